Context: an optimization exercise on an open-source flow, tuned for small area. The choices shown serve that exercise and are no tape-out recipe. The RTL was checked by simulation tests, not by an equivalence proof against the original design. The runs stand in the order in which they began. Some may have run side by side, so a run need not build on the results above it, and the first need not be the original design. Not every run is shown, and edits may drop behaviour that the tests do not exercise. In runs 7 to 14 the design's own scripts or RTL, not TritonCTS, make the clock network. No driver is modelled on the clock port, so clock power and skew are understated where the tree is cut down; a real chip needs a root buffer or a tree. Power is estimated from default activity; no workload was simulated.

==> design.v <==
module computer_4_bit(INPUT_A,INPUT_B,command,ADDRESS,OUTPUT_A,OUTPUT_B,ZF,CF,clk,reset);
input [3:0]INPUT_A,INPUT_B;
input [3:0]ADDRESS;
output reg [3:0]OUTPUT_A,OUTPUT_B;
output reg ZF, CF;
input clk, reset;
output reg [3:0]command;
reg [3:0]AX;
reg [3:0]BX;
reg [15:0]SI;
reg [3:0]stack_memory[15:0];
reg [15:0] IP, SP;
reg [3:0]temp;
reg hlt;
always @(posedge clk)
 begin
     SI[3:0] = 4'b0100;
     SI[7:4] = 4'b0110;
     SI[11:8] = 4'b1000;
     SI[15:12] = 4'b1010;
   if (reset == 1) 
    begin
        command = -1;
		hlt = 0;			
		IP = ADDRESS;	  
        SP = 15;          
		AX = INPUT_A;
		BX = INPUT_B;
        ZF = 0;
        CF = 0;
		OUTPUT_A = 4'b0000;
		OUTPUT_B = 4'b0000;
    end
    else if (reset == 0 && hlt == 0) 
       begin
         IP = IP + 1;
         command = command + 1;
            case(command)
            00: begin                      
                 {CF,OUTPUT_A} = AX+BX;
                 AX = OUTPUT_A; 
                 ZF = (OUTPUT_A==0)? 1:0; 
                end             
            01: begin                       
                 {CF,OUTPUT_A} = AX-BX;
                 AX = OUTPUT_A; 
                 ZF = (OUTPUT_A==0)? 1:0; 
                end              
            02: begin                       
                 temp = AX;
                 AX = BX;
                 BX = temp;
                 OUTPUT_A = AX;
                 OUTPUT_B = BX;
                 ZF = (OUTPUT_A==0)? 1:0; 
                end
            03: begin                       
                 OUTPUT_A = SI[IP[3:0]];    
                 AX = OUTPUT_A; 
                 ZF = (OUTPUT_A==0)? 1:0; 
                end
            04: begin                       
                 OUTPUT_A = AX;
                 ZF = (OUTPUT_A==0)? 1:0;
                end              
            05: begin                       
                 {CF, OUTPUT_A} = AX+1;
                 AX = OUTPUT_A; 
                 ZF = (OUTPUT_A==0)? 1:0; 
                end         
            06: begin                       
                 OUTPUT_A[3:0]={CF, AX[3:1]};
                 CF = AX[0];
                 AX = OUTPUT_A; 
                 ZF = (OUTPUT_A==0)? 1:0;
		        end
            07: begin 
                 AX = IP;                 
                 OUTPUT_A = AX;
                 ZF = (OUTPUT_A==0)? 1:0;
                end
            08: begin                       
                 if (ZF == 0)
			      IP = ADDRESS;
			      OUTPUT_B = IP;            
                end   
            09: begin                       
                 stack_memory[SP] = BX;
                 OUTPUT_A = stack_memory[SP];  
                 SP = SP - 1; 
                 OUTPUT_B = SP;                
                end
            10: begin
                 SP = SP + 1;         
                 BX = stack_memory[SP];         
                 OUTPUT_B = stack_memory[SP];
                 OUTPUT_A = SP;             
                 ZF = (OUTPUT_B==0)? 1:0;
                end
            11: begin	                    
	             OUTPUT_B = IP;             
	             stack_memory[SP] = IP;
	       	     OUTPUT_A = stack_memory[SP];  
	       	     IP = ADDRESS;
		         SP = SP - 1;
	            end
            12: begin	                    
		         SP = SP + 1;
		         OUTPUT_A = stack_memory[SP];  
		         IP = stack_memory[SP];
		         OUTPUT_B = IP;                
		        end
            13: begin                     
                 OUTPUT_B = IP;
                 OUTPUT_A= AX| SI[IP[3:0]];    
                 AX = OUTPUT_A;
                 ZF = (OUTPUT_A==0)? 1:0;
                end       
            14: begin 
                 OUTPUT_B = IP;                    
                 OUTPUT_A = AX^ SI[IP[3:0]];    
                 AX = OUTPUT_A;
                 ZF = (OUTPUT_A==0)? 1:0;
                end        
            15: hlt = 1;                     
            endcase
    end
 end
endmodule
==> run.sh <==
#!/bin/bash
# synth_recipe.tcl (not shown) runs the flow's synth.tcl, then flattens the netlist and writes it again
# the make line also repeats each setting of config.mk as NAME=value (left out here)
make -C /OpenROAD-flow-scripts/flow DESIGN_CONFIG=/design/flow/config.mk WORK_HOME=/design/flow/orfs CLKGATE_MAP_FILE= SYNTH_SCRIPT=/design/flow/synth_recipe.tcl finish
==> config.mk <==
export PLATFORM = sky130hd
export DESIGN_NAME = computer_4_bit
export DESIGN_NICKNAME = computer_4_bit
export VERILOG_FILES = /design/flow/design.v
export SDC_FILE = /design/flow/constraint.sdc
export NUM_CORES = 4
export LEC_CHECK = 0
export CAP_MARGIN = 20
export CORE_MARGIN = 2
export CORE_UTILIZATION = 40
export SLEW_MARGIN = 20
==> constraint.sdc <==
create_clock -name core_clock -period 5.0 [get_ports {clk}]
set_input_delay 1.0000 -clock core_clock [delete_from_list [all_inputs] [get_ports {clk}]]
set_output_delay 1.0000 -clock core_clock [all_outputs]
set_load 0.01 [all_outputs]
==> results.txt, run 1 <==
----------------------------------------------------
[Place]
  Number of placed instances, taps included ... about 1200
  Input/output buffers ... 27
  DP Area ... 8510 sq um
  Routability-driven placement congestion ratio ... 1.03
  HPWL after detailed placement ... about 22 mm

[STA]
  Number of hold violations in the final report ... 0
  Clock skew ... 0.0175 ns
  Final max-slew violation count ... 0
  Setup repair after global routing missed its margin ... no
  Final critical delay including setup and external delays ... 3.82 ns
  Final setup violation count ... 0
  Tightest Pin Transition ... roughly 1.1 ns
  Slew HR ... 27.3%
  Max Freq ... 262 MHz
  Total negative slack for setup checks ... 0 ns
  Share of the clock period used by the worst path ... 76.4%

[Setup path]
  Category of the most critical setup path ... reg2reg
  Standard cell with the maximum stage delay on the critical path ... sky130_fd_sc_hd__o21ai_1
  Critical path origin ... SP[0]$_SDFFE_PP1P_
  Delay-heaviest family, CP ... simple AND/OR/NAND/NOR gates
  Delay of the slowest cell on the worst path ... roughly 0.8 ns
  Required arrival time at the worst endpoint ... between 5 and 6 ns
  Largest driver fanout on the critical path ... 22
  Crit. End Element ... flop
  Arrival time at the worst endpoint ... 4.07 ns
  Kind of start point of the critical path ... flop
  Reg-to-reg startpoint ... SP[0]$_SDFFE_PP1P_
  CP Cell Sequence ... inv_1, ha_1, buf_4, inv_2, o21ai_1, nand2_1, nor4_1, nor2_1, nand3b_1, o31a_1
  Count of buffer and inverter cells on the critical path ... 3

[Die]
  Ports placed on the boundary ... 28
  Core area ... 20000 sq um
  Die span in y ... 146 um
  Die Wd ... approximately 150 um
  Initial core utilization ... between 40% and 50%
  FP Rows ... 52
  Die area ... 21400 sq um

[Clock tree]
  Total clock buffers created by CTS ... 9
  Post-CTS repair timing setup buffer count ... 0
  Clk slew on worst S/H paths ... 0.09 ns
  Number of sinks driven by the clock tree ... 95
  Cell at the root of the clock tree ... sky130_fd_sc_hd__clkbuf_16
  Quantity of hold-fixing buffers added after cts ... 0
  Post-CTS Resized ... 0
  Number of buffers on the longest clock path ... 2
  Number of levels the H-tree was split into ... 3
  TritonCTS clock tree ... built
  Clock Latency Late Sink ... 0.37 ns

[Global routing]
  Pin count of the biggest net entering global routing ... 65
  Overall routing resource usage ... 28.0%
  Number of antenna violations at the first check in global routing ... 0
  Wire length of the first global-routing pass ... 46.1 mm
  Global-route congestion overflow total ... 0
  Number of global-route vias before repair ... 7377

[Synth]
  Post-synthesis instance total ... approximately 1000
  Cell type with the largest total area after synthesis ... sky130_fd_sc_hd__edfxtp_1
  Leading register cell type out of synthesis ... sky130_fd_sc_hd__edfxtp_1
  Post-synth design cell area ... just over 8000 sq um
  Count of different cell masters after synthesis ... 89
  Fraction of registers with async set or reset after synthesis ... 0%
  Synth warn ... 2
  Average size of a mapped cell ... 8.26 sq um
  Register bit total from synthesis ... 95
  Top cell types by occurrence after synthesis ... 139 x sky130_fd_sc_hd__nand2_1, 96 x sky130_fd_sc_hd__o21ai_0, 81 x sky130_fd_sc_hd__nor2_1
  Post-synth EDFFs ... 76
  Area share of the largest cell type after synthesis ... 28.2%
  Portion of the post-synthesis area used by sequential elements ... around 33%
  Dominant cell by count in the synthesized netlist ... sky130_fd_sc_hd__nand2_1
  Net count after synthesis ... 1026
  Ranking of synthesized cells by area ... sky130_fd_sc_hd__edfxtp_1 28%, sky130_fd_sc_hd__nand2_1 6.4%, sky130_fd_sc_hd__o21ai_0 5.9%

[Cells and area]
  Layout cells sized above 1 ... 8.37%
  Post-layout instance area ... 8800 sq um
  Number of diodes ... 0
  Layout net count ... 1008
  Area grow syn2layout ... 8.67%
  Final core utilization ... between 40% and 50%
  Count of placed standard cells in the final layout, fillers left out ... 1238

[Drt]
  Total detailed-routing wirelength ... 30.1 mm
  Iteration count of the initial detailed-routing pass ... 8
  Final routed wire length divided by cell count ... 24.3 um
  Vias after detailed routing ... 8078
  DR DRC count ... 0
  DRC marker count from the first detailed-route iteration ... ~1200
  Count of nets left with antenna violations after detail routing ... 0
  Vias per cell ... 6.53

[Min path]
  Hold_sp ... OUTPUT_B[1]$_SDFFE_PP0P_
  Class of the tightest hold or removal check ... reg2reg

[Run status]
  Result of the run ... timing/DRC/antenna clean

[Job]
  Number of max-capacitance violations reported ... 0

----------------------------------------------------
[metrics by stage]
stage                     hold slack, ns  setup slack [ns]
after global routing               0.523             0.982
after CTS                          0.485              1.28
final                              0.490              1.18
after floorplan                    0.490             0.395
after detailed placement           0.470              1.31
after global placement             0.458              1.34
[state kept, by name (all words and copies together), names as in the netlist]
signal        count
AX                4
OUTPUT_A          4
IP                4
BX                4
OUTPUT_B          4
ZF                1
CF                1
stack_memory     64
command           4
SP                4
hlt               1
[final cells by class]
type,instances,area [sq um]
Clock inverter,7,63.8
Inverter,33,124
Fill cell,2086,11200
Tap cell,270,338
Clock buffer,9,225
Sequential cell,95,2660
Multi-Input combinational cell,778,4980
Timing Repair Buffer,46,413
[worst min-delay path, cell delays in order, from the launching register on]
cell and delay [ns]:
sky130_fd_sc_hd__dfxtp_1 0.32, sky130_fd_sc_hd__nand2b_1 0.07, sky130_fd_sc_hd__a21oi_1 0.06
[kinds of logic after synthesis]
group / Yosys count / share of synthesized area [%]
compound gates: 348 / 28.9
xor+xnor: 25 / 3.26
fa+ha+maj: 31 / 4.97
buf+inv: 108 / 5.88
flops: 95 / 32.9
mux: 33 / 4.34
simple gates: 341 / 19.8
[placed cells by master, fill, tap and decap left out, types with 10 or more instances in the layout]
| cell type | netlist | layout |
|---|---|---|
| sky130_fd_sc_hd__nand2_1 | 139 | 139 |
| sky130_fd_sc_hd__o21ai_0 | 96 | 96 |
| sky130_fd_sc_hd__nor2_1 | 81 | 81 |
| sky130_fd_sc_hd__edfxtp_1 | 76 | 76 |
| sky130_fd_sc_hd__a21oi_1 | 58 | 57 |
| sky130_fd_sc_hd__inv_1 | 29 | 29 |
| sky130_fd_sc_hd__nand3_1 | 29 | 29 |
| sky130_fd_sc_hd__ha_1 | 29 | 29 |
| sky130_fd_sc_hd__clkdlybuf4s50_1 | 0 | 27 |
| sky130_fd_sc_hd__a22oi_1 | 20 | 20 |
| sky130_fd_sc_hd__dfxtp_1 | 19 | 19 |
| sky130_fd_sc_hd__mux2i_1 | 19 | 19 |
| sky130_fd_sc_hd__buf_4 | 7 | 19 |
| sky130_fd_sc_hd__o21ai_1 | 18 | 18 |
| sky130_fd_sc_hd__nor3_1 | 18 | 17 |
| sky130_fd_sc_hd__a211oi_1 | 15 | 15 |
| sky130_fd_sc_hd__nand2b_1 | 13 | 13 |
| sky130_fd_sc_hd__a221oi_1 | 12 | 12 |
| sky130_fd_sc_hd__mux2_2 | 11 | 11 |
| sky130_fd_sc_hd__xnor2_1 | 10 | 10 |
| sky130_fd_sc_hd__o22ai_1 | 10 | 10 |
| sky130_fd_sc_hd__o211ai_1 | 10 | 10 |
[metal layers]
layer	part of all wire [%]	global-route usage [%]	routed length, um	vias to the layer above
li1	-	-	-	3661
met1	42	39.7	12800	3838
met2	44	42.5	13400	496
met3	8.8	4.53	2660	83
met4	4.2	11.6	1260	0
met5	0	0	0	-
[path summary, 6_finish.rpt]
kind / end / slack, ns / cells past startpoint
hold / removal: OUTPUT_B[1]$_SDFFE_PP0P_ / 0.49 / 2
hold reg to reg: OUTPUT_B[1]$_SDFFE_PP0P_ / 0.49 / 2
setup / recovery: OUTPUT_A[3]$_SDFFE_PP0P_ / 1.18 / 10
setup reg to reg: OUTPUT_A[3]$_SDFFE_PP0P_ / 1.18 / 10
Power of run 1 is not shown: the default activity estimate is doubtful for this run.
==> inputs of run 2 (changes only) <==
==> design.v (replaced) <==
module computer_4_bit(INPUT_A,INPUT_B,command,ADDRESS,OUTPUT_A,OUTPUT_B,ZF,CF,clk,reset);
input [3:0]INPUT_A,INPUT_B;
input [3:0]ADDRESS;
output reg [3:0]OUTPUT_A,OUTPUT_B;
output reg ZF, CF;
input clk, reset;
output reg [3:0]command;
reg [3:0] X, Y, Z;
localparam [15:0] SI = 16'b1010_1000_0110_0100;
wire [3:0] nc   = command + 4'd1;
wire       run  = (command != 4'd15) | ((OUTPUT_A == 4'd0) & ~ZF);
wire [3:0] ax8  = {~Z[3], Z[2:0]};           
wire [3:0] i4   = Z + 4'd4;
wire       s    = SI[i4];                    
wire [4:0] sum  = X + Y;
wire [3:0] ip11 = Y + 4'd3;
wire [3:0] ipn  = OUTPUT_B + 4'd1;
wire       sn   = SI[ipn];
always @(posedge clk) begin
    if (reset) begin
        command  <= 4'd15;
        X        <= INPUT_A;
        Y        <= INPUT_B;
        Z        <= ADDRESS;
        ZF       <= 1'b0;
        CF       <= 1'b0;
        OUTPUT_A <= 4'd0;
        OUTPUT_B <= 4'd0;
    end else if (run) begin
        command <= nc;
        case (nc)
        4'd0: begin                                    
            OUTPUT_A <= sum[3:0];
            CF       <= sum[4];
            ZF       <= (sum[3:0] == 4'd0);
        end
        4'd1: begin                                    
            OUTPUT_A <= X;
            ZF       <= (X == 4'd0);
        end
        4'd2: begin                                    
            OUTPUT_A <= Y;
            OUTPUT_B <= X;
            ZF       <= (Y == 4'd0);
        end
        4'd3: begin                                    
            OUTPUT_A <= {3'b000, s};
            ZF       <= ~s;
        end
        4'd5: begin                                    
            OUTPUT_A <= {2'b00, s, ~s};
            CF       <= 1'b0;
            ZF       <= 1'b0;
        end
        4'd6: begin                                    
            OUTPUT_A <= {3'b000, s};
            CF       <= ~s;
            ZF       <= ~s;
        end
        4'd7: begin                                    
            OUTPUT_A <= ax8;
            ZF       <= (ax8 == 4'd0);
        end
        4'd8: OUTPUT_B <= ZF ? 4'd1 : ADDRESS;         
        4'd9: begin                                    
            OUTPUT_A <= X;
            OUTPUT_B <= 4'd14;
            Y        <= OUTPUT_B;
        end
        4'd10: begin                                   
            OUTPUT_A <= 4'd15;
            OUTPUT_B <= X;
            ZF       <= (X == 4'd0);
        end
        4'd11: begin                                   
            OUTPUT_A <= ip11;
            OUTPUT_B <= ip11;
        end
        4'd13: begin                                   
            OUTPUT_A <= {ax8[3:1], ax8[0] | sn};
            OUTPUT_B <= ipn;
            ZF       <= ({ax8[3:1], ax8[0] | sn} == 4'd0);
        end
        4'd14: begin                                   
            OUTPUT_A <= {OUTPUT_A[3:1], OUTPUT_A[0] ^ sn};
            OUTPUT_B <= ipn;
            ZF       <= ({OUTPUT_A[3:1], OUTPUT_A[0] ^ sn} == 4'd0);
        end
        default: ;                                     
        endcase
    end
end
endmodule
==> run 2 against run 1 <==
  * Still clean
  * Non-clock buffer count is 18 lower
  * Global-route usage is 8.2 points lower
  * Synthesized cell count is 75% lower
  * Critical path depth is 4 lower
  * Clock skew is 0.012 ns lower
  * Sequential cell count is 69 lower
  * Routed wire length is 81% lower
  * Utilization is 4.4 points higher
  * Register-to-register slack better by 1.1 ns
  * Via count is 76% lower
  * Sequential share of layout area is 4.1 points lower
  * Critical endpoint is now OUTPUT_B[2]$_SDFFE_PP0P_
==> results.txt, run 2 <==
----------------------------------------------------
[Cells and area]
  Layout cells sized above 1 ... 5.68% (-2.7 points)
  Layout net count ... 298 (-70%)
  Most common library cell in the layout ignoring fill and taps ... sky130_fd_sc_hd__clkdlybuf4s50_1
  Highest-count cells in the layout ignoring fill and taps ... 27 x sky130_fd_sc_hd__clkdlybuf4s50_1, 19 x sky130_fd_sc_hd__nor2_1, 18 x sky130_fd_sc_hd__ha_1, 16 x sky130_fd_sc_hd__nand2_1
  Number of diodes ... 0 (unchanged)
  Area grow syn2layout ... 17.5%
  Final core utilization ... 48.3% (+4.4 points)
  Post-layout instance area ... 2450 sq um (-72%)
  Filler Cells Inserted ... 501 (-76%)

[Die]
  Ports placed on the boundary ... 28 (unchanged)
  Die area ... 5810 sq um (-73%)
  Initial core utilization ... 41.1% (+0.70 points)
  Die Wd ... 76.2 um (-48%)
  FP Rows ... 26 (-50%)
  Core area ... 5070 sq um (-75%)
  Die span in y ... 76.2 um (-48%)

[Clock tree]
  Number of sinks driven by the clock tree ... 26 (-73%)
  Cell at the root of the clock tree ... sky130_fd_sc_hd__clkbuf_8
  Post-CTS Resized ... 0 (unchanged)
  Number of levels the H-tree was split into ... 1 (-2)
  Clock Latency Late Sink ... 0.28 ns (-0.09 ns)
  Number of buffers on the longest clock path ... 2 (unchanged)
  Total clock buffers created by CTS ... 3 (-6)
  Quantity of hold-fixing buffers added after cts ... 0 (unchanged)
  Post-CTS repair timing setup buffer count ... 0 (unchanged)
  Clk slew on worst S/H paths ... 0.10 ns (about the same)
  TritonCTS clock tree ... built

[Synth]
  Top cell types by occurrence after synthesis ... 19 x sky130_fd_sc_hd__nor2_1, 18 x sky130_fd_sc_hd__ha_1, 16 x sky130_fd_sc_hd__nand2_1
  Post-synth design cell area ... 2090 sq um (-74%)
  Net count after synthesis ... 277 (-73%)
  Portion of the post-synthesis area used by sequential elements ... 30.7% (-2.2 points)
  Fraction of registers with async set or reset after synthesis ... 0% (unchanged)
  Area share of the largest cell type after synthesis ... 17.3% (-11 points)
  Leading register cell type out of synthesis ... sky130_fd_sc_hd__dfxtp_1
  Count of different cell masters after synthesis ... 58 (-35%)
  Register bit total from synthesis ... 26 (-73%)
  Cell type with the largest total area after synthesis ... sky130_fd_sc_hd__edfxtp_1
  Dominant cell by count in the synthesized netlist ... sky130_fd_sc_hd__nor2_1
  Post-synthesis instance total ... 244 (-75%)
  Average size of a mapped cell ... 8.55 sq um (+3.6%)
  Ranking of synthesized cells by area ... sky130_fd_sc_hd__edfxtp_1 17%, sky130_fd_sc_hd__dfxtp_1 13%, sky130_fd_sc_hd__ha_1 11%
  Post-synth EDFFs ... 12 (-84%)
  Synth warn ... 1 (-1)

[Global routing]
  Wire length of the first global-routing pass ... 9.29 mm (-80%)
  Overall routing resource usage ... 19.7% (-8.2 points)
  Number of antenna violations at the first check in global routing ... 0 (unchanged)
  Number of global-route vias before repair ... 1885 (-74%)
  Global-route congestion overflow total ... 0 (unchanged)
  Pin count of the biggest net entering global routing ... 30 (-54%)

[Drt]
  Iteration count of the initial detailed-routing pass ... 5 (-3)
  DRC marker count from the first detailed-route iteration ... 190 (-84%)
  Vias after detailed routing ... 1951 (-76%)
  Vias per cell ... 5.84 (-10%)
  Total detailed-routing wirelength ... 5.68 mm (-81%)
  DR DRC count ... 0 (unchanged)
  Count of nets left with antenna violations after detail routing ... 0 (unchanged)
  Final routed wire length divided by cell count ... 17.0 um (-30%)

[Place]
  Routability-driven placement congestion ratio ... 0.868 (-15%)
  HPWL after detailed placement ... 4.22 mm (-81%)
  DP Area ... 2400 sq um (-72%)
  Worst slack at placement ... 2.08 ns (+0.773 ns)
  Input/output buffers ... 27 (unchanged)

[STA]
  Tightest Pin Transition ... 0.838 ns (-0.253 ns)
  Number of hold violations in the final report ... 0 (unchanged)
  Max Freq ... 370 MHz (+41%)
  Setup slack of the critical path after layout ... 2.29 ns (+1.11 ns)
  Clock skew ... 0.00602 ns (-0.0115 ns)
  Setup repair after global routing missed its margin ... no
  Share of the clock period used by the worst path ... 54.1% (-22 points)
  Slew HR ... 44.0% (+17 points)
  Final max-slew violation count ... 0 (unchanged)
  Total negative slack for setup checks ... 0 ns (unchanged)
  Final setup violation count ... 0 (unchanged)
  Final critical delay including setup and external delays ... 2.71 ns (-1.11 ns)

[Setup path]
  Category of the most critical setup path ... reg2reg
  Kind of start point of the critical path ... flop
  Largest driver fanout on the critical path ... 11 (-50%)
  Standard cell with the maximum stage delay on the critical path ... sky130_fd_sc_hd__xor2_1
  Count of buffer and inverter cells on the critical path ... 0 (-3)
  Cell mode on critical path ... sky130_fd_sc_hd__a21oi_1
  Arrival time at the worst endpoint ... 2.90 ns (-1.17 ns)
  CP Cell Sequence ... nand3_1, xor2_1, nand2_1, a21oi_1, a21oi_1, a211oi_1
  Crit. End Element ... flop
  Delay of the slowest cell on the worst path ... 0.69 ns (-0.09 ns)
  Delay-heaviest family, CP ... compound AO/OA/AOI/OAI gates
  Required arrival time at the worst endpoint ... 5.20 ns (-0.06 ns)

[Job]
  Number of max-capacitance violations reported ... 0 (unchanged)

[Pwr]
  Static Leak ... 0.938 nW
  Max IR drop VDD ... 0.000211 V
  Sum of internal, switching and leakage power ... 1.50 mW
  Power density cells ... 612 nW/um^2

[Min path]
  Class of the tightest hold or removal check ... reg2reg

[Run status]
  Result of the run ... timing/DRC/antenna clean

----------------------------------------------------
run 2: cells by family after synthesis:
family	after synthesis	share of synthesized area, %
xor+xnor	12	5.40
fa+ha+maj	19	11.8
simple gates	79	18.9
buf+inv	27	5.22
mux	7	4.08
flops	26	30.7
compound gates	74	23.9
run 2: tightest hold or removal path, cell delays in order, from the launching register on:
cell,delay [ns]
sky130_fd_sc_hd__dfxtp_1,0.34
sky130_fd_sc_hd__nand2_1,0.07
sky130_fd_sc_hd__a21oi_2,0.05
run 2: stage by stage:
stage                     hold WS [ns]  std cells
after floorplan                  0.493        244
after global placement           0.481        330
after detailed placement         0.487        330
after CTS                        0.501        334
after global routing             0.535        334
final                            0.496        334
run 2: area by class of cell:
| type | count | area [sq um] | area share [%] |
|---|---|---|---|
| clock buffer | 3 | 41.3 | 1.68 |
| multi-input combinational | 191 | 1350 | 54.8 |
| inverter | 15 | 56.3 | 2.30 |
| sequential | 26 | 641 | 26.1 |
| timing repair buffer | 28 | 278 | 11.3 |
| clock inverter | 1 | 3.75 | 0.153 |
| tap | 70 | 87.6 | 3.57 |
run 2: power breakdown:
group,leakage [nW],internal (mW),switching [mW]
clock network,0.0231,0.0552,0.0712
registers,0.235,0.276,0.0742
logic,0.680,0.390,0.634
total,0.938,0.721,0.780
run 2: routing by layer:
layer  vias to the layer above  global-route usage [%]  wire length [um]
met5                         -                       0                 0
met4                         0                    6.73               115
met3                        14                    3.91               376
met2                        84                    31.5              2540
met1                       907                    26.7              2650
li1                        946                       -                 -
run 2: worst paths after layout:
check	from	endpoint	slack (ns)	depth (start not counted)
setup / recovery	command[2]$_SDFFE_PP1P_	OUTPUT_B[2]$_SDFFE_PP0P_	2.29	6
hold / removal	OUTPUT_A[3]$_SDFFE_PP0P_	OUTPUT_A[3]$_SDFFE_PP0P_	0.50	2
setup reg to reg	command[2]$_SDFFE_PP1P_	OUTPUT_B[2]$_SDFFE_PP0P_	2.29	6
hold reg to reg	OUTPUT_A[3]$_SDFFE_PP0P_	OUTPUT_A[3]$_SDFFE_PP0P_	0.50	2
==> inputs of run 3 (changes only) <==
==> flow/run.sh (new file) <==
#!/bin/bash
# Own layout flow: the standard synthesis, then the combinational logic
# is re-mapped by ABC with a stronger area script (flip-flops, their names
# and cell types are kept as the standard synthesis made them), then the standard flow's
# standard layout of that netlist with single-drive port buffers.
set -euo pipefail
HERE=$PWD
FL=$HERE/flow
LIB=$FLOW_HOME/platforms/sky130hd/lib/sky130_fd_sc_hd__tt_025C_1v80.lib

# 1. standard synthesis into ref/
bash standard.sh WORK_HOME=$HERE/ref synth > $HERE/std_synth.log 2>&1
SYN=$HERE/ref/results/sky130hd/computer_4_bit/base/1_2_yosys.v

# 2. re-map the combinational logic, keeping the flip-flops
cat > $HERE/reopt.ys <<EOY
read_liberty -ignore_miss_func $LIB
read_verilog $SYN
hierarchy -top computer_4_bit
setattr -mod -set keep_hierarchy 1 sky130_fd_sc_hd__*df* sky130_fd_sc_hd__*dl* sky130_fd_sc_hd__conb*
flatten
opt_clean
select computer_4_bit
rename -hide w:*.*
opt_clean -purge
techmap
opt -fast
abc -liberty $LIB -script $FL/reopt.abc -dont_use sky130_fd_sc_hd__probe_p_8 -dont_use sky130_fd_sc_hd__probec_p_8 -dont_use sky130_fd_sc_hd__lpflow_*
opt_clean -purge
hilomap -singleton -hicell sky130_fd_sc_hd__conb_1 HI -locell sky130_fd_sc_hd__conb_1 LO
splitnets
opt_clean -purge
tee -o $HERE/reopt_stat.txt stat -liberty $LIB computer_4_bit
write_verilog -noattr -noexpr -nohex -nodec -selected $HERE/reopt.v
EOY
yosys -s $HERE/reopt.ys > $HERE/reopt.log 2>&1

# 3. standard layout of the re-mapped netlist
bash standard.sh SYNTH_NETLIST_FILES=$HERE/reopt.v \
  "BUFFER_PORTS_ARGS=-buffer_cell sky130_fd_sc_hd__buf_1" finish > $HERE/layout.log 2>&1
==> flow/reopt.abc (new file) <==
strash
&get -n
&deepsyn -T 30
&put
&get -n
&dch -f
&nf -R 1000
&put
==> standard.sh (new file) <==
#!/bin/bash
# synth_recipe.tcl (not shown) runs the flow's synth.tcl, then flattens the netlist and writes it again
# the make line also repeats each setting of config.mk as NAME=value (left out here)
make -C /OpenROAD-flow-scripts/flow DESIGN_CONFIG=/design/flow/config.mk WORK_HOME=/design/flow/orfs CLKGATE_MAP_FILE= SYNTH_SCRIPT=/design/flow/synth_recipe.tcl "${@:-finish}"
--- a/config.mk
+++ b/config.mk
@@ -9,3 +9,4 @@
 export CORE_MARGIN = 2
 export CORE_UTILIZATION = 40
+export CTS_BUF_LIST = sky130_fd_sc_hd__clkbuf_8
 export SLEW_MARGIN = 20
removed: run.sh
==> run 3 against run 2 <==
  * Still clean on timing, DRC and antenna
  * Via count fell by 29%
  * Non-clock buffer count did not move
  * Global-route usage rose by 1.3 points
  * Critical path depth rose by 3
  * Worst setup slack improved by 0.36 ns
  * Clock-buffer cell count did not move
  * Sequential share of layout area rose by 12 points
  * Die area fell by 29%
  * Highest routed layer unchanged
==> results.txt, run 3 <==
----------------------------------------------------
[Run status]
  Result of the run ... timing/DRC/antenna clean

[Die]
  Die Wd ... 64.4 um (-15%)
  FP Rows ... 21 (-19%)
  Die span in y ... 64.4 um (-15%)
  Initial core utilization ... 42.8% (+1.7 points)
  Core area ... 3420 sq um (-33%)
  Die area ... 4150 sq um (-29%)
  Ports placed on the boundary ... 28 (unchanged)

[Clock tree]
  Number of sinks driven by the clock tree ... 26 (unchanged)
  Post-CTS repair timing setup buffer count ... 0 (unchanged)
  Total clock buffers created by CTS ... 3 (unchanged)
  Number of levels the H-tree was split into ... 1 (unchanged)
  Clk slew on worst S/H paths ... 0.09 ns (about the same)
  Quantity of hold-fixing buffers added after cts ... 0 (unchanged)
  Cell at the root of the clock tree ... sky130_fd_sc_hd__clkbuf_8
  Post-CTS Resized ... 0 (unchanged)
  TritonCTS clock tree ... built
  Number of buffers on the longest clock path ... 2 (unchanged)
  Clock Latency Late Sink ... 0.28 ns (about the same)

[STA]
  Total negative slack for setup checks ... 0 ns (unchanged)
  Final setup violation count ... 0 (unchanged)
  Clock skew ... 0.00934 ns (+0.00332 ns)
  Share of the clock period used by the worst path ... 47.0% (-7.1 points)
  Final critical delay including setup and external delays ... 2.35 ns (-0.356 ns)
  Setup repair after global routing missed its margin ... no
  Max Freq ... 426 MHz (+15%)
  Number of hold violations in the final report ... 0 (unchanged)
  Setup slack of the critical path after layout ... 2.65 ns (+0.356 ns)
  Tightest Pin Transition ... 0.636 ns (-0.202 ns)
  Final max-slew violation count ... 0 (unchanged)
  Slew HR ... 57.5% (+14 points)
  Worst hold margin ... 0.503 ns (+0.00699 ns)

[Pwr]
  Portion of total power attributed to combinational logic ... 42.4% (-26 points)
  Relative contribution of sequential cells to total power ... 42.7% (+19 points)
  Switching part of the total power ... 43.3% (-8.7 points)
  Internal power component ... 0.464 mW (-36%)
  Sw power ... 0.354 mW (-55%)
  Static Leak ... 0.563 nW (-40%)
  Sum of internal, switching and leakage power ... 0.818 mW (-46%)
  Max IR drop VDD ... 0.000210 V (-0.35%)
  Power density cells ... 488 nW/um^2 (-20%)
  Clock network fraction of total power ... 14.9% (+6.5 points)

[Global routing]
  Number of antenna violations at the first check in global routing ... 0 (unchanged)
  Number of global-route vias before repair ... 1354 (-28%)
  Global-route congestion overflow total ... 0 (unchanged)
  Wire length of the first global-routing pass ... 6.72 mm (-28%)
  Overall routing resource usage ... 21.0% (+1.3 points)
  Pin count of the biggest net entering global routing ... 20 (-33%)

[Cells and area]
  Number of diodes ... 0 (unchanged)
  Final core utilization ... 49.1% (+0.76 points)
  Most common library cell in the layout ignoring fill and taps ... sky130_fd_sc_hd__nor2_1
  Layout cells sized above 1 ... 2.02% (-3.7 points)
  Area grow syn2layout ... 14.7%
  Highest-count cells in the layout ignoring fill and taps ... 33 x sky130_fd_sc_hd__nor2_1, 27 x sky130_fd_sc_hd__buf_1, 14 x sky130_fd_sc_hd__dfxtp_1, 12 x sky130_fd_sc_hd__edfxtp_1, 11 x sky130_fd_sc_hd__nand2_1
  Layout net count ... 213 (-29%)
  Count of placed standard cells in the final layout, fillers left out ... 244 (-27%)
  Post-layout instance area ... 1680 sq um (-32%)

[Setup path]
  Largest driver fanout on the critical path ... 14 (+3)
  Kind of start point of the critical path ... flop
  Arrival time at the worst endpoint ... 2.51 ns (-0.39 ns)
  Category of the most critical setup path ... reg2reg
  Crit. End Element ... flop
  Required arrival time at the worst endpoint ... 5.16 ns (-0.04 ns)

[Place]
  Worst slack at placement ... 2.69 ns (+0.614 ns)
  HPWL after detailed placement ... 2.92 mm (-31%)
  Input/output buffers ... 27 (unchanged)
  Number of placed instances, taps included ... 240 (-27%)
  Routability-driven placement congestion ratio ... 0.896 (+3.2%)
  DP Area ... 1630 sq um (-32%)

[Drt]
  Vias per cell ... 5.70 (-2.3%)
  DR DRC count ... 0 (unchanged)
  Vias after detailed routing ... 1392 (-29%)
  Final routed wire length divided by cell count ... 15.8 um (-6.9%)
  DRC marker count from the first detailed-route iteration ... 140 (-26%)
  Iteration count of the initial detailed-routing pass ... 4 (-1)
  Total detailed-routing wirelength ... 3.87 mm (-32%)
  Count of nets left with antenna violations after detail routing ... 0 (unchanged)

[Synth]
  Post-synth design cell area ... 1460 sq um (-30%)
  Post-synthesis instance total ... 166 (-32%)
  Synth warn ... 0 (-1)
  Net count after synthesis ... 180 (-35%)
  Average size of a mapped cell ... 8.80 sq um (+2.9%)

[Job]
  Number of max-capacitance violations reported ... 0 (unchanged)

[Min path]
  Class of the tightest hold or removal check ... reg2reg

----------------------------------------------------
## run 3: changes by cell type in the layout (fill, tap and decap cells not counted), sizes merged, moves of 9 or more
cell / before / now
buf: 1 / 28
ha: 18 / 0
clkdlybuf4s50: 27 / 0
a21oi: 16 / 6
o21ai: 20 / 10
nand3: 13 / 4
nor2: 19 / 33
inv: 15 / 1
## run 3: worst paths after layout
kind              cells past startpoint  slack [ns]                       end                    start
setup / recovery                      9        2.65  OUTPUT_A[2]$_SDFFE_PP0P_  command[2]$_SDFFE_PP1P_
hold / removal                        2        0.50           CF$_SDFFE_PP0P_          CF$_SDFFE_PP0P_
setup reg to reg                      9        2.65  OUTPUT_A[2]$_SDFFE_PP0P_  command[2]$_SDFFE_PP1P_
hold reg to reg                       2        0.50           CF$_SDFFE_PP0P_          CF$_SDFFE_PP0P_
## run 3: final cells by class
cell class / instances / area (sq um)
sequential: 26 / 641
timing repair buffer: 28 / 113
clock buffer: 3 / 41.3
inverter: 3 / 11.3
tap: 46 / 57.6
fill: 348 / 1740
clock inverter: 1 / 3.75
multi-input combinational: 137 / 810
## run 3: critical path, stage by stage (launching register included)
cell                        delay, ns
sky130_fd_sc_hd__dfxtp_1         0.46
sky130_fd_sc_hd__nor2_1          0.37
sky130_fd_sc_hd__nor2_1          0.08
sky130_fd_sc_hd__nor2_1          0.25
sky130_fd_sc_hd__o21ai_0         0.23
sky130_fd_sc_hd__nor2_1          0.13
sky130_fd_sc_hd__nand2_1         0.19
sky130_fd_sc_hd__nor2_1          0.15
sky130_fd_sc_hd__nor3_1          0.05
sky130_fd_sc_hd__a2111oi_0       0.33
## run 3: metal layers
layer  GRT usage, %  up-vias  wire length, um
li1               -      691                -
met1           29.2      642             1790
met2           33.3       53             1790
met3           2.95        6              225
met4           7.98        0               68
met5              0        -                0
## run 3: power groups by stage
| stage | combinational (mW) | clock, mW | sequential [mW] |
|---|---|---|---|
| 2_1_floorplan | 0.237 | 0 | 0.346 |
| 3_3_place_gp | 0.339 | 0 | 0.351 |
| 3_5_place_dp | 0.343 | 0 | 0.353 |
| 4_1_cts | 0.345 | 0.123 | 0.348 |
| 5_1_grt | 0.397 | 0.133 | 0.359 |
| 6_report | 0.347 | 0.122 | 0.349 |
==> inputs of run 4 (changes only) <==
--- a/config.mk
+++ b/config.mk
@@ -9,4 +9,4 @@
 export CORE_MARGIN = 2
 export CORE_UTILIZATION = 40
-export CTS_BUF_LIST = sky130_fd_sc_hd__clkbuf_8
+export CTS_BUF_LIST = sky130_fd_sc_hd__clkbuf_16
 export SLEW_MARGIN = 20
==> run 4 against run 3 <==
  * Largest cell class unchanged
  * Non-clock buffer count did not move
  * Clock power grew 44%
  * Via count rose by 1.7%
  * Fmax fell by 1.7%
  * Critical endpoint unchanged
==> results.txt, run 4 <==
----------------------------------------------------
[Run status]
  Result of the run ... timing/DRC/antenna clean

[STA]
  Tightest Pin Transition ... 0.650 ns (+0.0138 ns)
  Max Freq ... 418 MHz (-1.7%)
  Share of the clock period used by the worst path ... 47.8% (+0.81 points)
  Number of hold violations in the final report ... 0 (unchanged)
  Total negative slack for setup checks ... 0 ns (unchanged)
  Setup slack of the critical path after layout ... 2.61 ns (-0.0407 ns)
  Final setup violation count ... 0 (unchanged)
  Slew HR ... 56.6% (-0.92 points)
  Final max-slew violation count ... 0 (unchanged)
  Setup repair after global routing missed its margin ... no
  Final critical delay including setup and external delays ... 2.39 ns (+0.0407 ns)
  Clock skew ... 0.00570 ns (-0.00364 ns)

[Clock tree]
  Quantity of hold-fixing buffers added after cts ... 0 (unchanged)
  TritonCTS clock tree ... built
  Post-CTS repair timing setup buffer count ... 0 (unchanged)
  Post-CTS Resized ... 0 (unchanged)
  Clock Latency Late Sink ... 0.26 ns (-0.02 ns)
  Clk slew on worst S/H paths ... 0.06 ns (-0.03 ns)
  Number of sinks driven by the clock tree ... 26 (unchanged)
  Number of levels the H-tree was split into ... 1 (unchanged)
  Number of buffers on the longest clock path ... 2 (unchanged)
  Cell at the root of the clock tree ... sky130_fd_sc_hd__clkbuf_16
  Total clock buffers created by CTS ... 3 (unchanged)

[Setup path]
  Crit. End Element ... flop
  R2r endpoint ... OUTPUT_A[2]$_SDFFE_PP0P_
  Arrival time at the worst endpoint ... 2.53 ns (+0.02 ns)
  R2R depth ... 9 (unchanged)
  Required arrival time at the worst endpoint ... 5.14 ns (-0.02 ns)
  Largest driver fanout on the critical path ... 14 (unchanged)
  Critical path origin ... command[2]$_SDFFE_PP1P_
  Worst setup slack for register-to-register paths ... 2.61 ns (-0.04 ns)
  Capturing instance or port of the critical path ... OUTPUT_A[2]$_SDFFE_PP0P_
  Reg-to-reg startpoint ... command[2]$_SDFFE_PP1P_
  Kind of start point of the critical path ... flop
  Category of the most critical setup path ... reg2reg

[Min path]
  Class of the tightest hold or removal check ... reg2reg

[Cells and area]
  Layout cells sized above 1 ... 2.02% (unchanged)
  Area grow syn2layout ... 17.0%
  Number of diodes ... 0 (unchanged)
  Highest-count cells in the layout ignoring fill and taps ... 33 x sky130_fd_sc_hd__nor2_1, 27 x sky130_fd_sc_hd__buf_1, 14 x sky130_fd_sc_hd__dfxtp_1, 12 x sky130_fd_sc_hd__edfxtp_1, 11 x sky130_fd_sc_hd__nand2_1
  Filler Cells Inserted ... 345 (-0.86%)
  Most common library cell in the layout ignoring fill and taps ... sky130_fd_sc_hd__nor2_1
  Layout net count ... 213 (unchanged)

[Drt]
  Iteration count of the initial detailed-routing pass ... 5 (+1)
  Vias after detailed routing ... 1416 (+1.7%)
  Final routed wire length divided by cell count ... 15.8 um (-0.52%)
  Total detailed-routing wirelength ... 3.85 mm (-0.52%)
  DRC marker count from the first detailed-route iteration ... 128 (-8.6%)
  Count of nets left with antenna violations after detail routing ... 0 (unchanged)
  DR DRC count ... 0 (unchanged)
  Vias per cell ... 5.80 (+1.7%)

[Synth]
  Post-synth design cell area ... 1460 sq um (unchanged)
  Synth warn ... 0 (unchanged)
  Post-synthesis instance total ... 166 (unchanged)
  Average size of a mapped cell ... 8.80 sq um (unchanged)
  Net count after synthesis ... 180 (unchanged)

[Die]
  FP Rows ... 21 (unchanged)
  Ports placed on the boundary ... 28 (unchanged)
  Die span in y ... 64.4 um (unchanged)
  Core area ... 3420 sq um (unchanged)
  Die Wd ... 64.4 um (unchanged)
  Initial core utilization ... 42.8% (unchanged)
  Die area ... 4150 sq um (unchanged)

[Global routing]
  Global-route congestion overflow total ... 0 (unchanged)
  Number of global-route vias before repair ... 1362 (+0.59%)
  Number of antenna violations at the first check in global routing ... 0 (unchanged)
  Overall routing resource usage ... 20.9% (-0.11 points)
  Wire length of the first global-routing pass ... 6.73 mm (+0.21%)
  Pin count of the biggest net entering global routing ... 20 (unchanged)

[Pwr]
  Static Leak ... 0.578 nW (+2.7%)
  Max IR drop VDD ... 0.000222 V (+5.8%)
  Power density cells ... 512 nW/um^2 (+4.9%)

[Job]
  Number of max-capacitance violations reported ... 0 (unchanged)

[Place]
  Worst slack at placement ... 2.69 ns (unchanged)
  Input/output buffers ... 27 (unchanged)
  HPWL after detailed placement ... 2.92 mm (unchanged)
  Routability-driven placement congestion ratio ... 0.896 (unchanged)

----------------------------------------------------
## run 4: changes by cell type in the layout (fill, tap and decap cells not counted)
cell / before / now
sky130_fd_sc_hd__clkbuf_16: 0 / 3
sky130_fd_sc_hd__clkbuf_8: 3 / 0
## run 4: layer usage
layer  GRT usage [%]  part of all wire, %  vias to the layer above
met5               0                    0                        -
met4            5.59                  1.5                        0
met3            3.47                  7.0                        9
met2            33.9                   46                       68
met1            29.1                   46                      647
li1                -                    -                      692
## run 4: per-stage QoR
stage / std cells / cell area, sq um / hold slack [ns] / utilization (%) / power (mW)
2_1_floorplan: 166 / 1460 / 0.513 / - / 0.583
5_1_grt: 244 / 1710 / 0.563 / 50.1 / 0.947
3_3_place_gp: 239 / 1620 / 0.487 / 47.4 / 0.691
6_report: 244 / 1710 / 0.500 / 50.1 / 0.876
3_5_place_dp: 240 / 1630 / 0.496 / 47.8 / 0.696
4_1_cts: 244 / 1710 / 0.505 / 50.1 / 0.875
## run 4: worst max-delay path: stages (launching register included)
cell,delay [ns]
sky130_fd_sc_hd__dfxtp_1,0.45
sky130_fd_sc_hd__nor2_1,0.38
sky130_fd_sc_hd__nor2_1,0.09
sky130_fd_sc_hd__nor2_1,0.26
sky130_fd_sc_hd__o21ai_0,0.23
sky130_fd_sc_hd__nor2_1,0.13
sky130_fd_sc_hd__nand2_1,0.20
sky130_fd_sc_hd__nor2_1,0.15
sky130_fd_sc_hd__nor3_1,0.05
sky130_fd_sc_hd__a2111oi_0,0.33
## run 4: worst min-delay path by stage
stage	endpoint	depth (start not counted)	start
floorplan	CF$_SDFFE_PP0P_	2	CF$_SDFFE_PP0P_
global placement	CF$_SDFFE_PP0P_	2	CF$_SDFFE_PP0P_
detailed placement	CF$_SDFFE_PP0P_	2	CF$_SDFFE_PP0P_
CTS	CF$_SDFFE_PP0P_	2	CF$_SDFFE_PP0P_
global route	CF$_SDFFE_PP0P_	2	CF$_SDFFE_PP0P_
finish	CF$_SDFFE_PP0P_	2	CF$_SDFFE_PP0P_
## run 4: power by group
group | leakage [nW] | internal [mW] | switching, mW
combinational | 0.302 | 0.139 | 0.210
clock | 0.0423 | 0.107 | 0.0694
sequential | 0.234 | 0.270 | 0.0803
total | 0.578 | 0.516 | 0.359
## run 4: final cells by class
class                      count  area [sq um]  share of cell area, %
tap                           46          57.6                   3.37
multi-input combinational    137           810                   47.3
inverter                       3          11.3                  0.658
clock inverter                 1          3.75                  0.219
timing repair buffer          28           113                   6.58
sequential                    26           641                   37.5
clock buffer                   3          75.1                   4.39
==> inputs of run 5 (changes only) <==
--- a/flow/run.sh
+++ b/flow/run.sh
@@ -37,4 +37,6 @@
 
 # 3. standard layout of the re-mapped netlist
+CTS="-sink_clustering_enable -sink_clustering_size 30 -sink_clustering_max_diameter 500"
+CTS="$CTS -buf_list sky130_fd_sc_hd__clkbuf_8 -root_buf sky130_fd_sc_hd__clkbuf_8 -dont_use_dummy_load -repair_clock_nets"
 bash standard.sh SYNTH_NETLIST_FILES=$HERE/reopt.v \
-  "BUFFER_PORTS_ARGS=-buffer_cell sky130_fd_sc_hd__buf_1" finish > $HERE/layout.log 2>&1
+  "BUFFER_PORTS_ARGS=-buffer_cell sky130_fd_sc_hd__buf_1" "CTS_ARGS=$CTS" finish > $HERE/layout.log 2>&1
--- a/config.mk
+++ b/config.mk
@@ -9,4 +9,4 @@
 export CORE_MARGIN = 2
 export CORE_UTILIZATION = 40
-export CTS_BUF_LIST = sky130_fd_sc_hd__clkbuf_16
+export CTS_BUF_LIST = sky130_fd_sc_hd__clkbuf_8
 export SLEW_MARGIN = 20
==> run 5 against run 4 <==
  * Routed wire length is 0.60% lower
  * Clock-buffer cell count stayed put
  * Clock skew is 0.0030 ns lower
  * Cell count is 0.41% lower
  * Area after synthesis stayed put
  * Die area stayed put
  * Via count is 1.4% lower
  * Combinational power hardly changed
  * Fmax is 0.75% higher
  * Critical path type unchanged
  * Clock power is 34% lower
  * First-iteration DRC count is 7.0% higher
  * Utilization is 1.1 points lower
  * Critical endpoint unchanged
==> results.txt, run 5 <==
----------------------------------------------------
[Run status]
  Result of the run ... timing/DRC/antenna clean

[Pwr]
  Sw power ... 0.352 mW (-2.1%)
  Max IR drop VDD ... 0.000210 V (-5.4%)
  Static Leak ... 0.557 nW (-3.6%)
  Relative contribution of sequential cells to total power ... 42.9% (+2.9 points)
  Internal power component ... 0.463 mW (-10%)
  Clock network fraction of total power ... 14.3% (-5.8 points)
  Portion of total power attributed to combinational logic ... 42.8% (+3.0 points)
  Switching part of the total power ... 43.2% (+2.1 points)
  Power density cells ... 487 nW/um^2 (-4.9%)

[Clock tree]
  Number of sinks driven by the clock tree ... 26 (unchanged)
  Post-CTS Resized ... 0 (unchanged)
  Clock Latency Late Sink ... 0.27 ns (about the same)
  Cell at the root of the clock tree ... sky130_fd_sc_hd__clkbuf_8
  Number of levels the H-tree was split into ... 1 (unchanged)
  Clk slew on worst S/H paths ... 0.08 ns (+0.02 ns)
  Post-CTS repair timing setup buffer count ... 0 (unchanged)
  TritonCTS clock tree ... built
  Total clock buffers created by CTS ... 3 (unchanged)
  Number of buffers on the longest clock path ... 2 (unchanged)
  Quantity of hold-fixing buffers added after cts ... 0 (unchanged)

[STA]
  Number of hold violations in the final report ... 0 (unchanged)
  Setup repair after global routing missed its margin ... no
  Share of the clock period used by the worst path ... 47.4% (-0.36 points)
  Slew HR ... 59.0% (+2.4 points)
  Final setup violation count ... 0 (unchanged)
  Final critical delay including setup and external delays ... 2.37 ns (-0.0178 ns)
  Max Freq ... 422 MHz (+0.75%)
  Tightest Pin Transition ... 0.614 ns (-0.0359 ns)
  Total negative slack for setup checks ... 0 ns (unchanged)
  Final max-slew violation count ... 0 (unchanged)
  Clock skew ... 0.00268 ns (-0.00302 ns)

[Global routing]
  Wire length of the first global-routing pass ... 6.69 mm (-0.61%)
  Overall routing resource usage ... 21.0% (+0.037 points)
  Number of antenna violations at the first check in global routing ... 0 (unchanged)
  Number of global-route vias before repair ... 1350 (-0.88%)
  Global-route congestion overflow total ... 0 (unchanged)
  Pin count of the biggest net entering global routing ... 20 (unchanged)

[Cells and area]
  Area of the multi-input gates ... 810 sq um (unchanged)
  Final core utilization ... 49.0% (-1.1 points)
  Layout net count ... 213 (unchanged)
  Most common library cell in the layout ignoring fill and taps ... sky130_fd_sc_hd__nor2_1
  FF/Latch Area ... 641 sq um (unchanged)
  Filler Cells Inserted ... 348 (+0.87%)
  Layout cells sized above 1 ... 2.03% (+0.010 points)
  Area grow syn2layout ... 14.5%
  Highest-count cells in the layout ignoring fill and taps ... 33 x sky130_fd_sc_hd__nor2_1, 27 x sky130_fd_sc_hd__buf_1, 14 x sky130_fd_sc_hd__dfxtp_1, 12 x sky130_fd_sc_hd__edfxtp_1, 11 x sky130_fd_sc_hd__nand2_1
  Number of diodes ... 0 (unchanged)

[Place]
  Input/output buffers ... 27 (unchanged)
  HPWL after detailed placement ... 2.92 mm (unchanged)
  Routability-driven placement congestion ratio ... 0.896 (unchanged)

[Synth]
  Average size of a mapped cell ... 8.80 sq um (unchanged)
  Post-synthesis instance total ... 166 (unchanged)
  Synth warn ... 0 (unchanged)
  Post-synth design cell area ... 1460 sq um (unchanged)
  Net count after synthesis ... 180 (unchanged)

[Drt]
  DRC marker count from the first detailed-route iteration ... 137 (+7.0%)
  Iteration count of the initial detailed-routing pass ... 4 (-1)
  Total detailed-routing wirelength ... 3.82 mm (-0.60%)
  DR DRC count ... 0 (unchanged)
  Count of nets left with antenna violations after detail routing ... 0 (unchanged)
  Vias after detailed routing ... 1396 (-1.4%)
  Final routed wire length divided by cell count ... 15.7 um (-0.19%)
  Vias per cell ... 5.74 (-1.0%)

[Die]
  Die span in y ... 64.4 um (unchanged)
  Ports placed on the boundary ... 28 (unchanged)
  Die area ... 4150 sq um (unchanged)
  Die Wd ... 64.4 um (unchanged)
  FP Rows ... 21 (unchanged)
  Initial core utilization ... 42.8% (unchanged)
  Core area ... 3420 sq um (unchanged)

[Min path]
  Class of the tightest hold or removal check ... reg2reg

[Setup path]
  Delay of the slowest cell on the worst path ... 0.46 ns (about the same)
  CP Cell Sequence ... nor2_1, nor2_1, nor2_1, o21ai_0, nor2_1, nand2_1, nor2_1, nor3_1, a2111oi_0
  Required arrival time at the worst endpoint ... 5.15 ns (about the same)
  Kind of start point of the critical path ... flop
  Standard cell with the maximum stage delay on the critical path ... sky130_fd_sc_hd__dfxtp_1
  Category of the most critical setup path ... reg2reg
  Largest driver fanout on the critical path ... 14 (unchanged)
  Crit. End Element ... flop
  Arrival time at the worst endpoint ... 2.52 ns (about the same)
  Cell mode on critical path ... sky130_fd_sc_hd__nor2_1

[Job]
  Number of max-capacitance violations reported ... 0 (unchanged)

----------------------------------------------------
==> run 5: cell count changes in the layout (fill, tap and decap cells not counted) <==
cell	before	now
sky130_fd_sc_hd__inv_1	1	0
sky130_fd_sc_hd__clkbuf_16	3	0
sky130_fd_sc_hd__clkbuf_8	0	3
==> run 5: cell type report <==
cell class / instances / share of cell area [%]
Clock buffer: 3 / 2.47
Inverter: 3 / 0.673
Multi-Input combinational cell: 137 / 48.4
Sequential cell: 26 / 38.3
Tap cell: 46 / 3.44
Timing Repair Buffer: 28 / 6.73
==> run 5: metrics by stage <==
stage | total power [mW] | cells | setup WS [ns] | instance area [sq um] | hold slack [ns]
final | 0.815 | 243 | 2.63 | 1670 | 0.503
after global routing | 0.885 | 243 | 2.34 | 1670 | 0.567
after CTS | 0.812 | 243 | 2.68 | 1670 | 0.507
after detailed placement | 0.696 | 240 | 2.69 | 1630 | 0.496
after global placement | 0.691 | 239 | 2.49 | 1620 | 0.487
after floorplan | 0.583 | 166 | 3.01 | 1460 | 0.513
==> run 5: critical path: cells and delay by family (launching register included) <==
| family | cells | cell delay [ns] |
|---|---|---|
| compound gates | 2 | 0.57 |
| flops | 1 | 0.46 |
| simple gates | 7 | 1.23 |
==> run 5: final timing paths <==
kind         slack (ns)                        to  cells after the start                     from
max                2.63  OUTPUT_A[2]$_SDFFE_PP0P_                      9  command[2]$_SDFFE_PP1P_
min                0.50           CF$_SDFFE_PP0P_                      2          CF$_SDFFE_PP0P_
max reg2reg        2.63  OUTPUT_A[2]$_SDFFE_PP0P_                      9  command[2]$_SDFFE_PP1P_
min reg2reg        0.50           CF$_SDFFE_PP0P_                      2          CF$_SDFFE_PP0P_
==> run 5: power groups by stage <==
stage,logic [mW],clock network (mW),registers [mW]
floorplan,0.237,0,0.346
global placement,0.339,0,0.351
detailed placement,0.343,0,0.353
CTS,0.345,0.119,0.348
global route,0.397,0.130,0.359
finish,0.348,0.117,0.350
==> run 5: per-layer routing <==
layer / global-route usage (%) / vias to the layer above / share of wire, %
met5: 0 / - / 0
met4: 7.98 / 0 / 1.6
met3: 2.95 / 4 / 5.8
met2: 33.1 / 51 / 46
met1: 29.2 / 649 / 47
li1: - / 692 / -
==> inputs of run 6 (changes only) <==
==> design.v (replaced) <==
module computer_4_bit(INPUT_A,INPUT_B,command,ADDRESS,OUTPUT_A,OUTPUT_B,ZF,CF,clk,reset);
input [3:0]INPUT_A,INPUT_B;
input [3:0]ADDRESS;
output reg [3:0]OUTPUT_A;
output [3:0]OUTPUT_B;
output reg ZF, CF;
input clk, reset;
output reg [3:0]command;
reg [3:0] X, Z, B;
reg       R;
localparam [15:0] SI = 16'b1010_1000_0110_0100;
wire       halt = (command == 4'd15) & ~R;
wire       mask = R | (command[3:1] == 3'd0);
assign OUTPUT_B = mask ? 4'd0 : B;
wire [3:0] ax8  = {~Z[3], Z[2:0]};
wire       s    = SI[Z + 4'd4];
wire [4:0] sum  = X + B;
wire [3:0] ipn  = B + 4'd1;
wire       sn   = SI[ipn];
wire [3:0] ip8  = ZF ? 4'd1 : ADDRESS;
reg  [3:0] oa_n;
always @* begin
    case (command)
    4'd15:   oa_n = halt ? OUTPUT_A : sum[3:0];
    4'd0:    oa_n = X;
    4'd1:    oa_n = B;
    4'd2:    oa_n = {3'b000, s};
    4'd4:    oa_n = {2'b00, s, ~s};
    4'd5:    oa_n = {3'b000, s};
    4'd6:    oa_n = ax8;
    4'd8:    oa_n = X;
    4'd9:    oa_n = 4'd15;
    4'd10:   oa_n = X;
    4'd12:   oa_n = {ax8[3:1], ax8[0] | sn};
    4'd13:   oa_n = {OUTPUT_A[3:1], OUTPUT_A[0] ^ sn};
    default: oa_n = OUTPUT_A;
    endcase
end
wire zf_hold = halt | (command == 4'd7) | (command == 4'd8) | (command == 4'd10) | (command == 4'd11) | (command == 4'd14);
wire zf_n    = zf_hold ? ZF : (command == 4'd9) ? (OUTPUT_A == 4'd0) : (oa_n == 4'd0);
always @(posedge clk) begin
    R <= reset;
    if (reset) begin
        command  <= 4'd15;
        X        <= INPUT_A;
        B        <= INPUT_B;
        Z        <= ADDRESS;
        ZF       <= 1'b0;
        CF       <= 1'b0;
        OUTPUT_A <= 4'd0;
    end else begin
        if (!halt) command <= command + 4'd1;
        OUTPUT_A <= oa_n;
        ZF       <= zf_n;
        case (command)
        4'd15: if (!halt) CF <= sum[4];
        4'd1:  B  <= OUTPUT_A;
        4'd4:  CF <= 1'b0;
        4'd5:  CF <= ~s;
        4'd7:  B  <= ip8;
        4'd8:  begin B <= 4'd14; X <= B + 4'd3; end
        4'd9:  B  <= OUTPUT_A;
        4'd10: B  <= X;
        4'd12: B  <= ipn;
        4'd13: B  <= ipn;
        default: ;
        endcase
    end
end
endmodule
==> flow/run.sh (replaced) <==
#!/bin/bash
# Own layout flow:
#  1. the standard synthesis (standard.sh synth), unchanged, into ref/;
#  2. its combinational logic re-mapped by ABC with several area scripts
#     (flow/s*.abc); the flip-flops keep their instances, names and cell
#     types; each result is proven equivalent to the standard netlist
#     (Yosys equiv_simple/equiv_induct, registers paired by name) and the
#     smallest proven one is kept (the standard netlist if none is proven);
#  3. the standard layout (standard.sh) of that netlist, with buf_1 port
#     buffers, a clkbuf_8 clock tree without dummy loads.
set -uo pipefail
HERE=$PWD
FL=$HERE/flow
LIB=$FLOW_HOME/platforms/sky130hd/lib/sky130_fd_sc_hd__tt_025C_1v80.lib

bash standard.sh WORK_HOME=$HERE/ref synth > $HERE/std_synth.log 2>&1 || exit 1
SYN=$HERE/ref/results/sky130hd/computer_4_bit/base/1_2_yosys.v

best=$SYN
best_area=999999999
for scr in $FL/s*.abc; do
  n=$(basename $scr .abc)
  cat > $HERE/reopt_$n.ys <<EOY
read_liberty -ignore_miss_func $LIB
read_verilog $SYN
hierarchy -top computer_4_bit
setattr -mod -set keep_hierarchy 1 sky130_fd_sc_hd__*df*
flatten
opt_clean
select computer_4_bit
rename -hide w:*.*
opt_clean -purge
techmap
opt -fast
abc -liberty $LIB -script $scr -dont_use sky130_fd_sc_hd__probe_p_8 -dont_use sky130_fd_sc_hd__probec_p_8 -dont_use sky130_fd_sc_hd__lpflow_*
opt_clean -purge
hilomap -singleton -hicell sky130_fd_sc_hd__conb_1 HI -locell sky130_fd_sc_hd__conb_1 LO
splitnets
opt_clean -purge
tee -o $HERE/reopt_$n.stat stat -liberty $LIB computer_4_bit
write_verilog -noattr -noexpr -nohex -nodec -selected $HERE/reopt_$n.v
EOY
  cat > $HERE/equiv_$n.ys <<EOY
read_liberty -ignore_miss_func $LIB
read_verilog $SYN
rename computer_4_bit gold
read_verilog $HERE/reopt_$n.v
rename computer_4_bit gate
flatten gold gate
rename -hide w:_* w:*.*
opt_clean
equiv_make gold gate equiv
hierarchy -top equiv
equiv_simple
equiv_induct
equiv_status -assert
EOY
  ( yosys -s $HERE/reopt_$n.ys > $HERE/reopt_$n.log 2>&1 && \
    yosys -s $HERE/equiv_$n.ys > $HERE/equiv_$n.log 2>&1 && touch $HERE/ok_$n ) &
done
wait
for scr in $FL/s*.abc; do
  n=$(basename $scr .abc)
  [[ -f $HERE/ok_$n ]] || continue
  grep -qE '^\s*\\\$' $HERE/reopt_$n.v && continue
  a=$(awk '/Chip area/ {print $NF}' $HERE/reopt_$n.stat)
  if awk "BEGIN{exit !($a < $best_area)}"; then best_area=$a; best=$HERE/reopt_$n.v; fi
done
echo "netlist: $best ($best_area)" > $HERE/reopt_choice.txt
cp $best $HERE/netlist.v

CTS="-sink_clustering_enable -sink_clustering_size 30 -sink_clustering_max_diameter 500"
CTS="$CTS -buf_list sky130_fd_sc_hd__clkbuf_8 -root_buf sky130_fd_sc_hd__clkbuf_8 -dont_use_dummy_load -repair_clock_nets"
bash standard.sh SYNTH_NETLIST_FILES=$HERE/netlist.v \
  "BUFFER_PORTS_ARGS=-buffer_cell sky130_fd_sc_hd__buf_1" "CTS_ARGS=$CTS" finish > $HERE/layout.log 2>&1
==> flow/s1.abc (new file) <==
strash
&get -n
&deepsyn -T 30
&put
&get -n
&dch -f
&nf -R 1000
&put
==> flow/s2.abc (new file) <==
strash
&get -n
&deepsyn -T 60 -S 1
&put
&get -n
&dch -f
&nf -R 1000
&put
==> flow/s3.abc (new file) <==
strash
dc2
&get -n
&deepsyn -T 30 -S 2
&put
&get -n
&dch -f
&nf -p -R 1000
&put
==> flow/s4.abc (new file) <==
strash
dc2
balance
 rewrite
 refactor
 balance
 rewrite
 rewrite -z
 balance
 refactor -z
 rewrite -z
 balance
&get -n
&dch -f
&nf -R 1000 -a
&put
--- a/config.mk
+++ b/config.mk
@@ -6,7 +6,6 @@
 export NUM_CORES = 4
 export LEC_CHECK = 0
-export CAP_MARGIN = 20
+export CAP_MARGIN = 5
 export CORE_MARGIN = 2
 export CORE_UTILIZATION = 40
-export CTS_BUF_LIST = sky130_fd_sc_hd__clkbuf_8
 export SLEW_MARGIN = 20
removed: flow/reopt.abc
==> run 6 against run 5 <==
  * Clock power shrank 3%
  * Global-route usage is 0.27 points higher
  * Cell count shrank 6.2%
  * Routed wire length fell by 3.3%
  * Still clean
  * Worst hold slack got worse by 0.011 ns
  * Clock skew is essentially flat
  * Critical path type unchanged
  * Synthesized cell count is 7.8% lower
  * Largest power group unchanged
  * Register-to-register slack lost 0.34 ns
  * Power fell by 17%
  * Die area is 8.9% lower
  * Via count is 3.7% lower
  * First-iteration DRC count decreased by 27%
  * Largest cell class unchanged
==> results.txt, run 6 <==
----------------------------------------------------
[Run status]
  Result of the run ... timing/DRC/antenna clean

[STA]
  Final critical delay including setup and external delays ... 2.71 ns (+0.337 ns)
  Final max-slew violation count ... 0 (unchanged)
  Clock skew ... 0.00273 ns (+0.0000483 ns)
  Setup repair after global routing missed its margin ... no
  Tightest Pin Transition ... 1.00 ns (+0.391 ns)
  Max Freq ... 369 MHz (-12%)
  Total negative slack for setup checks ... 0 ns (unchanged)
  Worst hold margin ... 0.492 ns (-0.0107 ns)
  Slew HR ... 32.3% (-27 points)
  Share of the clock period used by the worst path ... 54.2% (+6.7 points)
  Final setup violation count ... 0 (unchanged)
  Number of hold violations in the final report ... 0 (unchanged)

[Pwr]
  Static Leak ... 0.510 nW (-8.5%)
  Power density cells ... 443 nW/um^2 (-8.9%)
  Max IR drop VDD ... 0.000174 V (-17%)

[Clock tree]
  Number of sinks driven by the clock tree ... 23 (-12%)
  Post-CTS repair timing setup buffer count ... 0 (unchanged)
  Number of levels the H-tree was split into ... 1 (unchanged)
  Total clock buffers created by CTS ... 3 (unchanged)
  Clk slew on worst S/H paths ... 0.08 ns (about the same)
  Number of buffers on the longest clock path ... 2 (unchanged)
  Quantity of hold-fixing buffers added after cts ... 0 (unchanged)
  TritonCTS clock tree ... built
  Clock Latency Late Sink ... 0.26 ns (about the same)
  Post-CTS Resized ... 0 (unchanged)
  Cell at the root of the clock tree ... sky130_fd_sc_hd__clkbuf_8

[Drt]
  Iteration count of the initial detailed-routing pass ... 5 (+1)
  DRC marker count from the first detailed-route iteration ... 100 (-27%)
  Final routed wire length divided by cell count ... 16.2 um (+3.0%)
  DR DRC count ... 0 (unchanged)
  Count of nets left with antenna violations after detail routing ... 0 (unchanged)
  Vias per cell ... 5.90 (+2.7%)
  Vias after detailed routing ... 1345 (-3.7%)
  Total detailed-routing wirelength ... 3.69 mm (-3.3%)

[Place]
  Number of placed instances, taps included ... 225 (-6.3%)
  DP Area ... 1490 sq um (-8.8%)
  Routability-driven placement congestion ratio ... 0.896 (about the same)
  HPWL after detailed placement ... 2.72 mm (-7.0%)
  Input/output buffers ... 27 (unchanged)

[Cells and area]
  Highest-count cells in the layout ignoring fill and taps ... 27 x sky130_fd_sc_hd__buf_1, 23 x sky130_fd_sc_hd__nand2_1, 16 x sky130_fd_sc_hd__o21ai_0, 15 x sky130_fd_sc_hd__nor2_1, 12 x sky130_fd_sc_hd__edfxtp_1
  Layout cells sized above 1 ... 2.17% (+0.14 points)
  Final core utilization ... 49.3% (+0.30 points)
  Number of diodes ... 0 (unchanged)
  Area grow syn2layout ... 15.5%
  Area of the multi-input gates ... 724 sq um (-11%)
  Filler Cells Inserted ... 317 (-8.9%)
  Post-layout instance area ... 1530 sq um (-8.6%)
  FF/Latch Area ... 581 sq um (-9.4%)
  Count of placed standard cells in the final layout, fillers left out ... 228 (-6.2%)
  Layout net count ... 200 (-6.1%)
  Most common library cell in the layout ignoring fill and taps ... sky130_fd_sc_hd__buf_1

[Setup path]
  CP Cell Sequence ... and2_0, nand2_1, nor2_1, nor4_1, a22oi_1, xor2_1, a211oi_1, nand4_1, a31oi_1
  Crit. End Element ... flop
  Worst setup slack for register-to-register paths ... 2.29 ns (-0.34 ns)
  Required arrival time at the worst endpoint ... 5.19 ns (+0.04 ns)
  Critical path origin ... command[1]$_SDFFE_PP1N_
  Count of buffer and inverter cells on the critical path ... 0 (unchanged)
  Reg-to-reg startpoint ... command[1]$_SDFFE_PP1N_
  Capturing instance or port of the critical path ... ZF$_SDFFE_PP0N_
  Kind of start point of the critical path ... flop
  Delay of the slowest cell on the worst path ... 0.72 ns (+0.26 ns)
  Standard cell with the maximum stage delay on the critical path ... sky130_fd_sc_hd__nor4_1
  Stages on the worst setup path ... 9 (unchanged)
  Category of the most critical setup path ... reg2reg
  Delay-heaviest family, CP ... simple AND/OR/NAND/NOR gates
  R2r endpoint ... ZF$_SDFFE_PP0N_
  Arrival time at the worst endpoint ... 2.90 ns (+0.38 ns)
  R2R depth ... 9 (unchanged)
  Largest driver fanout on the critical path ... 11 (-3)

[Global routing]
  Pin count of the biggest net entering global routing ... 24 (+20%)
  Wire length of the first global-routing pass ... 5.88 mm (-12%)
  Overall routing resource usage ... 21.2% (+0.27 points)
  Global-route congestion overflow total ... 0 (unchanged)
  Number of global-route vias before repair ... 1159 (-14%)
  Number of antenna violations at the first check in global routing ... 0 (unchanged)

[Die]
  Ports placed on the boundary ... 28 (unchanged)
  FP Rows ... 20 (-4.8%)
  Initial core utilization ... 42.7% (-0.12 points)
  Core area ... 3100 sq um (-9.2%)
  Die Wd ... 61.5 um (-4.5%)
  Die span in y ... 61.5 um (-4.5%)
  Die area ... 3790 sq um (-8.9%)

[Min path]
  Class of the tightest hold or removal check ... reg2reg

[Synth]
  Average size of a mapped cell ... 8.65 sq um (-1.7%)
  Net count after synthesis ... 167 (-7.2%)
  Synth warn ... 0 (unchanged)
  Post-synthesis instance total ... 153 (-7.8%)
  Post-synth design cell area ... 1320 sq um (-9.4%)

[Job]
  Number of max-capacitance violations reported ... 0 (unchanged)

----------------------------------------------------
[run 6: area by class of cell]
| cell class | count | share of cell area (%) |
|---|---|---|
| clock buffer | 3 | 2.70 |
| inverter | 5 | 1.23 |
| sequential | 23 | 38.0 |
| multi-input combinational | 125 | 47.4 |
| timing repair buffer | 28 | 7.12 |
| tap | 44 | 3.60 |
[run 6: routing by layer]
| layer | track usage [%] | routed length [um] |
|---|---|---|
| met5 | 0 | 0 |
| met4 | 6.08 | 43 |
| met3 | 3.36 | 334 |
| met2 | 32.9 | 1700 |
| met1 | 30.6 | 1610 |
[run 6: how the worst min path moves through the flow]
stage / depth (start not counted) / slack [ns] / to / start
4_1_cts: 1 / 0.49 / command[0]$_SDFFE_PP1N_ / command[0]$_SDFFE_PP1N_
2_1_floorplan: 1 / 0.46 / command[0]$_SDFFE_PP1N_ / command[0]$_SDFFE_PP1N_
5_1_grt: 1 / 0.53 / command[0]$_SDFFE_PP1N_ / command[0]$_SDFFE_PP1N_
3_3_place_gp: 1 / 0.47 / command[0]$_SDFFE_PP1N_ / command[0]$_SDFFE_PP1N_
3_5_place_dp: 1 / 0.47 / command[0]$_SDFFE_PP1N_ / command[0]$_SDFFE_PP1N_
6_report: 1 / 0.49 / command[0]$_SDFFE_PP1N_ / command[0]$_SDFFE_PP1N_
[run 6: power breakdown]
part / internal, mW / switching (mW)
Clock: 0.0538 / 0.0591
Sequential: 0.245 / 0.0733
Combinational: 0.101 / 0.145
Total: 0.400 / 0.278
[run 6: through the flow]
stage / total power [mW] / worst slack (ns)
after floorplan: 0.476 / 2.82
after global placement: 0.564 / 2.37
after detailed placement: 0.564 / 2.29
after CTS: 0.674 / 2.37
after global routing: 0.725 / 2.13
final: 0.678 / 2.29
==> inputs of run 7 (changes only) <==
--- a/flow/run.sh
+++ b/flow/run.sh
@@ -8,5 +8,5 @@
 #     smallest proven one is kept (the standard netlist if none is proven);
 #  3. the standard layout (standard.sh) of that netlist, with buf_1 port
-#     buffers, a clkbuf_8 clock tree without dummy loads.
+#     buffers and a clock tree of one clkbuf_16 (flow/cts_one.tcl).
 set -uo pipefail
 HERE=$PWD
@@ -70,6 +70,4 @@
 cp $best $HERE/netlist.v
 
-CTS="-sink_clustering_enable -sink_clustering_size 30 -sink_clustering_max_diameter 500"
-CTS="$CTS -buf_list sky130_fd_sc_hd__clkbuf_8 -root_buf sky130_fd_sc_hd__clkbuf_8 -dont_use_dummy_load -repair_clock_nets"
 bash standard.sh SYNTH_NETLIST_FILES=$HERE/netlist.v \
-  "BUFFER_PORTS_ARGS=-buffer_cell sky130_fd_sc_hd__buf_1" "CTS_ARGS=$CTS" finish > $HERE/layout.log 2>&1
+  "BUFFER_PORTS_ARGS=-buffer_cell sky130_fd_sc_hd__buf_1" PRE_CTS_TCL=$FL/cts_one.tcl finish > $HERE/layout.log 2>&1
==> flow/cts_one.tcl (new file) <==
# Clock tree of one buffer: the clock port drives a single clkbuf_16 placed
# at the centre of the flip-flops, which drives every flip-flop clock pin.
# Replaces clock_tree_synthesis for this small design (a few dozen sinks).
rename clock_tree_synthesis cts_tritoncts
proc clock_tree_synthesis { args } {
  set block [ord::get_db_block]
  set master [[ord::get_db] findMaster sky130_fd_sc_hd__clkbuf_16]
  set port [$block findBTerm clk]
  set clknet [$port getNet]
  set sinks [$clknet getITerms]
  set newnet [odb::dbNet_create $block clknet_0_clk]
  $newnet setSigType CLOCK
  set buf [odb::dbInst_create $block $master clkbuf_0_clk]
  set sx 0
  set sy 0
  set n 0
  foreach it $sinks {
    set inst [$it getInst]
    set loc [$inst getLocation]
    set sx [expr {$sx + [lindex $loc 0]}]
    set sy [expr {$sy + [lindex $loc 1]}]
    incr n
    $it disconnect
    $it connect $newnet
  }
  [$buf findITerm A] connect $clknet
  [$buf findITerm X] connect $newnet
  $buf setLocation [expr {$sx / $n}] [expr {$sy / $n}]
  $buf setPlacementStatus PLACED
  puts "clock_tree_synthesis (one buffer): clkbuf_0_clk drives $n sinks"
  set_propagated_clock [all_clocks]
}
==> flow/s1.abc (replaced) <==
strash
&get -n
&deepsyn -T 60 -S 1
&put
&get -n
&dch -f
&nf -R 1000
&put
==> flow/s2.abc (replaced) <==
strash
&get -n
&deepsyn -T 60 -S 2
&put
&get -n
&dch -f
&nf -R 1000
&put
==> flow/s3.abc (replaced) <==
strash
&get -n
&deepsyn -T 60 -S 3
&put
&get -n
&dch -f
&nf -R 1000
&put
==> flow/s4.abc (replaced) <==
strash
&get -n
&deepsyn -T 60 -S 4
&put
&get -n
&dch -f
&nf -R 1000
&put
==> flow/s5.abc (new file) <==
strash
&get -n
&deepsyn -T 60 -S 5
&put
&get -n
&dch -f
&nf -R 1000
&put
==> flow/s6.abc (new file) <==
strash
&get -n
&deepsyn -T 60 -S 6
&put
&get -n
&dch -f
&nf -R 1000
&put
--- a/config.mk
+++ b/config.mk
@@ -8,4 +8,4 @@
 export CAP_MARGIN = 5
 export CORE_MARGIN = 2
-export CORE_UTILIZATION = 40
+export CORE_UTILIZATION = 60
 export SLEW_MARGIN = 20
==> run 7 against run 6 <==
  * Still clean
  * Sequential cell count stayed put
  * Clock power down 25%
  * Area after synthesis did not move
  * Fmax is 3.1% higher
  * Clock skew increased by 0.0021 ns
  * Sequential power shrank 1%
  * Power fell by 4.0%
  * Final area decreased by 2.4%
  * First-iteration DRC count rose by 20%
  * Register-to-register slack better by 0.08 ns
  * Critical endpoint unchanged
==> results.txt, run 7 <==
----------------------------------------------------
[Place]
  Input/output buffers ... 27 (unchanged)
  HPWL after detailed placement ... 2.62 mm (-3.5%)
  DP Area ... 1470 sq um (-1.3%)
  Routability-driven placement congestion ratio ... 1.04 (+16%)

[Die]
  FP Rows ... 17 (-15%)
  Die span in y ... 51.0 um (-17%)
  Die Wd ... 51.0 um (-17%)
  Initial core utilization ... 61.6% (+19 points)
  Core area ... 2150 sq um (-31%)
  Ports placed on the boundary ... 28 (unchanged)
  Die area ... 2600 sq um (-31%)

[Clock tree]
  Clock Latency Late Sink ... 0.16 ns (-0.10 ns)
  Post-CTS Resized ... 0 (unchanged)
  Clk slew on worst S/H paths ... 0.09 ns (about the same)
  Quantity of hold-fixing buffers added after cts ... 0 (unchanged)
  Post-CTS repair timing setup buffer count ... 0 (unchanged)

[Synth]
  Synth warn ... 0 (unchanged)
  Average size of a mapped cell ... 8.65 sq um (unchanged)
  Post-synth design cell area ... 1320 sq um (unchanged)
  Post-synthesis instance total ... 153 (unchanged)
  Net count after synthesis ... 167 (unchanged)

[Drt]
  Met2 wire len ... 1.57 mm (-8.2%)
  M1 WL ... 1.56 mm (-3.1%)
  DR DRC count ... 0 (unchanged)
  Count of nets left with antenna violations after detail routing ... 0 (unchanged)
  Iteration count of the initial detailed-routing pass ... 5 (unchanged)
  Vias after detailed routing ... 1354 (+0.67%)
  Final routed wire length divided by cell count ... 16.9 um (+4.1%)
  Met3 routed WL ... 351 um (+5.1%)
  Total detailed-routing wirelength ... 3.54 mm (-4.1%)
  Vias per cell ... 6.45 (+9.3%)
  Max layer used ... met4
  DRC marker count from the first detailed-route iteration ... 120 (+20%)

[Min path]
  Hold_sp ... command[0]$_SDFFE_PP1N_
  Class of the tightest hold or removal check ... reg2reg
  WHS Path Cells ... 1 (unchanged)
  End of the worst hold path ... command[0]$_SDFFE_PP1N_

[Global routing]
  Global-route congestion overflow total ... 0 (unchanged)
  Overall routing resource usage ... 28.1% (+6.9 points)
  Wire length of the first global-routing pass ... 5.65 mm (-3.9%)
  Pin count of the biggest net entering global routing ... 24 (unchanged)
  Number of global-route vias before repair ... 1234 (+6.5%)
  Number of antenna violations at the first check in global routing ... 0 (unchanged)

[Setup path]
  Largest driver fanout on the critical path ... 11 (unchanged)
  R2R depth ... 9 (unchanged)
  R2r endpoint ... ZF$_SDFFE_PP0N_
  Arrival time at the worst endpoint ... 2.71 ns (-0.19 ns)
  Reg-to-reg startpoint ... command[1]$_SDFFE_PP1N_
  Worst setup slack for register-to-register paths ... 2.37 ns (+0.08 ns)
  Crit. End Element ... flop
  Required arrival time at the worst endpoint ... 5.09 ns (-0.10 ns)
  Category of the most critical setup path ... reg2reg
  Kind of start point of the critical path ... flop

[STA]
  Tightest Pin Transition ... 0.702 ns (-0.302 ns)
  Number of hold violations in the final report ... 0 (unchanged)
  Final max-slew violation count ... 0 (unchanged)
  Final setup violation count ... 0 (unchanged)
  Total negative slack for setup checks ... 0 ns (unchanged)
  Slew HR ... 52.9% (+21 points)
  Worst hold margin ... 0.493 ns (+0.000722 ns)
  Clock skew ... 0.00485 ns (+0.00212 ns)
  Final critical delay including setup and external delays ... 2.63 ns (-0.0811 ns)
  Setup repair after global routing missed its margin ... no
  Max Freq ... 380 MHz (+3.1%)
  Share of the clock period used by the worst path ... 52.6% (-1.6 points)

[Cells and area]
  Number of diodes ... 0 (unchanged)
  Most common library cell in the layout ignoring fill and taps ... sky130_fd_sc_hd__buf_1
  Area of the multi-input gates ... 724 sq um (unchanged)
  Area grow syn2layout ... 12.8%
  Highest-count cells in the layout ignoring fill and taps ... 27 x sky130_fd_sc_hd__buf_1, 23 x sky130_fd_sc_hd__nand2_1, 15 x sky130_fd_sc_hd__o21ai_0, 15 x sky130_fd_sc_hd__nor2_1, 12 x sky130_fd_sc_hd__edfxtp_1
  Layout cells sized above 1 ... 1.10% (-1.1 points)
  Post-layout instance area ... 1490 sq um (-2.4%)
  Filler Cells Inserted ... 168 (-47%)
  Layout net count ... 198 (-1.0%)
  FF/Latch Area ... 581 sq um (unchanged)

[Job]
  Number of max-capacitance violations reported ... 0 (unchanged)

[Pwr]
  Max IR drop VDD ... 0.000383 V (+120%)
  Static Leak ... 0.501 nW (-1.8%)
  Sum of internal, switching and leakage power ... 0.651 mW (-4.0%)
  Power density cells ... 436 nW/um^2 (-1.7%)

[Run status]
  Result of the run ... timing/DRC/antenna clean

----------------------------------------------------
-- run 7: cell types whose count changed in the layout (fill, tap and decap cells not counted), sizes merged --
cell and delta:
clkbuf -2
-- run 7: worst max path at each step --
stage	start	to	slack, ns	depth (start not counted)
after floorplan	command[1]$_SDFFE_PP1N_	ZF$_SDFFE_PP0N_	2.82	9
after global placement	reset	B[3]$_DFFE_PP_	2.21	7
after detailed placement	reset	B[3]$_DFFE_PP_	2.24	7
after CTS	reset	B[3]$_DFFE_PP_	2.41	7
after global routing	command[1]$_SDFFE_PP1N_	ZF$_SDFFE_PP0N_	2.08	9
final	command[1]$_SDFFE_PP1N_	ZF$_SDFFE_PP0N_	2.37	9
-- run 7: metal layers --
layer | vias up | GRT usage [%]
li1 | 639 | -
met1 | 610 | 42.2
met2 | 95 | 44.8
met3 | 10 | 2.34
met4 | 0 | 5.41
met5 | - | 0
-- run 7: power breakdown --
| group | switching [mW] | internal [mW] | leakage [nW] |
|---|---|---|---|
| combinational | 0.150 | 0.101 | 0.279 |
| sequential | 0.0696 | 0.245 | 0.210 |
| clock | 0.0484 | 0.0367 | 0.0123 |
| total | 0.268 | 0.383 | 0.501 |
-- run 7: stage by stage --
step           utilization (%)  cells  setup slack, ns
2_1_floorplan                -    153             2.82
3_3_place_gp              68.3    209             2.21
3_5_place_dp              68.3    209             2.24
4_1_cts                   69.5    210             2.41
5_1_grt                   69.5    210             2.08
6_report                  69.5    210             2.37
-- run 7: cell type report --
cell class                      count  area share [%]
Tap cell                           28            2.35
Buffer                              1            1.68
Sequential cell                    23            38.9
Timing Repair Buffer               28            7.29
Multi-Input combinational cell    125            48.5
Inverter                            5            1.26
-- run 7: critical path: stages, from the launching register on --
cell,delay [ns]
sky130_fd_sc_hd__dfxtp_1,0.41
sky130_fd_sc_hd__and2_0,0.24
sky130_fd_sc_hd__nand2_1,0.11
sky130_fd_sc_hd__nor2_1,0.12
sky130_fd_sc_hd__nor4_1,0.64
sky130_fd_sc_hd__a22oi_1,0.21
sky130_fd_sc_hd__xor2_1,0.17
sky130_fd_sc_hd__a211oi_1,0.36
sky130_fd_sc_hd__nand4_1,0.14
sky130_fd_sc_hd__a31oi_1,0.15
==> inputs of run 8 (changes only) <==
==> design.v (replaced) <==
module computer_4_bit(INPUT_A,INPUT_B,command,ADDRESS,OUTPUT_A,OUTPUT_B,ZF,CF,clk,reset);
input [3:0]INPUT_A,INPUT_B;
input [3:0]ADDRESS;
output [3:0]OUTPUT_A;
output [3:0]OUTPUT_B;
output reg ZF, CF;
input clk, reset;
output reg [3:0]command;
reg [3:0] A, B, Z;
reg       R;
localparam [15:0] SI = 16'b1010_1000_0110_0100;
wire       halt = (command == 4'd15) & ~R;
assign OUTPUT_A = R ? 4'd0 : (command == 4'd10) ? 4'd15 : A;
assign OUTPUT_B = (command == 4'd9) ? 4'd14 : (R | (command[3:1] == 3'd0)) ? 4'd0 : B;
wire       s    = SI[Z + 4'd12];             
wire       sub  = (command == 4'd0);
wire [3:0] op1  = (command == 4'd15 || sub) ? A : {2'b00, command == 4'd8, 1'b1};
wire [4:0] sum  = op1 + (B ^ {4{sub}}) + sub;
wire       sn   = SI[sum[3:0]];              
wire [3:0] ip8  = ZF ? 4'd1 : ADDRESS;       
reg  [3:0] a_n;
always @* begin
    case (command)
    4'd15:   a_n = halt ? A : sum[3:0];      
    4'd0:    a_n = sum[3:0];                 
    4'd1:    a_n = B;                        
    4'd2:    a_n = {3'b000, s};              
    4'd4:    a_n = {2'b00, s, ~s};           
    4'd5:    a_n = {3'b000, s};              
    4'd6:    a_n = Z;                        
    4'd8:    a_n = Z;                        
    4'd9:    a_n = B;                        
    4'd12:   a_n = {Z[3:1], Z[0] | sn};      
    4'd13:   a_n = {A[3:1], A[0] ^ sn};      
    default: a_n = A;
    endcase
end
wire zf_hold = halt | (command == 4'd7) | (command == 4'd8) | (command == 4'd10) | (command == 4'd11) | (command == 4'd14);
wire zf_n    = zf_hold ? ZF : (command == 4'd9) ? (A == 4'd0) : (a_n == 4'd0);
always @(posedge clk) begin
    R <= reset;
    if (reset) begin
        command <= 4'd15;
        A       <= INPUT_A;
        B       <= INPUT_B;
        Z       <= ADDRESS ^ 4'd8;
        ZF      <= 1'b0;
        CF      <= 1'b0;
    end else begin
        if (!halt) command <= command + 4'd1;
        A  <= a_n;
        ZF <= zf_n;
        case (command)
        4'd15: if (!halt) CF <= sum[4];                  
        4'd1:  B  <= A;                                  
        4'd4:  CF <= 1'b0;                               
        4'd5:  CF <= ~s;                                 
        4'd7:  begin B <= ip8; Z <= B; end               
        4'd8:  begin B <= sum[3:0]; Z <= A; end          
        4'd9:  B  <= A;                                  
        4'd10: B  <= A;                                  
        4'd12: B  <= sum[3:0];                           
        4'd13: B  <= sum[3:0];                           
        default: ;
        endcase
    end
end
endmodule
--- a/flow/run.sh
+++ b/flow/run.sh
@@ -8,5 +8,6 @@
 #     smallest proven one is kept (the standard netlist if none is proven);
 #  3. the standard layout (standard.sh) of that netlist, with buf_1 port
-#     buffers and a clock tree of one clkbuf_16 (flow/cts_one.tcl).
+#     buffers and a one-level clock tree of one or two buffers
+#     (flow/cts_one.tcl).
 set -uo pipefail
 HERE=$PWD
==> flow/cts_one.tcl (replaced) <==
rename clock_tree_synthesis cts_tritoncts

proc onelevel_build { mname nbuf } {
  set block [ord::get_db_block]
  set master [[ord::get_db] findMaster $mname]
  set clknet [[$block findBTerm clk] getNet]
  set sinks {}
  foreach it [$clknet getITerms] {
    set loc [[$it getInst] getLocation]
    lappend sinks [list [lindex $loc 0] [lindex $loc 1] $it]
  }
  set sinks [lsort -integer -index 0 $sinks]
  set n [llength $sinks]
  set made {}
  for {set g 0} {$g < $nbuf} {incr g} {
    set lo [expr {$g * $n / $nbuf}]
    set hi [expr {($g + 1) * $n / $nbuf - 1}]
    set net [odb::dbNet_create $block clknet_0_clk_$g]
    $net setSigType CLOCK
    set buf [odb::dbInst_create $block $master clkbuf_0_clk_$g]
    set sx 0
    set sy 0
    foreach s [lrange $sinks $lo $hi] {
      set sx [expr {$sx + [lindex $s 0]}]
      set sy [expr {$sy + [lindex $s 1]}]
      set it [lindex $s 2]
      $it disconnect
      $it connect $net
    }
    set k [expr {$hi - $lo + 1}]
    [$buf findITerm A] connect $clknet
    [$buf findITerm X] connect $net
    $buf setLocation [expr {$sx / $k}] [expr {$sy / $k}]
    $buf setPlacementStatus PLACED
    lappend made [list $buf $net]
    puts "one-level clock tree: clkbuf_0_clk_$g ($mname) drives $k flip-flops"
  }
  return $made
}

proc onelevel_undo { made } {
  set block [ord::get_db_block]
  set clknet [[$block findBTerm clk] getNet]
  foreach m $made {
    lassign $m buf net
    foreach it [$net getITerms] {
      if { [$it getInst] != $buf } {
        $it disconnect
        $it connect $clknet
      }
    }
    odb::dbInst_destroy $buf
    odb::dbNet_destroy $net
  }
}

proc onelevel_max_clk_slew { } {
  set_propagated_clock [all_clocks]
  estimate_parasitics -placement
  set m 0.0
  foreach p [get_pins -hierarchical */CLK] {
    set m [expr {max($m, [get_property $p slew_max_rise], [get_property $p slew_max_fall])}]
  }
  return $m
}

proc clock_tree_synthesis { args } {
  foreach choice { {sky130_fd_sc_hd__clkbuf_8 1} {sky130_fd_sc_hd__clkbuf_4 2} } {
    lassign $choice mname nbuf
    set made [onelevel_build $mname $nbuf]
    set s [onelevel_max_clk_slew]
    puts "one-level clock tree: $nbuf x $mname, estimated max clock-pin slew $s ns"
    if { $s <= 0.105 } {
      set_propagated_clock [all_clocks]
      return
    }
    onelevel_undo $made
  }
  onelevel_build sky130_fd_sc_hd__clkbuf_16 1
  set_propagated_clock [all_clocks]
}
--- a/config.mk
+++ b/config.mk
@@ -8,4 +8,5 @@
 export CAP_MARGIN = 5
 export CORE_MARGIN = 2
-export CORE_UTILIZATION = 60
-export SLEW_MARGIN = 20
+export CORE_UTILIZATION = 40
+export GPL_TIMING_DRIVEN = 0
+export SLEW_MARGIN = 5
==> run 8 against run 7 <==
  * Fmax is 12% lower
  * Largest cell class unchanged
  * Via count is 0.74% higher
  * Clock power is 6.5% lower
  * Critical path depth is 1 higher
  * Critical path type unchanged
  * Routed wire length is 7.7% higher
  * Cell count is 14% higher
  * First-iteration DRC count is 7.5% lower
  * Combinational power is 55% higher
  * Worst hold slack better by 0.050 ns
  * Clock skew hardly changed
==> results.txt, run 8 <==
----------------------------------------------------
[Synth]
  Post-synth design cell area ... 1270 sq um (-4.1%)
  Post-synthesis instance total ... 167 (+9.2%)
  Synth warn ... 0 (unchanged)
  Net count after synthesis ... 181 (+8.4%)
  Average size of a mapped cell ... 7.60 sq um (-12%)

[Setup path]
  Required arrival time at the worst endpoint ... 5.07 ns (-0.02 ns)
  Kind of start point of the critical path ... flop
  Largest driver fanout on the critical path ... 19 (+8)
  Delay of the slowest cell on the worst path ... 0.73 ns (+0.09 ns)
  Crit. End Element ... flop
  Category of the most critical setup path ... reg2reg
  CP Cell Sequence ... nand3_1, nor2_1, nand2_1, o21ai_0, nand3_1, nand2_1, nor3_1, a2111oi_0, nand4_1, o32ai_1
  Standard cell with the maximum stage delay on the critical path ... sky130_fd_sc_hd__a2111oi_0
  Arrival time at the worst endpoint ... 3.05 ns (+0.34 ns)
  R2R depth ... 10 (+1)

[Drt]
  DR DRC count ... 0 (unchanged)
  DRC marker count from the first detailed-route iteration ... 111 (-7.5%)
  Met3 routed WL ... 255 um (-27%)
  Vias after detailed routing ... 1364 (+0.74%)
  Vias per cell ... 5.71 (-11%)
  Iteration count of the initial detailed-routing pass ... 4 (-1)
  Met2 wire len ... 1.84 mm (+18%)
  Total detailed-routing wirelength ... 3.82 mm (+7.7%)
  Max layer used ... met4
  M1 WL ... 1.70 mm (+9.0%)
  Final routed wire length divided by cell count ... 16.0 um (-5.4%)
  Count of nets left with antenna violations after detail routing ... 0 (unchanged)

[STA]
  Tightest Pin Transition ... 0.869 ns (+0.167 ns)
  Setup repair after global routing missed its margin ... no
  Slew HR ... 41.5% (-11 points)
  Total negative slack for setup checks ... 0 ns (unchanged)
  Clock skew ... 0.00443 ns (-0.000422 ns)
  Final setup violation count ... 0 (unchanged)
  Number of hold violations in the final report ... 0 (unchanged)
  Max Freq ... 335 MHz (-12%)
  Share of the clock period used by the worst path ... 59.6% (+7.1 points)
  Final critical delay including setup and external delays ... 2.98 ns (+0.354 ns)
  Final max-slew violation count ... 0 (unchanged)

[Cells and area]
  Number of diodes ... 0 (unchanged)
  Filler Cells Inserted ... 317 (+89%)
  Layout net count ... 211 (+6.6%)
  Area grow syn2layout ... 14.3%
  Area of the multi-input gates ... 791 sq um (+9.2%)
  Most common library cell in the layout ignoring fill and taps ... sky130_fd_sc_hd__nor2_1
  Count of placed standard cells in the final layout, fillers left out ... 239 (+14%)
  Highest-count cells in the layout ignoring fill and taps ... 28 x sky130_fd_sc_hd__nor2_1, 27 x sky130_fd_sc_hd__buf_1, 23 x sky130_fd_sc_hd__nand2_1, 15 x sky130_fd_sc_hd__o21ai_0, 13 x sky130_fd_sc_hd__a21oi_1
  FF/Latch Area ... 460 sq um (-21%)
  Post-layout instance area ... 1450 sq um (-2.8%)
  Layout cells sized above 1 ... 0.513% (-0.59 points)

[Run status]
  Result of the run ... timing/DRC/antenna clean

[Die]
  Die span in y ... 60.3 um (+18%)
  FP Rows ... 20 (+3)
  Die area ... 3640 sq um (+40%)
  Core area ... 3030 sq um (+41%)
  Ports placed on the boundary ... 28 (unchanged)
  Initial core utilization ... 41.9% (-20 points)
  Die Wd ... 60.3 um (+18%)

[Job]
  Number of max-capacitance violations reported ... 0 (unchanged)

[Place]
  HPWL after detailed placement ... 2.84 mm (+8.5%)
  Number of placed instances, taps included ... 238 (+14%)
  Input/output buffers ... 27 (unchanged)
  Routability-driven placement congestion ratio ... 1.03 (-1.4%)
  DP Area ... 1430 sq um (-2.8%)

[Clock tree]
  Post-CTS Resized ... 0 (unchanged)
  Clock Latency Late Sink ... 0.15 ns (about the same)
  Clk slew on worst S/H paths ... 0.09 ns (about the same)
  Quantity of hold-fixing buffers added after cts ... 0 (unchanged)
  Post-CTS repair timing setup buffer count ... 0 (unchanged)

[Min path]
  WHS Path Cells ... 2 (+1)
  Class of the tightest hold or removal check ... reg2reg

[Global routing]
  Overall routing resource usage ... 21.6% (-6.5 points)
  Pin count of the biggest net entering global routing ... 20 (-17%)
  Number of global-route vias before repair ... 1214 (-1.6%)
  Wire length of the first global-routing pass ... 6.02 mm (+6.5%)
  Number of antenna violations at the first check in global routing ... 0 (unchanged)
  Global-route congestion overflow total ... 0 (unchanged)

[Pwr]
  Power density cells ... 546 nW/um^2 (+25%)
  Max IR drop VDD ... 0.000240 V (-37%)
  Static Leak ... 0.503 nW (+0.52%)

----------------------------------------------------
[run 8: worst paths after layout]
path / end / from / slack [ns]
min: CF$_SDFFE_PP0P_ / CF$_SDFFE_PP0P_ / 0.54
max reg2reg: ZF$_SDFFE_PP0N_ / command[2]$_SDFFE_PP1N_ / 2.02
max: ZF$_SDFFE_PP0N_ / command[2]$_SDFFE_PP1N_ / 2.02
min reg2reg: CF$_SDFFE_PP0P_ / CF$_SDFFE_PP0P_ / 0.54
[run 8: area by class of cell]
cell class,instances,area share [%]
Sequential cell,19,31.7
Multi-Input combinational cell,143,54.5
Tap cell,44,3.79
Timing Repair Buffer,27,6.98
Buffer,1,1.72
Inverter,5,1.29
[run 8: layer usage]
layer	global-route usage, %	vias up
met1	31.1	633
met5	0	-
met3	0.640	2
li1	-	676
met2	37.4	53
met4	2.54	0
[run 8: report_power, final]
part / internal [mW] / switching (mW)
Sequential: 0.216 / 0.109
Clock: 0.0365 / 0.0431
Combinational: 0.154 / 0.234
Total: 0.406 / 0.386
[run 8: through the flow]
step | hold slack [ns] | power, mW | setup slack, ns | utilization (%)
5_1_grt | 0.568 | 0.842 | 1.72 | 47.9
6_report | 0.544 | 0.792 | 2.02 | 47.9
3_5_place_dp | 0.516 | 0.706 | 1.90 | 47.1
3_3_place_gp | 0.502 | 0.699 | 1.95 | 47.1
4_1_cts | 0.536 | 0.783 | 2.06 | 47.9
2_1_floorplan | 0.523 | 0.571 | 2.63 | -
[run 8: worst max-delay path: cells and delay by family (launching register included)]
| kind | cells | cell delay, ns |
|---|---|---|
| simple gates | 7 | 0.96 |
| compound gates | 3 | 1.23 |
| flops | 1 | 0.72 |
==> inputs of run 9 (changes only) <==
--- a/flow/run.sh
+++ b/flow/run.sh
@@ -8,5 +8,5 @@
 #     smallest proven one is kept (the standard netlist if none is proven);
 #  3. the standard layout (standard.sh) of that netlist, with buf_1 port
-#     buffers and a one-level clock tree of one or two buffers
+#     buffers and a one-level clock tree of one to three buffers
 #     (flow/cts_one.tcl).
 set -uo pipefail
--- a/flow/cts_one.tcl
+++ b/flow/cts_one.tcl
@@ -10,5 +10,12 @@
     lappend sinks [list [lindex $loc 0] [lindex $loc 1] $it]
   }
-  set sinks [lsort -integer -index 0 $sinks]
+  # split along the axis in which the flip-flops spread further
+  set xs [lsort -integer [lmap s $sinks {lindex $s 0}]]
+  set ys [lsort -integer [lmap s $sinks {lindex $s 1}]]
+  if { [lindex $ys end] - [lindex $ys 0] > [lindex $xs end] - [lindex $xs 0] } {
+    set sinks [lsort -integer -index 1 $sinks]
+  } else {
+    set sinks [lsort -integer -index 0 $sinks]
+  }
   set n [llength $sinks]
   set made {}
@@ -66,10 +73,10 @@
 
 proc clock_tree_synthesis { args } {
-  foreach choice { {sky130_fd_sc_hd__clkbuf_8 1} {sky130_fd_sc_hd__clkbuf_4 2} } {
+  foreach choice { {sky130_fd_sc_hd__clkbuf_8 1} {sky130_fd_sc_hd__clkbuf_4 2} {sky130_fd_sc_hd__buf_4 2} {sky130_fd_sc_hd__clkbuf_4 3} {sky130_fd_sc_hd__buf_4 3} } {
     lassign $choice mname nbuf
     set made [onelevel_build $mname $nbuf]
     set s [onelevel_max_clk_slew]
     puts "one-level clock tree: $nbuf x $mname, estimated max clock-pin slew $s ns"
-    if { $s <= 0.105 } {
+    if { $s <= 0.110 } {
       set_propagated_clock [all_clocks]
       return
--- a/flow/s1.abc
+++ b/flow/s1.abc
@@ -7,2 +7,3 @@
 &nf -R 1000
 &put
+mfs3 -ae
--- a/flow/s2.abc
+++ b/flow/s2.abc
@@ -7,2 +7,3 @@
 &nf -R 1000
 &put
+mfs3 -ae
--- a/flow/s3.abc
+++ b/flow/s3.abc
@@ -7,2 +7,3 @@
 &nf -R 1000
 &put
+mfs3 -ae
--- a/flow/s4.abc
+++ b/flow/s4.abc
@@ -7,2 +7,3 @@
 &nf -R 1000
 &put
+mfs3 -ae
--- a/flow/s5.abc
+++ b/flow/s5.abc
@@ -7,2 +7,3 @@
 &nf -R 1000
 &put
+mfs3 -ae
--- a/flow/s6.abc
+++ b/flow/s6.abc
@@ -7,2 +7,3 @@
 &nf -R 1000
 &put
+mfs3 -ae
==> flow/s7.abc (new file) <==
strash
&get -n
&deepsyn -T 60 -S 7
&put
&get -n
&dch -f
&nf -R 1000
&put
mfs3 -ae
==> flow/s8.abc (new file) <==
strash
&get -n
&deepsyn -T 60 -S 8
&put
&get -n
&dch -f
&nf -R 1000
&put
mfs3 -ae
==> run 9 against run 8 <==
  * Still clean on timing, DRC and antenna
  * Sequential cell count unchanged
  * Sequential share of layout area increased by 0.44 points
  * Cell count decreased by 1.3%
  * Clock power decreased by 25%
  * Global-route usage decreased by 1.2 points
  * Critical path type unchanged
  * Largest cell class unchanged
  * Largest power group unchanged
==> results.txt, run 9 <==
----------------------------------------------------
[Run status]
  Result of the run ... timing/DRC/antenna clean

[Setup path]
  R2R depth ... 17 (+7)
  Standard cell with the maximum stage delay on the critical path ... sky130_fd_sc_hd__dfxtp_1
  Cell mode on critical path ... sky130_fd_sc_hd__nand2_1
  Arrival time at the worst endpoint ... 3.59 ns (+0.54 ns)
  Required arrival time at the worst endpoint ... 5.06 ns (about the same)
  CP Cell Sequence ... nand2_1, o21ai_0, nand2_1, xnor2_1, mux2i_1, nand2_1, o21ai_0, nand2_1, o21a_1, xnor2_1, nand2_1, o21ai_0, o21ai_0, xor2_1, a31oi_1, nand3_1, a31oi_1
  Delay-heaviest family, CP ... compound AO/OA/AOI/OAI gates
  Category of the most critical setup path ... reg2reg
  Largest driver fanout on the critical path ... 15 (-4)
  Delay of the slowest cell on the worst path ... 0.64 ns (-0.09 ns)
  R2r endpoint ... CF$_SDFFE_PP0P_
  Worst setup slack for register-to-register paths ... 1.47 ns (-0.55 ns)
  Reg-to-reg startpoint ... command[3]$_SDFFE_PP1N_
  Crit. End Element ... flop
  Count of buffer and inverter cells on the critical path ... 0 (unchanged)
  Kind of start point of the critical path ... flop

[STA]
  Tightest Pin Transition ... 1.05 ns (+0.181 ns)
  Final setup violation count ... 0 (unchanged)
  Setup slack of the critical path after layout ... 1.47 ns (-0.546 ns)
  Share of the clock period used by the worst path ... 70.6% (+11 points)
  Slew HR ... 30.0% (-11 points)
  Total negative slack for setup checks ... 0 ns (unchanged)
  Final critical delay including setup and external delays ... 3.53 ns (+0.546 ns)
  Number of hold violations in the final report ... 0 (unchanged)
  Max Freq ... 283 MHz (-15%)
  Clock skew ... 0.0108 ns (+0.00632 ns)
  Setup repair after global routing missed its margin ... no
  Final max-slew violation count ... 0 (unchanged)

[Cells and area]
  Layout cells sized above 1 ... 1.04% (+0.53 points)
  Count of placed standard cells in the final layout, fillers left out ... 236 (-1.3%)
  Number of diodes ... 0 (unchanged)
  Post-layout instance area ... 1430 sq um (-1.4%)
  Highest-count cells in the layout ignoring fill and taps ... 27 x sky130_fd_sc_hd__buf_1, 23 x sky130_fd_sc_hd__nand2_1, 22 x sky130_fd_sc_hd__nor2_1, 14 x sky130_fd_sc_hd__o21ai_0, 14 x sky130_fd_sc_hd__a21oi_1
  FF/Latch Area ... 460 sq um (unchanged)
  Area grow syn2layout ... 13.6%
  Most common library cell in the layout ignoring fill and taps ... sky130_fd_sc_hd__buf_1
  Area of the multi-input gates ... 758 sq um (-4.1%)
  Layout net count ... 208 (-1.4%)
  Filler Cells Inserted ... 321 (+1.3%)

[Global routing]
  Global-route congestion overflow total ... 0 (unchanged)
  Number of global-route vias before repair ... 1157 (-4.7%)
  Overall routing resource usage ... 20.4% (-1.2 points)
  Number of antenna violations at the first check in global routing ... 0 (unchanged)
  Wire length of the first global-routing pass ... 5.78 mm (-3.9%)
  Pin count of the biggest net entering global routing ... 27 (+35%)

[Clock tree]
  Post-CTS Resized ... 0 (unchanged)
  Post-CTS repair timing setup buffer count ... 0 (unchanged)
  Clk slew on worst S/H paths ... 0.08 ns (about the same)
  Quantity of hold-fixing buffers added after cts ... 0 (unchanged)
  Clock Latency Late Sink ... 0.14 ns (about the same)

[Synth]
  Average size of a mapped cell ... 7.73 sq um (+1.6%)
  Post-synthesis instance total ... 163 (-2.4%)
  Post-synth design cell area ... 1260 sq um (-0.79%)
  Net count after synthesis ... 177 (-2.2%)
  Synth warn ... 0 (unchanged)

[Drt]
  Vias per cell ... 5.75 (+0.75%)
  Total detailed-routing wirelength ... 3.60 mm (-5.8%)
  Count of nets left with antenna violations after detail routing ... 0 (unchanged)
  Iteration count of the initial detailed-routing pass ... 4 (unchanged)
  DRC marker count from the first detailed-route iteration ... 110 (-0.90%)
  Final routed wire length divided by cell count ... 15.2 um (-4.6%)
  DR DRC count ... 0 (unchanged)
  Vias after detailed routing ... 1357 (-0.51%)

[Pwr]
  Static Leak ... 0.494 nW (-1.9%)
  Sum of internal, switching and leakage power ... 1.03 mW (+29%)
  Power density cells ... 717 nW/um^2 (+31%)
  Max IR drop VDD ... 0.000337 V (+40%)

[Job]
  Number of max-capacitance violations reported ... 0 (unchanged)

[Place]
  Routability-driven placement congestion ratio ... 0.894 (-13%)
  Input/output buffers ... 27 (unchanged)
  HPWL after detailed placement ... 2.70 mm (-5.1%)
  Worst slack at placement ... 1.59 ns (-0.313 ns)
  DP Area ... 1420 sq um (-0.70%)
  Number of placed instances, taps included ... 234 (-1.7%)

[Min path]
  End of the worst hold path ... command[0]$_SDFFE_PP1N_
  Hold_sp ... command[0]$_SDFFE_PP1N_
  Class of the tightest hold or removal check ... reg2reg
  WHS Path Cells ... 1 (-1)

[Die]
  Die area ... 3620 sq um (-0.73%)
  FP Rows ... 20 (unchanged)
  Ports placed on the boundary ... 28 (unchanged)
  Core area ... 3030 sq um (unchanged)
  Initial core utilization ... 41.6% (-0.33 points)
  Die span in y ... 60.1 um (-0.36%)
  Die Wd ... 60.1 um (-0.36%)

----------------------------------------------------
run 9: metal layers:
metal | up-vias | global-route usage [%] | wire length [um]
met3 | 5 | 1.73 | 243
met1 | 631 | 30.2 | 1630
li1 | 664 | - | -
met2 | 57 | 32.6 | 1670
met5 | - | 0 | 0
met4 | 0 | 3.17 | 54
run 9: worst max-delay path by stage:
stage,startpoint,endpoint,slack (ns),cells after the start
2_1_floorplan,command[3]$_SDFFE_PP1N_,CF$_SDFFE_PP0P_,2.15,17
5_1_grt,command[3]$_SDFFE_PP1N_,CF$_SDFFE_PP0P_,1.15,17
3_3_place_gp,command[3]$_SDFFE_PP1N_,CF$_SDFFE_PP0P_,1.70,17
4_1_cts,command[3]$_SDFFE_PP1N_,CF$_SDFFE_PP0P_,1.55,17
6_report,command[3]$_SDFFE_PP1N_,CF$_SDFFE_PP0P_,1.47,17
3_5_place_dp,command[3]$_SDFFE_PP1N_,CF$_SDFFE_PP0P_,1.59,17
run 9: area by class of cell:
class,instances,share of cell area (%)
Buffer,2,1.05
Inverter,11,2.88
Multi-Input combinational cell,133,53.0
Sequential cell,19,32.2
Tap cell,44,3.85
Timing Repair Buffer,27,7.08
run 9: worst reg2reg max path, stage by stage (launching register included):
cell and delay, ns:
sky130_fd_sc_hd__dfxtp_1 0.64, sky130_fd_sc_hd__nand2_1 0.09, sky130_fd_sc_hd__o21ai_0 0.09, sky130_fd_sc_hd__nand2_1 0.12, sky130_fd_sc_hd__xnor2_1 0.30, sky130_fd_sc_hd__mux2i_1 0.29, sky130_fd_sc_hd__nand2_1 0.09, sky130_fd_sc_hd__o21ai_0 0.11
sky130_fd_sc_hd__nand2_1 0.11, sky130_fd_sc_hd__o21a_1 0.14, sky130_fd_sc_hd__xnor2_1 0.33, sky130_fd_sc_hd__nand2_1 0.12, sky130_fd_sc_hd__o21ai_0 0.09, sky130_fd_sc_hd__o21ai_0 0.12, sky130_fd_sc_hd__xor2_1 0.17, sky130_fd_sc_hd__a31oi_1 0.28
sky130_fd_sc_hd__nand3_1 0.16, sky130_fd_sc_hd__a31oi_1 0.19
run 9: power breakdown:
part | switching [mW] | internal [mW] | total, mW
registers | 0.126 | 0.231 | 0.357
clock network | 0.0385 | 0.0210 | 0.0595
logic | 0.367 | 0.242 | 0.609
total | 0.532 | 0.494 | 1.03
run 9: metrics by stage:
step	hold slack [ns]	utilization, %
after floorplan	0.496	-
after global placement	0.525	46.8
after detailed placement	0.529	46.8
after CTS	0.552	47.3
after global routing	0.578	47.3
final	0.551	47.3
==> inputs of run 10 (changes only) <==
--- a/flow/s1.abc
+++ b/flow/s1.abc
@@ -8,2 +8,8 @@
 &put
 mfs3 -ae
+strash
+&get -n
+&dch -f
+&nf -R 1000
+&put
+mfs3 -ae
--- a/flow/s2.abc
+++ b/flow/s2.abc
@@ -8,2 +8,8 @@
 &put
 mfs3 -ae
+strash
+&get -n
+&dch -f
+&nf -R 1000
+&put
+mfs3 -ae
--- a/flow/s3.abc
+++ b/flow/s3.abc
@@ -8,2 +8,8 @@
 &put
 mfs3 -ae
+strash
+&get -n
+&dch -f
+&nf -R 1000
+&put
+mfs3 -ae
--- a/flow/s4.abc
+++ b/flow/s4.abc
@@ -8,2 +8,8 @@
 &put
 mfs3 -ae
+strash
+&get -n
+&dch -f
+&nf -R 1000
+&put
+mfs3 -ae
--- a/flow/s5.abc
+++ b/flow/s5.abc
@@ -8,2 +8,8 @@
 &put
 mfs3 -ae
+strash
+&get -n
+&dch -f
+&nf -R 1000
+&put
+mfs3 -ae
--- a/flow/s6.abc
+++ b/flow/s6.abc
@@ -8,2 +8,8 @@
 &put
 mfs3 -ae
+strash
+&get -n
+&dch -f
+&nf -R 1000
+&put
+mfs3 -ae
--- a/flow/s7.abc
+++ b/flow/s7.abc
@@ -8,2 +8,8 @@
 &put
 mfs3 -ae
+strash
+&get -n
+&dch -f
+&nf -R 1000
+&put
+mfs3 -ae
--- a/flow/s8.abc
+++ b/flow/s8.abc
@@ -8,2 +8,8 @@
 &put
 mfs3 -ae
+strash
+&get -n
+&dch -f
+&nf -R 1000
+&put
+mfs3 -ae
==> run 10 against run 9 <==
  * Sequential power decreased by 2%
  * Still clean on timing, DRC and antenna
  * First-iteration DRC count decreased by 14%
  * Area after synthesis decreased by 0.40%
==> results.txt, run 10 <==
----------------------------------------------------
[Setup path]
  Required arrival time at the worst endpoint ... 5.05 ns (about the same)
  Arrival time at the worst endpoint ... 3.54 ns (-0.05 ns)
  CP Cell Sequence ... nand2_1, o21ai_0, nand2_1, xor2_1, nor2_1, a21oi_1, nor2_1, a31oi_1, xnor2_1, xnor2_1, nand2_1, o21ai_0, o21ai_0, xor2_1, a31oi_1, a21oi_1, nor4_1
  R2R depth ... 17 (unchanged)
  Count of buffer and inverter cells on the critical path ... 0 (unchanged)
  Stages on the worst setup path ... 17 (unchanged)
  Crit. End Element ... flop
  Largest driver fanout on the critical path ... 13 (-2)
  Reg-to-reg startpoint ... command[3]$_SDFFE_PP1N_
  Kind of start point of the critical path ... flop
  Delay of the slowest cell on the worst path ... 0.61 ns (-0.03 ns)
  Standard cell with the maximum stage delay on the critical path ... sky130_fd_sc_hd__dfxtp_1
  Worst setup slack for register-to-register paths ... 1.51 ns (+0.04 ns)
  Delay-heaviest family, CP ... compound AO/OA/AOI/OAI gates
  Category of the most critical setup path ... reg2reg
  R2r endpoint ... CF$_SDFFE_PP0P_

[Cells and area]
  Most common library cell in the layout ignoring fill and taps ... sky130_fd_sc_hd__buf_1
  Count of placed standard cells in the final layout, fillers left out ... 239 (+1.3%)
  Post-layout instance area ... 1430 sq um (+0.18%)
  Layout net count ... 211 (+1.4%)
  Area grow syn2layout ... 14.3%
  FF/Latch Area ... 460 sq um (unchanged)
  Highest-count cells in the layout ignoring fill and taps ... 27 x sky130_fd_sc_hd__buf_1, 24 x sky130_fd_sc_hd__nor2_1, 21 x sky130_fd_sc_hd__nand2_1, 21 x sky130_fd_sc_hd__a21oi_1, 13 x sky130_fd_sc_hd__o21ai_0
  Number of diodes ... 0 (unchanged)
  Filler Cells Inserted ... 299 (-6.9%)
  Layout cells sized above 1 ... 1.54% (+0.50 points)
  Area of the multi-input gates ... 757 sq um (-0.16%)

[Drt]
  Total detailed-routing wirelength ... 3.49 mm (-3.0%)
  M1 WL ... 1.54 mm (-5.4%)
  Max layer used ... met4
  Iteration count of the initial detailed-routing pass ... 4 (unchanged)
  Met3 routed WL ... 247 um (+1.6%)
  Count of nets left with antenna violations after detail routing ... 0 (unchanged)
  Met2 wire len ... 1.68 mm (+0.48%)
  Vias after detailed routing ... 1343 (-1.0%)
  Vias per cell ... 5.62 (-2.3%)
  Final routed wire length divided by cell count ... 14.6 um (-4.2%)
  DR DRC count ... 0 (unchanged)
  DRC marker count from the first detailed-route iteration ... 95 (-14%)

[Synth]
  Synth warn ... 0 (unchanged)
  Net count after synthesis ... 179 (+1.1%)
  Average size of a mapped cell ... 7.61 sq um (-1.6%)
  Post-synthesis instance total ... 165 (+1.2%)
  Post-synth design cell area ... 1250 sq um (-0.40%)

[STA]
  Max Freq ... 287 MHz (+1.2%)
  Final max-slew violation count ... 0 (unchanged)
  Total negative slack for setup checks ... 0 ns (unchanged)
  Final critical delay including setup and external delays ... 3.49 ns (-0.0403 ns)
  Share of the clock period used by the worst path ... 69.8% (-0.81 points)
  Final setup violation count ... 0 (unchanged)
  Clock skew ... 0.00315 ns (-0.00760 ns)
  Number of hold violations in the final report ... 0 (unchanged)
  Tightest Pin Transition ... 1.05 ns (-0.00121 ns)
  Slew HR ... 30.1% (+0.080 points)
  Setup repair after global routing missed its margin ... no

[Pwr]
  Power density cells ... 721 nW/um^2 (+0.57%)
  Relative contribution of sequential cells to total power ... 33.8% (-1.0 points)
  Sw power ... 0.531 mW (-0.13%)
  Max IR drop VDD ... 0.000223 V (-34%)
  Switching part of the total power ... 51.4% (-0.45 points)
  Sum of internal, switching and leakage power ... 1.03 mW (+0.75%)
  Portion of total power attributed to combinational logic ... 59.2% (-0.2 points)
  Clock network fraction of total power ... 7.0% (+1.2 points)
  Internal power component ... 0.502 mW (+1.7%)
  Static Leak ... 0.497 nW (+0.61%)

[Min path]
  WHS Path Cells ... 1 (unchanged)
  Class of the tightest hold or removal check ... reg2reg
  Hold_sp ... command[0]$_SDFFE_PP1N_
  End of the worst hold path ... command[0]$_SDFFE_PP1N_

[Die]
  Die Wd ... 60.0 um (-0.19%)
  Die span in y ... 60.0 um (-0.19%)
  Initial core utilization ... 41.4% (-0.17 points)
  FP Rows ... 20 (unchanged)
  Ports placed on the boundary ... 28 (unchanged)
  Die area ... 3600 sq um (-0.38%)
  Core area ... 3030 sq um (unchanged)

[Clock tree]
  Post-CTS Resized ... 0 (unchanged)
  Quantity of hold-fixing buffers added after cts ... 0 (unchanged)
  Clock Latency Late Sink ... 0.15 ns (about the same)
  Clk slew on worst S/H paths ... 0.08 ns (about the same)
  Post-CTS repair timing setup buffer count ... 0 (unchanged)

[Place]
  Number of placed instances, taps included ... 236 (+0.85%)
  Input/output buffers ... 27 (unchanged)
  DP Area ... 1410 sq um (-0.35%)
  HPWL after detailed placement ... 2.62 mm (-2.7%)
  Routability-driven placement congestion ratio ... 0.922 (+3.2%)

[Global routing]
  Number of antenna violations at the first check in global routing ... 0 (unchanged)
  Overall routing resource usage ... 20.1% (-0.23 points)
  Wire length of the first global-routing pass ... 5.51 mm (-4.8%)
  Number of global-route vias before repair ... 1151 (-0.52%)
  Pin count of the biggest net entering global routing ... 27 (unchanged)
  Global-route congestion overflow total ... 0 (unchanged)

[Run status]
  Result of the run ... timing/DRC/antenna clean

[Job]
  Number of max-capacitance violations reported ... 0 (unchanged)

----------------------------------------------------
-- run 10: changes by cell type in the layout (fill, tap and decap cells not counted), moves of 2 or more --
cell,delta
sky130_fd_sc_hd__clkbuf_4,+3
sky130_fd_sc_hd__a21oi_1,+7
sky130_fd_sc_hd__and3_1,+2
sky130_fd_sc_hd__buf_4,-2
sky130_fd_sc_hd__o21a_1,-2
sky130_fd_sc_hd__xor2_1,+2
sky130_fd_sc_hd__a222oi_1,-2
sky130_fd_sc_hd__mux2i_1,-2
sky130_fd_sc_hd__nor2_1,+2
sky130_fd_sc_hd__a22o_1,+3
sky130_fd_sc_hd__xnor2_1,-2
sky130_fd_sc_hd__nand2_1,-2
-- run 10: stage by stage --
stage | hold slack [ns] | util [%] | setup WS (ns)
2_1_floorplan | 0.513 | - | 2.15
3_3_place_gp | 0.536 | 46.6 | 1.64
3_5_place_dp | 0.546 | 46.6 | 1.59
4_1_cts | 0.567 | 47.4 | 1.55
5_1_grt | 0.619 | 47.4 | 1.03
6_report | 0.576 | 47.4 | 1.51
-- run 10: how the worst max path moves through the flow --
stage / start / endpoint
2_1_floorplan: command[3]$_SDFFE_PP1N_ / CF$_SDFFE_PP0P_
3_3_place_gp: command[3]$_SDFFE_PP1N_ / ZF$_SDFFE_PP0N_
3_5_place_dp: command[3]$_SDFFE_PP1N_ / CF$_SDFFE_PP0P_
4_1_cts: command[3]$_SDFFE_PP1N_ / CF$_SDFFE_PP0P_
5_1_grt: command[3]$_SDFFE_PP1N_ / CF$_SDFFE_PP0P_
6_report: command[3]$_SDFFE_PP1N_ / CF$_SDFFE_PP0P_
-- run 10: per-layer routing --
metal  vias up  GRT usage (%)
li1        674              -
met1       602           29.8
met2        65           34.0
met3         2          0.649
met4         0           1.59
met5         -              0
-- run 10: final cells by class --
type                       instances  share of cell area (%)
tap                               44                    3.84
inverter                          10                    2.62
timing repair buffer              27                    7.07
multi-input combinational        136                    52.8
sequential                        19                    32.1
buffer                             3                    1.57
-- run 10: power groups by stage --
stage | registers (mW) | clock network, mW | logic, mW
floorplan | 0.321 | 0 | 0.460
global placement | 0.350 | 0 | 0.595
detailed placement | 0.352 | 0 | 0.602
CTS | 0.348 | 0.0723 | 0.608
global route | 0.363 | 0.0808 | 0.690
finish | 0.350 | 0.0724 | 0.612
==> inputs of run 11 (changes only) <==
--- a/flow/cts_one.tcl
+++ b/flow/cts_one.tcl
@@ -1,5 +1,5 @@
 rename clock_tree_synthesis cts_tritoncts
 
-proc onelevel_build { mname nbuf } {
+proc onelevel_build { mname nbuf {axis auto} } {
   set block [ord::get_db_block]
   set master [[ord::get_db] findMaster $mname]
@@ -13,5 +13,12 @@
   set xs [lsort -integer [lmap s $sinks {lindex $s 0}]]
   set ys [lsort -integer [lmap s $sinks {lindex $s 1}]]
-  if { [lindex $ys end] - [lindex $ys 0] > [lindex $xs end] - [lindex $xs 0] } {
+  if { $axis == "auto" } {
+    if { [lindex $ys end] - [lindex $ys 0] > [lindex $xs end] - [lindex $xs 0] } {
+      set axis y
+    } else {
+      set axis x
+    }
+  }
+  if { $axis == "y" } {
     set sinks [lsort -integer -index 1 $sinks]
   } else {
@@ -75,12 +82,15 @@
   foreach choice { {sky130_fd_sc_hd__clkbuf_8 1} {sky130_fd_sc_hd__clkbuf_4 2} {sky130_fd_sc_hd__buf_4 2} {sky130_fd_sc_hd__clkbuf_4 3} {sky130_fd_sc_hd__buf_4 3} } {
     lassign $choice mname nbuf
-    set made [onelevel_build $mname $nbuf]
-    set s [onelevel_max_clk_slew]
-    puts "one-level clock tree: $nbuf x $mname, estimated max clock-pin slew $s ns"
-    if { $s <= 0.110 } {
-      set_propagated_clock [all_clocks]
-      return
+    foreach axis { x y } {
+      set made [onelevel_build $mname $nbuf $axis]
+      set s [onelevel_max_clk_slew]
+      puts "one-level clock tree: $nbuf x $mname split by $axis, estimated max clock-pin slew $s ns"
+      if { $s <= 0.118 } {
+        set_propagated_clock [all_clocks]
+        return
+      }
+      onelevel_undo $made
+      if { $nbuf == 1 } { break }
     }
-    onelevel_undo $made
   }
   onelevel_build sky130_fd_sc_hd__clkbuf_16 1
--- a/config.mk
+++ b/config.mk
@@ -10,3 +10,4 @@
 export CORE_UTILIZATION = 40
 export GPL_TIMING_DRIVEN = 0
+export PLACE_DENSITY = 0.8
 export SLEW_MARGIN = 5
==> run 11 against run 10 <==
  * Sequential cell count stayed put
  * Sequential share of layout area is 0.17 points higher
  * Highest routed layer unchanged
  * Utilization is 0.25 points lower
  * Sequential power hardly changed
  * Synthesized cell count stayed put
  * First-iteration DRC count is 18% lower
  * Die area stayed put
  * Clock skew is 0.012 ns higher
  * Final area is 0.52% lower
==> results.txt, run 11 <==
----------------------------------------------------
[STA]
  Number of hold violations in the final report ... 0 (unchanged)
  Clock skew ... 0.0155 ns (+0.0123 ns)
  Max Freq ... 285 MHz (-0.76%)
  Final critical delay including setup and external delays ... 3.51 ns (+0.0266 ns)
  Setup repair after global routing missed its margin ... no
  Total negative slack for setup checks ... 0 ns (unchanged)
  Final setup violation count ... 0 (unchanged)
  Tightest Pin Transition ... 1.03 ns (-0.0193 ns)
  Final max-slew violation count ... 0 (unchanged)
  Slew HR ... 31.4% (+1.3 points)
  Share of the clock period used by the worst path ... 70.3% (+0.53 points)

[Cells and area]
  Filler Cells Inserted ... 329 (+10%)
  Most common library cell in the layout ignoring fill and taps ... sky130_fd_sc_hd__buf_1
  Area grow syn2layout ... 13.7%
  Layout net count ... 210 (-0.47%)
  Layout cells sized above 1 ... 1.03% (-0.51 points)
  Number of diodes ... 0 (unchanged)
  Highest-count cells in the layout ignoring fill and taps ... 27 x sky130_fd_sc_hd__buf_1, 24 x sky130_fd_sc_hd__nor2_1, 21 x sky130_fd_sc_hd__nand2_1, 21 x sky130_fd_sc_hd__a21oi_1, 13 x sky130_fd_sc_hd__o21ai_0
  Post-layout instance area ... 1430 sq um (-0.52%)

[Place]
  DP Area ... 1410 sq um (unchanged)
  HPWL after detailed placement ... 2.43 mm (-7.3%)
  Input/output buffers ... 27 (unchanged)
  Routability-driven placement congestion ratio ... 0.926 (+0.44%)

[Global routing]
  Overall routing resource usage ... 18.9% (-1.3 points)
  Number of antenna violations at the first check in global routing ... 0 (unchanged)
  Wire length of the first global-routing pass ... 5.21 mm (-5.4%)
  Number of global-route vias before repair ... 1065 (-7.5%)
  Pin count of the biggest net entering global routing ... 27 (unchanged)
  Global-route congestion overflow total ... 0 (unchanged)

[Clock tree]
  Clk slew on worst S/H paths ... 0.11 ns (+0.03 ns)
  Post-CTS repair timing setup buffer count ... 0 (unchanged)
  Clock Latency Late Sink ... 0.17 ns (+0.02 ns)
  Quantity of hold-fixing buffers added after cts ... 0 (unchanged)
  Post-CTS Resized ... 0 (unchanged)

[Synth]
  Post-synthesis instance total ... 165 (unchanged)
  Average size of a mapped cell ... 7.61 sq um (unchanged)
  Synth warn ... 0 (unchanged)
  Net count after synthesis ... 179 (unchanged)
  Post-synth design cell area ... 1250 sq um (unchanged)

[Job]
  Number of max-capacitance violations reported ... 0 (unchanged)

[Drt]
  Count of nets left with antenna violations after detail routing ... 0 (unchanged)
  DRC marker count from the first detailed-route iteration ... 78 (-18%)
  Vias per cell ... 5.64 (+0.35%)
  DR DRC count ... 0 (unchanged)
  Total detailed-routing wirelength ... 3.26 mm (-6.5%)
  Vias after detailed routing ... 1342 (-0.074%)
  Final routed wire length divided by cell count ... 13.7 um (-6.1%)
  Iteration count of the initial detailed-routing pass ... 5 (+1)

[Setup path]
  Required arrival time at the worst endpoint ... 5.06 ns (about the same)
  Kind of start point of the critical path ... flop
  Largest driver fanout on the critical path ... 13 (unchanged)
  Crit. End Element ... flop
  Category of the most critical setup path ... reg2reg
  Arrival time at the worst endpoint ... 3.57 ns (+0.03 ns)

[Die]
  FP Rows ... 20 (unchanged)
  Die Wd ... 60.0 um (unchanged)
  Die span in y ... 60.0 um (unchanged)
  Ports placed on the boundary ... 28 (unchanged)
  Die area ... 3600 sq um (unchanged)
  Core area ... 3030 sq um (unchanged)
  Initial core utilization ... 41.4% (unchanged)

[Run status]
  Result of the run ... timing/DRC/antenna clean

[Pwr]
  Static Leak ... 0.492 nW (-0.93%)
  Max IR drop VDD ... 0.000340 V (+53%)
  Power density cells ... 712 nW/um^2 (-1.2%)

[Min path]
  Class of the tightest hold or removal check ... reg2reg

----------------------------------------------------
## run 11: area by class of cell
cell class | instances | area [sq um] | area share, %
flip-flops and latches | 19 | 460 | 32.3
repair buffers | 27 | 101 | 7.11
plain buffers | 2 | 15.0 | 1.05
multi-input cells | 136 | 757 | 53.1
well taps | 44 | 55.1 | 3.86
inverters | 10 | 37.5 | 2.63
## run 11: stage by stage
| stage | hold WS (ns) | std cells | util (%) | worst slack (ns) | total power, mW |
|---|---|---|---|---|---|
| floorplan | 0.513 | 165 | - | 2.15 | 0.780 |
| global placement | 0.544 | 236 | 46.6 | 1.73 | 0.935 |
| detailed placement | 0.539 | 236 | 46.6 | 1.60 | 0.945 |
| CTS | 0.565 | 238 | 47.1 | 1.55 | 1.00 |
| global route | 0.608 | 238 | 47.1 | 1.11 | 1.11 |
| finish | 0.565 | 238 | 47.1 | 1.49 | 1.02 |
## run 11: final timing paths
check	startpoint	end	slack, ns	cells past startpoint
hold reg to reg	command[0]$_SDFFE_PP1N_	command[0]$_SDFFE_PP1N_	0.56	1
hold / removal	command[0]$_SDFFE_PP1N_	command[0]$_SDFFE_PP1N_	0.56	1
setup reg to reg	command[3]$_SDFFE_PP1N_	ZF$_SDFFE_PP0N_	1.49	17
setup / recovery	command[3]$_SDFFE_PP1N_	ZF$_SDFFE_PP0N_	1.49	17
## run 11: critical path, stage by stage, from the launching register on
cell                      delay [ns]
sky130_fd_sc_hd__dfxtp_1        0.61
sky130_fd_sc_hd__nand2_1        0.09
sky130_fd_sc_hd__o21ai_0        0.08
sky130_fd_sc_hd__nand2_1        0.11
sky130_fd_sc_hd__xor2_1         0.24
sky130_fd_sc_hd__nor2_1         0.09
sky130_fd_sc_hd__a21oi_1        0.19
sky130_fd_sc_hd__nor2_1         0.09
sky130_fd_sc_hd__a31oi_1        0.24
sky130_fd_sc_hd__xnor2_1        0.14
sky130_fd_sc_hd__xnor2_1        0.33
sky130_fd_sc_hd__nand2_1        0.11
sky130_fd_sc_hd__o21ai_0        0.09
sky130_fd_sc_hd__o21ai_0        0.14
sky130_fd_sc_hd__xor2_1         0.16
sky130_fd_sc_hd__a31oi_1        0.29
sky130_fd_sc_hd__nand2_1        0.09
sky130_fd_sc_hd__o32ai_1        0.30
## run 11: layer usage
metal,share of wire [%],GRT usage (%),vias to the layer above
met2,47,30.9,59
met5,0,0,-
li1,-,-,670
met1,44,28.1,611
met3,7.5,1.30,2
met4,0.71,1.90,0
## run 11: power by group
| group | internal, mW | total [mW] | switching [mW] |
|---|---|---|---|
| clock network | 0.0192 | 0.0574 | 0.0382 |
| registers | 0.231 | 0.349 | 0.118 |
| logic | 0.242 | 0.609 | 0.367 |
| total | 0.492 | 1.02 | 0.523 |
==> inputs of run 12 (changes only) <==
--- a/design.v
+++ b/design.v
@@ -26,4 +26,5 @@
     4'd1:    a_n = B;                        
     4'd2:    a_n = {3'b000, s};              
+    4'd3:    a_n = {3'b000, s};              
     4'd4:    a_n = {2'b00, s, ~s};           
     4'd5:    a_n = {3'b000, s};              
@@ -36,5 +37,5 @@
     endcase
 end
-wire zf_hold = halt | (command == 4'd7) | (command == 4'd8) | (command == 4'd10) | (command == 4'd11) | (command == 4'd14);
+wire zf_hold = (command == 4'd8) | (command == 4'd10) | (command == 4'd11);
 wire zf_n    = zf_hold ? ZF : (command == 4'd9) ? (A == 4'd0) : (a_n == 4'd0);
 always @(posedge clk) begin
--- a/flow/run.sh
+++ b/flow/run.sh
@@ -57,4 +57,5 @@
 equiv_status -assert
 EOY
+  while [[ $(jobs -rp | wc -l) -ge 4 ]]; do wait -n; done
   ( yosys -s $HERE/reopt_$n.ys > $HERE/reopt_$n.log 2>&1 && \
     yosys -s $HERE/equiv_$n.ys > $HERE/equiv_$n.log 2>&1 && touch $HERE/ok_$n ) &
==> flow/s91.abc (new file) <==
strash
&get -n
&deepsyn -T 60 -S 1
&put
&get -n
&dch -f
&nf -R 1000
&put
==> flow/s92.abc (new file) <==
strash
&get -n
&deepsyn -T 60 -S 2
&put
&get -n
&dch -f
&nf -R 1000
&put
==> flow/s93.abc (new file) <==
strash
&get -n
&deepsyn -T 60 -S 3
&put
&get -n
&dch -f
&nf -R 1000
&put
==> flow/s94.abc (new file) <==
strash
&get -n
&deepsyn -T 60 -S 4
&put
&get -n
&dch -f
&nf -R 1000
&put
==> run 12 against run 11 <==
  * Area after synthesis fell by 2.1%
  * Synthesized cell count did not move
  * Highest routed layer unchanged
  * First-iteration DRC count fell by 15%
  * Critical endpoint is now CF$_SDFFE_PP0P_
==> results.txt, run 12 <==
----------------------------------------------------
[Run status]
  Result of the run ... timing/DRC/antenna clean

[STA]
  Total negative slack for setup checks ... 0 ns (unchanged)
  Setup repair after global routing missed its margin ... no
  Number of hold violations in the final report ... 0 (unchanged)
  Final critical delay including setup and external delays ... 3.02 ns (-0.498 ns)
  Tightest Pin Transition ... 0.891 ns (-0.138 ns)
  Share of the clock period used by the worst path ... 60.3% (-10 points)
  Clock skew ... 0.0255 ns (+0.00995 ns)
  Max Freq ... 331 MHz (+17%)
  Slew HR ... 40.0% (+8.6 points)
  Final max-slew violation count ... 0 (unchanged)
  Final setup violation count ... 0 (unchanged)

[Die]
  Ports placed on the boundary ... 28 (unchanged)
  Die area ... 3530 sq um (-2.0%)
  Die span in y ... 59.4 um (-0.98%)
  Core area ... 2980 sq um (-1.7%)
  Initial core utilization ... 41.3% (-0.19 points)
  FP Rows ... 20 (unchanged)
  Die Wd ... 59.4 um (-0.98%)

[Global routing]
  Pin count of the biggest net entering global routing ... 22 (-19%)
  Number of global-route vias before repair ... 1151 (+8.1%)
  Overall routing resource usage ... 20.0% (+1.1 points)
  Global-route congestion overflow total ... 0 (unchanged)
  Wire length of the first global-routing pass ... 5.48 mm (+5.2%)
  Number of antenna violations at the first check in global routing ... 0 (unchanged)

[Pwr]
  Sw power ... 0.300 mW (-43%)
  Portion of total power attributed to combinational logic ... 46.4% (-14 points)
  Internal power component ... 0.351 mW (-29%)
  Static Leak ... 0.528 nW (+7.1%)
  Max IR drop VDD ... 0.000220 V (-35%)
  Clock network fraction of total power ... 9.3% (+3.7 points)
  Switching part of the total power ... 46.0% (-5.5 points)
  Relative contribution of sequential cells to total power ... 44.2% (+9.8 points)
  Power density cells ... 470 nW/um^2 (-34%)

[Synth]
  Synth warn ... 0 (unchanged)
  Post-synthesis instance total ... 165 (unchanged)
  Post-synth design cell area ... 1230 sq um (-2.1%)
  Net count after synthesis ... 179 (unchanged)
  Average size of a mapped cell ... 7.45 sq um (-2.1%)

[Place]
  Number of placed instances, taps included ... 225 (-4.7%)
  HPWL after detailed placement ... 2.49 mm (+2.4%)
  Routability-driven placement congestion ratio ... 0.902 (-2.6%)
  Input/output buffers ... 27 (unchanged)

[Drt]
  Iteration count of the initial detailed-routing pass ... 5 (unchanged)
  Vias after detailed routing ... 1309 (-2.5%)
  DR DRC count ... 0 (unchanged)
  Vias per cell ... 5.77 (+2.3%)
  Total detailed-routing wirelength ... 3.30 mm (+1.1%)
  Final routed wire length divided by cell count ... 14.5 um (+6.0%)
  DRC marker count from the first detailed-route iteration ... 66 (-15%)
  Count of nets left with antenna violations after detail routing ... 0 (unchanged)

[Setup path]
  Required arrival time at the worst endpoint ... 5.12 ns (+0.06 ns)
  Crit. End Element ... flop
  Category of the most critical setup path ... reg2reg
  Delay of the slowest cell on the worst path ... 0.52 ns (-0.09 ns)
  Kind of start point of the critical path ... flop
  Arrival time at the worst endpoint ... 3.13 ns (-0.44 ns)
  Count of buffer and inverter cells on the critical path ... 1 (+1)
  CP Cell Sequence ... clkinv_1, o21ai_0, xnor2_1, nor2_1, o21ai_0, nand2_1, and2_0, nor2_1, nand2_1, a22o_1, nor3_1, nand4_1, a31oi_1
  Largest driver fanout on the critical path ... 10 (-3)
  Delay-heaviest family, CP ... compound AO/OA/AOI/OAI gates
  Standard cell with the maximum stage delay on the critical path ... sky130_fd_sc_hd__dfxtp_1

[Clock tree]
  Clk slew on worst S/H paths ... 0.12 ns (about the same)
  Post-CTS repair timing setup buffer count ... 0 (unchanged)
  Quantity of hold-fixing buffers added after cts ... 0 (unchanged)
  Clock Latency Late Sink ... 0.18 ns (about the same)
  Post-CTS Resized ... 0 (unchanged)

[Cells and area]
  Layout cells sized above 1 ... 1.03% (unchanged)
  Area grow syn2layout ... 12.8%
  Highest-count cells in the layout ignoring fill and taps ... 34 x sky130_fd_sc_hd__nand2_1, 28 x sky130_fd_sc_hd__nor2_1, 27 x sky130_fd_sc_hd__buf_1, 12 x sky130_fd_sc_hd__o21ai_0
  Number of diodes ... 0 (unchanged)
  Layout net count ... 210 (unchanged)
  Count of placed standard cells in the final layout, fillers left out ... 227 (-4.6%)
  Filler Cells Inserted ... 321 (-2.4%)
  Most common library cell in the layout ignoring fill and taps ... sky130_fd_sc_hd__nand2_1

[Min path]
  Class of the tightest hold or removal check ... reg2reg

[Job]
  Number of max-capacitance violations reported ... 0 (unchanged)

----------------------------------------------------
run 12: cell types whose count changed in the layout (fill, tap and decap cells not counted), moves of 3 or more:
cell,previous run,this run
sky130_fd_sc_hd__clkinv_1,10,5
sky130_fd_sc_hd__a221oi_1,2,5
sky130_fd_sc_hd__o22ai_1,4,1
sky130_fd_sc_hd__nand2_1,21,34
sky130_fd_sc_hd__a22oi_1,0,5
sky130_fd_sc_hd__a21oi_1,21,11
sky130_fd_sc_hd__nor2_1,24,28
sky130_fd_sc_hd__nor4_1,3,0
run 12: final timing paths:
path / slack (ns) / start / end / cells after the start
worst max-delay path: 1.98 / command[3]$_SDFFE_PP1N_ / CF$_SDFFE_PP0P_ / 13
worst min-delay path: 0.51 / command[0]$_SDFFE_PP1N_ / command[0]$_SDFFE_PP1N_ / 1
worst max register to register: 1.98 / command[3]$_SDFFE_PP1N_ / CF$_SDFFE_PP0P_ / 13
worst min register to register: 0.51 / command[0]$_SDFFE_PP1N_ / command[0]$_SDFFE_PP1N_ / 1
run 12: layout make-up:
| cell class | count | area [sq um] | share of cell area [%] |
|---|---|---|---|
| tap | 33 | 41.3 | 2.98 |
| multi-input combinational | 141 | 749 | 54.1 |
| buffer | 2 | 15.0 | 1.08 |
| timing repair buffer | 27 | 101 | 7.31 |
| inverter | 5 | 18.8 | 1.35 |
| sequential | 19 | 460 | 33.2 |
run 12: worst reg2reg max path: stages (launching register included):
cell and delay, ns:
sky130_fd_sc_hd__dfxtp_1 0.52, sky130_fd_sc_hd__clkinv_1 0.20, sky130_fd_sc_hd__o21ai_0 0.23, sky130_fd_sc_hd__xnor2_1 0.14, sky130_fd_sc_hd__nor2_1 0.06, sky130_fd_sc_hd__o21ai_0 0.48
sky130_fd_sc_hd__nand2_1 0.16, sky130_fd_sc_hd__and2_0 0.21, sky130_fd_sc_hd__nor2_1 0.10, sky130_fd_sc_hd__nand2_1 0.07, sky130_fd_sc_hd__a22o_1 0.21, sky130_fd_sc_hd__nor3_1 0.20
sky130_fd_sc_hd__nand4_1 0.18, sky130_fd_sc_hd__a31oi_1 0.19
run 12: power by group through the flow:
stage	Combinational [mW]	Clock [mW]	Sequential [mW]
after global placement	0.292	0	0.289
after CTS	0.299	0.0612	0.287
after global routing	0.343	0.0668	0.298
after floorplan	0.225	0	0.270
after detailed placement	0.297	0	0.292
final	0.302	0.0607	0.288
run 12: through the flow:
stage	area [sq um]	hold WS, ns	worst slack, ns	utilization [%]	total power [mW]
after floorplan	1230	0.470	2.41	-	0.495
after global placement	1370	0.474	1.85	46.1	0.582
after detailed placement	1370	0.472	1.81	46.1	0.589
after CTS	1390	0.498	2.04	46.6	0.647
after global routing	1390	0.545	1.63	46.6	0.708
final	1390	0.506	1.98	46.6	0.651
run 12: routing by layer:
layer / global-route usage, % / part of all wire (%)
met1: 29.1 / 46
met2: 32.8 / 46
met3: 1.97 / 7.3
met4: 2.27 / 0.52
met5: 0 / 0
==> inputs of run 13 (changes only) <==
--- a/flow/cts_one.tcl
+++ b/flow/cts_one.tcl
@@ -86,5 +86,5 @@
       set s [onelevel_max_clk_slew]
       puts "one-level clock tree: $nbuf x $mname split by $axis, estimated max clock-pin slew $s ns"
-      if { $s <= 0.118 } {
+      if { $s <= 0.105 } {
         set_propagated_clock [all_clocks]
         return
==> run 13 against run 12 <==
  * Utilization unchanged
  * Worst setup slack got worse by 0.019 ns
  * Cell count unchanged
  * Critical path depth fell by 9
  * Global-route usage unchanged
  * Power is 0.20% higher
  * Clock skew fell by 0.0036 ns
  * Fmax is 0.62% lower
  * Via count is essentially flat
  * Worst hold slack got worse by 0.0061 ns
  * Critical path type is now in2reg
  * Highest routed layer unchanged
==> results.txt, run 13 <==
----------------------------------------------------
[Clock tree]
  Clock Latency Late Sink ... 0.15 ns (-0.03 ns)
  Quantity of hold-fixing buffers added after cts ... 0 (unchanged)
  Post-CTS repair timing setup buffer count ... 0 (unchanged)
  Post-CTS Resized ... 0 (unchanged)
  Clk slew on worst S/H paths ... 0.11 ns (about the same)

[Synth]
  Net count after synthesis ... 179 (unchanged)
  Post-synth design cell area ... 1230 sq um (unchanged)
  Post-synthesis instance total ... 165 (unchanged)
  Average size of a mapped cell ... 7.45 sq um (unchanged)
  Synth warn ... 0 (unchanged)

[Global routing]
  Pin count of the biggest net entering global routing ... 22 (unchanged)
  Global-route congestion overflow total ... 0 (unchanged)
  Overall routing resource usage ... 20.0% (unchanged)
  Wire length of the first global-routing pass ... 5.48 mm (unchanged)
  Number of global-route vias before repair ... 1151 (unchanged)
  Number of antenna violations at the first check in global routing ... 0 (unchanged)

[Pwr]
  Power density cells ... 470 nW/um^2 (+0.20%)
  Static Leak ... 0.528 nW (about the same)
  Sum of internal, switching and leakage power ... 0.652 mW (+0.20%)
  Max IR drop VDD ... 0.000225 V (+2.1%)

[Run status]
  Result of the run ... timing/DRC/antenna clean

[Drt]
  Final routed wire length divided by cell count ... 14.4 um (-0.55%)
  DR DRC count ... 0 (unchanged)
  Iteration count of the initial detailed-routing pass ... 4 (-1)
  Count of nets left with antenna violations after detail routing ... 0 (unchanged)
  Total detailed-routing wirelength ... 3.28 mm (-0.55%)
  DRC marker count from the first detailed-route iteration ... 65 (-1.5%)
  Vias per cell ... 5.76 (about the same)
  Vias after detailed routing ... 1308 (-0.076%)

[STA]
  Slew HR ... 40.0% (about the same)
  Number of hold violations in the final report ... 0 (unchanged)
  Share of the clock period used by the worst path ... 60.7% (+0.37 points)
  Tightest Pin Transition ... 0.891 ns (-0.000455 ns)
  Clock skew ... 0.0218 ns (-0.00364 ns)
  Setup repair after global routing missed its margin ... no
  Final setup violation count ... 0 (unchanged)
  Total negative slack for setup checks ... 0 ns (unchanged)
  Final max-slew violation count ... 0 (unchanged)
  Final critical delay including setup and external delays ... 3.04 ns (+0.0187 ns)
  Max Freq ... 329 MHz (-0.62%)

[Cells and area]
  Layout cells sized above 1 ... 1.03% (unchanged)
  Highest-count cells in the layout ignoring fill and taps ... 34 x sky130_fd_sc_hd__nand2_1, 28 x sky130_fd_sc_hd__nor2_1, 27 x sky130_fd_sc_hd__buf_1, 12 x sky130_fd_sc_hd__o21ai_0
  FF/Latch Area ... 460 sq um (unchanged)
  Most common library cell in the layout ignoring fill and taps ... sky130_fd_sc_hd__nand2_1
  Area of the multi-input gates ... 749 sq um (unchanged)
  Area grow syn2layout ... 12.8% (unchanged)
  Filler Cells Inserted ... 321 (unchanged)
  Number of diodes ... 0 (unchanged)
  Layout net count ... 210 (unchanged)

[Place]
  Input/output buffers ... 27 (unchanged)
  HPWL after detailed placement ... 2.49 mm (unchanged)
  Routability-driven placement congestion ratio ... 0.902 (unchanged)

[Die]
  Die span in y ... 59.4 um (unchanged)
  Die area ... 3530 sq um (unchanged)
  FP Rows ... 20 (unchanged)
  Ports placed on the boundary ... 28 (unchanged)
  Core area ... 2980 sq um (unchanged)
  Initial core utilization ... 41.3% (unchanged)
  Die Wd ... 59.4 um (unchanged)

[Job]
  Number of max-capacitance violations reported ... 0 (unchanged)

[Min path]
  Class of the tightest hold or removal check ... reg2reg
  Hold_sp ... command[0]$_SDFFE_PP1N_
  WHS Path Cells ... 1 (unchanged)
  End of the worst hold path ... command[0]$_SDFFE_PP1N_

[Setup path]
  Required arrival time at the worst endpoint ... 4.89 ns (-0.23 ns)
  Worst setup slack for register-to-register paths ... 1.98 ns (about the same)
  Kind of start point of the critical path ... input port
  Reg-to-reg startpoint ... command[3]$_SDFFE_PP1N_
  R2R depth ... 13 (unchanged)
  Arrival time at the worst endpoint ... 2.93 ns (-0.20 ns)
  Critical path origin ... reset
  Category of the most critical setup path ... in2reg
  Largest driver fanout on the critical path ... 21 (+11)
  R2r endpoint ... CF$_SDFFE_PP0P_
  Crit. End Element ... flop

----------------------------------------------------
## run 13: cell count changes in the layout (fill, tap and decap cells not counted)
cell	change
sky130_fd_sc_hd__buf_4	+2
sky130_fd_sc_hd__clkbuf_4	-2
## run 13: through the flow
stage / setup slack [ns] / instances / hold WS, ns / util [%] / area [sq um]
floorplan: 2.41 / 165 / 0.470 / - / 1230
global placement: 1.85 / 225 / 0.474 / 46.1 / 1370
detailed placement: 1.81 / 225 / 0.472 / 46.1 / 1370
CTS: 2.00 / 227 / 0.495 / 46.6 / 1390
global route: 1.63 / 227 / 0.543 / 46.6 / 1390
finish: 1.96 / 227 / 0.500 / 46.6 / 1390
## run 13: worst max-delay path by stage
stage	end	depth (start not counted)
after floorplan	CF$_SDFFE_PP0P_	14
after global placement	B[0]$_DFFE_PP_	4
final	B[2]$_DFFE_PP_	4
after detailed placement	B[0]$_DFFE_PP_	4
after CTS	B[3]$_DFFE_PP_	4
after global routing	CF$_SDFFE_PP0P_	13
## run 13: routing by layer
metal / up-vias / part of all wire [%] / track usage [%] / wire, um
li1: 663 / - / - / -
met1: 590 / 45 / 29.1 / 1480
met2: 53 / 46 / 32.8 / 1510
met3: 2 / 8.2 / 1.97 / 270
met4: 0 / 0.52 / 2.27 / 17
met5: - / 0 / 0 / 0
## run 13: power breakdown
| part | internal, mW | switching, mW |
|---|---|---|
| Combinational | 0.122 | 0.180 |
| Clock | 0.0211 | 0.0415 |
| Sequential | 0.210 | 0.0778 |
| Total | 0.353 | 0.299 |
## run 13: critical path, stage by stage
cell                      delay, ns
sky130_fd_sc_hd__buf_1         0.35
sky130_fd_sc_hd__a21oi_1       0.53
sky130_fd_sc_hd__o21ai_0       0.47
sky130_fd_sc_hd__or3_1         0.57
## run 13: cell type report
| class | count | share of cell area [%] |
|---|---|---|
| Tap cell | 33 | 2.98 |
| Sequential cell | 19 | 33.2 |
| Inverter | 5 | 1.35 |
| Buffer | 2 | 1.08 |
| Timing Repair Buffer | 27 | 7.31 |
| Multi-Input combinational cell | 141 | 54.1 |
==> inputs of run 14 (changes only) <==
--- a/design.v
+++ b/design.v
@@ -14,6 +14,6 @@
 assign OUTPUT_B = (command == 4'd9) ? 4'd14 : (R | (command[3:1] == 3'd0)) ? 4'd0 : B;
 wire       s    = SI[Z + 4'd12];             
-wire       sub  = (command == 4'd0);
-wire [3:0] op1  = (command == 4'd15 || sub) ? A : {2'b00, command == 4'd8, 1'b1};
+wire       sub  = ~command[3] & ~command[0];
+wire [3:0] op1  = (~command[3] | (command[2] & command[1])) ? A : {2'b00, ~command[2], 1'b1};
 wire [4:0] sum  = op1 + (B ^ {4{sub}}) + sub;
 wire       sn   = SI[sum[3:0]];              
==> run 14 against run 13 <==
  * Synthesized cell count is 2.4% lower
  * Worst setup slack worse by 0.058 ns
  * Clock skew is 0.0031 ns lower
  * Routed wire length is 5.2% higher
  * Sequential power is 3% lower
  * Final area is 0.36% higher
  * Critical endpoint is now A[3]$_DFF_P_
  * Largest power group unchanged
==> results.txt, run 14 <==
----------------------------------------------------
[Job]
  Number of max-capacitance violations reported ... 0 (unchanged)

[STA]
  Tightest Pin Transition ... 0.855 ns (-0.0352 ns)
  Setup slack of the critical path after layout ... 1.91 ns (-0.0582 ns)
  Number of hold violations in the final report ... 0 (unchanged)
  Share of the clock period used by the worst path ... 61.9% (+1.2 points)
  Final setup violation count ... 0 (unchanged)
  Worst hold margin ... 0.511 ns (+0.0104 ns)
  Final critical delay including setup and external delays ... 3.09 ns (+0.0582 ns)
  Max Freq ... 323 MHz (-1.9%)
  Slew HR ... 43.0% (+3.0 points)
  Total negative slack for setup checks ... 0 ns (unchanged)
  Final max-slew violation count ... 0 (unchanged)
  Clock skew ... 0.0187 ns (-0.00314 ns)
  Setup repair after global routing missed its margin ... no

[Clock tree]
  Clk slew on worst S/H paths ... 0.10 ns (about the same)
  Post-CTS repair timing setup buffer count ... 0 (unchanged)
  Clock Latency Late Sink ... 0.14 ns (about the same)
  Post-CTS Resized ... 0 (unchanged)
  Quantity of hold-fixing buffers added after cts ... 0 (unchanged)

[Setup path]
  R2r endpoint ... A[3]$_DFF_P_
  Worst setup slack for register-to-register paths ... 1.91 ns (-0.07 ns)
  Standard cell with the maximum stage delay on the critical path ... sky130_fd_sc_hd__dfxtp_1
  Kind of start point of the critical path ... flop
  Crit. End Element ... flop
  R2R depth ... 16 (+3)
  Delay of the slowest cell on the worst path ... 0.71 ns (+0.14 ns)
  Largest driver fanout on the critical path ... 18 (-14%)
  Required arrival time at the worst endpoint ... 5.02 ns (+0.13 ns)
  Category of the most critical setup path ... reg2reg
  Arrival time at the worst endpoint ... 3.11 ns (+0.18 ns)
  Reg-to-reg startpoint ... command[3]$_SDFFE_PP1N_
  CP Cell Sequence ... nand2_1, o21ai_0, and3_1, a21oi_1, nor2_1, nand2_1, o21a_1, nand2_1, nand3_1, o21ai_0, a21oi_1, or2_0, and3_1, o21ai_0, nand3_1, mux2_1

[Cells and area]
  Area grow syn2layout ... 12.8% (about the same)
  Layout cells sized above 1 ... 1.05% (+0.022 points)
  Most common library cell in the layout ignoring fill and taps ... sky130_fd_sc_hd__buf_1
  Final core utilization ... 46.3% (-0.22 points)
  Area of the multi-input gates ... 751 sq um (+0.17%)
  Highest-count cells in the layout ignoring fill and taps ... 27 x sky130_fd_sc_hd__buf_1, 25 x sky130_fd_sc_hd__nand2_1, 20 x sky130_fd_sc_hd__nor2_1, 17 x sky130_fd_sc_hd__o21ai_0, 13 x sky130_fd_sc_hd__a21oi_1
  Number of diodes ... 0 (unchanged)
  FF/Latch Area ... 460 sq um (unchanged)
  Filler Cells Inserted ... 320 (-0.31%)
  Layout net count ... 206 (-1.9%)

[Place]
  Input/output buffers ... 27 (unchanged)
  Worst slack at placement ... 2.00 ns (+0.195 ns)
  HPWL after detailed placement ... 2.55 mm (+2.3%)
  Routability-driven placement congestion ratio ... 0.929 (+2.9%)

[Global routing]
  Wire length of the first global-routing pass ... 5.48 mm (unchanged)
  Overall routing resource usage ... 19.9% (-0.054 points)
  Pin count of the biggest net entering global routing ... 22 (unchanged)
  Number of global-route vias before repair ... 1142 (-0.78%)
  Number of antenna violations at the first check in global routing ... 0 (unchanged)
  Global-route congestion overflow total ... 0 (unchanged)

[Drt]
  Vias per cell ... 6.05 (+5.1%)
  Count of nets left with antenna violations after detail routing ... 0 (unchanged)
  Total detailed-routing wirelength ... 3.45 mm (+5.2%)
  Iteration count of the initial detailed-routing pass ... 6 (+2)
  DRC marker count from the first detailed-route iteration ... 126 (+94%)
  Final routed wire length divided by cell count ... 15.5 um (+7.0%)
  DR DRC count ... 0 (unchanged)
  Vias after detailed routing ... 1350 (+3.2%)

[Synth]
  Post-synth design cell area ... 1230 sq um (+0.41%)
  Synth warn ... 0 (unchanged)
  Net count after synthesis ... 175 (-2.2%)
  Post-synthesis instance total ... 161 (-2.4%)
  Average size of a mapped cell ... 7.66 sq um (+2.9%)

[Die]
  Die area ... 3540 sq um (+0.39%)
  Die Wd ... 59.5 um (+0.19%)
  Die span in y ... 59.5 um (+0.19%)
  Initial core utilization ... 41.1% (-0.18 points)
  FP Rows ... 20 (unchanged)
  Core area ... 3000 sq um (+0.84%)
  Ports placed on the boundary ... 28 (unchanged)

[Min path]
  Hold_sp ... command[0]$_SDFFE_PP1N_
  End of the worst hold path ... command[0]$_SDFFE_PP1N_
  WHS Path Cells ... 1 (unchanged)
  Class of the tightest hold or removal check ... reg2reg

[Pwr]
  Sum of internal, switching and leakage power ... 0.621 mW (-4.8%)
  Max IR drop VDD ... 0.000274 V (+22%)
  Power density cells ... 446 nW/um^2 (-5.2%)
  Static Leak ... 0.506 nW (-4.1%)

[Run status]
  Result of the run ... timing/DRC/antenna clean

----------------------------------------------------
==> run 14: cell count changes in the layout (fill, tap and decap cells not counted), moves of 4 or more <==
| cell | previous run | this run |
|---|---|---|
| sky130_fd_sc_hd__nor2_1 | 28 | 20 |
| sky130_fd_sc_hd__nand2_1 | 34 | 25 |
| sky130_fd_sc_hd__a222oi_1 | 0 | 4 |
| sky130_fd_sc_hd__o21ai_0 | 12 | 17 |
==> run 14: worst max path at each step <==
stage | from | to | slack, ns
after detailed placement | command[3]$_SDFFE_PP1N_ | A[3]$_DFF_P_ | 2.00
after floorplan | command[3]$_SDFFE_PP1N_ | A[3]$_DFF_P_ | 2.39
after global placement | reset | Z[3]$_DFFE_PP_ | 2.10
after global routing | command[3]$_SDFFE_PP1N_ | A[3]$_DFF_P_ | 1.70
after CTS | command[3]$_SDFFE_PP1N_ | A[3]$_DFF_P_ | 1.96
final | command[3]$_SDFFE_PP1N_ | A[3]$_DFF_P_ | 1.91
==> run 14: power by group <==
part | total (mW) | internal [mW] | switching (mW) | leakage (nW)
Combinational | 0.281 | 0.112 | 0.170 | 0.326
Sequential | 0.280 | 0.206 | 0.0736 | 0.171
Clock | 0.0599 | 0.0210 | 0.0389 | 0.00961
Total | 0.621 | 0.339 | 0.282 | 0.506
==> run 14: layout make-up <==
type / instances / area share (%)
Multi-Input combinational cell: 136 / 54.0
Sequential cell: 19 / 33.1
Timing Repair Buffer: 27 / 7.28
Buffer: 2 / 1.08
Inverter: 6 / 1.62
Tap cell: 33 / 2.97
==> run 14: critical path, delay by kind of cell, from the launching register on <==
kind	cells	cell delay, ns
flip-flops	1	0.71
multiplexers	1	0.31
AO/OA/AOI/OAI	6	0.68
AND/OR/NAND/NOR	9	1.27
==> run 14: per-stage QoR <==
stage | cell area (sq um) | instances
after floorplan | 1230 | 161
after global placement | 1380 | 221
after detailed placement | 1380 | 221
after CTS | 1390 | 223
after global routing | 1390 | 223
final | 1390 | 223
==> run 14: layer usage <==
layer	routed length, um	global-route usage, %	vias to the layer above
met3	383	2.18	5
met2	1600	33.3	73
met1	1430	27.9	606
met4	32	3.81	0
li1	-	-	666
met5	0	0	-

==> afterwards: timing with drivers on the ports <==
The results above use ideal ports. As a check the final layouts listed here were re-extracted and re-timed, cells and wires unchanged. Step 1, drivers: a clkbuf_16 drives clk and a buf_2 each remaining input, both assumed. Step 2, shift: input delay + t, output delay - t, t = (earliest + latest rising clock arrival at the registers) / 2. This alone moves slack from input paths to output paths. Three values: ideal ports, drivers, drivers and shift; two values: the first two.
run	t (ns)	slack for setup (ns)	cell pins on the clock port's net
run 1	0.405	1.182 / 1.182 / 1.182	1
run 2	0.303	2.294 / 2.294 / 2.294	1
run 3	0.301	2.651 / 2.651 / 2.651	1
run 4	0.287	2.610 / 2.610 / 2.610	1
run 5	0.297	2.628 / 2.628 / 2.628	1
run 6	0.286	2.291 / 2.291 / 2.291	1
run 7	0.184	2.372 / 2.372 / 2.372	1
run 8	0.177	2.018 / 2.018 / 1.915	1
run 9	0.165	1.472 / 1.472 / 1.472	2
run 10	0.176	1.512 / 1.512 / 1.512	3
run 11	0.188	1.485 / 1.485 / 1.485	2
run 12	0.193	1.983 / 1.983 / 1.811	2
run 13	0.165	1.964 / 1.975 / 1.810	2
run 14	0.162	1.906 / 1.906 / 1.906	2
After both steps setup and hold are still met in every run listed. For run 12, which loses most, drivers alone change the setup slack by 0.000 ns; drivers and shift together by -0.172 ns.
